This design comes from an exercise in tuning for small area, a short achievable clock period and few clock cycles on the open sky130 flow, not from production work. Function was checked by simulation only, so behaviour that the tests miss may differ from the original. Order is by start time. A run may have started before the one above it ended, and the first run may already hold edits. Some runs may be left out. An edit can pass the tests and still lose a function that they never use. Power figures rest on the tool's default switching activity, not on a simulated workload.

==> flow/config.mk <==
export PLATFORM = sky130hd
export DESIGN_NAME = miriscv_top
export DESIGN_NICKNAME = miriscv_top
export VERILOG_FILES = /design/flow/design.v
export SDC_FILE = /design/flow/constraint.sdc
export NUM_CORES = 4
export LEC_CHECK = 0
export CAP_MARGIN = 20
export CORE_MARGIN = 2
export CORE_UTILIZATION = 40
export SLEW_MARGIN = 20
==> flow/constraint.sdc <==
create_clock -name core_clock -period 12.5 [get_ports {clk_i}]
set_input_delay 2.5000 -clock core_clock [delete_from_list [all_inputs] [get_ports {clk_i}]]
set_output_delay 2.5000 -clock core_clock [all_outputs]
set_load 0.01 [all_outputs]
==> flow/design.v <==
package  miriscv_pkg;
  parameter     XLEN       = 32;     
  parameter     ILEN       = 32;     
  parameter bit RV32M      = 1;      
  parameter bit RV32C      = 1;      
  parameter     DUAL_ISSUE = 0;      
endpackage :  miriscv_pkg
package  miriscv_gpr_pkg;
  parameter RISCV_E         = 0;
  parameter GPR_ADDR_W      = 5 - RISCV_E;
  parameter GPR_DEPTH       = 2**GPR_ADDR_W;
endpackage:  miriscv_gpr_pkg
package  miriscv_alu_pkg;
  parameter ALU_OP_W = 5;
  parameter ALU_ADD  = 5'b00000;     
  parameter ALU_SUB  = 5'b00001;     
  parameter ALU_EQ   = 5'b00010;     
  parameter ALU_NE   = 5'b00011;     
  parameter ALU_LT   = 5'b00100;     
  parameter ALU_LTU  = 5'b00101;     
  parameter ALU_GE   = 5'b00110;     
  parameter ALU_GEU  = 5'b00111;     
  parameter ALU_SLT  = 5'b01000;     
  parameter ALU_SLTU = 5'b01001;     
  parameter ALU_SLL  = 5'b01010;     
  parameter ALU_SRL  = 5'b01011;     
  parameter ALU_SRA  = 5'b01100;     
  parameter ALU_XOR  = 5'b01101;     
  parameter ALU_OR   = 5'b01110;     
  parameter ALU_AND  = 5'b01111;     
  parameter ALU_JAL  = 5'b10000;     
endpackage :  miriscv_alu_pkg
package  miriscv_mdu_pkg;
  parameter MDU_OP_W   = 3;
  parameter MDU_MUL    = 3'd0;  
  parameter MDU_MULH   = 3'd1;  
  parameter MDU_MULHSU = 3'd2;  
  parameter MDU_MULHU  = 3'd3;  
  parameter MDU_DIV    = 3'd4;  
  parameter MDU_DIVU   = 3'd5;  
  parameter MDU_REM    = 3'd6;  
  parameter MDU_REMU   = 3'd7;  
endpackage :  miriscv_mdu_pkg
package  miriscv_lsu_pkg;
  parameter MEM_ACCESS_W     = 3;
  parameter MEM_ACCESS_WORD  = 3'd0;  
  parameter MEM_ACCESS_HALF  = 3'd1;  
  parameter MEM_ACCESS_BYTE  = 3'd2;  
  parameter MEM_ACCESS_UHALF = 3'd3;  
  parameter MEM_ACCESS_UBYTE = 3'd4;  
  parameter MEM_ACCESS_DWORD = 3'd5;
  parameter MEM_ACCESS_UWORD = 3'd6;
endpackage :  miriscv_lsu_pkg
package  miriscv_decode_pkg;
  parameter WB_SRC_W   = 2;
  parameter ALU_DATA   = 2'd0;
  parameter MDU_DATA   = 2'd1;
  parameter LSU_DATA   = 2'd2;
  parameter CSR_DATA   = 2'd3;
  parameter OP1_SEL_W  = 2;
  parameter RS1_DATA   = 2'd0;
  parameter CURRENT_PC = 2'd1;
  parameter ZERO       = 2'd3;
  parameter OP2_SEL_W  = 2;
  parameter RS2_DATA   = 2'd0;
  parameter IMM_I      = 2'd1;
  parameter IMM_U      = 2'd2;
  parameter NEXT_PC    = 2'd3;
endpackage
package  miriscv_opcodes_pkg;
    parameter logic [4:0] S_OPCODE_SYSTEM = 5'b11100;
    parameter logic [4:0] S_OPCODE_FENCE  = 5'b00011;
    parameter logic [4:0] S_OPCODE_OP     = 5'b01100;
    parameter logic [4:0] S_OPCODE_OPIMM  = 5'b00100;
    parameter logic [4:0] S_OPCODE_LOAD   = 5'b00000;
    parameter logic [4:0] S_OPCODE_STORE  = 5'b01000;
    parameter logic [4:0] S_OPCODE_BRANCH = 5'b11000;
    parameter logic [4:0] S_OPCODE_JAL    = 5'b11011;
    parameter logic [4:0] S_OPCODE_JALR   = 5'b11001;
    parameter logic [4:0] S_OPCODE_AUIPC  = 5'b00101;
    parameter logic [4:0] S_OPCODE_LUI    = 5'b01101;
    parameter logic [6:0] OPCODE_SYSTEM = {S_OPCODE_SYSTEM,2'b11};
    parameter logic [6:0] OPCODE_FENCE  = {S_OPCODE_FENCE ,2'b11};
    parameter logic [6:0] OPCODE_OP     = {S_OPCODE_OP    ,2'b11};
    parameter logic [6:0] OPCODE_OPIMM  = {S_OPCODE_OPIMM ,2'b11};
    parameter logic [6:0] OPCODE_LOAD   = {S_OPCODE_LOAD  ,2'b11};
    parameter logic [6:0] OPCODE_STORE  = {S_OPCODE_STORE ,2'b11};
    parameter logic [6:0] OPCODE_BRANCH = {S_OPCODE_BRANCH,2'b11};
    parameter logic [6:0] OPCODE_JAL    = {S_OPCODE_JAL   ,2'b11};
    parameter logic [6:0] OPCODE_JALR   = {S_OPCODE_JALR  ,2'b11};
    parameter logic [6:0] OPCODE_AUIPC  = {S_OPCODE_AUIPC ,2'b11};
    parameter logic [6:0] OPCODE_LUI    = {S_OPCODE_LUI   ,2'b11};
endpackage
package  miriscv_cu_pkg;
  parameter NO_BYPASS = 2'd0;
  parameter BYPASS_E  = 2'd1;
  parameter BYPASS_M  = 2'd2;
endpackage :  miriscv_cu_pkg
import miriscv_pkg::XLEN;
import miriscv_alu_pkg::*;
module miriscv_alu
(
  input  logic [XLEN-1:0]     alu_port_a_i,     
  input  logic [XLEN-1:0]     alu_port_b_i,     
  input  logic [ALU_OP_W-1:0] alu_op_i,         
  output logic [XLEN-1:0]     alu_result_o,     
  output logic                alu_branch_des_o  
);
  logic [XLEN-1:0]         alu_sum;
  logic                    alu_cmp;
  logic [XLEN-1:0]         alu_shift;
  logic [XLEN-1:0]         alu_bit;
  logic                    carry_out;
  logic                    op_add;
  logic                    signs_eq;
  logic                    signed_op;
  logic                    cmp_ne;
  logic                    cmp_lt;
  logic [$clog2(XLEN)-1:0] shift;
  logic signed [XLEN-1:0]  sra_res;
  assign op_add = (alu_op_i == ALU_ADD);
  assign {carry_out, alu_sum} = op_add ? (alu_port_a_i + alu_port_b_i)
                                       : (alu_port_a_i - alu_port_b_i);
  always_comb begin
    case (alu_op_i)
      ALU_LT,
      ALU_GE,
      ALU_SLT: signed_op = 1'b1;
      default: signed_op = 1'b0;
    endcase
  end
  assign signs_eq = (alu_port_a_i[XLEN-1] == alu_port_b_i[XLEN-1]);
  assign cmp_ne = |alu_bit;
  assign cmp_lt  = signs_eq ? carry_out
                            : (alu_port_a_i[XLEN-1] == signed_op);
  always_comb begin
    case (alu_op_i)
      ALU_EQ:  alu_branch_des_o = ~cmp_ne;
      ALU_NE:  alu_branch_des_o = cmp_ne;
      ALU_LT,
      ALU_LTU: alu_branch_des_o = cmp_lt;
      ALU_GE,
      ALU_GEU: alu_branch_des_o = ~cmp_lt;
      default: alu_branch_des_o = 1'b0;
    endcase
  end
  assign alu_cmp = cmp_lt;
  assign shift = alu_port_b_i[$clog2(XLEN)-1:0];
  assign sra_res = $signed(alu_port_a_i) >>> shift;
  always_comb begin
    case (alu_op_i)
      ALU_SLL: alu_shift = alu_port_a_i << shift;
      ALU_SRL: alu_shift = alu_port_a_i >> shift;
      default: alu_shift = sra_res;  
   endcase
  end
  always_comb begin
    case (alu_op_i)
      ALU_OR:  alu_bit = alu_port_a_i | alu_port_b_i;
      ALU_AND: alu_bit = alu_port_a_i & alu_port_b_i;
      default: alu_bit = alu_port_a_i ^ alu_port_b_i;  
    endcase
  end
  always_comb begin
    case (alu_op_i)
      ALU_ADD,
      ALU_SUB:  alu_result_o = alu_sum;
      ALU_SLT,
      ALU_SLTU: alu_result_o = {{(XLEN-1){1'b0}}, alu_cmp};
      ALU_SLL,
      ALU_SRL,
      ALU_SRA:  alu_result_o = alu_shift;
      ALU_XOR,
      ALU_OR,
      ALU_AND:  alu_result_o = alu_bit;
      default: alu_result_o = alu_port_b_i;  
    endcase
  end
endmodule
import miriscv_pkg::XLEN;
import miriscv_pkg::ILEN;
import miriscv_pkg::RV32M;
import miriscv_opcodes_pkg::*;
import miriscv_alu_pkg::*;
import miriscv_mdu_pkg::*;
import miriscv_decode_pkg::*;
import miriscv_lsu_pkg::*;
module miriscv_decoder
(
  input  logic [ILEN-1:0]         decode_instr_i,
  output logic                    decode_rs1_re_o,
  output logic                    decode_rs2_re_o,
  output logic [OP1_SEL_W-1:0]    decode_ex_op1_sel_o,
  output logic [OP2_SEL_W-1:0]    decode_ex_op2_sel_o,
  output logic [ALU_OP_W-1:0]     decode_alu_operation_o,
  output logic [MDU_OP_W-1:0]     decode_mdu_operation_o,
  output logic                    decode_ex_mdu_req_o,
  output logic                    decode_mem_we_o,
  output logic [MEM_ACCESS_W-1:0] decode_mem_size_o,
  output logic                    decode_mem_req_o,
  output logic [WB_SRC_W-1:0]     decode_wb_src_sel_o,
  output logic                    decode_wb_we_o,
  output logic                    decode_fence_o,
  output logic                    decode_branch_o,
  output logic                    decode_jal_o,
  output logic                    decode_jalr_o,
  output logic                    decode_load_o,
  output logic                    decode_illegal_instr_o
);
  logic [6:0] funct7;
  logic [4:0] opcode;
  logic [2:0] funct3;
  logic [ALU_OP_W-1:0] alu_op;
  logic       ill_fence;
  logic       ill_op;
  logic       ill_opimm;
  logic       ill_load;
  logic       ill_store;
  logic       ill_branch;
  logic       ill_opcode;
  logic       ill_op_mul;
  logic       ill_op_s;
  logic       ill_op_others;
  logic       ill_last_bits;
  assign opcode = decode_instr_i[6:2];
  assign funct3 = decode_instr_i[14:12];
  assign funct7 = decode_instr_i[31:25];
  assign decode_rs1_re_o        = (decode_ex_op1_sel_o == RS1_DATA) && !decode_illegal_instr_o;
  assign decode_rs2_re_o        = (decode_ex_op2_sel_o == RS2_DATA) && !decode_illegal_instr_o;
  assign decode_ex_mdu_req_o    = (opcode == S_OPCODE_OP) && (funct7 == 1'b1) && !(ill_last_bits || ill_op_mul);
  assign decode_wb_we_o         = !((opcode == S_OPCODE_FENCE) || decode_illegal_instr_o ||
                                    (opcode[3:0] == 4'b1000));  
  assign decode_mem_req_o       = ((opcode == S_OPCODE_LOAD) || (opcode == S_OPCODE_STORE)) &&
                                    !(ill_load|| ill_store || ill_last_bits);
  assign decode_mem_we_o        = (opcode == S_OPCODE_STORE) && !(ill_store || ill_last_bits);
  assign decode_load_o          = ((opcode == S_OPCODE_LOAD)) &&
                                    !(ill_load || ill_last_bits);
  assign decode_illegal_instr_o = ill_fence || ill_op || ill_opimm ||
                                  ill_load || ill_store || ill_branch ||
                                  ill_opcode || ill_last_bits;
  assign decode_fence_o         = (opcode == S_OPCODE_FENCE) && !(ill_fence || ill_last_bits);
  assign ill_last_bits = (decode_instr_i[1:0] != 2'b11);
  always_comb begin
    ill_fence     = 1'b0;
    ill_op        = 1'b0;
    ill_opimm     = 1'b0;
    ill_load      = 1'b0;
    ill_store     = 1'b0;
    ill_branch    = 1'b0;
    ill_op_mul    = 1'b0;
    ill_op_s      = 1'b0;
    ill_op_others = 1'b0;
    if(opcode == S_OPCODE_FENCE || opcode == S_OPCODE_JALR) begin
      if(funct3 != 3'b0) begin
        ill_fence = 1'b1;
      end
    end
    if(funct7 != 7'd0 && funct7 != 7'b010_0000 && funct7 != 3'd1) begin
      ill_op_others = 1'b1;
    end
    if(funct7 == 7'b010_0000 && funct3 != 3'b000 && funct3 != 3'b101) begin
      ill_op_s = 1'b1;
    end
    if(funct7 == 7'd1 && !RV32M) begin
      ill_op_mul = 1'b1;
    end
    if(opcode == S_OPCODE_OP) begin
      ill_op = ill_op_others || ill_op_s || ill_op_mul;
    end
    if(opcode == S_OPCODE_OPIMM) begin
      if((funct3[1:0] == 2'b01 && {funct7[6], funct7[4:0]} != 6'd0) ||
         (funct3 == 3'b001 && funct7[5] == 1'b1)) begin
        ill_opimm = 1'b1;
      end
    end
    if(opcode == S_OPCODE_LOAD) begin
      if(funct3 == 3 || funct3 > 5) begin
        ill_load = 1'b1;
      end
    end
    if(opcode == S_OPCODE_STORE) begin
      if(funct3 > 2) begin
          ill_store = 1'b1;
      end
    end
    if(opcode == S_OPCODE_BRANCH) begin
      if(funct3 == 3'b010 || funct3 == 3'b011) begin
        ill_branch = 1'b1;
      end
    end
    case(opcode)
      S_OPCODE_FENCE:  ill_opcode = 1'b0;
      S_OPCODE_OP:     ill_opcode = 1'b0;
      S_OPCODE_OPIMM:  ill_opcode = 1'b0;
      S_OPCODE_LOAD:   ill_opcode = 1'b0;
      S_OPCODE_STORE:  ill_opcode = 1'b0;
      S_OPCODE_BRANCH: ill_opcode = 1'b0;
      S_OPCODE_JAL:    ill_opcode = 1'b0;
      S_OPCODE_JALR:   ill_opcode = 1'b0;
      S_OPCODE_AUIPC:  ill_opcode = 1'b0;
      S_OPCODE_LUI:    ill_opcode = 1'b0;
      default:         ill_opcode = 1'b1;
    endcase
  end
  always_comb begin
    decode_jal_o    = 1'b0;
    decode_jalr_o   = 1'b0;
    decode_branch_o = 1'b0;
    unique case(opcode)
      S_OPCODE_LUI:   decode_ex_op1_sel_o = ZERO;
      S_OPCODE_AUIPC: decode_ex_op1_sel_o = CURRENT_PC;
      S_OPCODE_JAL:   decode_ex_op1_sel_o = ZERO;
      S_OPCODE_FENCE: decode_ex_op1_sel_o = ZERO;
      default:        decode_ex_op1_sel_o = RS1_DATA;
    endcase
    unique case(opcode)
      S_OPCODE_OP,
      S_OPCODE_BRANCH,
      S_OPCODE_STORE:   decode_ex_op2_sel_o = RS2_DATA;
      S_OPCODE_AUIPC,
      S_OPCODE_LUI:     decode_ex_op2_sel_o = IMM_U;
      S_OPCODE_JAL,
      S_OPCODE_JALR:    decode_ex_op2_sel_o = NEXT_PC;
      default:          decode_ex_op2_sel_o = IMM_I;
    endcase
    unique case(opcode)
      S_OPCODE_LOAD: decode_wb_src_sel_o = LSU_DATA;
      default:       decode_wb_src_sel_o = decode_ex_mdu_req_o ? MDU_DATA : ALU_DATA;
    endcase
    unique case(funct3)
      3'b000:  decode_mem_size_o = MEM_ACCESS_BYTE;
      3'b001:  decode_mem_size_o = MEM_ACCESS_HALF;
      3'b100:  decode_mem_size_o = MEM_ACCESS_UBYTE;
      3'b101:  decode_mem_size_o = MEM_ACCESS_UHALF;
      default: decode_mem_size_o = MEM_ACCESS_WORD;
    endcase
    unique case(funct3)
      3'b000:  decode_mdu_operation_o = MDU_MUL;
      3'b001:  decode_mdu_operation_o = MDU_MULH;
      3'b010:  decode_mdu_operation_o = MDU_MULHSU;
      3'b011:  decode_mdu_operation_o = MDU_MULHU;
      3'b100:  decode_mdu_operation_o = MDU_DIV;
      3'b101:  decode_mdu_operation_o = MDU_DIVU;
      3'b110:  decode_mdu_operation_o = MDU_REM;
      default: decode_mdu_operation_o = MDU_REMU;
    endcase
    casez ({funct7[5],funct3,opcode})
      {1'b1,3'b000,S_OPCODE_OP}:      alu_op = ALU_SUB;
      {1'b?,3'b010,5'b0?100}:         alu_op = ALU_SLT;
      {1'b?,3'b011,5'b0?100}:         alu_op = ALU_SLTU;
      {1'b?,3'b100,5'b0?100}:         alu_op = ALU_XOR;
      {1'b?,3'b110,5'b0?100}:         alu_op = ALU_OR;
      {1'b?,3'b111,5'b0?100}:         alu_op = ALU_AND;
      {1'b?,3'b001,5'b0?100}:         alu_op = ALU_SLL;
      {1'b0,3'b101,5'b0?100}:         alu_op = ALU_SRL;
      {1'b1,3'b101,5'b0?100}:         alu_op = ALU_SRA;
      {1'b?,3'b000,S_OPCODE_BRANCH}:  alu_op = ALU_EQ;
      {1'b?,3'b001,S_OPCODE_BRANCH}:  alu_op = ALU_NE;
      {1'b?,3'b100,S_OPCODE_BRANCH}:  alu_op = ALU_LT;
      {1'b?,3'b101,S_OPCODE_BRANCH}:  alu_op = ALU_GE;
      {1'b?,3'b110,S_OPCODE_BRANCH}:  alu_op = ALU_LTU;
      {1'b?,3'b111,S_OPCODE_BRANCH}:  alu_op = ALU_GEU;
      {1'b?,3'b???,S_OPCODE_JALR},
      {1'b?,3'b???,S_OPCODE_JAL}:     alu_op = ALU_JAL;
      default:                        alu_op = ALU_ADD;
    endcase
    if (decode_illegal_instr_o) begin
      decode_alu_operation_o = ALU_ADD;
    end
    else if(decode_ex_mdu_req_o == 1'b1) begin
      decode_alu_operation_o = ALU_ADD;
    end
    else begin
      decode_alu_operation_o = alu_op;
    end
    if(opcode[4:2] == 3'b110) begin
      case(opcode[1:0])
        2'b01:    decode_jalr_o   = !(ill_last_bits || ill_fence);
        2'b11:    decode_jal_o    = !(ill_last_bits);
        default:  decode_branch_o = !(ill_last_bits || ill_branch);
      endcase
    end
  end
endmodule
module miriscv_signextend
#(
  parameter IN_WIDTH  = 12,
  parameter OUT_WIDTH = 32
) (
  input  logic [IN_WIDTH-1:0]  data_i,
  output logic [OUT_WIDTH-1:0] data_o
);
  assign data_o = {{(OUT_WIDTH - IN_WIDTH){data_i[IN_WIDTH-1]}}, data_i};
endmodule
import miriscv_pkg::XLEN;
import miriscv_gpr_pkg::*;
 module miriscv_gpr
(
  input  logic                  clk_i,
  input  logic                  arstn_i,
  input  logic                  wr_en_i,
  input  logic [GPR_ADDR_W-1:0] wr_addr_i,
  input  logic [XLEN-1:0]       wr_data_i,
  input  logic [GPR_ADDR_W-1:0] r1_addr_i,
  output logic [XLEN-1:0]       r1_data_o,
  input  logic [GPR_ADDR_W-1:0] r2_addr_i,
  output logic [XLEN-1:0]       r2_data_o
  );
  localparam NUM_WORDS = 2**GPR_ADDR_W;
  logic [NUM_WORDS-1:0][XLEN-1:0] rf_reg;
  logic [NUM_WORDS-1:0][XLEN-1:0] rf_reg_tmp_ff;
  logic [NUM_WORDS-1:0]           wr_en_dec;
  always_comb begin : wr_en_decoder
    for (int i = 0; i < NUM_WORDS; i++) begin
      if (wr_addr_i == i)
        wr_en_dec[i] = wr_en_i;
      else
        wr_en_dec[i] = 1'b0;
    end
  end
  genvar i;
  generate
    for (i = 1; i < NUM_WORDS; i++) begin : rf_gen
      always_ff @(posedge clk_i or negedge arstn_i) begin : register_write_behavioral
        if (arstn_i==1'b0) begin
          rf_reg_tmp_ff[i] <= 'b0;
        end else begin
          if (wr_en_dec[i])
            rf_reg_tmp_ff[i] <= wr_data_i;
        end
      end
    end
    assign rf_reg[0] = '0;
    assign rf_reg[NUM_WORDS-1:1] = rf_reg_tmp_ff[NUM_WORDS-1:1];
  endgenerate
  assign r1_data_o = rf_reg[r1_addr_i];
  assign r2_data_o = rf_reg[r2_addr_i];
endmodule: miriscv_gpr
import miriscv_pkg::XLEN;
import miriscv_pkg::ILEN;
module miriscv_fetch_unit
(
  input  logic            clk_i,
  input  logic            arstn_i,
  input  logic            instr_rvalid_i,
  input  logic [XLEN-1:0] instr_rdata_i,
  output logic            instr_req_o,
  output logic [XLEN-1:0] instr_addr_o,
  input  logic            cu_stall_f_i,
  input  logic [XLEN-1:0] cu_force_pc_i,
  input  logic            cu_force_f_i,
  output logic [XLEN-1:0] fetched_pc_addr_o,
  output logic [XLEN-1:0] fetched_pc_next_addr_o,
  output logic [ILEN-1:0] instr_o,
  output logic            fetch_rvalid_o
);
  localparam BYTE_ADDR_W = $clog2(XLEN/8);
  logic [15:0]     instr_rdata_s;
  logic            misaligned_access;
  logic [XLEN-1:0] pc_ff;
  logic [XLEN-1:0] pc_next;
  logic [XLEN-1:0] pc_plus_inc;
  logic            fetch_en;
  logic            compr_instr;
  logic [XLEN-1:0] fetched_pc_ff;
  logic [XLEN-1:0] fetched_pc_next_ff;
  assign fetch_en = instr_req_o | cu_force_f_i | cu_stall_f_i;
  always_ff @(posedge clk_i or negedge arstn_i) begin
    if (~arstn_i) begin
      pc_ff <= {XLEN{1'b0}};
    end
    else if (fetch_en) begin
      pc_ff <= pc_next;
    end
  end
  assign pc_plus_inc  = pc_ff + 'd4;
  assign pc_next      = cu_force_f_i ? cu_force_pc_i :
                        cu_stall_f_i ? fetched_pc_ff : pc_plus_inc;
  assign instr_req_o  = ~cu_force_f_i & ~cu_stall_f_i;
  assign instr_addr_o = pc_ff;
  always_ff @(posedge clk_i or negedge arstn_i) begin
    if (~arstn_i) begin
      fetched_pc_ff      <= '0;
      fetched_pc_next_ff <= '0;
    end
    else if (instr_req_o) begin
      fetched_pc_ff      <= pc_ff;
      fetched_pc_next_ff <= pc_next;
    end
  end
  assign fetched_pc_addr_o       = fetched_pc_ff;
  assign fetched_pc_next_addr_o  = fetched_pc_next_ff;
  assign instr_o                 = instr_rdata_i;
  assign fetch_rvalid_o          = instr_rvalid_i & ~cu_force_f_i;
endmodule
import miriscv_pkg::XLEN;
import miriscv_pkg::ILEN;
module miriscv_fetch_stage
#(
  parameter bit RVFI = 1'b0
) (
  input  logic            clk_i,
  input  logic            arstn_i,
  input  logic            cu_kill_f_i,
  input  logic            cu_stall_f_i,
  input  logic            cu_force_f_i,
  input  logic [XLEN-1:0] cu_force_pc_i,
  output logic            f_stall_req_o,
  input  logic            instr_rvalid_i,
  input  logic [XLEN-1:0] instr_rdata_i,
  output logic            instr_req_o,
  output logic [XLEN-1:0] instr_addr_o,
  output logic [ILEN-1:0] f_instr_o,
  output logic [XLEN-1:0] f_current_pc_o,
  output logic [XLEN-1:0] f_next_pc_o,
  output logic            f_valid_o
);
  logic [ILEN-1:0] fetch_instr;
  logic [XLEN-1:0] f_current_pc;
  logic [XLEN-1:0] f_next_pc;
  logic            fetch_instr_valid;
  logic [ILEN-1:0] f_instr_ff;
  logic [XLEN-1:0] f_current_pc_ff;
  logic [XLEN-1:0] f_next_pc_ff;
  logic            f_valid_ff;
  miriscv_fetch_unit
  i_fetch_unit
  (
    .clk_i                  ( clk_i             ),
    .arstn_i                ( arstn_i           ),
    .instr_rvalid_i         ( instr_rvalid_i    ),
    .instr_rdata_i          ( instr_rdata_i     ),
    .instr_req_o            ( instr_req_o       ),
    .instr_addr_o           ( instr_addr_o      ),
    .cu_stall_f_i           ( cu_stall_f_i      ),
    .cu_force_f_i           ( cu_force_f_i      ),
    .cu_force_pc_i          ( cu_force_pc_i     ),
    .fetched_pc_addr_o      ( f_current_pc      ),
    .fetched_pc_next_addr_o ( f_next_pc         ),
    .instr_o                ( fetch_instr       ),
    .fetch_rvalid_o         ( fetch_instr_valid )
  );
  always_ff @(posedge clk_i or negedge arstn_i) begin
    if(~arstn_i)
      f_valid_ff <= '0;
    else if (cu_kill_f_i)
      f_valid_ff <= '0;
    else if (~cu_stall_f_i)
      f_valid_ff <= fetch_instr_valid;
  end
  always_ff @(posedge clk_i) begin
    if (~cu_stall_f_i) begin
      f_instr_ff      <= fetch_instr;
      f_current_pc_ff <= f_current_pc;
      f_next_pc_ff    <= f_next_pc;
    end
  end
  assign f_instr_o      = f_instr_ff;
  assign f_current_pc_o = f_current_pc_ff;
  assign f_next_pc_o    = f_next_pc_ff;
  assign f_valid_o      = f_valid_ff;
  assign f_stall_req_o  = '0;
endmodule
import miriscv_pkg::XLEN;
import miriscv_pkg::ILEN;
import miriscv_gpr_pkg::GPR_ADDR_W;
import miriscv_alu_pkg::ALU_OP_W;
import miriscv_mdu_pkg::MDU_OP_W;
import miriscv_lsu_pkg::MEM_ACCESS_W;
import miriscv_decode_pkg::*;
module miriscv_decode_stage
#(
  parameter bit RVFI = 1'b0
) (
  input  logic                    clk_i,
  input  logic                    arstn_i,
  input  logic                    cu_kill_d_i,
  input  logic                    cu_stall_d_i,
  input  logic                    cu_stall_f_i,
  output logic                    d_stall_req_o,
  input  logic [ILEN-1:0]         f_instr_i,
  input  logic [XLEN-1:0]         f_current_pc_i,
  input  logic [XLEN-1:0]         f_next_pc_i,
  input  logic                    f_valid_i,
  input  logic                    m_gpr_wr_en_i,
  input  logic [XLEN-1:0]         m_gpr_wr_data_i,
  input  logic [GPR_ADDR_W-1:0]   m_gpr_wr_addr_i,
  output logic                    d_valid_o,
  output logic [XLEN-1:0]         d_op1_o,
  output logic [XLEN-1:0]         d_op2_o,
  output logic [ALU_OP_W-1:0]     d_alu_operation_o,
  output logic                    d_mdu_req_o,
  output logic [MDU_OP_W-1:0]     d_mdu_operation_o,
  output logic                    d_mem_req_o,
  output logic                    d_mem_we_o,
  output logic [MEM_ACCESS_W-1:0] d_mem_size_o,
  output logic [XLEN-1:0]         d_mem_addr_o,
  output logic [XLEN-1:0]         d_mem_data_o,
  output logic                    d_gpr_wr_en_o,
  output logic [GPR_ADDR_W-1:0]   d_gpr_wr_addr_o,
  output logic [WB_SRC_W-1:0]     d_gpr_src_sel_o,
  output logic                    d_branch_o,
  output logic                    d_jal_o,
  output logic                    d_jalr_o,
  output logic [XLEN-1:0]         d_target_pc_o,
  output logic [XLEN-1:0]         d_next_pc_o,
  output logic                    d_prediction_o,
  output logic                    d_br_j_taken_o,
  output logic [GPR_ADDR_W-1:0]   f_cu_rs1_addr_o,
  output logic                    f_cu_rs1_req_o,
  output logic [GPR_ADDR_W-1:0]   f_cu_rs2_addr_o,
  output logic                    f_cu_rs2_req_o,
  output logic                    d_rvfi_wb_we_o,
  output logic [GPR_ADDR_W-1:0]   d_rvfi_wb_rd_addr_o,
  output logic [ILEN-1:0]         d_rvfi_instr_o,
  output logic [GPR_ADDR_W-1:0]   d_rvfi_rs1_addr_o,
  output logic [GPR_ADDR_W-1:0]   d_rvfi_rs2_addr_o,
  output logic                    d_rvfi_op1_gpr_o,
  output logic                    d_rvfi_op2_gpr_o,
  output logic [XLEN-1:0]         d_rvfi_rs1_rdata_o,
  output logic [XLEN-1:0]         d_rvfi_rs2_rdata_o,
  output logic [XLEN-1:0]         d_rvfi_current_pc_o,
  output logic [XLEN-1:0]         d_rvfi_next_pc_o,
  output logic                    d_rvfi_valid_o,
  output logic                    d_rvfi_trap_o,
  output logic                    d_rvfi_intr_o,
  output logic                    d_rvfi_mem_req_o,
  output logic                    d_rvfi_mem_we_o,
  output logic [MEM_ACCESS_W-1:0] d_rvfi_mem_size_o,
  output logic [XLEN-1:0]         d_rvfi_mem_addr_o,
  output logic [XLEN-1:0]         d_rvfi_mem_wdata_o
);
  logic                    decode_rs1_re;
  logic                    decode_rs2_re;
  logic [OP1_SEL_W-1:0]    decode_ex_op1_sel;
  logic [OP2_SEL_W-1:0]    decode_ex_op2_sel;
  logic [ALU_OP_W-1:0]     decode_alu_operation;
  logic [MDU_OP_W-1:0]     decode_mdu_operation;
  logic                    decode_ex_mdu_req;
  logic                    decode_ex_result_sel;
  logic                    decode_mem_we;
  logic [MEM_ACCESS_W-1:0] decode_mem_size;
  logic                    decode_mem_req;
  logic [WB_SRC_W-1:0]     decode_wb_src_sel;
  logic                    decode_wb_we;
  logic [XLEN-1:0]         decode_mem_addr_imm;
  logic [XLEN-1:0]         decode_mem_addr;
  logic [XLEN-1:0]         decode_mem_data;
  logic                    decode_load;
  logic                    d_illegal_instr;
  logic                    d_ebreak;
  logic                    d_ecall;
  logic                    d_mret;
  logic                    d_fence;
  logic                    d_branch;
  logic                    d_jal;
  logic                    d_jalr;
  logic [GPR_ADDR_W-1:0]   r1_addr;
  logic [XLEN-1:0]         r1_data;
  logic [GPR_ADDR_W-1:0]   r2_addr;
  logic [XLEN-1:0]         r2_data;
  logic [GPR_ADDR_W-1:0]   rd_addr;
  logic                    gpr_wr_en;
  logic [GPR_ADDR_W-1:0]   gpr_wr_addr;
  logic [XLEN-1:0]         gpr_wr_data;
  logic [XLEN-1:0]         imm_i;
  logic [XLEN-1:0]         imm_u;
  logic [XLEN-1:0]         imm_s;
  logic [XLEN-1:0]         imm_b;
  logic [XLEN-1:0]         imm_j;
  logic [XLEN-1:0]         op1;
  logic [XLEN-1:0]         op2;
  logic [XLEN-1:0]         jalr_pc;
  logic [XLEN-1:0]         branch_pc;
  logic [XLEN-1:0]         jal_pc;
  logic [XLEN-1:0]         d_target_pc;
  logic                    f_handshake;
  logic                    d_valid_ff;
  logic [XLEN-1:0]         d_op1_ff;
  logic [XLEN-1:0]         d_op2_ff;
  logic [ALU_OP_W-1:0]     d_alu_operation_ff;
  logic                    d_mdu_req_ff;
  logic [MDU_OP_W-1:0]     d_mdu_operation_ff;
  logic                    d_mem_req_ff;
  logic                    d_mem_we_ff;
  logic [MEM_ACCESS_W-1:0] d_mem_size_ff;
  logic [XLEN-1:0]         d_mem_addr_ff;
  logic [XLEN-1:0]         d_mem_data_ff;
  logic                    d_gpr_wr_en_ff;
  logic [GPR_ADDR_W-1:0]   d_gpr_wr_addr_ff;
  logic [WB_SRC_W-1:0]     d_gpr_src_sel_ff;
  logic                    d_branch_ff;
  logic                    d_jal_ff;
  logic                    d_jalr_ff;
  logic [XLEN-1:0]         d_target_pc_ff;
  logic [XLEN-1:0]         d_next_pc_ff;
  logic                    d_prediction_ff;
  logic                    d_br_j_taken_ff;
  enum logic [3:0] {
    PC_INCR,
    PC_JAL,
    PC_JALR,
    PC_BRANCH,
    PC_MRET,
    PC_ECALL,
    PC_FENCE,
    PC_WFI,
    PC_IRQ,
    PC_EXCEPT
  } next_pc_sel;
  miriscv_decoder
  i_decoder
  (
    .decode_instr_i         ( f_instr_i            ),
    .decode_rs1_re_o        ( decode_rs1_re        ),
    .decode_rs2_re_o        ( decode_rs2_re        ),
    .decode_ex_op1_sel_o    ( decode_ex_op1_sel    ),
    .decode_ex_op2_sel_o    ( decode_ex_op2_sel    ),
    .decode_alu_operation_o ( decode_alu_operation ),
    .decode_mdu_operation_o ( decode_mdu_operation ),
    .decode_ex_mdu_req_o    ( decode_ex_mdu_req    ),
    .decode_mem_we_o        ( decode_mem_we        ),
    .decode_mem_size_o      ( decode_mem_size      ),
    .decode_mem_req_o       ( decode_mem_req       ),
    .decode_wb_src_sel_o    ( decode_wb_src_sel    ),
    .decode_wb_we_o         ( decode_wb_we         ),
    .decode_fence_o         ( d_fence              ),
    .decode_branch_o        ( d_branch             ),
    .decode_jal_o           ( d_jal                ),
    .decode_jalr_o          ( d_jalr               ),
    .decode_load_o          ( decode_load          ),
    .decode_illegal_instr_o ( d_illegal_instr      )
  );
  assign gpr_wr_en   = m_gpr_wr_en_i;
  assign gpr_wr_addr = m_gpr_wr_addr_i;
  assign gpr_wr_data = m_gpr_wr_data_i;
  assign r1_addr = f_instr_i[19:15];
  assign r2_addr = f_instr_i[24:20];
  assign rd_addr = f_instr_i[11:7];
  miriscv_gpr
  i_gpr
  (
    .clk_i      ( clk_i       ),
    .arstn_i    ( arstn_i     ),
    .wr_en_i    ( gpr_wr_en   ),
    .wr_addr_i  ( gpr_wr_addr ),
    .wr_data_i  ( gpr_wr_data ),
    .r1_addr_i  ( r1_addr     ),
    .r1_data_o  ( r1_data     ),
    .r2_addr_i  ( r2_addr     ),
    .r2_data_o  ( r2_data     )
  );
  miriscv_signextend
  #(
    .IN_WIDTH  ( 12   ),
    .OUT_WIDTH ( XLEN )
  )
  extend_imm_i
  (
    .data_i ( f_instr_i[31:20] ),
    .data_o ( imm_i            )
  );
  assign imm_u = {f_instr_i[31:12], 12'd0};
  miriscv_signextend
  #(
    .IN_WIDTH  ( 12   ),
    .OUT_WIDTH ( XLEN )
  )
  extend_imm_s
  (
    .data_i ( {f_instr_i[31:25], f_instr_i[11:7]} ),
    .data_o ( imm_s                               )
  );
  miriscv_signextend
  #(
    .IN_WIDTH  ( 13   ),
    .OUT_WIDTH ( XLEN )
  )
  extend_imm_b
  (
    .data_i ( {f_instr_i[31], f_instr_i[7], f_instr_i[30:25], f_instr_i[11:8], 1'b0} ),
    .data_o ( imm_b                                                                  )
  );
  miriscv_signextend
  #(
    .IN_WIDTH  ( 21   ),
    .OUT_WIDTH ( XLEN )
  )
  extend_imm_j
  (
    .data_i ( {f_instr_i[31], f_instr_i[19:12], f_instr_i[20], f_instr_i[30:21], 1'b0} ),
    .data_o ( imm_j                                                                    )
  );
  always_comb begin
    unique case (decode_ex_op1_sel)
      RS1_DATA:   op1 = r1_data;
      CURRENT_PC: op1 = f_current_pc_i;
      ZERO:       op1 = {XLEN{1'b0}};
    endcase
  end
  always_comb begin
    unique case (decode_ex_op2_sel)
      RS2_DATA: op2 = r2_data;
      IMM_I:    op2 = imm_i;
      IMM_U:    op2 = imm_u;
      NEXT_PC:  op2 = f_next_pc_i;
    endcase
  end
  assign decode_mem_data     = op2;
  assign decode_mem_addr_imm = decode_load ? imm_i : imm_s;
  assign decode_mem_addr     = op1 + decode_mem_addr_imm;
  assign jalr_pc   = (op1 + imm_i) & (~'b1);
  assign branch_pc = f_current_pc_i  + imm_b;
  assign jal_pc    = f_current_pc_i  + imm_j;
  always_comb begin
    case ({d_branch, d_jalr, d_jal})
      3'b100:  next_pc_sel = PC_BRANCH;
      3'b010:  next_pc_sel = PC_JALR;
      3'b001:  next_pc_sel = PC_JAL;
      default: next_pc_sel = PC_INCR;
    endcase
  end
  always_comb begin
    case (next_pc_sel)
      PC_JAL:    d_target_pc = jal_pc;
      PC_JALR:   d_target_pc = jalr_pc;
      PC_BRANCH: d_target_pc = branch_pc;
      default:   d_target_pc = branch_pc;  
    endcase
  end
  assign f_handshake = f_valid_i & ~cu_stall_f_i;
  always_ff @(posedge clk_i or negedge arstn_i) begin
    if (~arstn_i)
      d_valid_ff <= '0;
    else if (cu_kill_d_i)
      d_valid_ff <= '0;
    else if (~cu_stall_d_i)
      d_valid_ff <= f_handshake;
  end
  always_ff @(posedge clk_i) begin
    if (f_handshake & ~cu_stall_d_i) begin
      d_op1_ff           <= op1;
      d_op2_ff           <= op2;
      d_alu_operation_ff <= decode_alu_operation;
      d_mdu_req_ff       <= decode_ex_mdu_req;
      d_mdu_operation_ff <= decode_mdu_operation;
      d_mem_req_ff       <= decode_mem_req;
      d_mem_we_ff        <= decode_mem_we;
      d_mem_size_ff      <= decode_mem_size;
      d_mem_addr_ff      <= decode_mem_addr;
      d_mem_data_ff      <= decode_mem_data;
      d_gpr_wr_en_ff     <= decode_wb_we;
      d_gpr_wr_addr_ff   <= rd_addr;
      d_gpr_src_sel_ff   <= decode_wb_src_sel;
      d_branch_ff        <= d_branch;
      d_jal_ff           <= d_jal;
      d_jalr_ff          <= d_jalr;
      d_target_pc_ff     <= d_target_pc;
      d_next_pc_ff       <= f_next_pc_i;
      d_prediction_ff    <= '0;  
      d_br_j_taken_ff    <= d_jal | d_jalr;
    end
  end
  assign d_valid_o         = d_valid_ff;
  assign d_op1_o           = d_op1_ff;
  assign d_op2_o           = d_op2_ff;
  assign d_alu_operation_o = d_alu_operation_ff;
  assign d_mdu_req_o       = d_mdu_req_ff;
  assign d_mdu_operation_o = d_mdu_operation_ff;
  assign d_mem_req_o       = d_mem_req_ff;
  assign d_mem_we_o        = d_mem_we_ff;
  assign d_mem_size_o      = d_mem_size_ff;
  assign d_mem_addr_o      = d_mem_addr_ff;
  assign d_mem_data_o      = d_mem_data_ff;
  assign d_gpr_wr_en_o     = d_gpr_wr_en_ff;
  assign d_gpr_wr_addr_o   = d_gpr_wr_addr_ff;
  assign d_gpr_src_sel_o   = d_gpr_src_sel_ff;
  assign d_branch_o        = d_branch_ff;
  assign d_jal_o           = d_jal_ff;
  assign d_jalr_o          = d_jalr_ff;
  assign d_target_pc_o     = d_target_pc_ff;
  assign d_next_pc_o       = d_next_pc_ff;
  assign d_prediction_o    = d_prediction_ff;
  assign d_br_j_taken_o    = d_br_j_taken_ff;
  assign d_stall_req_o     = '0;
  assign f_cu_rs1_addr_o   = r1_addr;
  assign f_cu_rs1_req_o    = decode_rs1_re;
  assign f_cu_rs2_addr_o   = r2_addr;
  assign f_cu_rs2_req_o    = decode_rs2_re;
  if (RVFI) begin
    always_ff @(posedge clk_i or negedge arstn_i) begin
      if(~arstn_i) begin
        d_rvfi_wb_we_o          <= '0;
        d_rvfi_wb_rd_addr_o     <= '0;
        d_rvfi_instr_o          <= '0;
        d_rvfi_rs1_addr_o       <= '0;
        d_rvfi_rs2_addr_o       <= '0;
        d_rvfi_op1_gpr_o        <= '0;
        d_rvfi_op2_gpr_o        <= '0;
        d_rvfi_rs1_rdata_o      <= '0;
        d_rvfi_rs2_rdata_o      <= '0;
        d_rvfi_current_pc_o     <= '0;
        d_rvfi_next_pc_o        <= '0;
        d_rvfi_valid_o          <= '0;
        d_rvfi_trap_o           <= '0;
        d_rvfi_intr_o           <= '0;
        d_rvfi_mem_req_o        <= '0;
        d_rvfi_mem_we_o         <= '0;
        d_rvfi_mem_size_o       <= '0;
        d_rvfi_mem_addr_o       <= '0;
        d_rvfi_mem_wdata_o      <= '0;
      end
      else if (cu_kill_d_i) begin
        d_rvfi_wb_we_o          <= '0;
        d_rvfi_wb_rd_addr_o     <= '0;
        d_rvfi_instr_o          <= '0;
        d_rvfi_rs1_addr_o       <= '0;
        d_rvfi_rs2_addr_o       <= '0;
        d_rvfi_op1_gpr_o        <= '0;
        d_rvfi_op2_gpr_o        <= '0;
        d_rvfi_rs1_rdata_o      <= '0;
        d_rvfi_rs2_rdata_o      <= '0;
        d_rvfi_current_pc_o     <= '0;
        d_rvfi_next_pc_o        <= '0;
        d_rvfi_valid_o          <= '0;
        d_rvfi_trap_o           <= '0;
        d_rvfi_intr_o           <= '0;
        d_rvfi_mem_req_o        <= '0;
        d_rvfi_mem_we_o         <= '0;
        d_rvfi_mem_size_o       <= '0;
        d_rvfi_mem_addr_o       <= '0;
        d_rvfi_mem_wdata_o      <= '0;
      end
      else if (~cu_stall_d_i) begin
        d_rvfi_wb_we_o          <= decode_wb_we;
        d_rvfi_wb_rd_addr_o     <= rd_addr;
        d_rvfi_instr_o          <= f_instr_i;
        d_rvfi_rs1_addr_o       <= r1_addr;
        d_rvfi_rs2_addr_o       <= r2_addr;
        d_rvfi_op1_gpr_o        <= decode_rs1_re;
        d_rvfi_op2_gpr_o        <= decode_rs2_re;
        d_rvfi_rs1_rdata_o      <= op1;
        d_rvfi_rs2_rdata_o      <= op2;
        d_rvfi_current_pc_o     <= f_current_pc_i;
        d_rvfi_next_pc_o        <= f_next_pc_i;
        d_rvfi_valid_o          <= f_handshake;
        d_rvfi_trap_o           <= '0;
        d_rvfi_intr_o           <= '0;
        d_rvfi_mem_req_o        <= decode_mem_req;
        d_rvfi_mem_we_o         <= decode_mem_we;
        d_rvfi_mem_size_o       <= decode_mem_size;
        d_rvfi_mem_addr_o       <= decode_mem_addr;
        d_rvfi_mem_wdata_o      <= decode_mem_data;
      end
    end
  end
  else begin
    assign d_rvfi_wb_we_o          = '0;
    assign d_rvfi_wb_rd_addr_o     = '0;
    assign d_rvfi_instr_o          = '0;
    assign d_rvfi_rs1_addr_o       = '0;
    assign d_rvfi_rs2_addr_o       = '0;
    assign d_rvfi_op1_gpr_o        = '0;
    assign d_rvfi_op2_gpr_o        = '0;
    assign d_rvfi_rs1_rdata_o      = '0;
    assign d_rvfi_rs2_rdata_o      = '0;
    assign d_rvfi_current_pc_o     = '0;
    assign d_rvfi_next_pc_o        = '0;
    assign d_rvfi_valid_o          = '0;
    assign d_rvfi_trap_o           = '0;
    assign d_rvfi_intr_o           = '0;
    assign d_rvfi_mem_req_o        = '0;
    assign d_rvfi_mem_we_o         = '0;
    assign d_rvfi_mem_size_o       = '0;
    assign d_rvfi_mem_addr_o       = '0;
    assign d_rvfi_mem_wdata_o      = '0;
  end
endmodule
import miriscv_pkg::XLEN;
import miriscv_mdu_pkg::*;
module miriscv_div
#(
  parameter DIV_IMPLEMENTATION = "GENERIC"  
) (
  input  logic                clk_i,
  input  logic                arstn_i,
  input  logic                div_start_i,
  input  logic [XLEN-1:0]     port_a_i,
  input  logic [XLEN-1:0]     port_b_i,
  input  logic [MDU_OP_W-1:0] mdu_op_i,
  input  logic                zero_i,
  input  logic                kill_i,
  input  logic                keep_i,
  output logic [XLEN-1:0]     div_result_o,
  output logic [XLEN-1:0]     rem_result_o,
  output logic                div_stall_req_o
);
  enum logic [2:0] {DIV_IDLE, DIV_FIRST, DIV_COMP, DIV_LAST,
                    DIV_SIGN_CHANGE, DIV_FINISH} d_state_ff, d_next_state;
  logic        [XLEN-1:0]         div_result_ff;
  logic signed [2*XLEN:0]         rem_result_ff;
  logic        [XLEN-1:0]         div_operand_a_ff;
  logic        [XLEN-1:0]         div_operand_b_ff;
  logic                           sign_inv_ff;
  logic        [$clog2(XLEN)-1:0] iter_ff;
  logic                           sign_a;
  logic                           sign_b;
  logic                           div_done;
  assign sign_a = port_a_i[XLEN-1];
  assign sign_b = port_b_i[XLEN-1];
  assign div_done = (d_state_ff == DIV_FINISH);
  assign div_stall_req_o = (div_start_i && !div_done);
  always_ff @(posedge clk_i) begin
    if (~arstn_i) begin
      d_state_ff <= DIV_IDLE;
    end
    else begin
      if (kill_i)
        d_state_ff <= DIV_IDLE;
      else
        d_state_ff <= d_next_state;
    end
  end
  always_comb begin
    case (d_state_ff)
      DIV_IDLE: begin
        if (div_start_i)
          d_next_state = DIV_FIRST;
        else
          d_next_state = DIV_IDLE;
      end
      DIV_FIRST: begin
        if (zero_i)
          d_next_state = DIV_FINISH;
        else
          d_next_state = DIV_COMP;
      end
      DIV_COMP: begin
        if (iter_ff == 'd1)
          d_next_state = DIV_LAST;
        else
          d_next_state = DIV_COMP;
      end
      DIV_LAST: begin
        if (sign_inv_ff) begin
          d_next_state = DIV_SIGN_CHANGE;
        end
        else begin
          d_next_state = DIV_FINISH;
        end
      end
      DIV_SIGN_CHANGE: begin
        d_next_state = DIV_FINISH;
      end
      DIV_FINISH: begin
        if (~keep_i)
          d_next_state = DIV_IDLE;
        else
          d_next_state = DIV_FINISH;
      end
      default: begin
        d_next_state = DIV_IDLE;
      end
    endcase
  end
  generate
    if (DIV_IMPLEMENTATION == "XILINX_7_SERIES") begin : dsp_div
      logic        [6:0]  dsp48_opmode;
      logic        [3:0]  dsp48_alumode;
      logic signed [29:0] dsp48_A;
      logic signed [17:0] dsp48_B;
      logic signed [47:0] dsp48_C;
      logic signed [47:0] dsp48_P;
      localparam [1:0] OPMODE_X_AB_CONCAT = 2'b11;
      localparam [1:0] OPMODE_Y_ZERO      = 2'b00;
      localparam [2:0] OPMODE_Z_C         = 3'b011;
      localparam [3:0] ALUMODE_SUM        = 4'b0000;
      localparam [3:0] ALUMODE_INV_Z      = 4'b0001;
      localparam [3:0] ALUMODE_SUB        = 4'b0011;
      mrv1f_dsp48_wrapper
      #(
        .A_INPUT_SOURCE ( "DIRECT" ),
        .B_INPUT_SOURCE ( "DIRECT" ),
        .USE_MULT       ( "NONE"   ),
        .A_REG          ( 2'b0     ),
        .B_REG          ( 2'b0     ),
        .P_REG          ( 1'b0     )
      )
      i_dsp48
      (
        .clk_i   ( clk_i         ),
        .srstn_i ( arstn_i       ),
        .enable  ( 1'b1          ),
        .OPMODE  ( dsp48_opmode  ),
        .ALUMODE ( dsp48_alumode ),
        .A       ( dsp48_A       ),
        .B       ( dsp48_B       ),
        .C       ( dsp48_C       ),
        .P       ( dsp48_P       )
      );
      assign dsp48_opmode[6:4] = OPMODE_Z_C;
      assign dsp48_opmode[3:2] = OPMODE_Y_ZERO;
      assign dsp48_opmode[1:0] = OPMODE_X_AB_CONCAT;
      always_comb begin
        casez ({rem_result_ff[2*XLEN], d_state_ff})
          {1'b0, DIV_LAST},
          {1'b?, DIV_SIGN_CHANGE}: dsp48_A = 'd0;
          default:                 dsp48_A = {'0, div_operand_b_ff[XLEN-1:18]};
        endcase
        casez ({rem_result_ff[2*XLEN], d_state_ff})
          {1'b0, DIV_LAST}:        dsp48_B = 'd0;
          {1'b?, DIV_SIGN_CHANGE}: dsp48_B = 'd1;
          default:                 dsp48_B = div_operand_b_ff[17:0];
        endcase
        case (d_state_ff)
          DIV_FIRST: dsp48_C = div_operand_a_ff[XLEN-1];
          DIV_COMP:  dsp48_C = rem_result_ff[2*XLEN-1:XLEN-1];
          default:   dsp48_C = rem_result_ff[2*XLEN:XLEN];
        endcase
        casez ({rem_result_ff[2*XLEN], d_state_ff})
          {1'b1, DIV_COMP},
          {1'b1, DIV_LAST}:        dsp48_alumode = ALUMODE_SUM;
          {1'b?, DIV_SIGN_CHANGE}: dsp48_alumode = ALUMODE_INV_Z;
          default:                 dsp48_alumode = ALUMODE_SUB;
        endcase
      end
      always_ff @(posedge clk_i) begin
        if (~arstn_i) begin
          div_result_ff    <= {XLEN{1'b0}};
          rem_result_ff    <= {(2*XLEN+1){1'b0}};
          div_operand_a_ff <= {(XLEN){1'b0}};
          div_operand_b_ff <= {(XLEN){1'b0}};
          sign_inv_ff      <= 1'b0;
          iter_ff          <= {($clog2(XLEN)){1'b0}};
        end
        else begin
          rem_result_ff[2*XLEN:XLEN] <= dsp48_P[XLEN:0];
          case (d_state_ff)
            DIV_IDLE: begin
              case (mdu_op_i)
                MDU_DIV,
                MDU_REM:  begin
                  div_operand_a_ff <= sign_a ? (~port_a_i + 'd1) : (port_a_i);
                  div_operand_b_ff <= sign_b ? (~port_b_i + 'd1) : (port_b_i);
                end
                MDU_DIVU,
                MDU_REMU: begin
                  div_operand_a_ff <= port_a_i;
                  div_operand_b_ff <= port_b_i;
                end
                default: ;
              endcase
              case (mdu_op_i)
                MDU_DIV: sign_inv_ff <= (sign_a ^ sign_b);
                MDU_REM: sign_inv_ff <= sign_a;
                default: sign_inv_ff <= 1'b0;
              endcase
            end
            DIV_FIRST: begin
              iter_ff <= XLEN - 1;
              if (zero_i) begin
                div_result_ff <= '1;
                rem_result_ff[2*XLEN-1:XLEN] <= port_a_i;
              end
              else begin
                div_result_ff           <= {{(XLEN-1){~sign_inv_ff}}, 1'b1};
                rem_result_ff[XLEN-1:0] <= {div_operand_a_ff[XLEN-2:0], 1'b0};
              end
            end
            DIV_COMP,
            DIV_LAST: begin
              iter_ff <= iter_ff - 1;
              rem_result_ff[XLEN-1:0] <= {rem_result_ff[XLEN-2:0], 1'b0};
              div_result_ff[iter_ff]  <= !rem_result_ff[2*XLEN];
            end
            DIV_SIGN_CHANGE: begin
              div_result_ff <= ~div_result_ff + 'd1;
            end
            default: ;
          endcase
        end
      end
    end
    else if (DIV_IMPLEMENTATION == "GENERIC") begin
      always_ff @(posedge clk_i) begin
        if (~arstn_i) begin
          div_result_ff    <= {XLEN{1'b0}};
          rem_result_ff    <= {(2*XLEN+1){1'b0}};
          div_operand_a_ff <= {(XLEN){1'b0}};
          div_operand_b_ff <= {(XLEN){1'b0}};
          sign_inv_ff      <= 1'b0;
          iter_ff          <= {($clog2(XLEN)){1'b0}};
        end
        else begin
          case (d_state_ff)
            DIV_IDLE: begin
              case (mdu_op_i)
                MDU_DIV,
                MDU_REM:  begin
                  div_operand_a_ff <= sign_a ? (~port_a_i + 'd1) : port_a_i;
                  div_operand_b_ff <= sign_b ? (~port_b_i + 'd1) : port_b_i;
                end
                MDU_DIVU,
                MDU_REMU: begin
                  div_operand_a_ff <= port_a_i;
                  div_operand_b_ff <= port_b_i;
                end
                default: ;
              endcase
              case (mdu_op_i)
                MDU_DIV: sign_inv_ff <= (sign_a ^ sign_b);
                MDU_REM: sign_inv_ff <= sign_a;
                default: sign_inv_ff <= 1'b0;
              endcase
            end
            DIV_FIRST: begin
              iter_ff <= XLEN - 'd1;
              if (zero_i) begin
                div_result_ff <= '1;
                rem_result_ff[2*XLEN-1:XLEN] <= port_a_i;
              end
              else begin
                div_result_ff <= {{(XLEN-1){~sign_inv_ff}}, 1'b1};
                rem_result_ff[2*XLEN:XLEN] <= div_operand_a_ff[XLEN-1] - div_operand_b_ff[XLEN-1:0];
                rem_result_ff[XLEN-1:0] <= {div_operand_a_ff[XLEN-2:0], 1'b0};
              end
            end
            DIV_COMP: begin
              iter_ff <= iter_ff - 'd1;
              div_result_ff[iter_ff] <= !rem_result_ff[2*XLEN];
              rem_result_ff[XLEN-1:0] <= {rem_result_ff[XLEN-2:0], 1'b0};
              if (rem_result_ff[2*XLEN]) begin
                rem_result_ff[2*XLEN:XLEN] <= rem_result_ff[2*XLEN-1:XLEN-1] + div_operand_b_ff[XLEN-1:0];
              end
              else begin
                rem_result_ff[2*XLEN:XLEN] <= rem_result_ff[2*XLEN-1:XLEN-1] - div_operand_b_ff[XLEN-1:0];
              end
            end
            DIV_LAST: begin
              div_result_ff[0] <= !rem_result_ff[2*XLEN];
              if (rem_result_ff[2*XLEN]) begin
                rem_result_ff[2*XLEN:XLEN] <= rem_result_ff[2*XLEN:XLEN] + div_operand_b_ff[XLEN-1:0];
              end
            end
            DIV_SIGN_CHANGE: begin
              rem_result_ff[2*XLEN:XLEN] <= ~rem_result_ff[2*XLEN:XLEN] + 'd1;
              div_result_ff <= ~div_result_ff + 'd1;
            end
            default: ;
          endcase
        end
      end
    end
  endgenerate
  assign div_result_o = div_result_ff;
  assign rem_result_o = rem_result_ff[2*XLEN-1:XLEN];
  initial begin
    if ((DIV_IMPLEMENTATION != "XILINX_7_SERIES") &&
         (DIV_IMPLEMENTATION != "GENERIC")) begin
      $error("Illegal parameter 'DIV_IMPLEMENTATION' in module 'mrv1f_div': %s", DIV_IMPLEMENTATION);
    end
  end
endmodule
import miriscv_pkg::XLEN;
import miriscv_mdu_pkg::*;
module miriscv_mdu
(
  input  logic                clk_i,
  input  logic                arstn_i,
  input  logic                mdu_req_i,         
  input  logic [XLEN-1:0]     mdu_port_a_i,      
  input  logic [XLEN-1:0]     mdu_port_b_i,      
  input  logic [MDU_OP_W-1:0] mdu_op_i,          
  input  logic                mdu_kill_i,        
  input  logic                mdu_keep_i,        
  output logic [XLEN-1:0]     mdu_result_o,      
  output logic                mdu_stall_req_o    
);
  logic                     sign_a;
  logic                     sign_b;
  logic                     msb_a;
  logic                     msb_b;
  logic                     b_is_zero;
  logic                     mult_op;
  logic signed [XLEN:0]     mul_operand_a;
  logic signed [XLEN:0]     mul_operand_b;
  logic signed [2*XLEN+1:0] mult_result_full;
  logic        [2*XLEN-1:0] mult_result;
  logic        [XLEN-1:0]   div_result;
  logic signed [XLEN-1:0]   rem_result;
  logic                     div_start;
  logic                     div_stall;
  logic                     mult_stall;
  logic                     b_zero_flag_ff;
  assign sign_a = mdu_port_a_i[XLEN-1];
  assign sign_b = mdu_port_b_i[XLEN-1];
  assign b_is_zero = ~|mdu_port_b_i;
  always_comb begin
    case (mdu_op_i)
      MDU_MUL,
      MDU_MULH,
      MDU_MULHU,
      MDU_MULHSU:
        mult_op = 1'b1;
      MDU_DIV,
      MDU_REM,
      MDU_DIVU,
      MDU_REMU:
        mult_op = 1'b0;
      default:
        mult_op = 1'b0;
    endcase
  end
  assign mul_operand_a = {msb_a, mdu_port_a_i};
  assign mul_operand_b = {msb_b, mdu_port_b_i};
  always_comb begin
    case (mdu_op_i)
      MDU_MUL,
      MDU_MULH: begin
        msb_a = sign_a;
        msb_b = sign_b;
      end
      MDU_MULHU: begin
        msb_a = 1'b0;
        msb_b = 1'b0;
      end
      MDU_MULHSU: begin
        msb_a = sign_a;
        msb_b = 1'b0;
      end
      default: begin
        msb_a = 1'b0;
        msb_b = 1'b0;
      end
    endcase
  end
  assign mult_stall = 1'b0;
  assign mult_result_full = mul_operand_a * mul_operand_b;
  assign mult_result = mult_result_full[2*XLEN-1:0];
  assign div_start = !mult_op && mdu_req_i;
  always_ff @(posedge clk_i or negedge arstn_i) begin
    if (~arstn_i) begin
      b_zero_flag_ff <= 1'b0;
    end
    else begin
      b_zero_flag_ff <= b_is_zero;
    end
  end
  miriscv_div
  #(
    .DIV_IMPLEMENTATION( "GENERIC" )
  )
  i_div_unit
  (
    .clk_i           ( clk_i          ),
    .arstn_i         ( arstn_i        ),
    .div_start_i     ( div_start      ),
    .port_a_i        ( mdu_port_a_i   ),
    .port_b_i        ( mdu_port_b_i   ),
    .mdu_op_i        ( mdu_op_i       ),
    .zero_i          ( b_zero_flag_ff ),
    .kill_i          ( mdu_kill_i     ),
    .keep_i          ( mdu_keep_i     ),
    .div_result_o    ( div_result     ),
    .rem_result_o    ( rem_result     ),
    .div_stall_req_o ( div_stall      )
  );
  assign mdu_stall_req_o = div_stall || mult_stall;
  always_comb begin
    case (mdu_op_i)
      MDU_MUL:    mdu_result_o = mult_result[XLEN-1:0];
      MDU_MULH,
      MDU_MULHSU,
      MDU_MULHU:  mdu_result_o = mult_result[2*XLEN-1:XLEN];
      MDU_DIV,
      MDU_DIVU:   mdu_result_o = div_result;
      MDU_REM,
      MDU_REMU:   mdu_result_o = rem_result;
      default:    mdu_result_o = {XLEN{1'b0}};
    endcase
  end
endmodule
import miriscv_pkg::XLEN;
import miriscv_pkg::ILEN;
import miriscv_gpr_pkg::GPR_ADDR_W;
import miriscv_alu_pkg::ALU_OP_W;
import miriscv_mdu_pkg::MDU_OP_W;
import miriscv_lsu_pkg::MEM_ACCESS_W;
import miriscv_decode_pkg::WB_SRC_W;
module miriscv_execute_stage
#(
  parameter bit RVFI = 1'b0
) (
  input  logic                    clk_i,
  input  logic                    arstn_i,
  input  logic                    cu_kill_e_i,
  input  logic                    cu_stall_e_i,
  input  logic                    cu_stall_m_i,
  output logic                    e_stall_req_o,
  input  logic                    d_valid_i,
  input  logic [XLEN-1:0]         d_op1_i,
  input  logic [XLEN-1:0]         d_op2_i,
  input  logic [ALU_OP_W-1:0]     d_alu_operation_i,
  input  logic                    d_mdu_req_i,
  input  logic [MDU_OP_W-1:0]     d_mdu_operation_i,
  input  logic                    d_mem_req_i,
  input  logic                    d_mem_we_i,
  input  logic [MEM_ACCESS_W-1:0] d_mem_size_i,
  input  logic [XLEN-1:0]         d_mem_addr_i,
  input  logic [XLEN-1:0]         d_mem_data_i,
  input  logic                    d_gpr_wr_en_i,
  input  logic [GPR_ADDR_W-1:0]   d_gpr_wr_addr_i,
  input  logic [WB_SRC_W-1:0]     d_gpr_src_sel_i,
  input  logic                    d_branch_i,
  input  logic                    d_jal_i,
  input  logic                    d_jalr_i,
  input  logic [XLEN-1:0]         d_target_pc_i,
  input  logic [XLEN-1:0]         d_next_pc_i,
  input  logic                    d_prediction_i,
  input  logic                    d_br_j_taken_i,
  output logic                    e_valid_o,
  output logic [XLEN-1:0]         e_alu_result_o,
  output logic [XLEN-1:0]         e_mdu_result_o,
  output logic                    e_mem_req_o,
  output logic                    e_mem_we_o,
  output logic [MEM_ACCESS_W-1:0] e_mem_size_o,
  output logic [XLEN-1:0]         e_mem_addr_o,
  output logic [XLEN-1:0]         e_mem_data_o,
  output logic                    e_gpr_wr_en_o,
  output logic [GPR_ADDR_W-1:0]   e_gpr_wr_addr_o,
  output logic [WB_SRC_W-1:0]     e_gpr_src_sel_o,
  output logic                    e_branch_o,
  output logic                    e_jal_o,
  output logic                    e_jalr_o,
  output logic [XLEN-1:0]         e_target_pc_o,
  output logic [XLEN-1:0]         e_next_pc_o,
  output logic                    e_prediction_o,
  output logic                    e_br_j_taken_o,
  input  logic                    d_rvfi_wb_we_i,
  input  logic [GPR_ADDR_W-1:0]   d_rvfi_wb_rd_addr_i,
  input  logic [ILEN-1:0]         d_rvfi_instr_i,
  input  logic [GPR_ADDR_W-1:0]   d_rvfi_rs1_addr_i,
  input  logic [GPR_ADDR_W-1:0]   d_rvfi_rs2_addr_i,
  input  logic                    d_rvfi_op1_gpr_i,
  input  logic                    d_rvfi_op2_gpr_i,
  input  logic [XLEN-1:0]         d_rvfi_rs1_rdata_i,
  input  logic [XLEN-1:0]         d_rvfi_rs2_rdata_i,
  input  logic [XLEN-1:0]         d_rvfi_current_pc_i,
  input  logic [XLEN-1:0]         d_rvfi_next_pc_i,
  input  logic                    d_rvfi_valid_i,
  input  logic                    d_rvfi_trap_i,
  input  logic                    d_rvfi_intr_i,
  input  logic                    d_rvfi_mem_req_i,
  input  logic                    d_rvfi_mem_we_i,
  input  logic [MEM_ACCESS_W-1:0] d_rvfi_mem_size_i,
  input  logic [XLEN-1:0]         d_rvfi_mem_addr_i,
  input  logic [XLEN-1:0]         d_rvfi_mem_wdata_i,
  output logic                    e_rvfi_wb_we_o,
  output logic [GPR_ADDR_W-1:0]   e_rvfi_wb_rd_addr_o,
  output logic [ILEN-1:0]         e_rvfi_instr_o,
  output logic [GPR_ADDR_W-1:0]   e_rvfi_rs1_addr_o,
  output logic [GPR_ADDR_W-1:0]   e_rvfi_rs2_addr_o,
  output logic                    e_rvfi_op1_gpr_o,
  output logic                    e_rvfi_op2_gpr_o,
  output logic [XLEN-1:0]         e_rvfi_rs1_rdata_o,
  output logic [XLEN-1:0]         e_rvfi_rs2_rdata_o,
  output logic [XLEN-1:0]         e_rvfi_current_pc_o,
  output logic [XLEN-1:0]         e_rvfi_next_pc_o,
  output logic                    e_rvfi_valid_o,
  output logic                    e_rvfi_trap_o,
  output logic                    e_rvfi_intr_o,
  output logic                    e_rvfi_mem_req_o,
  output logic                    e_rvfi_mem_we_o,
  output logic [MEM_ACCESS_W-1:0] e_rvfi_mem_size_o,
  output logic [XLEN-1:0]         e_rvfi_mem_addr_o,
  output logic [XLEN-1:0]         e_rvfi_mem_wdata_o
);
  logic [XLEN-1:0]         alu_result;
  logic                    branch_des;
  logic [XLEN-1:0]         mdu_result;
  logic                    mdu_stall_req;
  logic                    mdu_req;
  logic                    e_valid_ff;
  logic [XLEN-1:0]         e_alu_result_ff;
  logic [XLEN-1:0]         e_mdu_result_ff;
  logic                    e_mem_req_ff;
  logic                    e_mem_we_ff;
  logic [MEM_ACCESS_W-1:0] e_mem_size_ff;
  logic [XLEN-1:0]         e_mem_addr_ff;
  logic [XLEN-1:0]         e_mem_data_ff;
  logic                    e_gpr_wr_en_ff;
  logic [GPR_ADDR_W-1:0]   e_gpr_wr_addr_ff;
  logic [WB_SRC_W-1:0]     e_gpr_src_sel_ff;
  logic                    e_branch_ff;
  logic                    e_jal_ff;
  logic                    e_jalr_ff;
  logic [XLEN-1:0]         e_target_pc_ff;
  logic [XLEN-1:0]         e_next_pc_ff;
  logic                    e_prediction_ff;
  logic                    e_br_j_taken_ff;
  miriscv_alu
  i_alu
  (
    .alu_port_a_i      ( d_op1_i           ),
    .alu_port_b_i      ( d_op2_i           ),
    .alu_op_i          ( d_alu_operation_i ),
    .alu_result_o      ( alu_result        ),
    .alu_branch_des_o  ( branch_des        )
  );
  assign mdu_req = d_mdu_req_i & d_valid_i;
  miriscv_mdu
  i_mdu
  (
    .clk_i           ( clk_i             ),
    .arstn_i         ( arstn_i           ),
    .mdu_req_i       ( mdu_req           ),
    .mdu_port_a_i    ( d_op1_i           ),
    .mdu_port_b_i    ( d_op2_i           ),
    .mdu_op_i        ( d_mdu_operation_i ),
    .mdu_kill_i      ( cu_kill_e_i       ),
    .mdu_keep_i      ( 1'b0              ),
    .mdu_result_o    ( mdu_result        ),
    .mdu_stall_req_o ( mdu_stall_req     )
  );
  always_ff @(posedge clk_i or negedge arstn_i) begin
    if (~arstn_i)
      e_valid_ff <= '0;
    else if (cu_kill_e_i)
      e_valid_ff <= '0;
    else if (~cu_stall_e_i)
      e_valid_ff <= d_valid_i;
    else if (~cu_stall_m_i)
      e_valid_ff <= '0;  
  end
  always_ff @(posedge clk_i) begin
    if (d_valid_i & ~cu_stall_e_i) begin
      e_alu_result_ff  <= alu_result;
      e_mdu_result_ff  <= mdu_result;
      e_mem_req_ff     <= d_mem_req_i;
      e_mem_we_ff      <= d_mem_we_i;
      e_mem_size_ff    <= d_mem_size_i;
      e_mem_addr_ff    <= d_mem_addr_i;
      e_mem_data_ff    <= d_mem_data_i;
      e_gpr_wr_en_ff   <= d_gpr_wr_en_i;
      e_gpr_wr_addr_ff <= d_gpr_wr_addr_i;
      e_gpr_src_sel_ff <= d_gpr_src_sel_i;
      e_branch_ff      <= d_branch_i;
      e_jal_ff         <= d_jal_i;
      e_jalr_ff        <= d_jalr_i;
      e_target_pc_ff   <= d_target_pc_i;
      e_next_pc_ff     <= d_next_pc_i;
      e_prediction_ff  <= d_prediction_i;
      e_br_j_taken_ff  <= d_br_j_taken_i | (d_branch_i & branch_des);
    end
  end
  assign e_valid_o       = e_valid_ff;
  assign e_alu_result_o  = e_alu_result_ff;
  assign e_mdu_result_o  = e_mdu_result_ff;
  assign e_mem_req_o     = e_mem_req_ff;
  assign e_mem_we_o      = e_mem_we_ff;
  assign e_mem_size_o    = e_mem_size_ff;
  assign e_mem_addr_o    = e_mem_addr_ff;
  assign e_mem_data_o    = e_mem_data_ff;
  assign e_gpr_wr_en_o   = e_gpr_wr_en_ff;
  assign e_gpr_wr_addr_o = e_gpr_wr_addr_ff;
  assign e_gpr_src_sel_o = e_gpr_src_sel_ff;
  assign e_branch_o      = e_branch_ff;
  assign e_jal_o         = e_jal_ff;
  assign e_jalr_o        = e_jalr_ff;
  assign e_target_pc_o   = e_target_pc_ff;
  assign e_next_pc_o     = e_next_pc_ff;
  assign e_prediction_o  = e_prediction_ff;
  assign e_br_j_taken_o  = e_br_j_taken_ff;
  assign e_stall_req_o   = mdu_stall_req;
  if (RVFI) begin
    always_ff @(posedge clk_i or negedge arstn_i) begin
      if(~arstn_i) begin
        e_rvfi_wb_we_o          <= '0;
        e_rvfi_wb_rd_addr_o     <= '0;
        e_rvfi_instr_o          <= '0;
        e_rvfi_rs1_addr_o       <= '0;
        e_rvfi_rs2_addr_o       <= '0;
        e_rvfi_op1_gpr_o        <= '0;
        e_rvfi_op2_gpr_o        <= '0;
        e_rvfi_rs1_rdata_o      <= '0;
        e_rvfi_rs2_rdata_o      <= '0;
        e_rvfi_current_pc_o     <= '0;
        e_rvfi_next_pc_o        <= '0;
        e_rvfi_valid_o          <= '0;
        e_rvfi_trap_o           <= '0;
        e_rvfi_intr_o           <= '0;
        e_rvfi_mem_req_o        <= '0;
        e_rvfi_mem_we_o         <= '0;
        e_rvfi_mem_size_o       <= '0;
        e_rvfi_mem_addr_o       <= '0;
        e_rvfi_mem_wdata_o      <= '0;
      end
      else if (cu_kill_e_i) begin
        e_rvfi_wb_we_o          <= '0;
        e_rvfi_wb_rd_addr_o     <= '0;
        e_rvfi_instr_o          <= '0;
        e_rvfi_rs1_addr_o       <= '0;
        e_rvfi_rs2_addr_o       <= '0;
        e_rvfi_op1_gpr_o        <= '0;
        e_rvfi_op2_gpr_o        <= '0;
        e_rvfi_rs1_rdata_o      <= '0;
        e_rvfi_rs2_rdata_o      <= '0;
        e_rvfi_current_pc_o     <= '0;
        e_rvfi_next_pc_o        <= '0;
        e_rvfi_valid_o          <= '0;
        e_rvfi_trap_o           <= '0;
        e_rvfi_intr_o           <= '0;
        e_rvfi_mem_req_o        <= '0;
        e_rvfi_mem_we_o         <= '0;
        e_rvfi_mem_size_o       <= '0;
        e_rvfi_mem_addr_o       <= '0;
        e_rvfi_mem_wdata_o      <= '0;
      end
      else if (~cu_stall_e_i) begin
        e_rvfi_wb_we_o          <= d_rvfi_wb_we_i;
        e_rvfi_wb_rd_addr_o     <= d_rvfi_wb_rd_addr_i;
        e_rvfi_instr_o          <= d_rvfi_instr_i;
        e_rvfi_rs1_addr_o       <= d_rvfi_rs1_addr_i;
        e_rvfi_rs2_addr_o       <= d_rvfi_rs2_addr_i;
        e_rvfi_op1_gpr_o        <= d_rvfi_op1_gpr_i;
        e_rvfi_op2_gpr_o        <= d_rvfi_op2_gpr_i;
        e_rvfi_rs1_rdata_o      <= d_rvfi_rs1_rdata_i;
        e_rvfi_rs2_rdata_o      <= d_rvfi_rs2_rdata_i;
        e_rvfi_current_pc_o     <= d_rvfi_current_pc_i;
        e_rvfi_next_pc_o        <= d_rvfi_next_pc_i;
        e_rvfi_valid_o          <= d_rvfi_valid_i;
        e_rvfi_trap_o           <= d_rvfi_trap_i;
        e_rvfi_intr_o           <= d_rvfi_intr_i;
        e_rvfi_mem_req_o        <= d_rvfi_mem_req_i;
        e_rvfi_mem_we_o         <= d_rvfi_mem_we_i;
        e_rvfi_mem_size_o       <= d_rvfi_mem_size_i;
        e_rvfi_mem_addr_o       <= d_rvfi_mem_addr_i;
        e_rvfi_mem_wdata_o      <= d_rvfi_mem_wdata_i;
      end
    end
  end
  else begin
    assign e_rvfi_wb_we_o          = '0;
    assign e_rvfi_wb_rd_addr_o     = '0;
    assign e_rvfi_instr_o          = '0;
    assign e_rvfi_rs1_addr_o       = '0;
    assign e_rvfi_rs2_addr_o       = '0;
    assign e_rvfi_op1_gpr_o        = '0;
    assign e_rvfi_op2_gpr_o        = '0;
    assign e_rvfi_rs1_rdata_o      = '0;
    assign e_rvfi_rs2_rdata_o      = '0;
    assign e_rvfi_current_pc_o     = '0;
    assign e_rvfi_next_pc_o        = '0;
    assign e_rvfi_valid_o          = '0;
    assign e_rvfi_trap_o           = '0;
    assign e_rvfi_intr_o           = '0;
    assign e_rvfi_mem_req_o        = '0;
    assign e_rvfi_mem_we_o         = '0;
    assign e_rvfi_mem_size_o       = '0;
    assign e_rvfi_mem_addr_o       = '0;
    assign e_rvfi_mem_wdata_o      = '0;
  end
endmodule
import miriscv_pkg::XLEN;
import miriscv_lsu_pkg::*;
module miriscv_lsu
(
  input  logic                    clk_i,
  input  logic                    arstn_i,
  input  logic                    data_rvalid_i,
  input  logic [XLEN-1:0]         data_rdata_i,
  output logic                    data_req_o,
  output logic                    data_we_o,
  output logic [XLEN/8-1:0]       data_be_o,
  output logic [XLEN-1:0]         data_addr_o,
  output logic [XLEN-1:0]         data_wdata_o,
  input  logic                    lsu_req_i,
  input  logic                    lsu_kill_i,
  input  logic                    lsu_keep_i,
  input  logic                    lsu_we_i,
  input  logic [MEM_ACCESS_W-1:0] lsu_size_i,
  input  logic [XLEN-1:0]         lsu_addr_i,
  input  logic [XLEN-1:0]         lsu_data_i,
  output logic [XLEN-1:0]         lsu_data_o,
  output logic                    lsu_stall_o
);
  localparam BYTE_ADDR_W = $clog2(XLEN/8);
  logic [XLEN/8-1:0] data_be;
  logic [XLEN-1:0]   lsu_data;
  always_comb begin
    case (lsu_size_i)
      MEM_ACCESS_WORD: begin
        data_be = 4'b1111;
      end
      MEM_ACCESS_UHALF,
      MEM_ACCESS_HALF: begin
        data_be = (4'b0011 << lsu_addr_i[1:0]);
      end
      MEM_ACCESS_UBYTE,
      MEM_ACCESS_BYTE: begin
        data_be = (4'b0001 << lsu_addr_i[1:0]);
      end
      default: begin
        data_be = {(XLEN/8){1'b0}};
      end
    endcase
    case (lsu_addr_i[1:0])
      2'b00:   data_wdata_o = {lsu_data_i[31:0]};
      2'b01:   data_wdata_o = {lsu_data_i[23:0], lsu_data_i[31:24]};
      2'b10:   data_wdata_o = {lsu_data_i[15:0], lsu_data_i[31:16]};
      2'b11:   data_wdata_o = {lsu_data_i[ 7:0], lsu_data_i[31: 8]};
      default: data_wdata_o = {XLEN{1'b0}};
    endcase
  end
  always_comb begin
    case (lsu_size_i)
      MEM_ACCESS_WORD: begin
        case (lsu_addr_i[1:0])
          2'b00:   lsu_data_o = data_rdata_i[31:0];
          default: lsu_data_o = {XLEN{1'b0}};
        endcase
      end
      MEM_ACCESS_HALF: begin
        case (lsu_addr_i[1:0])
          2'b00:   lsu_data_o = {{(XLEN-16){data_rdata_i[15]}}, data_rdata_i[15: 0]};
          2'b01:   lsu_data_o = {{(XLEN-16){data_rdata_i[23]}}, data_rdata_i[23: 8]};
          2'b10:   lsu_data_o = {{(XLEN-16){data_rdata_i[31]}}, data_rdata_i[31:16]};
          default: lsu_data_o = {XLEN{1'b0}};
        endcase
      end
      MEM_ACCESS_BYTE: begin
        case (lsu_addr_i[1:0])
          2'b00:   lsu_data_o = {{(XLEN-8){data_rdata_i[ 7]}}, data_rdata_i[ 7: 0]};
          2'b01:   lsu_data_o = {{(XLEN-8){data_rdata_i[15]}}, data_rdata_i[15: 8]};
          2'b10:   lsu_data_o = {{(XLEN-8){data_rdata_i[23]}}, data_rdata_i[23:16]};
          2'b11:   lsu_data_o = {{(XLEN-8){data_rdata_i[31]}}, data_rdata_i[31:24]};
          default: lsu_data_o = {XLEN{1'b0}};
        endcase
      end
      MEM_ACCESS_UHALF: begin
        case (lsu_addr_i[1:0])
          2'b00:   lsu_data_o = {{(XLEN-16){1'b0}}, data_rdata_i[15: 0]};
          2'b01:   lsu_data_o = {{(XLEN-16){1'b0}}, data_rdata_i[23: 8]};
          2'b10:   lsu_data_o = {{(XLEN-16){1'b0}}, data_rdata_i[31:16]};
          default: lsu_data_o = {XLEN{1'b0}};
        endcase
      end
      MEM_ACCESS_UBYTE: begin
        case (lsu_addr_i[1:0])
          2'b00:   lsu_data_o = {{(XLEN-8){1'b0}}, data_rdata_i[ 7: 0]};
          2'b01:   lsu_data_o = {{(XLEN-8){1'b0}}, data_rdata_i[15: 8]};
          2'b10:   lsu_data_o = {{(XLEN-8){1'b0}}, data_rdata_i[23:16]};
          2'b11:   lsu_data_o = {{(XLEN-8){1'b0}}, data_rdata_i[31:24]};
          default: lsu_data_o = {XLEN{1'b0}};
        endcase
      end
      default: begin
        lsu_data_o = {XLEN{1'b0}};
      end
    endcase
  end
  assign data_req_o  = lsu_req_i & ~lsu_kill_i & ~data_rvalid_i;
  assign data_addr_o = lsu_addr_i;
  assign data_we_o   = lsu_we_i;
  assign data_be_o   = data_be;
  assign lsu_stall_o = data_req_o;
endmodule
import miriscv_pkg::XLEN;
import miriscv_pkg::ILEN;
import miriscv_gpr_pkg::GPR_ADDR_W;
import miriscv_decode_pkg::LSU_DATA;
import miriscv_decode_pkg::ALU_DATA;
import miriscv_decode_pkg::MDU_DATA;
import miriscv_lsu_pkg::MEM_ACCESS_W;
import miriscv_decode_pkg::WB_SRC_W;
module miriscv_memory_stage
#(
  parameter bit RVFI = 1'b0
) (
  input  logic                    clk_i,
  input  logic                    arstn_i,
  input  logic                    cu_kill_m_i,
  input  logic                    cu_stall_m_i,
  output logic                    m_stall_req_o,
  input  logic                    e_valid_i,
  input  logic [XLEN-1:0]         e_alu_result_i,
  input  logic [XLEN-1:0]         e_mdu_result_i,
  input  logic                    e_mem_req_i,
  input  logic                    e_mem_we_i,
  input  logic [MEM_ACCESS_W-1:0] e_mem_size_i,
  input  logic [XLEN-1:0]         e_mem_addr_i,
  input  logic [XLEN-1:0]         e_mem_data_i,
  input  logic                    e_gpr_wr_en_i,
  input  logic [GPR_ADDR_W-1:0]   e_gpr_wr_addr_i,
  input  logic [WB_SRC_W-1:0]     e_gpr_src_sel_i,
  input  logic                    e_branch_i,
  input  logic                    e_jal_i,
  input  logic                    e_jalr_i,
  input  logic [XLEN-1:0]         e_target_pc_i,
  input  logic [XLEN-1:0]         e_next_pc_i,
  input  logic                    e_prediction_i,
  input  logic                    e_br_j_taken_i,
  output logic                    m_valid_o,
  output logic                    m_gpr_wr_en_o,
  output logic [GPR_ADDR_W-1:0]   m_gpr_wr_addr_o,
  output logic [XLEN-1:0]         m_gpr_wr_data_o,
  output logic                    m_branch_o,
  output logic                    m_jal_o,
  output logic                    m_jalr_o,
  output logic [XLEN-1:0]         m_target_pc_o,
  output logic [XLEN-1:0]         m_next_pc_o,
  output logic                    m_prediction_o,
  output logic                    m_br_j_taken_o,
  input  logic                    data_rvalid_i,
  input  logic [XLEN-1:0]         data_rdata_i,
  output logic                    data_req_o,
  output logic                    data_we_o,
  output logic [XLEN/8-1:0]       data_be_o,
  output logic [XLEN-1:0]         data_addr_o,
  output logic [XLEN-1:0]         data_wdata_o,
  input  logic                    e_rvfi_wb_we_i,
  input  logic [GPR_ADDR_W-1:0]   e_rvfi_wb_rd_addr_i,
  input  logic [ILEN-1:0]         e_rvfi_instr_i,
  input  logic [GPR_ADDR_W-1:0]   e_rvfi_rs1_addr_i,
  input  logic [GPR_ADDR_W-1:0]   e_rvfi_rs2_addr_i,
  input  logic                    e_rvfi_op1_gpr_i,
  input  logic                    e_rvfi_op2_gpr_i,
  input  logic [XLEN-1:0]         e_rvfi_rs1_rdata_i,
  input  logic [XLEN-1:0]         e_rvfi_rs2_rdata_i,
  input  logic [XLEN-1:0]         e_rvfi_current_pc_i,
  input  logic [XLEN-1:0]         e_rvfi_next_pc_i,
  input  logic                    e_rvfi_valid_i,
  input  logic                    e_rvfi_trap_i,
  input  logic                    e_rvfi_intr_i,
  input  logic                    e_rvfi_mem_req_i,
  input  logic                    e_rvfi_mem_we_i,
  input  logic [MEM_ACCESS_W-1:0] e_rvfi_mem_size_i,
  input  logic [XLEN-1:0]         e_rvfi_mem_addr_i,
  input  logic [XLEN-1:0]         e_rvfi_mem_wdata_i,
  output logic [XLEN-1:0]         m_rvfi_wb_data_o,
  output logic                    m_rvfi_wb_we_o,
  output logic [GPR_ADDR_W-1:0]   m_rvfi_wb_rd_addr_o,
  output logic [ILEN-1:0]         m_rvfi_instr_o,
  output logic [GPR_ADDR_W-1:0]   m_rvfi_rs1_addr_o,
  output logic [GPR_ADDR_W-1:0]   m_rvfi_rs2_addr_o,
  output logic                    m_rvfi_op1_gpr_o,
  output logic                    m_rvfi_op2_gpr_o,
  output logic [XLEN-1:0]         m_rvfi_rs1_rdata_o,
  output logic [XLEN-1:0]         m_rvfi_rs2_rdata_o,
  output logic [XLEN-1:0]         m_rvfi_current_pc_o,
  output logic [XLEN-1:0]         m_rvfi_next_pc_o,
  output logic                    m_rvfi_valid_o,
  output logic                    m_rvfi_trap_o,
  output logic                    m_rvfi_intr_o,
  output logic                    m_rvfi_mem_req_o,
  output logic                    m_rvfi_mem_we_o,
  output logic [MEM_ACCESS_W-1:0] m_rvfi_mem_size_o,
  output logic [XLEN-1:0]         m_rvfi_mem_addr_o,
  output logic [XLEN-1:0]         m_rvfi_mem_wdata_o,
  output logic [XLEN-1:0]         m_rvfi_mem_rdata_o
);
  logic [XLEN-1:0] lsu_result;
  logic            lsu_stall_req;
  logic            lsu_req;
  logic [XLEN-1:0] m_result;
  assign lsu_req = e_mem_req_i & e_valid_i;
  miriscv_lsu
  i_lsu
  (
    .clk_i                   ( clk_i         ),
    .arstn_i                 ( arstn_i       ),
    .data_rvalid_i           ( data_rvalid_i ),
    .data_rdata_i            ( data_rdata_i  ),
    .data_req_o              ( data_req_o    ),
    .data_we_o               ( data_we_o     ),
    .data_be_o               ( data_be_o     ),
    .data_addr_o             ( data_addr_o   ),
    .data_wdata_o            ( data_wdata_o  ),
    .lsu_req_i               ( lsu_req       ),
    .lsu_kill_i              ( cu_kill_m_i   ),
    .lsu_keep_i              ( 1'b0          ),
    .lsu_we_i                ( e_mem_we_i    ),
    .lsu_size_i              ( e_mem_size_i  ),
    .lsu_addr_i              ( e_mem_addr_i  ),
    .lsu_data_i              ( e_mem_data_i  ),
    .lsu_data_o              ( lsu_result    ),
    .lsu_stall_o             ( lsu_stall_req )
  );
  always_comb begin
    unique case (e_gpr_src_sel_i)
      LSU_DATA : m_result = lsu_result;
      ALU_DATA : m_result = e_alu_result_i;
      MDU_DATA : m_result = e_mdu_result_i;
      default  : m_result = e_alu_result_i;
    endcase
  end
  assign m_valid_o       = e_valid_i;
  assign m_gpr_wr_en_o   = e_gpr_wr_en_i & e_valid_i & ~cu_stall_m_i;
  assign m_gpr_wr_addr_o = e_gpr_wr_addr_i;
  assign m_gpr_wr_data_o = m_result;
  assign m_branch_o      = e_branch_i;
  assign m_jal_o         = e_jal_i;
  assign m_jalr_o        = e_jalr_i;
  assign m_target_pc_o   = e_target_pc_i;
  assign m_next_pc_o     = e_next_pc_i;
  assign m_prediction_o  = e_prediction_i;
  assign m_br_j_taken_o  = e_br_j_taken_i;
  assign m_stall_req_o   = lsu_stall_req;
  assign m_rvfi_wb_data_o        = m_result;
  assign m_rvfi_wb_we_o          = e_rvfi_wb_we_i;
  assign m_rvfi_wb_rd_addr_o     = e_rvfi_wb_rd_addr_i;
  assign m_rvfi_instr_o          = e_rvfi_instr_i;
  assign m_rvfi_rs1_addr_o       = e_rvfi_rs1_addr_i;
  assign m_rvfi_rs2_addr_o       = e_rvfi_rs2_addr_i;
  assign m_rvfi_op1_gpr_o        = e_rvfi_op1_gpr_i;
  assign m_rvfi_op2_gpr_o        = e_rvfi_op2_gpr_i;
  assign m_rvfi_rs1_rdata_o      = e_rvfi_rs1_rdata_i;
  assign m_rvfi_rs2_rdata_o      = e_rvfi_rs2_rdata_i;
  assign m_rvfi_current_pc_o     = e_rvfi_current_pc_i;
  assign m_rvfi_next_pc_o        = e_rvfi_next_pc_i;
  assign m_rvfi_valid_o          = e_rvfi_valid_i & ~cu_stall_m_i;
  assign m_rvfi_trap_o           = e_rvfi_trap_i;
  assign m_rvfi_intr_o           = e_rvfi_intr_i;
  assign m_rvfi_mem_req_o        = e_rvfi_mem_req_i;
  assign m_rvfi_mem_we_o         = e_rvfi_mem_we_i;
  assign m_rvfi_mem_size_o       = e_rvfi_mem_size_i;
  assign m_rvfi_mem_addr_o       = e_rvfi_mem_addr_i;
  assign m_rvfi_mem_wdata_o      = e_rvfi_mem_wdata_i;
  assign m_rvfi_mem_rdata_o      = lsu_result;
endmodule
import miriscv_pkg::XLEN;
import miriscv_gpr_pkg::GPR_ADDR_W;
module miriscv_control_unit
(
  input  logic                  clk_i,
  input  logic                  arstn_i,
  input  logic [XLEN-1:0]       boot_addr_i,
  input  logic                  f_stall_req_i,
  input  logic                  d_stall_req_i,
  input  logic                  e_stall_req_i,
  input  logic                  m_stall_req_i,
  input  logic [GPR_ADDR_W-1:0] f_cu_rs1_addr_i,
  input  logic                  f_cu_rs1_req_i,
  input  logic [GPR_ADDR_W-1:0] f_cu_rs2_addr_i,
  input  logic                  f_cu_rs2_req_i,
  input  logic [GPR_ADDR_W-1:0] d_cu_rd_addr_i,
  input  logic                  d_cu_rd_we_i,
  input  logic [GPR_ADDR_W-1:0] e_cu_rd_addr_i,
  input  logic                  e_cu_rd_we_i,
  input  logic                  f_valid_i,
  input  logic                  d_valid_i,
  input  logic                  e_valid_i,
  input  logic                  m_valid_i,
  input  logic                  m_branch_i,
  input  logic                  m_jal_i,
  input  logic                  m_jalr_i,
  input  logic [XLEN-1:0]       m_target_pc_i,
  input  logic [XLEN-1:0]       m_next_pc_i,
  input  logic                  m_prediction_i,
  input  logic                  m_br_j_taken_i,
  output logic                  cu_stall_f_o,
  output logic                  cu_stall_d_o,
  output logic                  cu_stall_e_o,
  output logic                  cu_stall_m_o,
  output logic                  cu_kill_f_o,
  output logic                  cu_kill_d_o,
  output logic                  cu_kill_e_o,
  output logic                  cu_kill_m_o,
  output logic [XLEN-1:0]       cu_force_pc_o,
  output logic                  cu_force_f_o
);
  logic [1:0] boot_addr_load_ff;
  logic       cu_boot_addr_load_en;
  logic       cu_mispredict;
  logic       e_raw_hazard_rs1;
  logic       e_raw_hazard_rs2;
  logic       e_raw_hazard;
  logic       m_raw_hazard_rs1;
  logic       m_raw_hazard_rs2;
  logic       m_raw_hazard;
  always_ff @(posedge clk_i or negedge arstn_i) begin
    if(~arstn_i) begin
      boot_addr_load_ff <= 2'b00;
    end
    else begin
      boot_addr_load_ff <= {boot_addr_load_ff[0], 1'b1};
    end
  end
  assign cu_boot_addr_load_en = ~boot_addr_load_ff[1];
  assign e_raw_hazard_rs1 = f_cu_rs1_req_i & f_valid_i
                          & d_cu_rd_we_i   & d_valid_i
                          & (f_cu_rs1_addr_i == d_cu_rd_addr_i)
                          & (d_cu_rd_addr_i != '0);  
  assign e_raw_hazard_rs2 = f_cu_rs2_req_i & f_valid_i
                          & d_cu_rd_we_i   & d_valid_i
                          & (f_cu_rs2_addr_i == d_cu_rd_addr_i)
                          & (d_cu_rd_addr_i != '0);  
  assign e_raw_hazard = e_raw_hazard_rs1
                      | e_raw_hazard_rs2;
  assign m_raw_hazard_rs1 = f_cu_rs1_req_i & f_valid_i
                          & e_cu_rd_we_i & e_valid_i
                          & (f_cu_rs1_addr_i == e_cu_rd_addr_i)
                          & (e_cu_rd_addr_i != '0);  
  assign m_raw_hazard_rs2 = f_cu_rs2_req_i & f_valid_i
                          & e_cu_rd_we_i & e_valid_i
                          & (f_cu_rs2_addr_i == e_cu_rd_addr_i)
                          & (e_cu_rd_addr_i != '0);  
  assign m_raw_hazard = m_raw_hazard_rs1
                      | m_raw_hazard_rs2;
  assign cu_stall_f_o = m_stall_req_i | e_stall_req_i | d_stall_req_i | e_raw_hazard | m_raw_hazard;
  assign cu_stall_d_o = m_stall_req_i | e_stall_req_i | d_stall_req_i;
  assign cu_stall_e_o = m_stall_req_i | e_stall_req_i;
  assign cu_stall_m_o = m_stall_req_i;
  assign cu_mispredict = m_valid_i & (m_prediction_i ^ m_br_j_taken_i) ;
  assign cu_kill_f_o = cu_mispredict;
  assign cu_kill_d_o = cu_mispredict;
  assign cu_kill_e_o = cu_mispredict;
  assign cu_kill_m_o = cu_mispredict;
  assign cu_force_pc_o = cu_boot_addr_load_en ? boot_addr_i
                                              : m_br_j_taken_i ? m_target_pc_i
                                                               : m_next_pc_i;
  assign cu_force_f_o = cu_boot_addr_load_en | cu_mispredict;
endmodule
import miriscv_pkg::XLEN;
import miriscv_pkg::ILEN;
import miriscv_gpr_pkg::GPR_ADDR_W;
import miriscv_decode_pkg::*;
import miriscv_lsu_pkg::*;
module miriscv_rvfi_controller
(
  input  logic                    clk_i,
  input  logic                    aresetn_i,
  input  logic [ILEN-1:0]         w_instr_i,
  input  logic [GPR_ADDR_W-1:0]   w_rs1_addr_i,
  input  logic [GPR_ADDR_W-1:0]   w_rs2_addr_i,
  input  logic                    w_op1_gpr_i,
  input  logic                    w_op2_gpr_i,
  input  logic [XLEN-1:0]         w_rs1_rdata_i,
  input  logic [XLEN-1:0]         w_rs2_rdata_i,
  input  logic [GPR_ADDR_W-1:0]   w_wb_rd_addr_i,
  input  logic [XLEN-1:0]         w_wb_data_i,
  input  logic                    w_wb_we_i,
  input  logic                    w_data_we_i,
  input  logic                    w_data_req_i,
  input  logic [MEM_ACCESS_W-1:0] w_data_size_i,
  input  logic [XLEN-1:0]         w_data_addr_i,
  input  logic [XLEN-1:0]         w_data_wdata_i,
  input  logic [XLEN-1:0]         w_data_rdata_i,
  input  logic [XLEN-1:0]         w_current_pc_i,
  input  logic [XLEN-1:0]         w_next_pc_i,
  input  logic                    w_valid_i,
  input  logic                    w_intr_i,
  input  logic                    w_trap_i,
  output logic                    rvfi_valid_o,
  output logic [63:0]             rvfi_order_o,
  output logic [31:0]             rvfi_insn_o,
  output logic                    rvfi_trap_o,
  output logic                    rvfi_halt_o,
  output logic                    rvfi_intr_o,
  output logic [ 1:0]             rvfi_mode_o,
  output logic [ 1:0]             rvfi_ixl_o,
  output logic [ 4:0]             rvfi_rs1_addr_o,
  output logic [ 4:0]             rvfi_rs2_addr_o,
  output logic [31:0]             rvfi_rs1_rdata_o,
  output logic [31:0]             rvfi_rs2_rdata_o,
  output logic [ 4:0]             rvfi_rd_addr_o,
  output logic [31:0]             rvfi_rd_wdata_o,
  output logic [31:0]             rvfi_pc_rdata_o,
  output logic [31:0]             rvfi_pc_wdata_o,
  output logic [31:0]             rvfi_mem_addr_o,
  output logic [ 3:0]             rvfi_mem_rmask_o,
  output logic [ 3:0]             rvfi_mem_wmask_o,
  output logic [31:0]             rvfi_mem_rdata_o,
  output logic [31:0]             rvfi_mem_wdata_o
);
  assign rvfi_mode_o = 2'd3;  
  assign rvfi_ixl_o  = 2'd1;
  assign rvfi_halt_o = 1'b0;
  always_ff @(posedge clk_i, negedge aresetn_i) begin
    if (~aresetn_i) begin
      rvfi_rs1_addr_o  <= '0;
      rvfi_rs1_rdata_o <= '0;
    end
    else begin
      if (w_op1_gpr_i) begin
        rvfi_rs1_addr_o  <= w_rs1_addr_i;
        rvfi_rs1_rdata_o <= w_rs1_rdata_i;
      end
      else begin
        rvfi_rs1_addr_o  <= '0;
        rvfi_rs1_rdata_o <= '0;
      end
    end
  end
  always_ff @(posedge clk_i, negedge aresetn_i) begin
    if (~aresetn_i) begin
      rvfi_rs2_addr_o  <= '0;
      rvfi_rs2_rdata_o <= '0;
    end
    else begin
      if (w_op2_gpr_i) begin
        rvfi_rs2_addr_o  <= w_rs2_addr_i;
        rvfi_rs2_rdata_o <= w_rs2_rdata_i;
      end
      else begin
        rvfi_rs2_addr_o  <= '0;
        rvfi_rs2_rdata_o <= '0;
      end
    end
  end
  always_ff @(posedge clk_i, negedge aresetn_i) begin
    if (~aresetn_i) begin
      rvfi_rd_addr_o  <= '0;
      rvfi_rd_wdata_o <= '0;
    end
    else begin
      if (w_wb_we_i) begin
        rvfi_rd_addr_o  <= w_wb_rd_addr_i;
        if (w_wb_rd_addr_i == 0) begin
          rvfi_rd_wdata_o <=  '0;
        end
        else begin
          rvfi_rd_wdata_o <=  w_wb_data_i;
        end
      end
      else begin
        rvfi_rd_addr_o  <= '0;
        rvfi_rd_wdata_o <= '0;
      end
    end
  end
  always_ff @(posedge clk_i, negedge aresetn_i) begin
    if (~aresetn_i) begin
      rvfi_insn_o <= '0;
    end
    else begin
      rvfi_insn_o <= w_instr_i;
    end
  end
  logic [3:0] w_data_mask;
  always_comb begin
    if (w_data_size_i == MEM_ACCESS_WORD) begin
      w_data_mask = 4'b1111;
    end
    else if (w_data_size_i == MEM_ACCESS_HALF ||
             w_data_size_i == MEM_ACCESS_UHALF) begin
      w_data_mask = 4'b0011;
    end
    else if (w_data_size_i == MEM_ACCESS_BYTE ||
             w_data_size_i == MEM_ACCESS_UBYTE) begin
      w_data_mask = 4'b0001;
    end
    else begin
      w_data_mask = 'bx;
    end
  end
  always_ff @(posedge clk_i, negedge aresetn_i) begin
    if (~aresetn_i) begin
      rvfi_mem_addr_o  <= '0;
      rvfi_mem_rmask_o <= '0;
      rvfi_mem_wmask_o <= '0;
      rvfi_mem_rdata_o <= '0;
      rvfi_mem_wdata_o <= '0;
    end
    else begin
      if (w_data_req_i) begin
        rvfi_mem_addr_o  <= w_data_addr_i;
        rvfi_mem_wmask_o <= '0;
        rvfi_mem_wdata_o <= '0;
        rvfi_mem_rmask_o <= '0;
        rvfi_mem_rdata_o <= '0;
        if (w_data_we_i) begin
          rvfi_mem_wmask_o <= w_data_mask;
          rvfi_mem_wdata_o <= w_data_wdata_i;
        end
        else begin
          rvfi_mem_rmask_o <= w_data_mask;
          rvfi_mem_rdata_o <= w_data_rdata_i;
        end
      end
      else begin
        rvfi_mem_addr_o  <= '0;
        rvfi_mem_rmask_o <= '0;
        rvfi_mem_wmask_o <= '0;
        rvfi_mem_rdata_o <= '0;
        rvfi_mem_wdata_o <= '0;
      end
    end
  end
  always_ff @(posedge clk_i, negedge aresetn_i) begin
    if (~aresetn_i) begin
      rvfi_valid_o <= '0;
      rvfi_order_o <= '0;
    end
    else begin
      rvfi_valid_o <= w_valid_i;
      rvfi_order_o <= rvfi_order_o + rvfi_valid_o;
    end
  end
  always_ff @(posedge clk_i, negedge aresetn_i) begin
    if (~aresetn_i) begin
      rvfi_pc_rdata_o <= '0;
      rvfi_pc_wdata_o <= '0;
    end
    else begin
      rvfi_pc_rdata_o <= w_current_pc_i;
      rvfi_pc_wdata_o <= w_next_pc_i;
    end
  end
  always_ff @(posedge clk_i, negedge aresetn_i) begin
    if (~aresetn_i) begin
      rvfi_trap_o <= '0;
    end
    else begin
      rvfi_trap_o <= w_trap_i;
    end
  end
  always_ff @(posedge clk_i, negedge aresetn_i) begin
    if (~aresetn_i) begin
      rvfi_intr_o <= '0;
    end
    else begin
      rvfi_intr_o <= w_intr_i;
    end
  end
endmodule
import miriscv_pkg::XLEN;
import miriscv_pkg::ILEN;
import miriscv_gpr_pkg::GPR_ADDR_W;
import miriscv_alu_pkg::ALU_OP_W;
import miriscv_mdu_pkg::MDU_OP_W;
import miriscv_lsu_pkg::MEM_ACCESS_W;
import miriscv_decode_pkg::WB_SRC_W;
module miriscv_core
#(
  parameter bit RVFI = 1'b1
) (
  input  logic              clk_i,
  input  logic              arstn_i,
  input  logic [XLEN-1:0]   boot_addr_i,
  input  logic              instr_rvalid_i,
  input  logic [XLEN-1:0]   instr_rdata_i,
  output logic              instr_req_o,
  output logic [XLEN-1:0]   instr_addr_o,
  input  logic              data_rvalid_i,
  input  logic [XLEN-1:0]   data_rdata_i,
  output logic              data_req_o,
  output logic              data_we_o,
  output logic [XLEN/8-1:0] data_be_o,
  output logic [XLEN-1:0]   data_addr_o,
  output logic [XLEN-1:0]   data_wdata_o,
  output logic              rvfi_valid_o,
  output logic [63:0]       rvfi_order_o,
  output logic [31:0]       rvfi_insn_o,
  output logic              rvfi_trap_o,
  output logic              rvfi_halt_o,
  output logic              rvfi_intr_o,
  output logic [ 1:0]       rvfi_mode_o,
  output logic [ 1:0]       rvfi_ixl_o,
  output logic [ 4:0]       rvfi_rs1_addr_o,
  output logic [ 4:0]       rvfi_rs2_addr_o,
  output logic [31:0]       rvfi_rs1_rdata_o,
  output logic [31:0]       rvfi_rs2_rdata_o,
  output logic [ 4:0]       rvfi_rd_addr_o,
  output logic [31:0]       rvfi_rd_wdata_o,
  output logic [31:0]       rvfi_pc_rdata_o,
  output logic [31:0]       rvfi_pc_wdata_o,
  output logic [31:0]       rvfi_mem_addr_o,
  output logic [ 3:0]       rvfi_mem_rmask_o,
  output logic [ 3:0]       rvfi_mem_wmask_o,
  output logic [31:0]       rvfi_mem_rdata_o,
  output logic [31:0]       rvfi_mem_wdata_o
);
  localparam f = 3'd0;  
  localparam d = 3'd1;  
  localparam e = 3'd2;  
  localparam m = 3'd3;  
  localparam w = 3'd4;  
  logic [XLEN-1:0]         current_pc      [f:f];
  logic [XLEN-1:0]         next_pc         [f:m];
  logic [ILEN-1:0]         instr           [f:f];
  logic                    valid           [f:m];
  logic                    gpr_wr_en       [d:m];
  logic [GPR_ADDR_W-1:0]   gpr_wr_addr     [d:m];
  logic [WB_SRC_W-1:0]     gpr_src_sel     [d:e];
  logic [XLEN-1:0]         gpr_wr_data     [m:m];
  logic [XLEN-1:0]         op1             [d:d];
  logic [XLEN-1:0]         op2             [d:d];
  logic [XLEN-1:0]         alu_result      [e:e];
  logic [XLEN-1:0]         mdu_result      [e:e];
  logic [ALU_OP_W-1:0]     alu_operation   [d:d];
  logic                    mdu_req         [d:d];
  logic [MDU_OP_W-1:0]     mdu_operation   [d:d];
  logic                    mem_req         [d:e];
  logic                    mem_we          [d:e];
  logic [MEM_ACCESS_W-1:0] mem_size        [d:e];
  logic [XLEN-1:0]         mem_addr        [d:e];
  logic [XLEN-1:0]         mem_data        [d:e];
  logic                    branch          [d:m];
  logic                    jal             [d:m];
  logic                    jalr            [d:m];
  logic [XLEN-1:0]         target_pc       [d:m];
  logic                    prediction      [d:m];
  logic                    br_j_taken      [d:m];
  logic                    cu_stall_req    [f:m];
  logic                    cu_stall        [f:m];
  logic                    cu_kill         [f:m];
  logic                    cu_force        [f:f];
  logic [XLEN-1:0]         cu_force_pc     [f:f];
  logic [GPR_ADDR_W-1:0]   cu_rs1_addr     [f:f];
  logic                    cu_rs1_req      [f:f];
  logic [GPR_ADDR_W-1:0]   cu_rs2_addr     [f:f];
  logic                    cu_rs2_req      [f:f];
  logic [XLEN-1:0]         rvfi_wb_data    [m:w];
  logic                    rvfi_wb_we      [f:w];
  logic [GPR_ADDR_W-1:0]   rvfi_wb_rd_addr [f:w];
  logic [ILEN-1:0]         rvfi_instr      [f:w];
  logic [GPR_ADDR_W-1:0]   rvfi_rs1_addr   [f:w];
  logic [GPR_ADDR_W-1:0]   rvfi_rs2_addr   [f:w];
  logic                    rvfi_op1_gpr    [f:w];
  logic                    rvfi_op2_gpr    [f:w];
  logic [XLEN-1:0]         rvfi_rs1_rdata  [f:w];
  logic [XLEN-1:0]         rvfi_rs2_rdata  [f:w];
  logic [XLEN-1:0]         rvfi_current_pc [f:w];
  logic [XLEN-1:0]         rvfi_next_pc    [f:w];
  logic                    rvfi_valid      [f:w];
  logic                    rvfi_trap       [f:w];
  logic                    rvfi_intr       [f:w];
  logic                    rvfi_mem_req    [f:w];
  logic                    rvfi_mem_we     [f:w];
  logic [MEM_ACCESS_W-1:0] rvfi_mem_size   [f:w];
  logic [XLEN-1:0]         rvfi_mem_addr   [f:w];
  logic [XLEN-1:0]         rvfi_mem_wdata  [f:w];
  logic [XLEN-1:0]         rvfi_mem_rdata  [m:w];
  miriscv_fetch_stage
  #(
    .RVFI ( RVFI )
  )
  i_fetch_stage
  (
    .clk_i          ( clk_i              ),
    .arstn_i        ( arstn_i            ),
    .cu_kill_f_i    ( cu_kill        [f] ),
    .cu_stall_f_i   ( cu_stall       [f] ),
    .cu_force_f_i   ( cu_force       [f] ),
    .cu_force_pc_i  ( cu_force_pc    [f] ),
    .f_stall_req_o  ( cu_stall_req   [f] ),
    .instr_rvalid_i ( instr_rvalid_i     ),
    .instr_rdata_i  ( instr_rdata_i      ),
    .instr_req_o    ( instr_req_o        ),
    .instr_addr_o   ( instr_addr_o       ),
    .f_instr_o      ( instr          [f] ),
    .f_current_pc_o ( current_pc     [f] ),
    .f_next_pc_o    ( next_pc        [f] ),
    .f_valid_o      ( valid          [f] )
  );
  miriscv_decode_stage
  #(
    .RVFI ( RVFI )
  )
  i_decode_stage
  (
    .clk_i               ( clk_i               ),
    .arstn_i             ( arstn_i             ),
    .cu_kill_d_i         ( cu_kill         [d] ),
    .cu_stall_d_i        ( cu_stall        [d] ),
    .cu_stall_f_i        ( cu_stall        [f] ),
    .d_stall_req_o       ( cu_stall_req    [d] ),
    .f_instr_i           ( instr           [f] ),
    .f_current_pc_i      ( current_pc      [f] ),
    .f_next_pc_i         ( next_pc         [f] ),
    .f_valid_i           ( valid           [f] ),
    .m_gpr_wr_en_i       ( gpr_wr_en       [m] ),
    .m_gpr_wr_data_i     ( gpr_wr_data     [m] ),
    .m_gpr_wr_addr_i     ( gpr_wr_addr     [m] ),
    .d_valid_o           ( valid           [d] ),
    .d_op1_o             ( op1             [d] ),
    .d_op2_o             ( op2             [d] ),
    .d_alu_operation_o   ( alu_operation   [d] ),
    .d_mdu_req_o         ( mdu_req         [d] ),
    .d_mdu_operation_o   ( mdu_operation   [d] ),
    .d_mem_req_o         ( mem_req         [d] ),
    .d_mem_we_o          ( mem_we          [d] ),
    .d_mem_size_o        ( mem_size        [d] ),
    .d_mem_addr_o        ( mem_addr        [d] ),
    .d_mem_data_o        ( mem_data        [d] ),
    .d_gpr_wr_en_o       ( gpr_wr_en       [d] ),
    .d_gpr_wr_addr_o     ( gpr_wr_addr     [d] ),
    .d_gpr_src_sel_o     ( gpr_src_sel     [d] ),
    .d_branch_o          ( branch          [d] ),
    .d_jal_o             ( jal             [d] ),
    .d_jalr_o            ( jalr            [d] ),
    .d_target_pc_o       ( target_pc       [d] ),
    .d_next_pc_o         ( next_pc         [d] ),
    .d_prediction_o      ( prediction      [d] ),
    .d_br_j_taken_o      ( br_j_taken      [d] ),
    .f_cu_rs1_addr_o     ( cu_rs1_addr     [f] ),
    .f_cu_rs1_req_o      ( cu_rs1_req      [f] ),
    .f_cu_rs2_addr_o     ( cu_rs2_addr     [f] ),
    .f_cu_rs2_req_o      ( cu_rs2_req      [f] ),
    .d_rvfi_wb_we_o      ( rvfi_wb_we      [d] ),
    .d_rvfi_wb_rd_addr_o ( rvfi_wb_rd_addr [d] ),
    .d_rvfi_instr_o      ( rvfi_instr      [d] ),
    .d_rvfi_rs1_addr_o   ( rvfi_rs1_addr   [d] ),
    .d_rvfi_rs2_addr_o   ( rvfi_rs2_addr   [d] ),
    .d_rvfi_op1_gpr_o    ( rvfi_op1_gpr    [d] ),
    .d_rvfi_op2_gpr_o    ( rvfi_op2_gpr    [d] ),
    .d_rvfi_rs1_rdata_o  ( rvfi_rs1_rdata  [d] ),
    .d_rvfi_rs2_rdata_o  ( rvfi_rs2_rdata  [d] ),
    .d_rvfi_current_pc_o ( rvfi_current_pc [d] ),
    .d_rvfi_next_pc_o    ( rvfi_next_pc    [d] ),
    .d_rvfi_valid_o      ( rvfi_valid      [d] ),
    .d_rvfi_trap_o       ( rvfi_trap       [d] ),
    .d_rvfi_intr_o       ( rvfi_intr       [d] ),
    .d_rvfi_mem_req_o    ( rvfi_mem_req    [d] ),
    .d_rvfi_mem_we_o     ( rvfi_mem_we     [d] ),
    .d_rvfi_mem_size_o   ( rvfi_mem_size   [d] ),
    .d_rvfi_mem_addr_o   ( rvfi_mem_addr   [d] ),
    .d_rvfi_mem_wdata_o  ( rvfi_mem_wdata  [d] )
  );
  miriscv_execute_stage
  #(
    .RVFI ( RVFI )
  )
  i_execute_stage
  (
    .clk_i               ( clk_i               ),
    .arstn_i             ( arstn_i             ),
    .cu_kill_e_i         ( cu_kill         [e] ),
    .cu_stall_e_i        ( cu_stall        [e] ),
    .cu_stall_m_i        ( cu_stall        [m] ),
    .e_stall_req_o       ( cu_stall_req    [e] ),
    .d_valid_i           ( valid           [d] ),
    .d_op1_i             ( op1             [d] ),
    .d_op2_i             ( op2             [d] ),
    .d_alu_operation_i   ( alu_operation   [d] ),
    .d_mdu_req_i         ( mdu_req         [d] ),
    .d_mdu_operation_i   ( mdu_operation   [d] ),
    .d_mem_req_i         ( mem_req         [d] ),
    .d_mem_we_i          ( mem_we          [d] ),
    .d_mem_size_i        ( mem_size        [d] ),
    .d_mem_addr_i        ( mem_addr        [d] ),
    .d_mem_data_i        ( mem_data        [d] ),
    .d_gpr_wr_en_i       ( gpr_wr_en       [d] ),
    .d_gpr_wr_addr_i     ( gpr_wr_addr     [d] ),
    .d_gpr_src_sel_i     ( gpr_src_sel     [d] ),
    .d_branch_i          ( branch          [d] ),
    .d_jal_i             ( jal             [d] ),
    .d_jalr_i            ( jalr            [d] ),
    .d_target_pc_i       ( target_pc       [d] ),
    .d_next_pc_i         ( next_pc         [d] ),
    .d_prediction_i      ( prediction      [d] ),
    .d_br_j_taken_i      ( br_j_taken      [d] ),
    .e_valid_o           ( valid           [e] ),
    .e_alu_result_o      ( alu_result      [e] ),
    .e_mdu_result_o      ( mdu_result      [e] ),
    .e_mem_req_o         ( mem_req         [e] ),
    .e_mem_we_o          ( mem_we          [e] ),
    .e_mem_size_o        ( mem_size        [e] ),
    .e_mem_addr_o        ( mem_addr        [e] ),
    .e_mem_data_o        ( mem_data        [e] ),
    .e_gpr_wr_en_o       ( gpr_wr_en       [e] ),
    .e_gpr_wr_addr_o     ( gpr_wr_addr     [e] ),
    .e_gpr_src_sel_o     ( gpr_src_sel     [e] ),
    .e_branch_o          ( branch          [e] ),
    .e_jal_o             ( jal             [e] ),
    .e_jalr_o            ( jalr            [e] ),
    .e_target_pc_o       ( target_pc       [e] ),
    .e_next_pc_o         ( next_pc         [e] ),
    .e_prediction_o      ( prediction      [e] ),
    .e_br_j_taken_o      ( br_j_taken      [e] ),
    .d_rvfi_wb_we_i      ( rvfi_wb_we      [d] ),
    .d_rvfi_wb_rd_addr_i ( rvfi_wb_rd_addr [d] ),
    .d_rvfi_instr_i      ( rvfi_instr      [d] ),
    .d_rvfi_rs1_addr_i   ( rvfi_rs1_addr   [d] ),
    .d_rvfi_rs2_addr_i   ( rvfi_rs2_addr   [d] ),
    .d_rvfi_op1_gpr_i    ( rvfi_op1_gpr    [d] ),
    .d_rvfi_op2_gpr_i    ( rvfi_op2_gpr    [d] ),
    .d_rvfi_rs1_rdata_i  ( rvfi_rs1_rdata  [d] ),
    .d_rvfi_rs2_rdata_i  ( rvfi_rs2_rdata  [d] ),
    .d_rvfi_current_pc_i ( rvfi_current_pc [d] ),
    .d_rvfi_next_pc_i    ( rvfi_next_pc    [d] ),
    .d_rvfi_valid_i      ( rvfi_valid      [d] ),
    .d_rvfi_trap_i       ( rvfi_trap       [d] ),
    .d_rvfi_intr_i       ( rvfi_intr       [d] ),
    .d_rvfi_mem_req_i    ( rvfi_mem_req    [d] ),
    .d_rvfi_mem_we_i     ( rvfi_mem_we     [d] ),
    .d_rvfi_mem_size_i   ( rvfi_mem_size   [d] ),
    .d_rvfi_mem_addr_i   ( rvfi_mem_addr   [d] ),
    .d_rvfi_mem_wdata_i  ( rvfi_mem_wdata  [d] ),
    .e_rvfi_wb_we_o      ( rvfi_wb_we      [e] ),
    .e_rvfi_wb_rd_addr_o ( rvfi_wb_rd_addr [e] ),
    .e_rvfi_instr_o      ( rvfi_instr      [e] ),
    .e_rvfi_rs1_addr_o   ( rvfi_rs1_addr   [e] ),
    .e_rvfi_rs2_addr_o   ( rvfi_rs2_addr   [e] ),
    .e_rvfi_op1_gpr_o    ( rvfi_op1_gpr    [e] ),
    .e_rvfi_op2_gpr_o    ( rvfi_op2_gpr    [e] ),
    .e_rvfi_rs1_rdata_o  ( rvfi_rs1_rdata  [e] ),
    .e_rvfi_rs2_rdata_o  ( rvfi_rs2_rdata  [e] ),
    .e_rvfi_current_pc_o ( rvfi_current_pc [e] ),
    .e_rvfi_next_pc_o    ( rvfi_next_pc    [e] ),
    .e_rvfi_valid_o      ( rvfi_valid      [e] ),
    .e_rvfi_trap_o       ( rvfi_trap       [e] ),
    .e_rvfi_intr_o       ( rvfi_intr       [e] ),
    .e_rvfi_mem_req_o    ( rvfi_mem_req    [e] ),
    .e_rvfi_mem_we_o     ( rvfi_mem_we     [e] ),
    .e_rvfi_mem_size_o   ( rvfi_mem_size   [e] ),
    .e_rvfi_mem_addr_o   ( rvfi_mem_addr   [e] ),
    .e_rvfi_mem_wdata_o  ( rvfi_mem_wdata  [e] )
  );
  miriscv_memory_stage
  #(
    .RVFI ( RVFI )
  )
  i_memory_stage
  (
    .clk_i               ( clk_i               ),
    .arstn_i             ( arstn_i             ),
    .cu_kill_m_i         ( cu_kill         [m] ),
    .cu_stall_m_i        ( cu_stall        [m] ),
    .m_stall_req_o       ( cu_stall_req    [m] ),
    .e_valid_i           ( valid           [e] ),
    .e_alu_result_i      ( alu_result      [e] ),
    .e_mdu_result_i      ( mdu_result      [e] ),
    .e_mem_req_i         ( mem_req         [e] ),
    .e_mem_we_i          ( mem_we          [e] ),
    .e_mem_size_i        ( mem_size        [e] ),
    .e_mem_addr_i        ( mem_addr        [e] ),
    .e_mem_data_i        ( mem_data        [e] ),
    .e_gpr_wr_en_i       ( gpr_wr_en       [e] ),
    .e_gpr_wr_addr_i     ( gpr_wr_addr     [e] ),
    .e_gpr_src_sel_i     ( gpr_src_sel     [e] ),
    .e_branch_i          ( branch          [e] ),
    .e_jal_i             ( jal             [e] ),
    .e_jalr_i            ( jalr            [e] ),
    .e_target_pc_i       ( target_pc       [e] ),
    .e_next_pc_i         ( next_pc         [e] ),
    .e_prediction_i      ( prediction      [e] ),
    .e_br_j_taken_i      ( br_j_taken      [e] ),
    .m_valid_o           ( valid           [m] ),
    .m_gpr_wr_en_o       ( gpr_wr_en       [m] ),
    .m_gpr_wr_addr_o     ( gpr_wr_addr     [m] ),
    .m_gpr_wr_data_o     ( gpr_wr_data     [m] ),
    .m_branch_o          ( branch          [m] ),
    .m_jal_o             ( jal             [m] ),
    .m_jalr_o            ( jalr            [m] ),
    .m_target_pc_o       ( target_pc       [m] ),
    .m_next_pc_o         ( next_pc         [m] ),
    .m_prediction_o      ( prediction      [m] ),
    .m_br_j_taken_o      ( br_j_taken      [m] ),
    .data_rvalid_i       ( data_rvalid_i       ),
    .data_rdata_i        ( data_rdata_i        ),
    .data_req_o          ( data_req_o          ),
    .data_we_o           ( data_we_o           ),
    .data_be_o           ( data_be_o           ),
    .data_addr_o         ( data_addr_o         ),
    .data_wdata_o        ( data_wdata_o        ),
    .e_rvfi_wb_we_i      ( rvfi_wb_we      [e] ),
    .e_rvfi_wb_rd_addr_i ( rvfi_wb_rd_addr [e] ),
    .e_rvfi_instr_i      ( rvfi_instr      [e] ),
    .e_rvfi_rs1_addr_i   ( rvfi_rs1_addr   [e] ),
    .e_rvfi_rs2_addr_i   ( rvfi_rs2_addr   [e] ),
    .e_rvfi_op1_gpr_i    ( rvfi_op1_gpr    [e] ),
    .e_rvfi_op2_gpr_i    ( rvfi_op2_gpr    [e] ),
    .e_rvfi_rs1_rdata_i  ( rvfi_rs1_rdata  [e] ),
    .e_rvfi_rs2_rdata_i  ( rvfi_rs2_rdata  [e] ),
    .e_rvfi_current_pc_i ( rvfi_current_pc [e] ),
    .e_rvfi_next_pc_i    ( rvfi_next_pc    [e] ),
    .e_rvfi_valid_i      ( rvfi_valid      [e] ),
    .e_rvfi_trap_i       ( rvfi_trap       [e] ),
    .e_rvfi_intr_i       ( rvfi_intr       [e] ),
    .e_rvfi_mem_req_i    ( rvfi_mem_req    [e] ),
    .e_rvfi_mem_we_i     ( rvfi_mem_we     [e] ),
    .e_rvfi_mem_size_i   ( rvfi_mem_size   [e] ),
    .e_rvfi_mem_addr_i   ( rvfi_mem_addr   [e] ),
    .e_rvfi_mem_wdata_i  ( rvfi_mem_wdata  [e] ),
    .m_rvfi_wb_data_o    ( rvfi_wb_data    [m] ),
    .m_rvfi_wb_we_o      ( rvfi_wb_we      [m] ),
    .m_rvfi_wb_rd_addr_o ( rvfi_wb_rd_addr [m] ),
    .m_rvfi_instr_o      ( rvfi_instr      [m] ),
    .m_rvfi_rs1_addr_o   ( rvfi_rs1_addr   [m] ),
    .m_rvfi_rs2_addr_o   ( rvfi_rs2_addr   [m] ),
    .m_rvfi_op1_gpr_o    ( rvfi_op1_gpr    [m] ),
    .m_rvfi_op2_gpr_o    ( rvfi_op2_gpr    [m] ),
    .m_rvfi_rs1_rdata_o  ( rvfi_rs1_rdata  [m] ),
    .m_rvfi_rs2_rdata_o  ( rvfi_rs2_rdata  [m] ),
    .m_rvfi_current_pc_o ( rvfi_current_pc [m] ),
    .m_rvfi_next_pc_o    ( rvfi_next_pc    [m] ),
    .m_rvfi_valid_o      ( rvfi_valid      [m] ),
    .m_rvfi_trap_o       ( rvfi_trap       [m] ),
    .m_rvfi_intr_o       ( rvfi_intr       [m] ),
    .m_rvfi_mem_req_o    ( rvfi_mem_req    [m] ),
    .m_rvfi_mem_we_o     ( rvfi_mem_we     [m] ),
    .m_rvfi_mem_size_o   ( rvfi_mem_size   [m] ),
    .m_rvfi_mem_addr_o   ( rvfi_mem_addr   [m] ),
    .m_rvfi_mem_wdata_o  ( rvfi_mem_wdata  [m] ),
    .m_rvfi_mem_rdata_o  ( rvfi_mem_rdata  [m] )
  );
  miriscv_control_unit
  i_control_unit
  (
    .clk_i              ( clk_i              ),
    .arstn_i            ( arstn_i            ),
    .boot_addr_i        ( boot_addr_i        ),
    .f_stall_req_i      ( cu_stall_req   [f] ),
    .d_stall_req_i      ( cu_stall_req   [d] ),
    .e_stall_req_i      ( cu_stall_req   [e] ),
    .m_stall_req_i      ( cu_stall_req   [m] ),
    .f_valid_i          ( valid          [f] ),
    .d_valid_i          ( valid          [d] ),
    .e_valid_i          ( valid          [e] ),
    .m_valid_i          ( valid          [m] ),
    .f_cu_rs1_addr_i    ( cu_rs1_addr    [f] ),
    .f_cu_rs1_req_i     ( cu_rs1_req     [f] ),
    .f_cu_rs2_addr_i    ( cu_rs2_addr    [f] ),
    .f_cu_rs2_req_i     ( cu_rs2_req     [f] ),
    .d_cu_rd_addr_i     ( gpr_wr_addr    [d] ),
    .d_cu_rd_we_i       ( gpr_wr_en      [d] ),
    .e_cu_rd_addr_i     ( gpr_wr_addr    [e] ),
    .e_cu_rd_we_i       ( gpr_wr_en      [e] ),
    .m_branch_i         ( branch         [m] ),
    .m_jal_i            ( jal            [m] ),
    .m_jalr_i           ( jalr           [m] ),
    .m_target_pc_i      ( target_pc      [m] ),
    .m_next_pc_i        ( next_pc        [m] ),
    .m_prediction_i     ( prediction     [m] ),
    .m_br_j_taken_i     ( br_j_taken     [m] ),
    .cu_stall_f_o       ( cu_stall       [f] ),
    .cu_stall_d_o       ( cu_stall       [d] ),
    .cu_stall_e_o       ( cu_stall       [e] ),
    .cu_stall_m_o       ( cu_stall       [m] ),
    .cu_kill_f_o        ( cu_kill        [f] ),
    .cu_kill_d_o        ( cu_kill        [d] ),
    .cu_kill_e_o        ( cu_kill        [e] ),
    .cu_kill_m_o        ( cu_kill        [m] ),
    .cu_force_pc_o      ( cu_force_pc    [f] ),
    .cu_force_f_o       ( cu_force       [f] )
  );
  assign rvfi_instr      [w] = rvfi_instr      [m];
  assign rvfi_rs1_addr   [w] = rvfi_rs1_addr   [m];
  assign rvfi_rs2_addr   [w] = rvfi_rs2_addr   [m];
  assign rvfi_op1_gpr    [w] = rvfi_op1_gpr    [m];
  assign rvfi_op2_gpr    [w] = rvfi_op2_gpr    [m];
  assign rvfi_rs1_rdata  [w] = rvfi_rs1_rdata  [m];
  assign rvfi_rs2_rdata  [w] = rvfi_rs2_rdata  [m];
  assign rvfi_wb_rd_addr [w] = rvfi_wb_rd_addr [m];
  assign rvfi_wb_we      [w] = rvfi_wb_we      [m];
  assign rvfi_wb_data    [w] = rvfi_wb_data    [m];
  assign rvfi_mem_we     [w] = rvfi_mem_we     [m];
  assign rvfi_mem_req    [w] = rvfi_mem_req    [m];
  assign rvfi_mem_size   [w] = rvfi_mem_size   [m];
  assign rvfi_mem_addr   [w] = rvfi_mem_addr   [m];
  assign rvfi_mem_wdata  [w] = rvfi_mem_wdata  [m];
  assign rvfi_mem_rdata  [w] = rvfi_mem_rdata  [m];
  assign rvfi_current_pc [w] = rvfi_current_pc [m];
  assign rvfi_next_pc    [w] = rvfi_next_pc    [m];
  assign rvfi_valid      [w] = rvfi_valid      [m];
  assign rvfi_intr       [w] = rvfi_intr       [m];
  assign rvfi_trap       [w] = rvfi_trap       [m];
  if (RVFI) begin
    miriscv_rvfi_controller
    i_rvfi
    (
      .clk_i            ( clk_i                ),
      .aresetn_i        ( arstn_i              ),
      .w_instr_i        ( rvfi_instr       [w] ),
      .w_rs1_addr_i     ( rvfi_rs1_addr    [w] ),
      .w_rs2_addr_i     ( rvfi_rs2_addr    [w] ),
      .w_op1_gpr_i      ( rvfi_op1_gpr     [w] ),
      .w_op2_gpr_i      ( rvfi_op2_gpr     [w] ),
      .w_rs1_rdata_i    ( rvfi_rs1_rdata   [w] ),
      .w_rs2_rdata_i    ( rvfi_rs2_rdata   [w] ),
      .w_wb_rd_addr_i   ( rvfi_wb_rd_addr  [w] ),
      .w_wb_we_i        ( rvfi_wb_we       [w] ),
      .w_wb_data_i      ( rvfi_wb_data     [w] ),
      .w_data_we_i      ( rvfi_mem_we      [w] ),
      .w_data_req_i     ( rvfi_mem_req     [w] ),
      .w_data_size_i    ( rvfi_mem_size    [w] ),
      .w_data_addr_i    ( rvfi_mem_addr    [w] ),
      .w_data_wdata_i   ( rvfi_mem_wdata   [w] ),
      .w_data_rdata_i   ( rvfi_mem_rdata   [w] ),
      .w_current_pc_i   ( rvfi_current_pc  [w] ),
      .w_next_pc_i      ( rvfi_next_pc     [w] ),
      .w_valid_i        ( rvfi_valid       [w] ),
      .w_intr_i         ( rvfi_intr        [w] ),
      .w_trap_i         ( rvfi_trap        [w] ),
      .rvfi_valid_o     ( rvfi_valid_o         ),
      .rvfi_order_o     ( rvfi_order_o         ),
      .rvfi_insn_o      ( rvfi_insn_o          ),
      .rvfi_trap_o      ( rvfi_trap_o          ),
      .rvfi_halt_o      ( rvfi_halt_o          ),
      .rvfi_intr_o      ( rvfi_intr_o          ),
      .rvfi_mode_o      ( rvfi_mode_o          ),
      .rvfi_ixl_o       ( rvfi_ixl_o           ),
      .rvfi_rs1_addr_o  ( rvfi_rs1_addr_o      ),
      .rvfi_rs2_addr_o  ( rvfi_rs2_addr_o      ),
      .rvfi_rs1_rdata_o ( rvfi_rs1_rdata_o     ),
      .rvfi_rs2_rdata_o ( rvfi_rs2_rdata_o     ),
      .rvfi_rd_addr_o   ( rvfi_rd_addr_o       ),
      .rvfi_rd_wdata_o  ( rvfi_rd_wdata_o      ),
      .rvfi_pc_rdata_o  ( rvfi_pc_rdata_o      ),
      .rvfi_pc_wdata_o  ( rvfi_pc_wdata_o      ),
      .rvfi_mem_addr_o  ( rvfi_mem_addr_o      ),
      .rvfi_mem_rmask_o ( rvfi_mem_rmask_o     ),
      .rvfi_mem_wmask_o ( rvfi_mem_wmask_o     ),
      .rvfi_mem_rdata_o ( rvfi_mem_rdata_o     ),
      .rvfi_mem_wdata_o ( rvfi_mem_wdata_o     )
    );
  end
  else begin
    assign rvfi_valid_o     = '0;
    assign rvfi_order_o     = '0;
    assign rvfi_insn_o      = '0;
    assign rvfi_trap_o      = '0;
    assign rvfi_halt_o      = '0;
    assign rvfi_intr_o      = '0;
    assign rvfi_mode_o      = '0;
    assign rvfi_ixl_o       = '0;
    assign rvfi_rs1_addr_o  = '0;
    assign rvfi_rs2_addr_o  = '0;
    assign rvfi_rs1_rdata_o = '0;
    assign rvfi_rs2_rdata_o = '0;
    assign rvfi_rd_addr_o   = '0;
    assign rvfi_rd_wdata_o  = '0;
    assign rvfi_pc_rdata_o  = '0;
    assign rvfi_pc_wdata_o  = '0;
    assign rvfi_mem_addr_o  = '0;
    assign rvfi_mem_rmask_o = '0;
    assign rvfi_mem_wmask_o = '0;
    assign rvfi_mem_rdata_o = '0;
    assign rvfi_mem_wdata_o = '0;
  end
endmodule
module miriscv_top (
  input  logic        clk_i,
  input  logic        arstn_i,
  input  logic [31:0] boot_addr_i,
  input  logic        instr_rvalid_i,
  input  logic [31:0] instr_rdata_i,
  output logic        instr_req_o,
  output logic [31:0] instr_addr_o,
  input  logic        data_rvalid_i,
  input  logic [31:0] data_rdata_i,
  output logic        data_req_o,
  output logic        data_we_o,
  output logic [3:0]  data_be_o,
  output logic [31:0] data_addr_o,
  output logic [31:0] data_wdata_o
);
  miriscv_core #(
    .RVFI ( 1'b0 )
  ) i_core (
    .clk_i            ( clk_i          ),
    .arstn_i          ( arstn_i        ),
    .boot_addr_i      ( boot_addr_i    ),
    .instr_rvalid_i   ( instr_rvalid_i ),
    .instr_rdata_i    ( instr_rdata_i  ),
    .instr_req_o      ( instr_req_o    ),
    .instr_addr_o     ( instr_addr_o   ),
    .data_rvalid_i    ( data_rvalid_i  ),
    .data_rdata_i     ( data_rdata_i   ),
    .data_req_o       ( data_req_o     ),
    .data_we_o        ( data_we_o      ),
    .data_be_o        ( data_be_o      ),
    .data_addr_o      ( data_addr_o    ),
    .data_wdata_o     ( data_wdata_o   ),
    .rvfi_valid_o     (                ),
    .rvfi_order_o     (                ),
    .rvfi_insn_o      (                ),
    .rvfi_trap_o      (                ),
    .rvfi_halt_o      (                ),
    .rvfi_intr_o      (                ),
    .rvfi_mode_o      (                ),
    .rvfi_ixl_o       (                ),
    .rvfi_rs1_addr_o  (                ),
    .rvfi_rs2_addr_o  (                ),
    .rvfi_rs1_rdata_o (                ),
    .rvfi_rs2_rdata_o (                ),
    .rvfi_rd_addr_o   (                ),
    .rvfi_rd_wdata_o  (                ),
    .rvfi_pc_rdata_o  (                ),
    .rvfi_pc_wdata_o  (                ),
    .rvfi_mem_addr_o  (                ),
    .rvfi_mem_rmask_o (                ),
    .rvfi_mem_wmask_o (                ),
    .rvfi_mem_rdata_o (                ),
    .rvfi_mem_wdata_o (                )
  );
endmodule
==> flow/run.sh <==
#!/bin/bash
# synth_recipe.tcl (not shown) runs the flow's synth.tcl, then flattens the netlist and writes it again
# the make line also repeats each setting of config.mk as NAME=value (left out here)
make -C /OpenROAD-flow-scripts/flow DESIGN_CONFIG=/design/flow/config.mk WORK_HOME=/design/flow/orfs CLKGATE_MAP_FILE= SYNTH_SCRIPT=/design/flow/synth_recipe.tcl finish
==> flow_summary.json, run 1 <==
{
  "fp.dieArea_mm2": 0.351,
  "cp_slowest_cell": "a211oi_4",
  "reg2regPathDepth": 23,
  "dpl.hpwl_mm": 411,
  "hold_violations": 0,
  "post_drt_via_cell_ratio": 6.08,
  "synth.largest_area_cell": "dfrtp_1",
  "synthesis.instances": 14400,
  "path_class": "reg -> reg",
  "area_growth_syn_to_layout_pct": 9.89,
  "synth_top_area_share_pct": 19.8,
  "core_region_area_mm2": 0.344,
  "rr_startpoint": "i_core.i_decode_stage.d_mdu_operation_ff[0]",
  "filler_cell_count": 33100,
  "flip_flop_count_of_the_largest_register_after_layout": 992,
  "cts_buffers": 192,
  "min_from": "i_core.i_control_unit.boot_addr_load_ff[0]",
  "number_of_max_slew_violations_in_the_final_report": 0,
  "final.period_utilization_pct": 83.0,
  "netlist_top_cells_count": "nand2_1, o21ai_0, inv_1",
  "crit_path_cell_trace": "a211oi_4 > nand2_1 > fa_1 > fa_1 > fa_1 > fa_1 > fa_1 > inv_1 > fa_1 > inv_1 > fa_1 > fa_1 > inv_1 > ha_1 > nand4_1 > nor3_1 > nand2_1 > a211oi_1 > o2111ai_1 > a2111oi_0 > or3_1 > a21oi_1 > a2bb2oi_1",
  "final_antenna_net_count": 0,
  "relSlewSlack_pct": 9.75,
  "initial_antenna_violation_count": 47,
  "grt_pass1_wl_mm": 824,
  "ys_ff_latch": 1687,
  "clk-insertion-delay-late_ns": 0.93,
  "setup.worst_path.end_class": "flop",
  "worstHoldEndpoint": "i_core.i_control_unit.boot_addr_load_ff[1]",
  "drc": 0,
  "post_cts_hold_buffer_count": 0,
  "syn_area_per_cell_um2": 9.63,
  "regToRegSetupSlack_ns": 2.12,
  "dr_total_vias": 114000,
  "route.detailed.wl_per_inst_um": 30.7,
  "outcome": "finished clean",
  "crit_path_max_incr_delay_ns": 1.05,
  "async_reset_ff_share_pct": 64.8,
  "min_period_ns": 10.38,
  "final_net_count": 15700,
  "top_regs": "i_core.i_decode_stage.i_gpr.rf_reg_tmp_ff: 992 flops, i_core.i_execute_stage.i_mdu.i_div_unit.rem_result_ff: 64 flops",
  "die_height_um": 592,
  "groute.usage.overall_pct": 32.7,
  "ios": 203,
  "initial_core_util_pct": 40.3,
  "unrepaired_setup_endpoints_after_global_routing": "no",
  "crit_path_max_fanout": 16,
  "std_cell_rows": 215,
  "globalRoute.totalOverflow": 0,
  "clock_tree.buffer_depth": 4,
  "worst_slew_pin_slew_ns": 1.34,
  "path_common_cell": "fa_1",
  "clkTransAtPathRegs_ns": 0.07,
  "wl_mm": 577,
  "detail_route.iter0.violations": 13600,
  "clock.fmax_ghz": 0.0964,
  "timing.rr.end": "i_core.i_execute_stage.e_mdu_result_ff[31]",
  "drv_cap": 0,
  "synthFlopType": "dfrtp_1",
  "post_cts_setup_buffers": 0,
  "cts_max_level": 4,
  "cp.required_ns": 13.12,
  "totalNegativeSetupSlack_ns": 0,
  "tritoncts": "built",
  "hold_path_depth": 0,
  "synth-seq-area-share_pct": 31.4,
  "gpl.final_weighted_congestion": 1.05,
  "drt_pass1_iterations": 8,
  "edff_count_synth": 422,
  "worst_hold_path_type": "reg -> reg",
  "post_cts_resize_count": 0,
  "numPortBuffers": 202,
  "grt_start_max_net_pins": 168,
  "synth_most_common_cell": "nand2_1",
  "synth_cell_types": 97,
  "first_global_vias": 112000,
  "regMostFlops": "i_core.i_decode_stage.i_gpr.rf_reg_tmp_ff",
  "root_buffer": "clkbuf_16",
  "worst-endpoint-arrival_ns": 11.00,
  "post_route_cells_drive_above_1_share_pct": 10.7,
  "finalSetupViolations": 0,
  "clock_skew_ns": 0.110,
  "die_extent_in_x_um": 592,
  "setup.worst_path.start_class": "flop",
  "count_of_clock_tree_sinks": 1687,
  "synth_area_mm2": 0.138,
  "ys_warn_count": 90,
  "synth_area_leaders": "dfrtp_1, fa_1, mux4_2"
}
## worst max-delay path by stage
stage | cells after the start | to | startpoint
2_1_floorplan | 33 | i_core.i_execute_stage.e_mdu_result_ff[31] | i_core.i_decode_stage.d_mem_data_ff[0]
3_5_place_dp | 23 | i_core.i_execute_stage.e_mdu_result_ff[31] | i_core.i_decode_stage.d_mdu_operation_ff[0]
6_report | 23 | i_core.i_execute_stage.e_mdu_result_ff[31] | i_core.i_decode_stage.d_mdu_operation_ff[0]
5_1_grt | 23 | i_core.i_execute_stage.e_mdu_result_ff[31] | i_core.i_decode_stage.d_mdu_operation_ff[0]
4_1_cts | 23 | i_core.i_execute_stage.e_mdu_result_ff[31] | i_core.i_decode_stage.d_mdu_operation_ff[0]
3_3_place_gp | 23 | i_core.i_execute_stage.e_mdu_result_ff[31] | i_core.i_decode_stage.d_mdu_operation_ff[0]
## placed cells by master, fill, tap and decap left out, types with 170 or more instances in the layout
master	count
clkbuf_16	199
dfrtp_1	1093
mux2i_1	275
nand2_1	2473
inv_1	1364
xnor2_1	288
edfxtp_1	422
buf_4	322
mux4_2	651
o21ai_0	1525
clkdlybuf4s50_1	201
a21oi_1	655
ha_1	485
dfxtp_1	170
nor2_1	887
fa_1	1131
## layer usage
layer / wire [um] / up-vias / GRT usage (%)
li1: - / 48400 / -
met1: 220000 / 58000 / 42.0
met2: 256000 / 6050 / 50.0
met3: 56400 / 1581 / 7.44
met4: 44600 / 30 / 20.8
met5: 276 / - / 0.230
## layout make-up
type	instances	area, um^2	area share (%)
well taps	4557	5700	3.75
clock buffers	255	5470	3.60
clock inverters	99	1160	0.762
repair buffers	542	4790	3.15
inverters	1404	5280	3.47
diodes	37	92.6	0.0609
multi-input cells	10200	86100	56.6
flip-flops and latches	1687	43500	28.6
## stage by stage
stage	cell area [um^2]	hold WS [ns]	worst slack (ns)	utilization (%)	instances
finish	152000	0.348	2.12	44.3	18800
global route	152000	0.358	1.82	44.2	18800
floorplan	138000	0.331	3.22	-	14400
detailed placement	145000	0.336	2.25	42.3	18400
CTS	152000	0.350	2.20	44.2	18700
global placement	145000	0.333	2.26	42.3	18400
## worst max-delay path: cells and delay by family, from the launching register on
family,cells,cell delay [ns]
AOI/OAI and AO/OA,6,2.72
adders and majority gates,9,5.35
DFF,1,0.69
and+or+nand+nor,5,1.11
buffers and inverters,3,0.16
## kinds of logic (layout without fill, tap and decap cells)
family / Yosys count / count (layout) / synth area share (%)
AND/OR/NAND/NOR: 4085 / 4085 / 12.3
AO/OA/AOI/OAI: 3108 / 3108 / 13.2
buffers and inverters: 2486 / 2300 / 6.79
flip-flops: 1687 / 1687 / 31.4
adder cells (fa/ha/maj): 1619 / 1619 / 20.8
multiplexers: 989 / 989 / 13.1
XOR/XNOR: 393 / 393 / 2.49
other: 1 / 38 / 0.00271
Testbench counts, summed over its fixed seeds: cycles 223,559.
Power of run 1 is not shown: default switching activity piles up to over one toggle a cycle in this logic, so the estimate is an artifact.
==> run 2, diff against run 1 <==
==> flow/design.v (replaced) <==
module miriscv_mdu (
  input  logic        clk_i,
  input  logic        arstn_i,
  input  logic        start_i,
  input  logic [2:0]  op_i,      
  input  logic [31:0] a_i,
  input  logic [31:0] b_i,
  output logic        done_o,
  output logic [31:0] result_o
);
  typedef enum logic [2:0] {
    S_IDLE, S_MUL, S_DCHK, S_DIV, S_DONE
  } state_t;
  state_t      state;
  logic [3:0]  cnt;
  logic [4:0]  dcnt;
  logic [2:0]  op;
  logic [32:0] mcand;         
  logic [37:0] acc;           
  logic [35:0] lo;            
  logic        lo_m1;         
  logic [31:0] dq;            
  logic [31:0] dr;            
  logic [31:0] dd;            
  logic        neg_q, neg_r, bzero;
  logic a_signed, b_signed;
  assign a_signed = (op_i == 3'b001) | (op_i == 3'b010);       
  assign b_signed = (op_i == 3'b000) | (op_i == 3'b001);       
  logic div_signed;
  logic sa, sb;
  assign div_signed = ~op_i[0];                                
  assign sa = div_signed & a_i[31];
  assign sb = div_signed & b_i[31];
  function automatic logic [35:0] booth_pp(input logic [2:0] bits, input logic [32:0] m);
    logic [35:0] mx;
    mx = {{3{m[32]}}, m};
    case (bits)
      3'b001, 3'b010: booth_pp = mx;
      3'b011:         booth_pp = mx << 1;
      3'b100:         booth_pp = -(mx << 1);
      3'b101, 3'b110: booth_pp = -mx;
      default:        booth_pp = 36'd0;
    endcase
  endfunction
  logic [35:0] pp0, pp1;
  logic [37:0] x0, x1, x2, cs_s, cs_c, msum;
  assign pp0  = booth_pp({lo[1], lo[0], lo_m1}, mcand);
  assign pp1  = booth_pp({lo[3], lo[2], lo[1]}, mcand);
  assign x0   = acc;
  assign x1   = {{2{pp0[35]}}, pp0};
  assign x2   = {pp1, 2'b00};
  assign cs_s = x0 ^ x1 ^ x2;
  assign cs_c = {((x0 & x1) | (x0 & x2) | (x1 & x2)), 1'b0} ;
  assign msum = cs_s + cs_c;
  logic [32:0] rsh;
  logic [32:0] dif;
  assign rsh = {dr, dq[31]};
  assign dif = rsh - {1'b0, dd};
  logic [31:0] a_abs, b_abs;
  assign a_abs = sa ? -a_i : a_i;
  assign b_abs = sb ? -b_i : b_i;
  always_ff @(posedge clk_i or negedge arstn_i) begin
    if (~arstn_i)
      state <= S_IDLE;
    else begin
      case (state)
        S_IDLE:  if (start_i) state <= op_i[2] ? S_DCHK : S_MUL;
        S_MUL:   if (cnt == ((op == 3'b000) ? 4'd7 : 4'd8)) state <= S_DONE;
        S_DCHK:  if (bzero || (dq < dd)) state <= S_DONE; else state <= S_DIV;
        S_DIV:   if (dcnt == 5'd31) state <= S_DONE;
        default: state <= S_IDLE;
      endcase
    end
  end
  always_ff @(posedge clk_i) begin
    case (state)
      S_IDLE: begin
        op    <= op_i;
        cnt   <= 4'd0;
        dcnt  <= 5'd0;
        mcand <= {a_signed & a_i[31], a_i};
        acc   <= '0;
        lo    <= {{4{b_signed & b_i[31]}}, b_i};
        lo_m1 <= 1'b0;
        dq    <= a_abs;
        dd    <= b_abs;
        dr    <= '0;
        bzero <= (b_i == 32'd0);
        neg_q <= (sa ^ sb) & (b_i != 32'd0);
        neg_r <= sa;
      end
      S_MUL: begin
        cnt   <= cnt + 4'd1;
        acc   <= {{4{msum[37]}}, msum[37:4]};
        lo    <= {msum[3:0], lo[35:4]};
        lo_m1 <= lo[3];
      end
      S_DCHK: begin
        if (bzero) begin
          dr <= dq;
          dq <= '1;
        end else if (dq < dd) begin
          dr <= dq;
          dq <= '0;
        end
      end
      S_DIV: begin
        dcnt <= dcnt + 5'd1;
        if (!dif[32]) begin
          dr <= dif[31:0];
          dq <= {dq[30:0], 1'b1};
        end else begin
          dr <= rsh[31:0];
          dq <= {dq[30:0], 1'b0};
        end
      end
      default: ;
    endcase
  end
  assign done_o = (state == S_DONE);
  always_comb begin
    case (op)
      3'b000:         result_o = lo[35:4];
      3'b001, 3'b010,
      3'b011:         result_o = {acc[27:0], lo[35:32]};
      3'b100, 3'b101: result_o = neg_q ? -dq : dq;
      default:        result_o = neg_r ? -dr : dr;
    endcase
  end
endmodule
module miriscv_core (
  input  logic        clk_i,
  input  logic        arstn_i,
  input  logic [31:0] boot_addr_i,
  input  logic        instr_rvalid_i,
  input  logic [31:0] instr_rdata_i,
  output logic        instr_req_o,
  output logic [31:0] instr_addr_o,
  input  logic        data_rvalid_i,
  input  logic [31:0] data_rdata_i,
  output logic        data_req_o,
  output logic        data_we_o,
  output logic [3:0]  data_be_o,
  output logic [31:0] data_addr_o,
  output logic [31:0] data_wdata_o
);
  localparam logic [6:0] OPC_LUI    = 7'b0110111;
  localparam logic [6:0] OPC_AUIPC  = 7'b0010111;
  localparam logic [6:0] OPC_JAL    = 7'b1101111;
  localparam logic [6:0] OPC_JALR   = 7'b1100111;
  localparam logic [6:0] OPC_BRANCH = 7'b1100011;
  localparam logic [6:0] OPC_LOAD   = 7'b0000011;
  localparam logic [6:0] OPC_STORE  = 7'b0100011;
  localparam logic [6:0] OPC_OPIMM  = 7'b0010011;
  localparam logic [6:0] OPC_OP     = 7'b0110011;
  logic        redirect;       
  logic [31:2] redirect_pc;
  logic        e_stall;        
  logic        d_hold;         
  logic        w_wen;
  logic [4:0]  w_rd;
  logic [31:0] w_data;         
  logic        boot_q;
  logic        req_q;
  logic        infl_q;         
  logic [31:2] pc_f;
  always_ff @(posedge clk_i or negedge arstn_i) begin
    if (~arstn_i) begin
      boot_q <= 1'b1;
      req_q  <= 1'b0;
      infl_q <= 1'b0;
    end else begin
      boot_q <= 1'b0;
      req_q  <= 1'b1;
      infl_q <= ~boot_q & ~redirect & ~d_hold;
    end
  end
  always_ff @(posedge clk_i) begin
    if (boot_q)
      pc_f <= boot_addr_i[31:2];
    else if (redirect)
      pc_f <= redirect_pc;
    else if (~d_hold)
      pc_f <= pc_f + 30'd1;
  end
  assign instr_req_o  = req_q;
  assign instr_addr_o = {pc_f, 2'b00};
  logic [31:0] ir_q;
  logic        ir_v;
  always_ff @(posedge clk_i or negedge arstn_i) begin
    if (~arstn_i)
      ir_v <= 1'b0;
    else
      ir_v <= d_hold & ~redirect;
  end
  always_ff @(posedge clk_i) begin
    if (~ir_v)
      ir_q <= instr_rdata_i;
  end
  logic [31:0] instr;
  logic        d_valid;
  logic [31:2] pc_d;
  assign instr   = ir_v ? ir_q : instr_rdata_i;
  assign d_valid = ir_v | infl_q;
  assign pc_d    = pc_f - 30'd1;
  logic [6:0] opc;
  logic [4:0] rs1, rs2, rd;
  logic [2:0] f3;
  assign opc = instr[6:0];
  assign rd  = instr[11:7];
  assign f3  = instr[14:12];
  assign rs1 = instr[19:15];
  assign rs2 = instr[24:20];
  logic is_lui, is_auipc, is_jal, is_jalr, is_br, is_ld, is_st, is_opimm, is_op, is_md;
  assign is_lui   = (opc == OPC_LUI);
  assign is_auipc = (opc == OPC_AUIPC);
  assign is_jal   = (opc == OPC_JAL);
  assign is_jalr  = (opc == OPC_JALR);
  assign is_br    = (opc == OPC_BRANCH);
  assign is_ld    = (opc == OPC_LOAD);
  assign is_st    = (opc == OPC_STORE);
  assign is_opimm = (opc == OPC_OPIMM);
  assign is_op    = (opc == OPC_OP) & ~instr[25];
  assign is_md    = (opc == OPC_OP) &  instr[25];
  logic use_rs1, use_rs2, d_wen;
  assign use_rs1 = is_jalr | is_br | is_ld | is_st | is_opimm | is_op | is_md;
  assign use_rs2 = is_br | is_st | is_op | is_md;
  assign d_wen   = (is_lui | is_auipc | is_jal | is_jalr | is_ld | is_opimm | is_op | is_md)
                 & (rd != 5'd0);
  logic [31:0] imm;
  always_comb begin
    if (is_st)
      imm = {{20{instr[31]}}, instr[31:25], instr[11:7]};
    else if (is_br)
      imm = {{19{instr[31]}}, instr[31], instr[7], instr[30:25], instr[11:8], 1'b0};
    else if (is_lui | is_auipc)
      imm = {instr[31:12], 12'd0};
    else if (is_jal)
      imm = {{11{instr[31]}}, instr[31], instr[19:12], instr[20], instr[30:21], 1'b0};
    else
      imm = {{20{instr[31]}}, instr[31:20]};
  end
  logic [31:0] rf [1:31];
  logic [31:1] rf_v;
  always_ff @(posedge clk_i or negedge arstn_i) begin
    if (~arstn_i)
      rf_v <= '0;
    else if (w_wen)
      rf_v[w_rd] <= 1'b1;
  end
  always_ff @(posedge clk_i) begin
    if (w_wen)
      rf[w_rd] <= w_data;
  end
  logic [31:0] rs1_val, rs2_val;
  always_comb begin
    if (w_wen && (w_rd == rs1))
      rs1_val = w_data;
    else if (rs1 == 5'd0 || !rf_v[rs1])
      rs1_val = 32'd0;
    else
      rs1_val = rf[rs1];
    if (w_wen && (w_rd == rs2))
      rs2_val = w_data;
    else if (rs2 == 5'd0 || !rf_v[rs2])
      rs2_val = 32'd0;
    else
      rs2_val = rf[rs2];
  end
  logic        e_valid, e_wen, e_ld;
  logic [4:0]  e_rd;
  logic        m_valid, m_wen, m_ld;
  logic [4:0]  m_rd;
  logic hz_rs1, hz_rs2, load_hazard;
  assign hz_rs1 = use_rs1 & ((e_valid & e_ld & e_wen & (e_rd == rs1)) |
                             (m_valid & m_ld & m_wen & (m_rd == rs1)));
  assign hz_rs2 = use_rs2 & ((e_valid & e_ld & e_wen & (e_rd == rs2)) |
                             (m_valid & m_ld & m_wen & (m_rd == rs2)));
  assign load_hazard = hz_rs1 | hz_rs2;
  assign d_hold = d_valid & (load_hazard | e_stall);
  logic fa_m, fa_w, fb_m, fb_w;
  assign fa_m = use_rs1 & e_valid & e_wen & (e_rd == rs1);
  assign fa_w = use_rs1 & m_valid & m_wen & (m_rd == rs1);
  assign fb_m = use_rs2 & e_valid & e_wen & (e_rd == rs2);
  assign fb_w = use_rs2 & m_valid & m_wen & (m_rd == rs2);
  logic        e_jal, e_jalr, e_br, e_st, e_md, e_alu_imm, e_alu_reg;
  logic [2:0]  e_f3;
  logic        e_alt;
  logic [31:0] e_a, e_b, e_imm;
  logic [31:2] e_pc;
  logic        e_use_imm, e_fa_m, e_fa_w, e_fb_m, e_fb_w;
  always_ff @(posedge clk_i or negedge arstn_i) begin
    if (~arstn_i)
      e_valid <= 1'b0;
    else if (~e_stall)
      e_valid <= d_valid & ~d_hold & ~redirect;
  end
  always_ff @(posedge clk_i) begin
    if (~e_stall) begin
      e_wen     <= d_wen;
      e_rd      <= rd;
      e_ld      <= is_ld;
      e_st      <= is_st;
      e_jal     <= is_jal;
      e_jalr    <= is_jalr;
      e_br      <= is_br;
      e_md      <= is_md;
      e_alu_imm <= is_opimm;
      e_alu_reg <= is_op;
      e_f3      <= f3;
      e_alt     <= instr[30];
    end
  end
  always_ff @(posedge clk_i) begin
    e_a       <= is_auipc ? {pc_d, 2'b00} : (is_lui ? 32'd0 : rs1_val);
    e_b       <= rs2_val;
    e_imm     <= imm;
    e_pc      <= pc_d;
    e_use_imm <= ~(is_op | is_md | is_br);
    e_fa_m    <= fa_m;
    e_fa_w    <= fa_w & ~fa_m;
    e_fb_m    <= fb_m;
    e_fb_w    <= fb_w & ~fb_m;
  end
  logic [31:0] m_res;    
  logic [31:0] w_res;    
  logic [31:0] opa, opb, op2;
  assign opa = e_fa_m ? m_res : (e_fa_w ? w_res : e_a);
  assign opb = e_fb_m ? m_res : (e_fb_w ? w_res : e_b);
  assign op2 = e_use_imm ? e_imm : opb;
  logic        alu_any;
  logic        sub;
  logic [32:0] sum33;
  logic [31:0] sum;
  logic        lt, ltu, eq;
  assign alu_any = e_alu_imm | e_alu_reg;
  assign sub = e_br | (alu_any & (e_f3 == 3'b010 || e_f3 == 3'b011)) |
               (e_alu_reg & e_alt & (e_f3 == 3'b000));
  assign sum33 = {1'b0, opa} + {1'b0, sub ? ~op2 : op2} + {32'd0, sub};
  assign sum   = sum33[31:0];
  assign ltu   = ~sum33[32];
  assign lt    = (opa[31] ^ op2[31]) ? opa[31] : sum[31];
  assign eq    = (opa == opb);
  logic [4:0]  shamt;
  logic [31:0] shl, shr;
  logic [32:0] shr33;
  assign shamt = op2[4:0];
  assign shl   = opa << shamt;
  assign shr33 = $signed({e_alt & opa[31], opa}) >>> shamt;
  assign shr   = shr33[31:0];
  logic [31:0] alu_res;
  always_comb begin
    if (alu_any) begin
      case (e_f3)
        3'b000:  alu_res = sum;
        3'b001:  alu_res = shl;
        3'b010:  alu_res = {31'd0, lt};
        3'b011:  alu_res = {31'd0, ltu};
        3'b100:  alu_res = opa ^ op2;
        3'b101:  alu_res = shr;
        3'b110:  alu_res = opa | op2;
        default: alu_res = opa & op2;
      endcase
    end else begin
      alu_res = sum;
    end
  end
  logic        br_taken;
  always_comb begin
    case (e_f3)
      3'b000:  br_taken = eq;
      3'b001:  br_taken = ~eq;
      3'b100:  br_taken = lt;
      3'b101:  br_taken = ~lt;
      3'b110:  br_taken = ltu;
      default: br_taken = ~ltu;
    endcase
  end
  logic [31:2] tgt;
  logic [31:2] link;
  assign tgt  = e_pc + e_imm[31:2];
  assign link = e_pc + 30'd1;
  assign redirect    = e_valid & (e_jal | e_jalr | (e_br & br_taken));
  assign redirect_pc = e_jalr ? sum[31:2] : tgt;
  logic        md_done;
  logic [31:0] md_res;
  miriscv_mdu i_mdu (
    .clk_i    ( clk_i           ),
    .arstn_i  ( arstn_i         ),
    .start_i  ( e_valid & e_md  ),
    .op_i     ( e_f3            ),
    .a_i      ( opa             ),
    .b_i      ( opb             ),
    .done_o   ( md_done         ),
    .result_o ( md_res          )
  );
  assign e_stall = e_valid & e_md & ~md_done;
  logic [31:0] e_res;
  always_comb begin
    if (e_jal | e_jalr)
      e_res = {link, 2'b00};
    else if (e_md)
      e_res = md_res;
    else
      e_res = alu_res;
  end
  logic [31:0] st_data;
  logic [3:0]  st_be;
  always_comb begin
    case (e_f3[1:0])
      2'b00: begin
        st_data = {4{opb[7:0]}};
        st_be   = 4'b0001 << sum[1:0];
      end
      2'b01: begin
        st_data = {2{opb[15:0]}};
        st_be   = sum[1] ? 4'b1100 : 4'b0011;
      end
      default: begin
        st_data = opb;
        st_be   = 4'b1111;
      end
    endcase
  end
  logic        m_req, m_we;
  logic [3:0]  m_be;
  logic [31:0] m_wdata;
  logic [2:0]  m_f3;
  always_ff @(posedge clk_i or negedge arstn_i) begin
    if (~arstn_i) begin
      m_valid <= 1'b0;
      m_req   <= 1'b0;
      m_wen   <= 1'b0;
    end else begin
      m_valid <= e_valid & ~e_stall;
      m_req   <= e_valid & ~e_stall & (e_ld | e_st);
      m_wen   <= e_valid & ~e_stall & e_wen;
    end
  end
  always_ff @(posedge clk_i) begin
    m_res   <= e_res;
    m_rd    <= e_rd;
    m_ld    <= e_ld;
    m_we    <= e_st;
    m_be    <= st_be;
    m_wdata <= st_data;
    m_f3    <= e_f3;
  end
  assign data_req_o   = m_req;
  assign data_we_o    = m_we;
  assign data_be_o    = m_be;
  assign data_addr_o  = m_res;
  assign data_wdata_o = m_wdata;
  logic        w_ld;
  logic [2:0]  w_f3;
  always_ff @(posedge clk_i or negedge arstn_i) begin
    if (~arstn_i)
      w_wen <= 1'b0;
    else
      w_wen <= m_wen;
  end
  always_ff @(posedge clk_i) begin
    w_res <= m_res;
    w_rd  <= m_rd;
    w_ld  <= m_ld;
    w_f3  <= m_f3;
  end
  logic [31:0] ld_sh;
  logic [31:0] ld_val;
  assign ld_sh = data_rdata_i >> {w_res[1:0], 3'b000};
  always_comb begin
    case (w_f3)
      3'b000:  ld_val = {{24{ld_sh[7]}}, ld_sh[7:0]};
      3'b001:  ld_val = {{16{ld_sh[15]}}, ld_sh[15:0]};
      3'b100:  ld_val = {24'd0, ld_sh[7:0]};
      3'b101:  ld_val = {16'd0, ld_sh[15:0]};
      default: ld_val = data_rdata_i;
    endcase
  end
  assign w_data = w_ld ? ld_val : w_res;
endmodule
module miriscv_top (
  input  logic        clk_i,
  input  logic        arstn_i,
  input  logic [31:0] boot_addr_i,
  input  logic        instr_rvalid_i,
  input  logic [31:0] instr_rdata_i,
  output logic        instr_req_o,
  output logic [31:0] instr_addr_o,
  input  logic        data_rvalid_i,
  input  logic [31:0] data_rdata_i,
  output logic        data_req_o,
  output logic        data_we_o,
  output logic [3:0]  data_be_o,
  output logic [31:0] data_addr_o,
  output logic [31:0] data_wdata_o
);
  miriscv_core i_core (
    .clk_i          ( clk_i          ),
    .arstn_i        ( arstn_i        ),
    .boot_addr_i    ( boot_addr_i    ),
    .instr_rvalid_i ( instr_rvalid_i ),
    .instr_rdata_i  ( instr_rdata_i  ),
    .instr_req_o    ( instr_req_o    ),
    .instr_addr_o   ( instr_addr_o   ),
    .data_rvalid_i  ( data_rvalid_i  ),
    .data_rdata_i   ( data_rdata_i   ),
    .data_req_o     ( data_req_o     ),
    .data_we_o      ( data_we_o      ),
    .data_be_o      ( data_be_o      ),
    .data_addr_o    ( data_addr_o    ),
    .data_wdata_o   ( data_wdata_o   )
  );
endmodule
==> run 2 against run 1 <==
  * Worst hold slack worse by 0.015 ns
  * Still clean on timing, DRC and antenna
  * Register-to-register slack better by 3.0 ns
  * Utilization is 0.69 points higher
  * Global-route usage is 0.96 points higher
  * Clock skew is 0.031 ns lower
  * Flip-flop and latch count is 108 lower
  * Wire length is 27% lower
  * Highest routed layer unchanged
  * Synthesized cell count is 27% lower
  * First-iteration DRC count is 12% lower
  * Worst setup slack better by 3.0 ns
  * Critical endpoint is now i_core.i_mdu.acc[36]
  * Via count is 24% lower
  * Final area is 30% lower
==> flow_summary.json, run 2 <==
{
  "outcome": "finished clean",
  "crit_path_max_fanout": 59,
  "count_of_clock_tree_sinks": 1579,
  "final_antenna_net_count": 0,
  "route.top_layer_used": "met5",
  "crit_path_max_incr_delay_ns": 1.01,
  "ys_ff_latch": 1579,
  "dpl.hpwl_mm": 279,
  "placed_cells_incl_taps": 13300,
  "reg2regPathDepth": 19,
  "max-vdd-ir-drop_mv": 0.229,
  "std_cell_rows": 179,
  "synth_area_leaders": "edfxtp_1, nand2_1, dfxtp_1",
  "initial_core_util_pct": 40.1,
  "netlist_top_cells_count": "nand2_1, edfxtp_1, nand3_1",
  "regMostFlops": "i_core.rf",
  "post_cts_hold_buffer_count": 0,
  "min_period_ns": 7.42,
  "relSlewSlack_pct": 14.7,
  "cp.required_ns": 13.07,
  "power.density_cell_area_mw_per_mm2": 173,
  "wl_mm": 422,
  "drv_cap": 0,
  "hold_violations": 0,
  "layout_common_cells": "nand2_1, edfxtp_1, nand3_1",
  "synthesis.instances": 10500,
  "post_route_cells_drive_above_1_share_pct": 7.23,
  "cts_max_level": 4,
  "worst_slew_pin_slew_ns": 1.25,
  "synth_cell_types": 96,
  "post_cts_setup_buffers": 0,
  "globalRoute.totalOverflow": 0,
  "top_regs": "i_core.rf: 992 flops, i_core.i_mdu.lo: 36 flops, i_core.i_mdu.acc: 34 flops",
  "initial_antenna_violation_count": 34,
  "clkTransAtPathRegs_ns": 0.06,
  "intPower_mw": 11.4,
  "netSwitchingPower_mw": 7.03,
  "synth_most_common_cell": "nand2_1",
  "crit_path_end": "i_core.i_mdu.acc[36]",
  "finalNonFillerCells": 13700,
  "most_common_cell_after_layout_fill_and_taps_aside": "nand2_1",
  "async_reset_ff_share_pct": 2.72,
  "numPortBuffers": 196,
  "worst_hold_path_type": "reg -> reg",
  "power.switching_fraction_pct": 38.1,
  "dr_wl_met3_mm": 45.2,
  "first_global_vias": 80200,
  "synth_top_area_share_pct": 39.5,
  "area_growth_syn_to_layout_pct": 12.0,
  "core_region_area_mm2": 0.237,
  "rr_startpoint": "i_core.i_mdu.lo[1]",
  "die_extent_in_x_um": 492,
  "comb_power_share_pct": 33.4,
  "fp.dieArea_mm2": 0.242,
  "setup.worst_path.start_class": "flop",
  "synth-seq-area-share_pct": 46.6,
  "tritoncts": "built",
  "min_from": "i_core.m_f3[0]",
  "synth_area_mm2": 0.0953,
  "cellLeakagePower_nw": 39.9,
  "clock_tree.buffer_depth": 3,
  "holdWs_ns": 0.333,
  "groute.usage.overall_pct": 33.7,
  "clk-insertion-delay-late_ns": 0.89,
  "crit_path_cell_trace": "buf_4 > nand2b_1 > nor2_1 > o21ai_0 > o21ai_0 > ha_1 > ha_1 > fa_1 > a21o_1 > a21oi_1 > o21ai_1 > a311oi_1 > a41oi_1 > a221oi_1 > o21ai_1 > a211o_1 > a21oi_1 > xnor2_1 > nor2_1",
  "drc": 0,
  "post_cts_resize_count": 0,
  "clock_skew_ns": 0.0791,
  "route.detailed.wl_per_inst_um": 30.9,
  "cts_buffers": 181,
  "totalNegativeSetupSlack_ns": 0,
  "edff_count_synth": 1255,
  "cp_slowest_cell": "edfxtp_1",
  "drt_pass1_iterations": 8,
  "finalSetupViolations": 0,
  "final_net_count": 10700,
  "post_drt_via_cell_ratio": 6.34,
  "seqPwrFrac_pct": 37.5,
  "number_of_max_slew_violations_in_the_final_report": 0,
  "pwr-share-clk_pct": 29.1,
  "synth.largest_area_cell": "edfxtp_1",
  "setup.worst_path.end_class": "flop",
  "syn_area_per_cell_um2": 9.07,
  "unrepaired_setup_endpoints_after_global_routing": "no",
  "detail_route.iter0.violations": 12000,
  "root_buffer": "clkbuf_16",
  "wl_met1_mm": 165,
  "ios": 203,
  "met2_wirelength_mm": 180,
  "synthFlopType": "edfxtp_1",
  "worst-endpoint-arrival_ns": 7.99,
  "ys_warn_count": 2,
  "grt_pass1_wl_mm": 595,
  "filler_cell_count": 22500,
  "timing.critical_path.from": "i_core.i_mdu.lo[1]",
  "timing.rr.end": "i_core.i_mdu.acc[36]",
  "grt_start_max_net_pins": 182,
  "clock.fmax_ghz": 0.135,
  "gpl.final_weighted_congestion": 1.06,
  "die_height_um": 492,
  "dr_total_vias": 86700,
  "regToRegSetupSlack_ns": 5.08,
  "path_class": "reg -> reg",
  "final.period_utilization_pct": 59.4,
  "flip_flop_count_of_the_largest_register_after_layout": 992
}
run 2: worst max-delay path, delay by kind of cell (launching register included):
family	cells	cell delay, ns
AOI/OAI and AO/OA	11	3.31
xor gates and xnor gates	1	0.13
adders and majority gates	3	1.03
buffers and inverters	1	0.65
DFF	1	1.01
and+or+nand+nor	3	0.97
run 2: logic make-up after synthesis:
| kind of cell | Yosys count | synth area share (%) |
|---|---|---|
| muxes | 324 | 3.88 |
| other | 2 | 0.00788 |
| AOI/OAI and AO/OA | 2241 | 16.0 |
| DFF | 1579 | 46.6 |
| adders and majority gates | 291 | 4.13 |
| xor gates and xnor gates | 471 | 4.33 |
| and+or+nand+nor | 4526 | 20.7 |
| buffers and inverters | 1075 | 4.39 |
run 2: cell type report:
type	instances	area, um^2	share of cell area, %
multi-input cells	7857	47300	44.3
flip-flops and latches	1579	44400	41.6
clock inverters	108	1150	1.08
repair buffers	455	4020	3.76
diodes	9	22.5	0.0211
well taps	3167	3960	3.71
inverters	275	1080	1.01
clock buffers	228	4800	4.50
run 2: power by group through the flow:
stage | clock network [mW] | registers (mW) | logic [mW]
final | 5.37 | 6.92 | 6.15
after global routing | 5.63 | 6.94 | 6.66
after CTS | 5.41 | 6.88 | 6.01
after detailed placement | 0 | 6.99 | 5.97
after global placement | 0 | 6.98 | 5.91
after floorplan | 0 | 6.63 | 4.19
run 2: stage by stage:
step	setup WS, ns	utilization [%]	total power [mW]	cell area [um^2]
after floorplan	4.56	-	10.8	95300
after global placement	5.31	42.4	12.9	101000
after detailed placement	5.33	42.4	13.0	101000
after CTS	5.30	44.9	18.3	107000
after global routing	4.67	44.9	19.2	107000
final	5.08	44.9	18.4	107000
run 2: metal layers:
layer | global-route usage, % | up-vias
met4 | 22.0 | 12
met2 | 49.9 | 5449
met3 | 7.01 | 1088
li1 | - | 37900
met1 | 44.6 | 42300
met5 | 0 | -
run 2: how the worst min path moves through the flow:
stage	end	cells past startpoint
6_report	i_core.w_f3[0]	0
5_1_grt	i_core.w_f3[0]	0
4_1_cts	i_core.w_f3[0]	0
3_5_place_dp	i_core.w_f3[1]	0
3_3_place_gp	i_core.w_f3[0]	0
2_1_floorplan	i_core.w_f3[0]	0
Testbench counts for the RTL of run 2, summed over its fixed seeds: cycles 151,966.
==> run 3, diff against run 2 <==
==> flow/design.v (replaced) <==
module miriscv_mdu (
  input  logic        clk_i,
  input  logic        arstn_i,
  input  logic        start_i,
  input  logic [2:0]  op_i,      
  input  logic [31:0] a_i,
  input  logic [31:0] b_i,
  output logic        done_o,
  output logic [31:0] result_o
);
  localparam int W = 44;         
  typedef enum logic [2:0] {
    S_IDLE, S_MUL, S_DCHK, S_DIV, S_DONE
  } state_t;
  state_t       state;
  logic [4:0]   cnt;
  logic [2:0]   op;
  logic [32:0]  rb;            
  logic [31:0]  rq;            
  logic [W-1:0] rs;            
  logic [W-1:0] rc;            
  logic [1:0]   cin;           
  logic         lo_m1;         
  logic         hi_corr;       
  logic         neg_q, neg_r, bzero;
  logic a_signed, b_signed;
  assign a_signed = (op_i == 3'b001) | (op_i == 3'b010);       
  assign b_signed = (op_i == 3'b000) | (op_i == 3'b001);       
  logic div_signed;
  logic sa, sb;
  assign div_signed = ~op_i[0];                                
  assign sa = div_signed & a_i[31];
  assign sb = div_signed & b_i[31];
  logic [32:0]  mc;
  logic [31:0]  ml;
  logic         ml_m1;
  logic [W-1:0] as, ac;
  assign mc    = rb;
  assign ml    = rq;
  assign ml_m1 = lo_m1;
  assign as    = rs;
  assign ac    = rc;
  function automatic logic [W-1:0] booth_pp(input logic [2:0] bits, input logic [32:0] m);
    logic [W-1:0] mx;
    mx = {{(W-33){m[32]}}, m};
    case (bits)
      3'b001, 3'b010: booth_pp = mx;
      3'b011:         booth_pp = mx << 1;
      3'b100:         booth_pp = ~(mx << 1);
      3'b101, 3'b110: booth_pp = ~mx;
      default:        booth_pp = '0;
    endcase
  endfunction
  logic [2:0] bd0, bd1, bd2, bd3;
  logic       ng0, ng1, ng2, ng3;
  assign bd0 = {ml[1], ml[0], ml_m1};
  assign bd1 = {ml[3], ml[2], ml[1]};
  assign bd2 = {ml[5], ml[4], ml[3]};
  assign bd3 = {ml[7], ml[6], ml[5]};
  assign ng0 = bd0[2] & ~(bd0[1] & bd0[0]);
  assign ng1 = bd1[2] & ~(bd1[1] & bd1[0]);
  assign ng2 = bd2[2] & ~(bd2[1] & bd2[0]);
  assign ng3 = bd3[2] & ~(bd3[1] & bd3[0]);
  logic [W-1:0] x0, x1, x2, x3;
  assign x0 = booth_pp(bd0, mc);
  assign x1 = (booth_pp(bd1, mc) << 2) | {{(W-1){1'b0}}, ng0};
  assign x2 = (booth_pp(bd2, mc) << 4) | {{(W-3){1'b0}}, ng1, 2'b00};
  assign x3 = (booth_pp(bd3, mc) << 6) | {{(W-5){1'b0}}, ng2, 4'b0000};
  logic [W-1:0] s1, c1, s2, c2, s3, c3, s4, c4;
  assign s1 = as ^ ac ^ x0;
  assign c1 = {((as & ac) | (as & x0) | (ac & x0)), cin[0]};
  assign s2 = x1 ^ x2 ^ x3;
  assign c2 = {((x1 & x2) | (x1 & x3) | (x2 & x3)), cin[1]};
  assign s3 = s1 ^ c1 ^ s2;
  assign c3 = {((s1 & c1) | (s1 & s2) | (c1 & s2)), cin[1]};
  assign s4 = s3 ^ c3 ^ c2;
  assign c4 = {((s3 & c3) | (s3 & c2) | (c3 & c2)), 1'b0};
  logic [9:0] low;
  assign low = {2'b00, s4[7:0]} + {2'b00, c4[7:0]} + {3'b000, ng3, 6'd0};
  logic [32:0] rsh;
  logic [32:0] dif;
  assign rsh = {rs[31:0], rq[31]};
  assign dif = rsh - {1'b0, rb[31:0]};
  logic [31:0] a_abs, b_abs;
  assign a_abs = sa ? -a_i : a_i;
  assign b_abs = sb ? -b_i : b_i;
  always_ff @(posedge clk_i or negedge arstn_i) begin
    if (~arstn_i)
      state <= S_IDLE;
    else begin
      case (state)
        S_IDLE:  if (start_i) state <= op_i[2] ? S_DCHK : S_MUL;
        S_MUL:   if (cnt[1:0] == 2'd3) state <= S_DONE;
        S_DCHK:  if (bzero || (rq < rb[31:0])) state <= S_DONE; else state <= S_DIV;
        S_DIV:   if (cnt == 5'd31) state <= S_DONE;
        default: state <= S_IDLE;
      endcase
    end
  end
  always_ff @(posedge clk_i) begin
    case (state)
      S_MUL: begin
        rs    <= {{8{s4[W-1]}}, s4[W-1:8]};
        rc    <= {{8{c4[W-1]}}, c4[W-1:8]};
        cin   <= low[9:8];
        lo_m1 <= ml[7];
      end
      S_DCHK: begin
        rs    <= {{(W-32){1'b0}}, (bzero || (rq < rb[31:0])) ? rq : 32'd0};
        rc    <= '0;
        cin   <= 2'd0;
        lo_m1 <= 1'b0;
      end
      S_DIV: begin
        rs    <= {{(W-32){1'b0}}, dif[32] ? rsh[31:0] : dif[31:0]};
        rc    <= '0;
        cin   <= 2'd0;
        lo_m1 <= 1'b0;
      end
      default: begin
        rs    <= '0;
        rc    <= '0;
        cin   <= 2'd0;
        lo_m1 <= 1'b0;
      end
    endcase
  end
  always_ff @(posedge clk_i) begin
    case (state)
      S_IDLE: begin
        op      <= op_i;
        hi_corr <= ~b_signed & b_i[31];
        bzero   <= (b_i == 32'd0);
        neg_q   <= (sa ^ sb) & (b_i != 32'd0);
        neg_r   <= sa;
        cnt     <= 5'd0;
        if (op_i[2]) begin
          rb <= {1'b0, b_abs};
          rq <= a_abs;
        end else begin
          rb <= {a_signed & a_i[31], a_i};
          rq <= b_i;
        end
      end
      S_MUL: begin
        cnt <= cnt + 5'd1;
        rq  <= {low[7:0], ml[31:8]};
      end
      S_DCHK: begin
        if (bzero)
          rq <= '1;
        else if (rq < rb[31:0])
          rq <= '0;
      end
      S_DIV: begin
        cnt <= cnt + 5'd1;
        rq  <= {rq[30:0], ~dif[32]};
      end
      default: ;
    endcase
  end
  assign done_o = (state == S_DONE);
  logic [31:0] hc, hi_s, hi_c;
  assign hc   = hi_corr ? rb[31:0] : 32'd0;
  assign hi_s = rs[31:0] ^ rc[31:0] ^ hc;
  assign hi_c = {((rs[30:0] & rc[30:0]) | (rs[30:0] & hc[30:0]) |
                  (rc[30:0] & hc[30:0])), 1'b0};
  logic        is_rem, neg;
  logic [31:0] dval;
  logic [31:0] add_x, add_y;
  logic [1:0]  add_ci;
  assign is_rem = op[1];
  assign neg    = is_rem ? neg_r : neg_q;
  assign dval   = is_rem ? rs[31:0] : rq;
  assign add_x  = op[2] ? (dval ^ {32{neg}}) : hi_s;
  assign add_y  = op[2] ? 32'd0 : hi_c;
  assign add_ci = op[2] ? {1'b0, neg} : cin;
  logic [31:0] sum;
  assign sum = add_x + add_y + {30'd0, add_ci};
  assign result_o = (op == 3'b000) ? rq : sum;
endmodule
module miriscv_core (
  input  logic        clk_i,
  input  logic        arstn_i,
  input  logic [31:0] boot_addr_i,
  input  logic        instr_rvalid_i,
  input  logic [31:0] instr_rdata_i,
  output logic        instr_req_o,
  output logic [31:0] instr_addr_o,
  input  logic        data_rvalid_i,
  input  logic [31:0] data_rdata_i,
  output logic        data_req_o,
  output logic        data_we_o,
  output logic [3:0]  data_be_o,
  output logic [31:0] data_addr_o,
  output logic [31:0] data_wdata_o
);
  localparam logic [6:0] OPC_LUI    = 7'b0110111;
  localparam logic [6:0] OPC_AUIPC  = 7'b0010111;
  localparam logic [6:0] OPC_JAL    = 7'b1101111;
  localparam logic [6:0] OPC_JALR   = 7'b1100111;
  localparam logic [6:0] OPC_BRANCH = 7'b1100011;
  localparam logic [6:0] OPC_LOAD   = 7'b0000011;
  localparam logic [6:0] OPC_STORE  = 7'b0100011;
  localparam logic [6:0] OPC_OPIMM  = 7'b0010011;
  localparam logic [6:0] OPC_OP     = 7'b0110011;
  logic        kill;           
  logic [31:2] kill_pc;        
  logic        e_stall;        
  logic        d_hold;         
  logic        w_wen;
  logic [4:0]  w_rd;
  logic [31:0] w_data;         
  logic        boot_q;
  logic        req_q;
  logic        infl_q;         
  logic [31:2] pc_f;
  logic [31:2] pc_seq;
  always_ff @(posedge clk_i or negedge arstn_i) begin
    if (~arstn_i) begin
      boot_q <= 1'b1;
      req_q  <= 1'b0;
      infl_q <= 1'b0;
    end else begin
      boot_q <= 1'b0;
      req_q  <= 1'b1;
      infl_q <= ~boot_q & ~kill & ~d_hold;
    end
  end
  always_comb begin
    if (boot_q)
      pc_seq = boot_addr_i[31:2];
    else if (d_hold)
      pc_seq = pc_f;
    else
      pc_seq = pc_f + 30'd1;
  end
  always_ff @(posedge clk_i) begin
    pc_f <= kill ? kill_pc : pc_seq;
  end
  assign instr_req_o  = req_q;
  assign instr_addr_o = {pc_f, 2'b00};
  logic [31:0] ir_q;
  logic        ir_v;
  always_ff @(posedge clk_i or negedge arstn_i) begin
    if (~arstn_i)
      ir_v <= 1'b0;
    else
      ir_v <= d_hold & ~kill;
  end
  always_ff @(posedge clk_i) begin
    if (~ir_v)
      ir_q <= instr_rdata_i;
  end
  logic [31:0] instr;
  logic        d_valid;
  logic [31:2] pc_d;
  assign instr   = ir_v ? ir_q : instr_rdata_i;
  assign d_valid = ir_v | infl_q;
  assign pc_d    = pc_f - 30'd1;
  logic [6:0] opc;
  logic [4:0] rs1, rs2, rd;
  logic [2:0] f3;
  assign opc = instr[6:0];
  assign rd  = instr[11:7];
  assign f3  = instr[14:12];
  assign rs1 = instr[19:15];
  assign rs2 = instr[24:20];
  logic is_lui, is_auipc, is_jal, is_jalr, is_br, is_ld, is_st, is_opimm, is_op, is_md;
  assign is_lui   = (opc == OPC_LUI);
  assign is_auipc = (opc == OPC_AUIPC);
  assign is_jal   = (opc == OPC_JAL);
  assign is_jalr  = (opc == OPC_JALR);
  assign is_br    = (opc == OPC_BRANCH);
  assign is_ld    = (opc == OPC_LOAD);
  assign is_st    = (opc == OPC_STORE);
  assign is_opimm = (opc == OPC_OPIMM);
  assign is_op    = (opc == OPC_OP) & ~instr[25];
  assign is_md    = (opc == OPC_OP) &  instr[25];
  logic use_rs1, use_rs2, d_wen, b_is_rs2;
  assign use_rs1  = is_jalr | is_br | is_ld | is_st | is_opimm | is_op | is_md;
  assign use_rs2  = is_br | is_st | is_op | is_md;
  assign b_is_rs2 = is_br | is_op | is_md;
  assign d_wen    = (is_lui | is_auipc | is_jal | is_jalr | is_ld | is_opimm | is_op | is_md)
                  & (rd != 5'd0);
  logic [31:0] imm;
  always_comb begin
    if (is_st)
      imm = {{20{instr[31]}}, instr[31:25], instr[11:7]};
    else if (is_br)
      imm = {{19{instr[31]}}, instr[31], instr[7], instr[30:25], instr[11:8], 1'b0};
    else if (is_lui | is_auipc)
      imm = {instr[31:12], 12'd0};
    else if (is_jal)
      imm = {{11{instr[31]}}, instr[31], instr[19:12], instr[20], instr[30:21], 1'b0};
    else
      imm = {{20{instr[31]}}, instr[31:20]};
  end
  logic [31:0][31:0] rf;
  logic [31:0]       rf_v;
  assign rf[0]   = 32'd0;
  assign rf_v[0] = 1'b0;
  for (genvar i = 1; i < 32; i++) begin : g_rf
    always_ff @(posedge clk_i or negedge arstn_i) begin
      if (~arstn_i)
        rf_v[i] <= 1'b0;
      else if (w_wen && (w_rd == i))
        rf_v[i] <= 1'b1;
    end
    always_ff @(posedge clk_i) begin
      if (w_wen && (w_rd == i))
        rf[i] <= w_data;
    end
  end
  logic [31:0] sel1, sel2;
  logic [31:0] rs1_rf, rs2_rf;
  always_comb begin
    rs1_rf = '0;
    rs2_rf = '0;
    for (int i = 0; i < 32; i++) begin
      sel1[i] = (rs1 == i) & rf_v[i];
      sel2[i] = (rs2 == i) & rf_v[i];
      rs1_rf  = rs1_rf | (rf[i] & {32{sel1[i]}});
      rs2_rf  = rs2_rf | (rf[i] & {32{sel2[i]}});
    end
  end
  logic [31:0] rs1_val, rs2_val;
  assign rs1_val = (w_wen && (w_rd == rs1)) ? w_data : rs1_rf;
  assign rs2_val = (w_wen && (w_rd == rs2)) ? w_data : rs2_rf;
  logic        e_valid, e_wen, e_ld;
  logic [4:0]  e_rd;
  logic        m_valid, m_wen, m_ld;
  logic [4:0]  m_rd;
  logic hz_rs1, hz_rs2, load_hazard;
  assign hz_rs1 = use_rs1 & ((e_valid & e_ld & e_wen & (e_rd == rs1)) |
                             (m_valid & m_ld & m_wen & (m_rd == rs1)));
  assign hz_rs2 = use_rs2 & ((e_valid & e_ld & e_wen & (e_rd == rs2)) |
                             (m_valid & m_ld & m_wen & (m_rd == rs2)));
  assign load_hazard = hz_rs1 | hz_rs2;
  assign d_hold = d_valid & (load_hazard | e_stall);
  logic a_m, a_w, r2_m, r2_w;
  assign a_m  = use_rs1 & e_valid & e_wen & (e_rd == rs1);
  assign a_w  = use_rs1 & m_valid & m_wen & (m_rd == rs1);
  assign r2_m = use_rs2 & e_valid & e_wen & (e_rd == rs2);
  assign r2_w = use_rs2 & m_valid & m_wen & (m_rd == rs2);
  logic d_alu;
  assign d_alu = is_opimm | is_op;
  logic [9:0] d_rsel;
  assign d_rsel[0] = ~(d_alu & (f3 != 3'b000)) & ~is_jal & ~is_jalr & ~is_md;  
  assign d_rsel[1] = d_alu & (f3 == 3'b001);                                   
  assign d_rsel[2] = d_alu & (f3 == 3'b010);                                   
  assign d_rsel[3] = d_alu & (f3 == 3'b011);                                   
  assign d_rsel[4] = d_alu & (f3 == 3'b100);                                   
  assign d_rsel[5] = d_alu & (f3 == 3'b101);                                   
  assign d_rsel[6] = d_alu & (f3 == 3'b110);                                   
  assign d_rsel[7] = d_alu & (f3 == 3'b111);                                   
  assign d_rsel[8] = is_jal | is_jalr;                                         
  assign d_rsel[9] = is_md;                                                    
  logic d_sub;
  assign d_sub = (d_alu & ((f3 == 3'b010) | (f3 == 3'b011))) |
                 (is_op & instr[30] & (f3 == 3'b000));
  logic [5:0] d_bsel;
  assign d_bsel[0] = is_br & (f3 == 3'b000);   
  assign d_bsel[1] = is_br & (f3 == 3'b001);   
  assign d_bsel[2] = is_br & (f3 == 3'b100);   
  assign d_bsel[3] = is_br & (f3 == 3'b101);   
  assign d_bsel[4] = is_br & (f3 == 3'b110);   
  assign d_bsel[5] = is_br & (f3 == 3'b111);   
  logic        e_jal, e_jalr, e_st, e_md;
  logic [2:0]  e_f3;
  logic [9:0]  e_rsel;
  logic [5:0]  e_bsel;
  logic        e_sub, e_sra;
  logic [31:0] e_a, e_b, e_c;
  logic [31:2] e_pc;
  logic        e_a_m, e_a_w, e_b_m, e_b_w, e_c_m, e_c_w;
  always_ff @(posedge clk_i or negedge arstn_i) begin
    if (~arstn_i)
      e_valid <= 1'b0;
    else if (~e_stall)
      e_valid <= d_valid & ~d_hold & ~kill;
  end
  always_ff @(posedge clk_i) begin
    if (~e_stall) begin
      e_wen  <= d_wen;
      e_rd   <= rd;
      e_ld   <= is_ld;
      e_st   <= is_st;
      e_jal  <= is_jal;
      e_jalr <= is_jalr;
      e_md   <= is_md;
      e_f3   <= f3;
      e_rsel <= d_rsel;
      e_bsel <= d_bsel;
      e_sub  <= d_sub;
      e_sra  <= instr[30];
    end
  end
  always_ff @(posedge clk_i) begin
    e_a    <= is_auipc ? {pc_d, 2'b00} : (is_lui ? 32'd0 : rs1_val);
    e_b    <= b_is_rs2 ? rs2_val : imm;
    e_c    <= is_st ? rs2_val : imm;
    e_pc   <= pc_d;
    e_a_m  <= a_m;
    e_a_w  <= a_w & ~a_m;
    e_b_m  <= r2_m & b_is_rs2;
    e_b_w  <= r2_w & ~r2_m & b_is_rs2;
    e_c_m  <= r2_m & is_st;
    e_c_w  <= r2_w & ~r2_m & is_st;
  end
  logic [31:0] m_res;    
  logic [31:0] w_res;    
  logic [31:0] opa, opb, opc_v;
  assign opa   = e_a_m ? m_res : (e_a_w ? w_res : e_a);
  assign opb   = e_b_m ? m_res : (e_b_w ? w_res : e_b);
  assign opc_v = e_c_m ? m_res : (e_c_w ? w_res : e_c);
  logic [32:0] sum33;
  logic [31:0] sum;
  assign sum33 = {1'b0, opa} + {1'b0, opb ^ {32{e_sub}}} + {32'd0, e_sub};
  assign sum   = sum33[31:0];
  logic slt, sltu;
  assign sltu = ~sum33[32];
  assign slt  = (opa[31] ^ opb[31]) ? opa[31] : sum[31];
  logic [4:0]  shamt;
  logic [31:0] shl, shr;
  logic [32:0] shr33;
  assign shamt = opb[4:0];
  assign shl   = opa << shamt;
  assign shr33 = $signed({e_sra & opa[31], opa}) >>> shamt;
  assign shr   = shr33[31:0];
  logic        eq, lo_lt, lt, ltu;
  assign eq    = (opa == opb);
  assign lo_lt = (opa[30:0] < opb[30:0]);
  assign lt    = (opa[31] ^ opb[31]) ? opa[31] : lo_lt;
  assign ltu   = (opa[31] ^ opb[31]) ? opb[31] : lo_lt;
  logic br_taken;
  assign br_taken = (e_bsel[0] & eq) | (e_bsel[1] & ~eq) | (e_bsel[2] & lt) |
                    (e_bsel[3] & ~lt) | (e_bsel[4] & ltu) | (e_bsel[5] & ~ltu);
  logic [31:2] tgt, link;
  assign tgt  = e_pc + e_c[31:2];
  assign link = e_pc + 30'd1;
  assign kill    = e_valid & (e_jal | e_jalr | br_taken);
  assign kill_pc = e_jalr ? sum[31:2] : tgt;
  logic        md_done;
  logic [31:0] md_res;
  miriscv_mdu i_mdu (
    .clk_i    ( clk_i           ),
    .arstn_i  ( arstn_i         ),
    .start_i  ( e_valid & e_md  ),
    .op_i     ( e_f3            ),
    .a_i      ( opa             ),
    .b_i      ( opb             ),
    .done_o   ( md_done         ),
    .result_o ( md_res          )
  );
  assign e_stall = e_valid & e_md & ~md_done;
  logic [31:0] e_res;
  assign e_res = ({32{e_rsel[0]}} & sum)
               | ({32{e_rsel[1]}} & shl)
               | ({32{e_rsel[2]}} & {31'd0, slt})
               | ({32{e_rsel[3]}} & {31'd0, sltu})
               | ({32{e_rsel[4]}} & (opa ^ opb))
               | ({32{e_rsel[5]}} & shr)
               | ({32{e_rsel[6]}} & (opa | opb))
               | ({32{e_rsel[7]}} & (opa & opb))
               | ({32{e_rsel[8]}} & {link, 2'b00})
               | ({32{e_rsel[9]}} & md_res);
  logic [31:0] st_data;
  logic [3:0]  st_be;
  always_comb begin
    case (e_f3[1:0])
      2'b00: begin
        st_data = {4{opc_v[7:0]}};
        st_be   = 4'b0001 << sum[1:0];
      end
      2'b01: begin
        st_data = {2{opc_v[15:0]}};
        st_be   = sum[1] ? 4'b1100 : 4'b0011;
      end
      default: begin
        st_data = opc_v;
        st_be   = 4'b1111;
      end
    endcase
  end
  logic        m_req, m_we;
  logic [3:0]  m_be;
  logic [31:0] m_wdata;
  logic [2:0]  m_f3;
  always_ff @(posedge clk_i or negedge arstn_i) begin
    if (~arstn_i) begin
      m_valid <= 1'b0;
      m_req   <= 1'b0;
      m_wen   <= 1'b0;
    end else begin
      m_valid <= e_valid & ~e_stall;
      m_req   <= e_valid & ~e_stall & (e_ld | e_st);
      m_wen   <= e_valid & ~e_stall & e_wen;
    end
  end
  always_ff @(posedge clk_i) begin
    m_res   <= e_res;
    m_rd    <= e_rd;
    m_ld    <= e_ld;
    m_we    <= e_st;
    m_be    <= st_be;
    m_wdata <= st_data;
    m_f3    <= e_f3;
  end
  assign data_req_o   = m_req;
  assign data_we_o    = m_we;
  assign data_be_o    = m_be;
  assign data_addr_o  = m_res;
  assign data_wdata_o = m_wdata;
  logic        w_ld;
  logic [2:0]  w_f3;
  always_ff @(posedge clk_i or negedge arstn_i) begin
    if (~arstn_i)
      w_wen <= 1'b0;
    else
      w_wen <= m_wen;
  end
  always_ff @(posedge clk_i) begin
    w_res <= m_res;
    w_rd  <= m_rd;
    w_ld  <= m_ld;
    w_f3  <= m_f3;
  end
  logic [31:0] ld_sh;
  logic [31:0] ld_val;
  assign ld_sh = data_rdata_i >> {w_res[1:0], 3'b000};
  always_comb begin
    case (w_f3)
      3'b000:  ld_val = {{24{ld_sh[7]}}, ld_sh[7:0]};
      3'b001:  ld_val = {{16{ld_sh[15]}}, ld_sh[15:0]};
      3'b100:  ld_val = {24'd0, ld_sh[7:0]};
      3'b101:  ld_val = {16'd0, ld_sh[15:0]};
      default: ld_val = data_rdata_i;
    endcase
  end
  assign w_data = w_ld ? ld_val : w_res;
endmodule
module miriscv_top (
  input  logic        clk_i,
  input  logic        arstn_i,
  input  logic [31:0] boot_addr_i,
  input  logic        instr_rvalid_i,
  input  logic [31:0] instr_rdata_i,
  output logic        instr_req_o,
  output logic [31:0] instr_addr_o,
  input  logic        data_rvalid_i,
  input  logic [31:0] data_rdata_i,
  output logic        data_req_o,
  output logic        data_we_o,
  output logic [3:0]  data_be_o,
  output logic [31:0] data_addr_o,
  output logic [31:0] data_wdata_o
);
  miriscv_core i_core (
    .clk_i          ( clk_i          ),
    .arstn_i        ( arstn_i        ),
    .boot_addr_i    ( boot_addr_i    ),
    .instr_rvalid_i ( instr_rvalid_i ),
    .instr_rdata_i  ( instr_rdata_i  ),
    .instr_req_o    ( instr_req_o    ),
    .instr_addr_o   ( instr_addr_o   ),
    .data_rvalid_i  ( data_rvalid_i  ),
    .data_rdata_i   ( data_rdata_i   ),
    .data_req_o     ( data_req_o     ),
    .data_we_o      ( data_we_o      ),
    .data_be_o      ( data_be_o      ),
    .data_addr_o    ( data_addr_o    ),
    .data_wdata_o   ( data_wdata_o   )
  );
endmodule
==> flow/flow/run.sh (new file) <==
#!/bin/bash
# Standard ORFS layout, with repair_timing aiming for a larger setup slack
# than the flow's default, so that gates on the critical paths get sized up.
set -euo pipefail
bash standard.sh SETUP_SLACK_MARGIN=7.5 finish > standard_flow.log 2>&1
==> flow/standard.sh (new file) <==
#!/bin/bash
# synth_recipe.tcl (not shown) runs the flow's synth.tcl, then flattens the netlist and writes it again
# the make line also repeats each setting of config.mk as NAME=value (left out here)
make -C /OpenROAD-flow-scripts/flow DESIGN_CONFIG=/design/flow/config.mk WORK_HOME=/design/flow/orfs CLKGATE_MAP_FILE= SYNTH_SCRIPT=/design/flow/synth_recipe.tcl "${@:-finish}"
--- a/flow/config.mk
+++ b/flow/config.mk
@@ -7,5 +7,6 @@
 export LEC_CHECK = 0
 export CAP_MARGIN = 20
 export CORE_MARGIN = 2
-export CORE_UTILIZATION = 40
+export CORE_UTILIZATION = 55
+export CTS_BUF_LIST = sky130_fd_sc_hd__clkbuf_8
 export SLEW_MARGIN = 20
removed: flow/run.sh
==> run 3 against run 2 <==
  * Final area is 4.5% lower
  * Total power is 23% higher
  * Die area is 32% lower
  * Sequential share of layout area is 0.32 points lower
  * Non-clock buffer count is 105 higher
  * Clock power is 12% lower
  * Utilization is 18 points higher
  * Clock-buffer cell count is 75 higher
  * Largest power group is now combinational cells
==> flow_summary.json, run 3 <==
{
  "outcome": "finished clean",
  "clk-insertion-delay-late_ns": 1.07,
  "root_buffer": "clkbuf_8",
  "globalRoute.totalOverflow": 0,
  "relSlewSlack_pct": 23.6,
  "initial_core_util_pct": 55.5,
  "async_reset_ff_share_pct": 2.82,
  "dr_total_vias": 83000,
  "die_height_um": 407,
  "intPower_mw": 13.0,
  "fp.dieArea_mm2": 0.165,
  "edff_count_synth": 1130,
  "top_regs": "i_core.rf: 992 flops, i_core.i_mdu.rc: 34 flops",
  "die_extent_in_x_um": 407,
  "seqPwrFrac_pct": 29.4,
  "clkTransAtPathRegs_ns": 0.06,
  "max-vdd-ir-drop_mv": 0.895,
  "worst_slew_pin_slew_ns": 1.15,
  "detail_route.iter0.violations": 15800,
  "syn_area_per_cell_um2": 10.6,
  "area_growth_syn_to_layout_pct": 14.3,
  "final_antenna_net_count": 0,
  "cellLeakagePower_nw": 38.3,
  "path_class": "reg -> reg",
  "power.switching_fraction_pct": 42.7,
  "synthesis.instances": 8380,
  "cts_max_level": 5,
  "ys_warn_count": 2,
  "tritoncts": "built",
  "clock.fmax_ghz": 0.189,
  "synth_most_common_cell": "edfxtp_1",
  "std_cell_rows": 147,
  "worst_hold_path_type": "reg -> reg",
  "initial_antenna_violation_count": 29,
  "netSwitchingPower_mw": 9.65,
  "setup.worst_path.start_class": "flop",
  "synth_area_mm2": 0.0892,
  "drt_pass1_iterations": 14,
  "layout_common_cells": "edfxtp_1, a22oi_1, nand2_1",
  "final.period_utilization_pct": 42.4,
  "totalNegativeSetupSlack_ns": 0,
  "most_common_cell_after_layout_fill_and_taps_aside": "edfxtp_1",
  "regMostFlops": "i_core.rf",
  "core_region_area_mm2": 0.161,
  "synth.largest_area_cell": "edfxtp_1",
  "post_cts_hold_buffer_count": 0,
  "placed_cells_incl_taps": 10300,
  "unrepaired_setup_endpoints_after_global_routing": "yes",
  "number_of_max_slew_violations_in_the_final_report": 0,
  "ys_ff_latch": 1526,
  "comb_power_share_pct": 49.6,
  "grt_start_max_net_pins": 104,
  "holdWs_ns": 0.329,
  "worst_path_setup_slack_after_routing_ns": 7.21,
  "finalNonFillerCells": 10900,
  "synthFlopType": "edfxtp_1",
  "gpl.final_weighted_congestion": 1.08,
  "count_of_clock_tree_sinks": 1526,
  "cts_buffers": 277,
  "filler_cell_count": 13000,
  "final_net_count": 9133,
  "route.detailed.wl_per_inst_um": 40.6,
  "worst-endpoint-arrival_ns": 6.01,
  "first_global_vias": 76400,
  "groute.usage.overall_pct": 51.9,
  "netlist_top_cells_count": "edfxtp_1, a22oi_1, nor2_1",
  "crit_path_max_fanout": 17,
  "setup.worst_path.end_class": "flop",
  "numPortBuffers": 196,
  "grt_pass1_wl_mm": 597,
  "wl_mm": 443,
  "synth-seq-area-share_pct": 47.2,
  "ios": 203,
  "dpl.hpwl_mm": 279,
  "clock_tree.buffer_depth": 4,
  "synth_cell_types": 103,
  "dpl_worst_slack_ns": 5.81,
  "clock_skew_ns": 0.124,
  "finish.utilization_pct": 63.4,
  "post_route_cells_drive_above_1_share_pct": 13.8,
  "post_drt_via_cell_ratio": 7.60,
  "cp.required_ns": 13.22,
  "drc": 0,
  "hold_violations": 0,
  "finalSetupViolations": 0,
  "flip_flop_count_of_the_largest_register_after_layout": 992,
  "synth_top_area_share_pct": 38.0,
  "synth_area_leaders": "edfxtp_1, dfxtp_1, a22oi_1",
  "drv_cap": 0,
  "min_period_ns": 5.29,
  "power.density_cell_area_mw_per_mm2": 222,
  "regToRegSetupSlack_ns": 7.21,
  "pwr-share-clk_pct": 21.0
}
==> run 3: cell types whose count changed after synthesis, moves of 116 or more <==
cell,before,now
a311oi_1,344,8
nand2_1,2419,486
nand3_1,970,243
edfxtp_1,1255,1130
fa_1,39,183
a22oi_1,42,577
clkbuf_1,653,495
a22o_1,14,217
a31oi_1,141,25
a221oi_1,61,247
==> run 3: per-layer routing <==
| metal | track usage (%) | part of all wire [%] | up-vias |
|---|---|---|---|
| li1 | - | - | 32400 |
| met1 | 61.5 | 33 | 39600 |
| met2 | 72.9 | 40 | 8288 |
| met3 | 22.5 | 16 | 2695 |
| met4 | 42.2 | 11 | 30 |
| met5 | 0 | 0.054 | - |
==> run 3: metrics by stage <==
step	power (mW)	instance area [um^2]
4_1_cts	21.9	100000
3_5_place_dp	16.5	93400
5_1_grt	23.7	102000
2_1_floorplan	12.9	89300
3_3_place_gp	16.3	93400
6_report	22.6	102000
==> run 3: kinds of logic (layout without fill, tap and decap cells) <==
logic type	after synthesis	after routing	synth area share, %
muxes	375	375	4.36
DFF	1526	1526	47.2
and+or+nand+nor	1936	1944	10.6
AOI/OAI and AO/OA	2647	2648	20.7
adders and majority gates	488	488	8.38
xor gates and xnor gates	475	475	4.67
other	2	23	0.00842
buffers and inverters	931	1278	4.16
==> run 3: layout make-up <==
| cell class | instances | area [um^2] | share of cell area (%) |
|---|---|---|---|
| Antenna cell | 19 | 47.5 | 0.0466 |
| Clock buffer | 303 | 4170 | 4.09 |
| Clock inverter | 169 | 1080 | 1.06 |
| Inverter | 245 | 930 | 0.912 |
| Multi-Input combinational cell | 5934 | 45400 | 44.5 |
| Sequential cell | 1526 | 42100 | 41.3 |
| Tap cell | 2160 | 2700 | 2.65 |
| Timing Repair Buffer | 560 | 5550 | 5.45 |
| Timing Repair inverter | 1 | 5.00 | 0.00491 |
==> run 3: timing repair <==
action,4_1_cts,5_1_grt
setup buffers,51,64
endpoints found under the hold margin,0,0
pin swaps,27,55
resized for setup,229,207
endpoints found under the setup margin,295,208
gates cloned,11,12
==> run 3: power by group through the flow <==
stage	logic [mW]	clock network (mW)	registers [mW]
after floorplan	6.69	0	6.21
after global placement	9.53	0	6.76
after detailed placement	9.75	0	6.77
after CTS	10.6	4.69	6.63
after global routing	12.1	4.92	6.66
final	11.2	4.74	6.66
==> run 3: worst max-delay path: stages (launching register included) <==
cell and delay (ns):
dfxtp_1 0.66, mux2i_1 0.30, o21ai_1 0.21, buf_4 0.27, inv_1 0.11, ha_1 0.36
nor4_2 0.35, nand2_1 0.13, a2111oi_2 0.46, a221oi_1 0.18, a21oi_2 0.44, a311oi_4 0.14
o21a_1 0.20, o31ai_4 0.33, clkbuf_16 0.25, or3b_2 0.57
==> run 3: path summary, 6_finish.rpt <==
kind | from | endpoint | depth (start not counted)
min in group asynchronous | arstn_i | i_core.i_mdu.state[2] | 2
setup reg to reg | i_core.w_res[10] | i_core.pc_f[3] | 15
max in group asynchronous | arstn_i | i_core.i_mdu.state[1] | 2
setup / recovery | i_core.w_res[10] | i_core.pc_f[3] | 15
hold reg to reg | i_core.m_f3[0] | i_core.w_f3[0] | 0
hold / removal | i_core.m_f3[0] | i_core.w_f3[0] | 0
Testbench counts for the RTL of run 3, summed over its fixed seeds: cycles 139,333.
==> run 4, diff against run 3 <==
--- a/flow/design.v
+++ b/flow/design.v
@@ -5,12 +5,14 @@
   input  logic [2:0]  op_i,      
   input  logic [31:0] a_i,
   input  logic [31:0] b_i,
+  output logic        idle_o,
+  output logic        inject_o,
   output logic        done_o,
   output logic [31:0] result_o
 );
   localparam int W = 44;         
   typedef enum logic [2:0] {
-    S_IDLE, S_MUL, S_DCHK, S_DIV, S_DONE
+    S_IDLE, S_MUL, S_DCHK, S_DIV, S_WAIT, S_DONE
   } state_t;
   state_t       state;
   logic [4:0]   cnt;
@@ -91,7 +93,8 @@
       case (state)
         S_IDLE:  if (start_i) state <= op_i[2] ? S_DCHK : S_MUL;
         S_MUL:   if (cnt[1:0] == 2'd3) state <= S_DONE;
-        S_DCHK:  if (bzero || (rq < rb[31:0])) state <= S_DONE; else state <= S_DIV;
+        S_DCHK:  if (bzero || (rq < rb[31:0])) state <= S_WAIT; else state <= S_DIV;
+        S_WAIT:  state <= S_DONE;
         S_DIV:   if (cnt == 5'd31) state <= S_DONE;
         default: state <= S_IDLE;
       endcase
@@ -105,8 +108,8 @@
         cin   <= low[9:8];
         lo_m1 <= ml[7];
       end
-      S_DCHK: begin
-        rs    <= {{(W-32){1'b0}}, (bzero || (rq < rb[31:0])) ? rq : 32'd0};
+      S_WAIT: begin
+        rs    <= {{(W-32){1'b0}}, rq};
         rc    <= '0;
         cin   <= 2'd0;
         lo_m1 <= 1'b0;
@@ -146,11 +149,8 @@
         cnt <= cnt + 5'd1;
         rq  <= {low[7:0], ml[31:8]};
       end
-      S_DCHK: begin
-        if (bzero)
-          rq <= '1;
-        else if (rq < rb[31:0])
-          rq <= '0;
+      S_WAIT: begin
+        rq <= bzero ? '1 : '0;
       end
       S_DIV: begin
         cnt <= cnt + 5'd1;
@@ -159,7 +159,11 @@
       default: ;
     endcase
   end
-  assign done_o = (state == S_DONE);
+  assign idle_o   = (state == S_IDLE);
+  assign inject_o = ((state == S_MUL) & (cnt[1:0] == 2'd3)) |
+                    ((state == S_DIV) & (cnt == 5'd31)) |
+                    (state == S_WAIT);
+  assign done_o   = (state == S_DONE);
   logic [31:0] hc, hi_s, hi_c;
   assign hc   = hi_corr ? rb[31:0] : 32'd0;
   assign hi_s = rs[31:0] ^ rc[31:0] ^ hc;
@@ -206,7 +210,7 @@
   localparam logic [6:0] OPC_OP     = 7'b0110011;
   logic        kill;           
   logic [31:2] kill_pc;        
-  logic        e_stall;        
+  logic        md_inject;      
   logic        d_hold;         
   logic        w_wen;
   logic [4:0]  w_rd;
@@ -337,7 +341,19 @@
   assign hz_rs2 = use_rs2 & ((e_valid & e_ld & e_wen & (e_rd == rs2)) |
                              (m_valid & m_ld & m_wen & (m_rd == rs2)));
   assign load_hazard = hz_rs1 | hz_rs2;
-  assign d_hold = d_valid & (load_hazard | e_stall);
+  logic        md_idle, md_flight, md_wen_q;
+  logic [4:0]  md_rd_q;
+  logic        md_fwen;
+  logic [4:0]  md_frd;
+  logic        md_hazard;
+  assign md_flight = (~md_idle & ~md_inject & ~md_res_ok) | (e_valid & e_md);
+  assign md_fwen   = md_idle ? e_wen : md_wen_q;
+  assign md_frd    = md_idle ? e_rd  : md_rd_q;
+  assign md_hazard = (md_flight & md_fwen &
+                       ((use_rs1 & (rs1 == md_frd)) | (use_rs2 & (rs2 == md_frd)) |
+                        (d_wen & (rd == md_frd)))) |
+                     (is_md & (~md_idle | (e_valid & e_md)));
+  assign d_hold = d_valid & (load_hazard | md_hazard | md_inject);
   logic a_m, a_w, r2_m, r2_w;
   assign a_m  = use_rs1 & e_valid & e_wen & (e_rd == rs1);
   assign a_w  = use_rs1 & m_valid & m_wen & (m_rd == rs1);
@@ -377,11 +393,23 @@
   always_ff @(posedge clk_i or negedge arstn_i) begin
     if (~arstn_i)
       e_valid <= 1'b0;
-    else if (~e_stall)
+    else if (md_inject)
+      e_valid <= md_wen_q;
+    else
       e_valid <= d_valid & ~d_hold & ~kill;
   end
   always_ff @(posedge clk_i) begin
-    if (~e_stall) begin
+    if (md_inject) begin
+      e_wen  <= md_wen_q;
+      e_rd   <= md_rd_q;
+      e_ld   <= 1'b0;
+      e_st   <= 1'b0;
+      e_jal  <= 1'b0;
+      e_jalr <= 1'b0;
+      e_md   <= 1'b0;
+      e_rsel <= 10'b10_0000_0000;
+      e_bsel <= 6'd0;
+    end else begin
       e_wen  <= d_wen;
       e_rd   <= rd;
       e_ld   <= is_ld;
@@ -389,12 +417,12 @@
       e_jal  <= is_jal;
       e_jalr <= is_jalr;
       e_md   <= is_md;
-      e_f3   <= f3;
       e_rsel <= d_rsel;
       e_bsel <= d_bsel;
-      e_sub  <= d_sub;
-      e_sra  <= instr[30];
     end
+    e_f3  <= f3;
+    e_sub <= d_sub;
+    e_sra <= instr[30];
   end
   always_ff @(posedge clk_i) begin
     e_a    <= is_auipc ? {pc_d, 2'b00} : (is_lui ? 32'd0 : rs1_val);
@@ -441,7 +469,7 @@
   assign link = e_pc + 30'd1;
   assign kill    = e_valid & (e_jal | e_jalr | br_taken);
   assign kill_pc = e_jalr ? sum[31:2] : tgt;
-  logic        md_done;
+  logic        md_res_ok;
   logic [31:0] md_res;
   miriscv_mdu i_mdu (
     .clk_i    ( clk_i           ),
@@ -450,10 +478,17 @@
     .op_i     ( e_f3            ),
     .a_i      ( opa             ),
     .b_i      ( opb             ),
-    .done_o   ( md_done         ),
+    .idle_o   ( md_idle         ),
+    .inject_o ( md_inject       ),
+    .done_o   ( md_res_ok       ),
     .result_o ( md_res          )
   );
-  assign e_stall = e_valid & e_md & ~md_done;
+  always_ff @(posedge clk_i) begin
+    if (md_idle) begin
+      md_wen_q <= e_wen;
+      md_rd_q  <= e_rd;
+    end
+  end
   logic [31:0] e_res;
   assign e_res = ({32{e_rsel[0]}} & sum)
                | ({32{e_rsel[1]}} & shl)
@@ -493,9 +528,9 @@
       m_req   <= 1'b0;
       m_wen   <= 1'b0;
     end else begin
-      m_valid <= e_valid & ~e_stall;
-      m_req   <= e_valid & ~e_stall & (e_ld | e_st);
-      m_wen   <= e_valid & ~e_stall & e_wen;
+      m_valid <= e_valid & ~e_md;
+      m_req   <= e_valid & (e_ld | e_st);
+      m_wen   <= e_valid & ~e_md & e_wen;
     end
   end
   always_ff @(posedge clk_i) begin
==> run 4 against run 3 <==
  * Fmax grew 2.6%
  * Highest routed layer unchanged
  * Total power shrank 4.1%
  * Clock power shrank 1%
  * Sequential share of layout area shrank 0.29 points
  * Critical endpoint is now i_core.e_c[29]
==> flow_summary.json, run 4 <==
{
  "numPortBuffers": 196,
  "dpl.hpwl_mm": 283,
  "globalRoute.totalOverflow": 0,
  "clock_skew_ns": 0.118,
  "reg2regPathDepth": 16,
  "netlist_top_cells_count": "edfxtp_1, nor2_1, nand2_1",
  "timing.critical_path.depth": 13,
  "cts_buffers": 277,
  "hold_violations": 0,
  "groute.usage.overall_pct": 51.2,
  "initial_antenna_violation_count": 30,
  "setup.worst_path.start_class": "input port",
  "core_region_area_mm2": 0.163,
  "cp_slowest_cell": "clkdlybuf4s50_1",
  "path_class": "in -> reg",
  "worst_hold_path_type": "reg -> reg",
  "crit_path_cell_trace": "clkdlybuf4s50_1 > or3_1 > a21oi_1 > and3_2 > buf_6 > buf_4 > a22o_1 > a221oi_1 > nand4_1 > nor3_1 > mux2i_2 > nand2_1 > o21ai_0",
  "fp.dieArea_mm2": 0.167,
  "clock_tree.buffer_depth": 4,
  "filler_cell_count": 13100,
  "drv_cap": 0,
  "outcome": "finished clean",
  "worst-endpoint-arrival_ns": 6.13,
  "initial_core_util_pct": 55.4,
  "edff_count_synth": 1099,
  "cp.buffers_inverters": 3,
  "gpl.final_weighted_congestion": 1.11,
  "clock.fmax_ghz": 0.194,
  "synth_top_area_share_pct": 36.6,
  "min_period_ns": 5.16,
  "timing.critical_path.from": "instr_rdata_i[22]",
  "final_area_mm2": 0.102,
  "power.density_cell_area_mw_per_mm2": 212,
  "cp.required_ns": 13.47,
  "post_cts_hold_buffer_count": 0,
  "clk-insertion-delay-late_ns": 1.10,
  "count_of_clock_tree_sinks": 1529,
  "drt_pass1_iterations": 15,
  "top_regs": "i_core.rf: 992 flops, i_core.i_mdu.rc: 34 flops",
  "synth_cell_types": 118,
  "final_antenna_net_count": 0,
  "crit_path_max_fanout": 22,
  "cts_max_level": 5,
  "cellLeakagePower_nw": 38.6,
  "relSlewSlack_pct": 12.4,
  "max-vdd-ir-drop_mv": 0.248,
  "wl_mm": 442,
  "crit_path_max_incr_delay_ns": 0.48,
  "first_global_vias": 77000,
  "std_cell_rows": 148,
  "async_reset_ff_share_pct": 2.81,
  "area_growth_syn_to_layout_pct": 13.2,
  "final.period_utilization_pct": 41.3,
  "worst_slew_pin_slew_ns": 1.31,
  "flip_flop_count_of_the_largest_register_after_layout": 992,
  "number_of_max_slew_violations_in_the_final_report": 0,
  "ios": 203,
  "synth_area_mm2": 0.0901,
  "root_buffer": "clkbuf_8",
  "most_common_cell_after_layout_fill_and_taps_aside": "edfxtp_1",
  "synth.largest_area_cell": "edfxtp_1",
  "layout_common_cells": "edfxtp_1, nor2_1, nand2_1",
  "finish.utilization_pct": 62.7,
  "setup.worst_path.end_class": "flop",
  "timing.rr.end": "i_core.pc_f[31]",
  "crit_path_end": "i_core.e_c[29]",
  "regToRegSetupSlack_ns": 7.46,
  "regMostFlops": "i_core.rf",
  "grt_pass1_wl_mm": 601,
  "final_net_count": 9245,
  "syn_area_per_cell_um2": 10.6,
  "tritoncts": "built",
  "synth_area_leaders": "edfxtp_1, dfxtp_1, ha_1",
  "ys_ff_latch": 1529,
  "post_dp_cell_area_mm2": 0.0946,
  "die_extent_in_x_um": 409,
  "rr_startpoint": "i_core.e_a_w",
  "route.detailed.wl_per_inst_um": 40.0,
  "post_route_cells_drive_above_1_share_pct": 13.1,
  "synth_most_common_cell": "edfxtp_1",
  "min_from": "i_core.m_f3[2]",
  "dr_total_vias": 83300,
  "critPathTopFamily": "buffers and inverters",
  "finalSetupViolations": 0,
  "synthFlopType": "edfxtp_1",
  "clkTransAtPathRegs_ns": 0.06,
  "synth-seq-area-share_pct": 46.4,
  "drc": 0,
  "post_drt_via_cell_ratio": 7.54,
  "unrepaired_setup_endpoints_after_global_routing": "yes",
  "die_height_um": 409,
  "totalNegativeSetupSlack_ns": 0,
  "grt_start_max_net_pins": 105,
  "holdWs_ns": 0.329,
  "ys_warn_count": 2,
  "detail_route.iter0.violations": 16300,
  "synthesis.instances": 8494
}
-- run 4: cell types whose count changed after synthesis, moves of 49 or more --
cell / change
o21ai_0: -49
clkbuf_1: -66
a22o_1: +59
a221oi_1: +74
nor2_1: +88
a21oi_1: -56
a22oi_1: -156
buf_2: +60
nand3_1: -56
-- run 4: worst register-to-register path: stages (launching register included) --
cell and delay, ns:
dfxtp_2 0.33, buf_8 0.33, mux2i_1 0.50, o21ai_1 0.13
buf_4 0.27, inv_1 0.29, ha_1 0.34, nor2_1 0.11
nand3_1 0.16, nor3_2 0.23, nand3_2 0.25, nor3_4 0.39
mux2_2 0.40, o31ai_4 0.31, buf_12 0.29, nand3b_1 0.19
buf_6 0.22
-- run 4: timing repair --
action / in CTS / in global routing
setup endpoints to repair: 220 / 375
pin swaps: 6 / 19
gates resized for setup: 178 / 137
cloned: 10 / 3
setup buffers: 31 / 53
-- run 4: layout make-up --
| class | count | area, um^2 | area share, % |
|---|---|---|---|
| diodes | 25 | 62.6 | 0.0613 |
| clock inverters | 168 | 1030 | 1.01 |
| flip-flops and latches | 1529 | 41900 | 41.0 |
| well taps | 2175 | 2720 | 2.67 |
| inverters | 256 | 980 | 0.960 |
| clock buffers | 299 | 4120 | 4.03 |
| multi-input cells | 6026 | 45900 | 44.9 |
| repair inverters | 3 | 17.5 | 0.0172 |
| repair buffers | 564 | 5430 | 5.32 |
-- run 4: worst min path at each step --
stage               cells past startpoint  slack, ns              to
detailed placement                      0       0.31  i_core.w_f3[2]
global placement                        0       0.31  i_core.w_f3[2]
global route                            0       0.34  i_core.w_f3[1]
floorplan                               0       0.31  i_core.w_f3[0]
CTS                                     0       0.33  i_core.w_f3[2]
finish                                  0       0.33  i_core.w_f3[2]
-- run 4: cells by family (layout without fill, tap and decap cells) --
| logic type | after synthesis | after routing | share of synthesized area (%) |
|---|---|---|---|
| xor+xnor | 478 | 478 | 4.64 |
| mux | 405 | 405 | 4.66 |
| fa+ha+maj | 488 | 488 | 8.30 |
| simple gates | 2065 | 2067 | 11.0 |
| other cells | 2 | 29 | 0.00833 |
| compound gates | 2584 | 2584 | 20.6 |
| flops | 1529 | 1529 | 46.4 |
| buf+inv | 943 | 1290 | 4.34 |
-- run 4: power by group --
part	total, mW	leakage (nW)	internal (mW)	switching (mW)
registers	6.80	13.9	6.06	0.738
logic	10.2	21.8	4.09	6.11
clock network	4.67	2.93	2.46	2.22
-- run 4: per-stage QoR --
stage	instances	total power [mW]	setup WS, ns
3_5_place_dp	10500	16.1	5.55
2_1_floorplan	8496	12.7	7.24
4_1_cts	11000	21.1	7.43
3_3_place_gp	10500	16.0	5.55
6_report	11000	21.7	7.34
5_1_grt	11000	22.6	7.41
-- run 4: per-layer routing --
layer / GRT usage [%] / share of wire, %
met3: 22.5 / 17
met4: 38.1 / 9.9
met2: 71.7 / 40
met5: 0.891 / 0.036
met1: 62.0 / 33
Testbench counts for the RTL of run 4, summed over its fixed seeds: cycles 129,705.
==> run 5, diff against run 4 <==
--- a/flow/config.mk
+++ b/flow/config.mk
@@ -5,8 +5,8 @@
 export SDC_FILE = /design/flow/constraint.sdc
 export NUM_CORES = 4
 export LEC_CHECK = 0
-export CAP_MARGIN = 20
+export CAP_MARGIN = 35
 export CORE_MARGIN = 2
 export CORE_UTILIZATION = 55
 export CTS_BUF_LIST = sky130_fd_sc_hd__clkbuf_8
-export SLEW_MARGIN = 20
+export SLEW_MARGIN = 25
==> run 5 against run 4 <==
  * Still clean
  * Die area unchanged
  * Worst setup slack lost 0.048 ns
  * Combinational power about the same
  * Clock skew decreased by 0.013 ns
==> flow_summary.json, run 5 <==
{
  "clock_skew_ns": 0.105,
  "clock.fmax_ghz": 0.192,
  "post_drt_via_cell_ratio": 7.51,
  "synth.largest_area_cell": "edfxtp_1",
  "cp_slowest_cell": "buf_4",
  "synthFlopType": "edfxtp_1",
  "route.top_layer_used": "met5",
  "core_region_area_mm2": 0.163,
  "gpl.final_weighted_congestion": 1.11,
  "initial_core_util_pct": 55.4,
  "dr_wl_met3_mm": 74.4,
  "initial_antenna_violation_count": 28,
  "final_net_count": 9305,
  "path_class": "in -> reg",
  "crit_path_max_fanout": 32,
  "clock_tree.buffer_depth": 4,
  "synth_area_mm2": 0.0901,
  "cts_max_level": 5,
  "worst_slew_pin_slew_ns": 1.10,
  "critPathTopFamily": "buffers and inverters",
  "final_antenna_net_count": 0,
  "finalSetupViolations": 0,
  "post_dp_cell_area_mm2": 0.0950,
  "flip_flop_count_of_the_largest_register_after_layout": 992,
  "unrepaired_setup_endpoints_after_global_routing": "yes",
  "final_area_mm2": 0.103,
  "post_route_cells_drive_above_1_share_pct": 13.6,
  "die_extent_in_x_um": 409,
  "tritoncts": "built",
  "setup.worst_path.start_class": "input port",
  "crit_path_max_incr_delay_ns": 0.80,
  "count_of_clock_tree_sinks": 1529,
  "drv_cap": 0,
  "dr_total_vias": 83300,
  "top_regs": "i_core.rf: 992 flops, i_core.i_mdu.rc: 34 flops",
  "area_growth_syn_to_layout_pct": 13.8,
  "most_common_cell_after_layout_fill_and_taps_aside": "edfxtp_1",
  "cellLeakagePower_nw": 38.9,
  "max-vdd-ir-drop_mv": 0.266,
  "path_common_cell": "nand2_1",
  "netlist_top_cells_count": "edfxtp_1, nor2_1, nand2_1",
  "worst_hold_path_type": "reg -> reg",
  "setup.worst_path.end_class": "flop",
  "cp.required_ns": 13.43,
  "ys_warn_count": 2,
  "hold_violations": 0,
  "root_buffer": "clkbuf_8",
  "relSlewSlack_pct": 26.7,
  "ios": 203,
  "dpl.hpwl_mm": 284,
  "grt_start_max_net_pins": 105,
  "drt_pass1_iterations": 12,
  "fp.dieArea_mm2": 0.167,
  "totalNegativeSetupSlack_ns": 0,
  "synth_most_common_cell": "edfxtp_1",
  "crit_path_cell_trace": "clkdlybuf4s50_1 > nand2_1 > o21ai_2 > and4_4 > buf_4 > a22o_1 > a221oi_1 > nand3_1 > nor3_2 > mux2i_2 > nand2_1 > o21ai_0",
  "cp.buffers_inverters": 2,
  "layout_common_cells": "edfxtp_1, nor2_1, nand2_1",
  "clk-insertion-delay-late_ns": 1.06,
  "met2_wirelength_mm": 178,
  "number_of_max_slew_violations_in_the_final_report": 0,
  "die_height_um": 409,
  "outcome": "finished clean",
  "regMostFlops": "i_core.rf",
  "wl_met1_mm": 147,
  "std_cell_rows": 148,
  "ys_ff_latch": 1529,
  "dpl_worst_slack_ns": 5.65,
  "clkTransAtPathRegs_ns": 0.06,
  "groute.usage.overall_pct": 51.3,
  "synth_area_leaders": "edfxtp_1, dfxtp_1, ha_1",
  "wl_mm": 443,
  "final.period_utilization_pct": 41.7,
  "drc": 0,
  "grt_pass1_wl_mm": 602,
  "detail_route.iter0.violations": 15800,
  "synthesis.instances": 8494,
  "synth-seq-area-share_pct": 46.4,
  "first_global_vias": 77400,
  "synth_cell_types": 118,
  "post_cts_hold_buffer_count": 0,
  "cts_buffers": 278,
  "worst-endpoint-arrival_ns": 6.13,
  "min_period_ns": 5.21,
  "syn_area_per_cell_um2": 10.6,
  "async_reset_ff_share_pct": 2.81,
  "route.detailed.wl_per_inst_um": 40.0,
  "numPortBuffers": 196,
  "worst_path_setup_slack_after_routing_ns": 7.29,
  "edff_count_synth": 1099,
  "power.density_cell_area_mw_per_mm2": 210,
  "synth_top_area_share_pct": 36.6,
  "globalRoute.totalOverflow": 0
}
## run 5: repair_timing
action,4_1_cts,5_1_grt
pin swaps,13,21
endpoints found under the hold margin,0,0
setup buffers,36,50
gates cloned,9,7
endpoints found under the setup margin,254,298
gates resized for setup,190,138
## run 5: metal layers
metal  track usage (%)  up-vias
li1                  -    32800
met2              71.7     8343
met1              61.7    39500
met4              38.9       16
met5             0.144        -
met3              22.7     2539
## run 5: power breakdown
group          leakage (nW)  internal (mW)  total (mW)  switching (mW)
clock network          2.76           2.25        4.43            2.18
registers              13.9           6.06        6.80           0.738
logic                  22.2           4.14        10.3            6.16
## run 5: worst register-to-register path: cells and delay by family (launching register included)
| family | cells | cell delay (ns) |
|---|---|---|
| flops | 1 | 0.49 |
| compound gates | 5 | 0.90 |
| fa+ha+maj | 5 | 2.28 |
| buf+inv | 5 | 0.62 |
| xor+xnor | 2 | 0.47 |
## run 5: layout make-up
cell class                 count  area [um^2]
timing repair inverter         5         35.0
clock buffer                 288         3960
clock inverter               167          863
sequential                  1529        41800
timing repair buffer         620         6240
fill                       13000        60200
multi-input combinational   6027        45900
antenna                       19         47.5
inverter                     256          992
tap                         2175         2720
## run 5: logic make-up (layout without fill, tap and decap cells)
group                      after synthesis  after routing  share of synthesized area, %
and+or+nand+nor                       2065           2067                          11.0
other                                    2             23                       0.00833
buffers and inverters                  943           1336                          4.34
xor gates and xnor gates               478            478                          4.64
muxes                                  405            405                          4.66
DFF                                   1529           1529                          46.4
AOI/OAI and AO/OA                     2584           2585                          20.6
adders and majority gates              488            488                          8.30
## run 5: path summary, 6_finish.rpt
check / endpoint / depth (start not counted) / slack, ns / from
setup reg to reg: i_core.i_mdu.rq[31] / 17 / 7.49 / i_core.i_mdu.rq[2]
hold reg to reg: i_core.w_f3[2] / 0 / 0.32 / i_core.m_f3[2]
setup / recovery: i_core.e_b[20] / 12 / 7.29 / instr_rdata_i[21]
hold / removal: i_core.w_f3[2] / 0 / 0.32 / i_core.m_f3[2]
min in group asynchronous: i_core.e_valid / 2 / 1.61 / arstn_i
max in group asynchronous: i_core.i_mdu.state[1] / 2 / 10.31 / arstn_i
## run 5: through the flow
stage / util, % / power (mW) / std cells / hold WS (ns)
after global placement: 58.1 / 16.0 / 10500 / 0.311
after global routing: 63.0 / 22.4 / 11100 / 0.340
after floorplan: - / 12.7 / 8496 / 0.310
final: 63.0 / 21.5 / 11100 / 0.317
after CTS: 62.1 / 20.8 / 11000 / 0.322
after detailed placement: 58.3 / 16.1 / 10500 / 0.314
==> run 6, diff against run 5 <==
--- a/flow/design.v
+++ b/flow/design.v
@@ -21,7 +21,9 @@
   logic [31:0]  rq;            
   logic [W-1:0] rs;            
   logic [W-1:0] rc;            
-  logic [1:0]   cin;           
+  logic [7:0]   pend_s;        
+  logic [7:0]   pend_c;
+  logic         pend_n;        
   logic         lo_m1;         
   logic         hi_corr;       
   logic         neg_q, neg_r, bzero;
@@ -37,6 +39,10 @@
   logic [31:0]  ml;
   logic         ml_m1;
   logic [W-1:0] as, ac;
+  logic [9:0]   pb;            
+  logic [1:0]   ci;
+  assign pb    = {2'b00, pend_s} + {2'b00, pend_c} + {3'b000, pend_n, 6'd0};
+  assign ci    = pb[9:8];
   assign mc    = rb;
   assign ml    = rq;
   assign ml_m1 = lo_m1;
@@ -70,15 +76,13 @@
   assign x3 = (booth_pp(bd3, mc) << 6) | {{(W-5){1'b0}}, ng2, 4'b0000};
   logic [W-1:0] s1, c1, s2, c2, s3, c3, s4, c4;
   assign s1 = as ^ ac ^ x0;
-  assign c1 = {((as & ac) | (as & x0) | (ac & x0)), cin[0]};
+  assign c1 = {((as & ac) | (as & x0) | (ac & x0)), ci[0]};
   assign s2 = x1 ^ x2 ^ x3;
-  assign c2 = {((x1 & x2) | (x1 & x3) | (x2 & x3)), cin[1]};
+  assign c2 = {((x1 & x2) | (x1 & x3) | (x2 & x3)), ci[1]};
   assign s3 = s1 ^ c1 ^ s2;
-  assign c3 = {((s1 & c1) | (s1 & s2) | (c1 & s2)), cin[1]};
+  assign c3 = {((s1 & c1) | (s1 & s2) | (c1 & s2)), ci[1]};
   assign s4 = s3 ^ c3 ^ c2;
   assign c4 = {((s3 & c3) | (s3 & c2) | (c3 & c2)), 1'b0};
-  logic [9:0] low;
-  assign low = {2'b00, s4[7:0]} + {2'b00, c4[7:0]} + {3'b000, ng3, 6'd0};
   logic [32:0] rsh;
   logic [32:0] dif;
   assign rsh = {rs[31:0], rq[31]};
@@ -103,28 +107,44 @@
   always_ff @(posedge clk_i) begin
     case (state)
       S_MUL: begin
-        rs    <= {{8{s4[W-1]}}, s4[W-1:8]};
-        rc    <= {{8{c4[W-1]}}, c4[W-1:8]};
-        cin   <= low[9:8];
-        lo_m1 <= ml[7];
+        rs     <= {{8{s4[W-1]}}, s4[W-1:8]};
+        rc     <= {{8{c4[W-1]}}, c4[W-1:8]};
+        pend_s <= s4[7:0];
+        pend_c <= c4[7:0];
+        pend_n <= ng3;
+        lo_m1  <= ml[7];
       end
       S_WAIT: begin
-        rs    <= {{(W-32){1'b0}}, rq};
-        rc    <= '0;
-        cin   <= 2'd0;
-        lo_m1 <= 1'b0;
+        rs     <= {{(W-32){1'b0}}, rq};
+        rc     <= '0;
+        pend_s <= '0;
+        pend_c <= '0;
+        pend_n <= 1'b0;
+        lo_m1  <= 1'b0;
       end
       S_DIV: begin
-        rs    <= {{(W-32){1'b0}}, dif[32] ? rsh[31:0] : dif[31:0]};
-        rc    <= '0;
-        cin   <= 2'd0;
-        lo_m1 <= 1'b0;
+        rs     <= {{(W-32){1'b0}}, dif[32] ? rsh[31:0] : dif[31:0]};
+        rc     <= '0;
+        pend_s <= '0;
+        pend_c <= '0;
+        pend_n <= 1'b0;
+        lo_m1  <= 1'b0;
+      end
+      S_DONE: begin
+        rs     <= '0;
+        rc     <= '0;
+        pend_s <= '0;
+        pend_c <= '0;
+        pend_n <= 1'b0;
+        lo_m1  <= 1'b0;
       end
       default: begin
-        rs    <= '0;
-        rc    <= '0;
-        cin   <= 2'd0;
-        lo_m1 <= 1'b0;
+        rs     <= '0;
+        rc     <= '0;
+        pend_s <= '0;
+        pend_c <= '0;
+        pend_n <= 1'b0;
+        lo_m1  <= 1'b0;
       end
     endcase
   end
@@ -147,7 +167,7 @@
       end
       S_MUL: begin
         cnt <= cnt + 5'd1;
-        rq  <= {low[7:0], ml[31:8]};
+        rq  <= {pb[7:0], ml[31:8]};
       end
       S_WAIT: begin
         rq <= bzero ? '1 : '0;
@@ -164,24 +184,25 @@
                     ((state == S_DIV) & (cnt == 5'd31)) |
                     (state == S_WAIT);
   assign done_o   = (state == S_DONE);
-  logic [31:0] hc, hi_s, hi_c;
-  assign hc   = hi_corr ? rb[31:0] : 32'd0;
-  assign hi_s = rs[31:0] ^ rc[31:0] ^ hc;
-  assign hi_c = {((rs[30:0] & rc[30:0]) | (rs[30:0] & hc[30:0]) |
-                  (rc[30:0] & hc[30:0])), 1'b0};
+  logic [39:0] hx, hy, hz, hi_s, hi_c;
+  assign hx   = {rs[31:0], pend_s};
+  assign hy   = {rc[31:0], pend_c};
+  assign hz   = {(hi_corr ? rb[31:0] : 32'd0), 1'b0, pend_n, 6'd0};
+  assign hi_s = hx ^ hy ^ hz;
+  assign hi_c = {((hx[38:0] & hy[38:0]) | (hx[38:0] & hz[38:0]) | (hy[38:0] & hz[38:0])), 1'b0};
   logic        is_rem, neg;
   logic [31:0] dval;
-  logic [31:0] add_x, add_y;
-  logic [1:0]  add_ci;
+  logic [39:0] add_x, add_y;
+  logic        add_ci;
   assign is_rem = op[1];
   assign neg    = is_rem ? neg_r : neg_q;
   assign dval   = is_rem ? rs[31:0] : rq;
-  assign add_x  = op[2] ? (dval ^ {32{neg}}) : hi_s;
-  assign add_y  = op[2] ? 32'd0 : hi_c;
-  assign add_ci = op[2] ? {1'b0, neg} : cin;
-  logic [31:0] sum;
-  assign sum = add_x + add_y + {30'd0, add_ci};
-  assign result_o = (op == 3'b000) ? rq : sum;
+  assign add_x  = op[2] ? {dval ^ {32{neg}}, 8'hff} : hi_s;
+  assign add_y  = op[2] ? 40'd0 : hi_c;
+  assign add_ci = op[2] & neg;
+  logic [39:0] sum;
+  assign sum = add_x + add_y + {39'd0, add_ci};
+  assign result_o = (op == 3'b000) ? {pb[7:0], rq[31:8]} : sum[39:8];
 endmodule
 module miriscv_core (
   input  logic        clk_i,
==> flow/flow/run.sh (replaced) <==
#!/bin/bash
# Standard ORFS layout, with two changes in how it is made:
#  - repair_timing aims for a larger setup slack than the flow's default, so
#    that gates on the critical paths get sized up and buffered;
#  - the port buffers that the standard flow inserts are buf_2 cells.
set -euo pipefail
bash standard.sh SETUP_SLACK_MARGIN=8.1 "BUFFER_PORTS_ARGS=-buffer_cell sky130_fd_sc_hd__buf_2" finish > standard_flow.log 2>&1
--- a/flow/config.mk
+++ b/flow/config.mk
@@ -5,8 +5,8 @@
 export SDC_FILE = /design/flow/constraint.sdc
 export NUM_CORES = 4
 export LEC_CHECK = 0
-export CAP_MARGIN = 35
+export CAP_MARGIN = 20
 export CORE_MARGIN = 2
 export CORE_UTILIZATION = 55
 export CTS_BUF_LIST = sky130_fd_sc_hd__clkbuf_8
-export SLEW_MARGIN = 25
+export SLEW_MARGIN = 20
==> run 6 against run 5 <==
  * Global-route usage rose by 2.2 points
  * Fmax rose by 7.7%
  * Sequential share of layout area down 0.60 points
  * Clock power increased by 3%
  * Worst setup slack better by 0.37 ns
  * Via count up 4.1%
  * Area after synthesis grew 1.0%
  * Non-clock buffer count grew 82
  * Flip-flop and latch count is 14 higher
  * Total power increased by 18%
  * Critical path type unchanged
  * Cell count up 2.4%
  * Utilization is 0.68 points higher
==> flow_summary.json, run 6 <==
{
  "synth.largest_area_cell": "edfxtp_1",
  "clock.fmax_ghz": 0.207,
  "cellLeakagePower_nw": 40.0,
  "regToRegSetupSlack_ns": 7.80,
  "cts_max_level": 5,
  "initial_core_util_pct": 55.3,
  "detail_route.iter0.violations": 17100,
  "numPortBuffers": 196,
  "drt_pass1_iterations": 22,
  "final_net_count": 9502,
  "seqPwrFrac_pct": 31.1,
  "globalRoute.totalOverflow": 0,
  "edff_count_synth": 1099,
  "wl_mm": 467,
  "cp_slowest_cell": "and3_4",
  "drv_cap": 0,
  "worst_slew_pin_slew_ns": 1.28,
  "crit_path_cell_trace": "buf_2 > or3b_2 > a21oi_2 > and3_4 > buf_8 > a22o_1 > a221oi_1 > nand4_1 > or3_1 > o211ai_1 > o31ai_1",
  "tritoncts": "built",
  "synth-seq-area-share_pct": 46.2,
  "min_from": "i_core.m_f3[1]",
  "pwr-share-clk_pct": 18.0,
  "drc": 0,
  "clock_skew_ns": 0.161,
  "synth_most_common_cell": "edfxtp_1",
  "cts_buffers": 278,
  "std_cell_rows": 149,
  "syn_area_per_cell_um2": 10.5,
  "number_of_max_slew_violations_in_the_final_report": 0,
  "synthesis.instances": 8637,
  "post_route_cells_drive_above_1_share_pct": 18.7,
  "root_buffer": "clkbuf_8",
  "cp.required_ns": 13.46,
  "outcome": "finished clean",
  "netSwitchingPower_mw": 11.5,
  "final.period_utilization_pct": 38.7,
  "die_height_um": 411,
  "grt_start_max_net_pins": 79,
  "first_global_vias": 79600,
  "initial_antenna_violation_count": 48,
  "rr_startpoint": "i_core.w_res[11]",
  "die_extent_in_x_um": 411,
  "totalNegativeSetupSlack_ns": 0,
  "groute.usage.overall_pct": 53.5,
  "synth_cell_types": 111,
  "synth_area_mm2": 0.0911,
  "ys_ff_latch": 1543,
  "grt_pass1_wl_mm": 630,
  "ios": 203,
  "reg2regPathDepth": 16,
  "path_class": "in -> reg",
  "holdWs_ns": 0.328,
  "route.detailed.wl_per_inst_um": 41.1,
  "relSlewSlack_pct": 14.4,
  "synthFlopType": "edfxtp_1",
  "clk-insertion-delay-late_ns": 1.11,
  "comb_power_share_pct": 50.9,
  "clock_tree.buffer_depth": 4,
  "crit_path_max_fanout": 22,
  "layout_common_cells": "edfxtp_1, a22oi_1, nand2_1",
  "final_antenna_net_count": 0,
  "synth_area_leaders": "edfxtp_1, dfxtp_1, a22oi_1",
  "setup.worst_path.end_class": "flop",
  "netlist_top_cells_count": "edfxtp_1, a22oi_1, nand2_1",
  "core_region_area_mm2": 0.165,
  "dr_total_vias": 86700,
  "power.switching_fraction_pct": 44.9,
  "min_period_ns": 4.84,
  "worst_hold_path_type": "reg -> reg",
  "most_common_cell_after_layout_fill_and_taps_aside": "edfxtp_1",
  "dpl.hpwl_mm": 297,
  "count_of_clock_tree_sinks": 1543,
  "gpl.final_weighted_congestion": 1.08,
  "crit_path_max_incr_delay_ns": 0.54,
  "hold_path_depth": 0,
  "clkTransAtPathRegs_ns": 0.06,
  "synth_top_area_share_pct": 36.2,
  "worst-endpoint-arrival_ns": 5.79,
  "finalSetupViolations": 0,
  "hold_violations": 0,
  "max-vdd-ir-drop_mv": 0.314,
  "timing.rr.end": "i_core.pc_f[31]",
  "flip_flop_count_of_the_largest_register_after_layout": 992,
  "async_reset_ff_share_pct": 2.79,
  "setup.worst_path.start_class": "input port",
  "intPower_mw": 14.1,
  "fp.dieArea_mm2": 0.169,
  "post_drt_via_cell_ratio": 7.63,
  "ys_warn_count": 2,
  "unrepaired_setup_endpoints_after_global_routing": "yes",
  "top_regs": "i_core.rf: 992 flops, i_core.i_mdu.rc: 34 flops",
  "power.density_cell_area_mw_per_mm2": 243,
  "regMostFlops": "i_core.rf",
  "worstHoldEndpoint": "i_core.w_f3[1]",
  "area_growth_syn_to_layout_pct": 15.1
}
## run 6: metrics by stage
stage / setup slack (ns) / utilization (%) / cell area [um^2] / total power [mW] / cells
finish: 7.66 / 63.7 / 105000 / 25.5 / 11400
global route: 7.88 / 63.7 / 105000 / 26.7 / 11300
CTS: 7.99 / 62.4 / 103000 / 24.8 / 11200
detailed placement: 5.97 / 57.6 / 94800 / 20.0 / 10600
global placement: 5.93 / 57.6 / 94800 / 19.7 / 10600
floorplan: 7.80 / - / 91600 / 15.5 / 8639
## run 6: cell type report
class                           instances  area [um^2]
Timing Repair Buffer                  702         6080
Multi-Input combinational cell       6141        47700
Tap cell                             2189         2740
Antenna cell                           33         82.6
Sequential cell                      1543        42200
Inverter                              273         1070
Clock inverter                        180          955
Clock buffer                          295         4060
Fill cell                           13300        59800
## run 6: repair_timing
action,CTS,global route
setup endpoints to repair,243,203
resized for setup,393,217
hold buffers,0,0
pin swaps,40,62
gates cloned,13,7
setup buffers,120,102
## run 6: worst max-delay path by stage
stage,startpoint,to,depth (start not counted)
5_1_grt,i_core.e_b_w,i_core.pc_f[31],18
3_3_place_gp,instr_rdata_i[23],i_core.e_b[9],11
2_1_floorplan,data_rdata_i[23],i_core.e_b[29],9
4_1_cts,instr_rdata_i[19],i_core.e_a[3],11
3_5_place_dp,instr_rdata_i[15],i_core.e_a[10],12
6_report,instr_rdata_i[19],i_core.e_a[3],11
## run 6: kinds of logic after synthesis
logic type,Yosys count,synth area share (%)
buffers and inverters,962,4.48
muxes,442,5.14
AOI/OAI and AO/OA,2623,20.1
DFF,1543,46.2
xor gates and xnor gates,485,4.66
and+or+nand+nor,2117,11.5
adders and majority gates,463,7.85
other,2,0.00825
## run 6: worst max-delay path, delay by kind of cell
family	cells	cell delay, ns
buf+inv	2	0.57
simple gates	4	1.59
compound gates	5	1.09
## run 6: per-layer routing
| metal | share of wire (%) | up-vias | track usage [%] |
|---|---|---|---|
| met2 | 40 | 8646 | 75.2 |
| met5 | 0.17 | - | 2.26 |
| met1 | 33 | 41400 | 63.0 |
| met3 | 16 | 2998 | 23.4 |
| met4 | 11 | 42 | 43.7 |
| li1 | - | 33600 | - |
## run 6: power by group through the flow
stage,clock network [mW],registers [mW],logic [mW]
finish,4.58,7.95,13.0
global route,4.75,7.93,14.0
CTS,4.53,7.88,12.4
detailed placement,0,8.07,11.9
global placement,0,8.06,11.7
floorplan,0,7.29,8.16
Testbench counts for the RTL of run 6, summed over its fixed seeds: cycles 129,705.
==> run 7, diff against run 6 <==
--- a/flow/config.mk
+++ b/flow/config.mk
@@ -5,8 +5,8 @@
 export SDC_FILE = /design/flow/constraint.sdc
 export NUM_CORES = 4
 export LEC_CHECK = 0
-export CAP_MARGIN = 20
+export CAP_MARGIN = 35
 export CORE_MARGIN = 2
 export CORE_UTILIZATION = 55
 export CTS_BUF_LIST = sky130_fd_sc_hd__clkbuf_8
-export SLEW_MARGIN = 20
+export SLEW_MARGIN = 25
==> run 7 against run 6 <==
  * Fmax increased by 2.8%
  * Non-clock buffer count rose by 40
  * Clock skew fell by 0.041 ns
  * Area after synthesis unchanged
  * Flip-flop and latch count unchanged
  * Worst setup slack improved by 0.13 ns
  * Cell count rose by 0.24%
  * Total power is essentially flat
  * Clock power hardly changed
  * Sequential power is essentially flat
  * Die area unchanged
  * Sequential share of layout area is 0.17 points lower
==> flow_summary.json, run 7 <==
{
  "outcome": "finished clean",
  "groute.usage.overall_pct": 53.3,
  "synth.mux.area_fraction_pct": 5.14,
  "reg2regPathDepth": 16,
  "dpl.hpwl_mm": 298,
  "synth-compound-area-share_pct": 20.1,
  "unrepaired_setup_endpoints_after_global_routing": "yes",
  "post_synth_xor_area_fraction_pct": 4.66,
  "dr_total_vias": 86200,
  "gpl.final_weighted_congestion": 1.08,
  "synth_most_common_cell": "edfxtp_1",
  "clkTransAtPathRegs_ns": 0.06,
  "cp.required_ns": 13.45,
  "regMostFlops": "i_core.rf",
  "syn_area_per_cell_um2": 10.5,
  "drt_pass1_iterations": 14,
  "synth_top_area_share_pct": 36.2,
  "setup.worst_path.end_class": "flop",
  "std_cell_rows": 149,
  "min_from": "i_core.m_f3[1]",
  "detail_route.iter0.violations": 16600,
  "globalRoute.totalOverflow": 0,
  "yosys.area_share.simple_pct": 11.5,
  "root_buffer": "clkbuf_8",
  "setup.worst_path.start_class": "input port",
  "drv_cap": 0,
  "number_of_max_slew_violations_in_the_final_report": 0,
  "synth_fa_ha_area_share_pct": 7.85,
  "grt_start_max_net_pins": 79,
  "post_drt_via_cell_ratio": 7.57,
  "finalSetupViolations": 0,
  "multi_input_area_mm2": 0.0476,
  "totalNegativeSetupSlack_ns": 0,
  "rr_startpoint": "i_core.w_res[11]",
  "die_height_um": 411,
  "clock.fmax_ghz": 0.213,
  "post_route_cells_drive_above_1_share_pct": 18.7,
  "synth.largest_area_cell": "edfxtp_1",
  "clock_skew_ns": 0.120,
  "power.density_cell_area_mw_per_mm2": 242,
  "async_reset_ff_share_pct": 2.79,
  "finish.utilization_pct": 64.0,
  "regArea_mm2": 0.0422,
  "ys_warn_count": 2,
  "synth_area_leaders": "edfxtp_1, dfxtp_1, a22oi_1",
  "cts_max_level": 5,
  "route.detailed.wl_per_inst_um": 40.8,
  "timing.rr.end": "i_core.pc_f[31]",
  "final_antenna_net_count": 0,
  "netlist_top_cells_count": "edfxtp_1, a22oi_1, nand2_1",
  "worst-endpoint-arrival_ns": 5.65,
  "final_net_count": 9541,
  "hold_violations": 0,
  "relSlewSlack_pct": 24.3,
  "drc": 0,
  "min_period_ns": 4.70,
  "hold_path_depth": 0,
  "path_class": "in -> reg",
  "synthesis.instances": 8637,
  "synthFlopType": "edfxtp_1",
  "wl_mm": 464,
  "count_of_clock_tree_sinks": 1543,
  "first_global_vias": 79400,
  "edff_count_synth": 1099,
  "die_extent_in_x_um": 411,
  "synth-seq-area-share_pct": 46.2,
  "area_growth_syn_to_layout_pct": 15.6,
  "fp.dieArea_mm2": 0.169,
  "holdWs_ns": 0.324,
  "numPortBuffers": 196,
  "ios": 203,
  "top_regs": "i_core.rf: 992 flops, i_core.i_mdu.rc: 34 flops",
  "synth_top_family_by_area": "compound AO/OA/AOI/OAI gates",
  "worst_hold_path_type": "reg -> reg",
  "cellLeakagePower_nw": 40.2,
  "regToRegSetupSlack_ns": 7.92,
  "initial_core_util_pct": 55.3,
  "clk-insertion-delay-late_ns": 1.08,
  "clock_tree.buffer_depth": 4,
  "synth_cell_types": 111,
  "flip_flop_count_of_the_largest_register_after_layout": 992,
  "layout_common_cells": "edfxtp_1, a22oi_1, nand2_1",
  "filler_cell_count": 13300,
  "most_common_cell_after_layout_fill_and_taps_aside": "edfxtp_1",
  "final.period_utilization_pct": 37.6,
  "worstHoldEndpoint": "i_core.w_f3[1]",
  "cts_buffers": 279,
  "worst_slew_pin_slew_ns": 1.13,
  "initial_antenna_violation_count": 47,
  "tritoncts": "built",
  "max-vdd-ir-drop_mv": 0.335,
  "core_region_area_mm2": 0.165,
  "crit_path_max_fanout": 23,
  "synth_area_mm2": 0.0911,
  "ys_ff_latch": 1543,
  "grt_pass1_wl_mm": 627,
  "post_cts_hold_buffer_count": 0
}
[run 7: critical path: stages]
cell     delay (ns)
buf_2          0.14
or3b_1         0.41
a21oi_2        0.15
buf_4          0.36
and2_2         0.46
buf_8          0.41
a22oi_1        0.13
nand4_1        0.13
nor2_1         0.05
nand3_1        0.27
o21ai_2        0.29
o21ai_0        0.26
[run 7: kinds of logic (layout without fill, tap and decap cells)]
logic type | after synthesis | count (layout)
AO/OA/AOI/OAI | 2623 | 2624
AND/OR/NAND/NOR | 2117 | 2121
flip-flops | 1543 | 1543
buffers and inverters | 962 | 1476
XOR/XNOR | 485 | 485
adder cells (fa/ha/maj) | 463 | 463
multiplexers | 442 | 442
other | 2 | 40
[run 7: final cells by class]
class | instances | area share, %
multi-input combinational | 6139 | 45.2
sequential | 1543 | 40.0
timing repair buffer | 742 | 6.27
clock buffer | 298 | 3.89
tap | 2189 | 2.60
inverter | 273 | 1.04
clock inverter | 163 | 0.870
antenna | 36 | 0.0856
[run 7: repair_timing]
action	4_1_cts	5_1_grt
cloned	11	9
setup buffers	108	114
setup endpoints to repair	243	195
resized for setup	344	232
pin swaps	34	58
[run 7: worst max path at each step]
stage                      start              to  slack (ns)  cells past startpoint
4_1_cts        instr_rdata_i[23]  i_core.e_c[29]        7.90                     11
6_report       instr_rdata_i[20]  i_core.e_c[10]        7.80                     12
2_1_floorplan   data_rdata_i[23]  i_core.e_b[29]        7.80                      9
5_1_grt        instr_rdata_i[21]  i_core.e_c[16]        7.87                     10
3_3_place_gp   instr_rdata_i[23]   i_core.e_b[9]        5.93                     11
3_5_place_dp   instr_rdata_i[23]   i_core.e_c[4]        5.89                     11
[run 7: layer usage]
metal	wire length, um	up-vias	track usage, %
met3	74500	2918	24.2
li1	-	33600	-
met1	151000	41100	62.3
met4	52500	58	44.2
met2	185000	8485	74.7
met5	774	-	2.23
[run 7: where the power goes]
part	internal (mW)	switching, mW	total, mW
combinational	5.04	7.92	13.0
sequential	6.71	1.21	7.93
clock	2.37	2.23	4.60
total	14.1	11.4	25.5
[run 7: metrics by stage]
stage               setup slack [ns]  power, mW  area, um^2  instances
finish                          7.80       25.5      105000      11400
global route                    7.87       26.7      105000      11400
CTS                             7.90       24.9      103000      11200
detailed placement              5.89       20.1       95200      10600
global placement                5.93       19.7       94800      10600
floorplan                       7.80       15.5       91600       8639

[separate check: timing with driven ports]
Ports are ideal in the flow. The routed layouts listed here were re-timed in OpenROAD. Step 1 assumes that a clkbuf_16 drives the clock port and a buf_2 every other input. Step 2, shift: input delay + t, output delay - t, t = (earliest + latest rising clock arrival at the registers) / 2. This alone moves slack from input paths to output paths. Slacks: ideal ports / drivers / drivers and shift; pairs: ideal ports / drivers.
| run | t, ns | slack for setup (ns) | worst hold slack (ns) | worst setup path after step 2 |
|---|---|---|---|---|
| run 1 | 0.988 | 2.123 / 2.123 / 2.123 | 0.348 / 0.348 / 0.348 | register to register |
| run 2 | 0.944 | 5.080 / 5.080 / 5.063 | 0.333 / 0.333 / 0.333 | input to register |
| run 3 | 1.107 | 7.206 / 7.206 / 6.320 | 0.329 / 0.329 / 0.329 | input to register |
| run 4 | 1.115 | 7.341 / 7.387 / 6.275 | 0.329 / 0.329 / 0.329 | input to register |
| run 5 | 1.093 | 7.293 / 7.358 / 6.265 | 0.317 / 0.317 / 0.317 | input to register |
| run 6 | 1.122 | 7.664 / 7.734 / 6.612 | 0.328 / 0.328 / 0.328 | input to register |
| run 7 | 1.136 | 7.796 / 7.872 / 6.736 | 0.324 / 0.324 / 0.324 | input to register |
After both steps every run listed still meets setup and hold. The setup slack of run 4, which loses most, moves by +0.046 ns with the drivers and by -1.066 ns with both steps.
